Source: an optimization exercise on an open RTL-to-GDS flow (aim: small area, a short achievable clock period and few clock cycles). Production flows keep margins and buffers that such runs may drop. At most, simulation tests tie the RTL to the original design; equivalence was not proved. The runs stand in the order in which they began. Some may have run side by side, so a run need not build on the results above it, and the first need not be the original design. The series may have gaps, and a smaller design here may also do less where the tests do not look. Function not checked in runs 2, 3 and 5 to 7: the RTL went through the layout flow alone. Power figures rest on the tool's default switching activity, not on a simulated workload.

==> flow/design.v <==
module ALU
(
	data1_i,
	data2_i,
	ALUCtrl_i,
	data_o
);
input			[31:0] data1_i,data2_i;
input			[2:0]  ALUCtrl_i;
output			[31:0] data_o;
assign data_o=(ALUCtrl_i==3'b000)? data1_i+data2_i:  
			  (ALUCtrl_i==3'b001)? data1_i-data2_i:  
			  (ALUCtrl_i==3'b010)? data1_i&data2_i:  
			  (ALUCtrl_i==3'b011)? data1_i|data2_i:  
			  (ALUCtrl_i==3'b100)? data1_i*data2_i:  
			  32'd0;
endmodule
module ALU_Control
(
	funct_i,
	ALUOp_i,
	ALUCtrl_o
);
input			[5:0] funct_i;
input			[1:0] ALUOp_i;
output		[2:0] ALUCtrl_o;
assign ALUCtrl_o=(ALUOp_i==2'b01)? 3'b000:  
				 (ALUOp_i==2'b10)? 3'b011:      
				 (ALUOp_i==2'b11)? 3'b001:      
				 (funct_i==6'b100000)? 3'b000:  
				 (funct_i==6'b100010)? 3'b001:  
				 (funct_i==6'b100100)? 3'b010:  
				 (funct_i==6'b100101)? 3'b011:  
				 (funct_i==6'b011000)? 3'b100:  
				 3'b101;
endmodule
module Adder
(
	data1_in,
	data2_in,
	data_o
);
input			[31:0] data1_in,data2_in;
output			[31:0] data_o;
assign			data_o = data1_in + data2_in;
endmodule
module Control
(
	Op_i,
	Control_o,
	Branch_o,
	Jump_o
);
input			[5:0] Op_i;
wire			ALUSrc,RegWrite,RegDst,MemtoReg,Memory_write, Memory_read;
wire			[1:0] ALUOp;
output			Jump_o,Branch_o;
output			[31:0] Control_o;
assign			RegDst=(Op_i==6'b000000)?   1'b1:1'b0;      
assign			RegWrite=(Op_i==6'b000000                   
							|| Op_i==6'b001000                      
							|| Op_i==6'b001101                      
							|| Op_i==6'b100011)? 1'b1:1'b0;         
assign			ALUSrc=(Op_i==6'b000000)?   1'b0:1'b1;      
assign			MemtoReg=(Op_i==6'b100011)? 1'b1:1'b0;      
assign			Memory_write=(Op_i==6'b101011)? 1'b1:1'b0;  
assign			Memory_read=(Op_i==6'b100011)? 1'b1:1'b0;   
assign			ALUOp=(Op_i==6'b000000)? 2'b00:             
						     (Op_i==6'b100011 || Op_i==6'b101011 || Op_i==6'b001000)? 2'b01: 
						     (Op_i==6'b001101)? 2'b10: 
						     (Op_i==6'b000100)? 2'b11: 
						      2'b00;
assign			Control_o = {24'b0,RegDst,ALUSrc,ALUOp,Memory_write,Memory_read,MemtoReg,RegWrite};	
assign         Branch_o = (Op_i == 6'b000100)? 1'b1 : 1'b0;
assign         Jump_o = (Op_i == 6'b000010)? 1'b1 : 1'b0;
endmodule
module Equal(
   data1_i,
   data2_i,
   data_o 
);
input    [31:0]   data1_i, data2_i;
output            data_o;
assign data_o = (data1_i == data2_i)? 1'b1 : 1'b0;
endmodule
module Forwarding_Unit
(
    Regdst_i_WB,
    Regdst_i_M,
    EX_RSaddr_i,
    EX_RTaddr_i,
    ID_RSaddr_i,
    ID_RTaddr_i,
    Stage4_RegWrite_i,
    Stage3_RegWrite_i,
    mux7_o,
    mux6_o,
    mux9_o,
    mux10_o
);
input        Stage4_RegWrite_i, Stage3_RegWrite_i;
input  [4:0] EX_RSaddr_i, EX_RTaddr_i, ID_RSaddr_i, ID_RTaddr_i, Regdst_i_WB, Regdst_i_M;
output [1:0] mux7_o, mux6_o;
output       mux9_o, mux10_o;
assign mux6_o = ((Stage3_RegWrite_i == 1) && (Regdst_i_M != 0) && (Regdst_i_M == EX_RSaddr_i))? 2'b10: 
                ((Stage4_RegWrite_i == 1) && (Regdst_i_WB != 0) && !((Stage3_RegWrite_i == 1) && (Regdst_i_M != 0) && (Regdst_i_M == EX_RSaddr_i)) && (Regdst_i_WB == EX_RSaddr_i))? 2'b01:
                2'b00;
assign mux7_o = ((Stage3_RegWrite_i == 1) && (Regdst_i_M != 0) && (Regdst_i_M == EX_RTaddr_i))? 2'b10: 
                ((Stage4_RegWrite_i == 1) && (Regdst_i_WB != 0) && !((Stage3_RegWrite_i == 1) && (Regdst_i_M != 0) && (Regdst_i_M == EX_RTaddr_i)) && (Regdst_i_WB == EX_RTaddr_i))? 2'b01:2'b00;               
assign mux9_o = ((Stage4_RegWrite_i == 1) && (Regdst_i_WB != 0)  && (Regdst_i_WB == ID_RSaddr_i))? 1 : 0;
assign mux10_o = ((Stage4_RegWrite_i == 1) && (Regdst_i_WB != 0)  && (Regdst_i_WB == ID_RTaddr_i))? 1 : 0;
endmodule
module Hazard_Detection_Unit(
   RTaddr_i,
   inst_i,
   Memory_read_i,
   EX_RegWrite_i,
   EX_RDaddr_i,
   M_RegWrite_i,
   M_RDaddr_i,
   HD_o_PC,
   HD_o_Stage1,
   HD_o_mux3
);
input    [4:0]    RTaddr_i;
input    [31:0]   inst_i;
input             Memory_read_i;
input             EX_RegWrite_i, M_RegWrite_i;
input    [4:0]    EX_RDaddr_i, M_RDaddr_i;
output            HD_o_PC, HD_o_Stage1, HD_o_mux3;
reg               HD_o_PC, HD_o_Stage1, HD_o_mux3;
wire              load_use;
wire              branch_dep;
assign load_use = (Memory_read_i == 1 && (RTaddr_i == inst_i[25:21] || RTaddr_i == inst_i[20:16]));
assign branch_dep = (inst_i[31:26] == 6'b000100) &&
   ((EX_RegWrite_i && EX_RDaddr_i != 5'd0 && (EX_RDaddr_i == inst_i[25:21] || EX_RDaddr_i == inst_i[20:16])) ||
    (M_RegWrite_i  && M_RDaddr_i  != 5'd0 && (M_RDaddr_i  == inst_i[25:21] || M_RDaddr_i  == inst_i[20:16])));
always @(*) begin
   if(load_use || branch_dep) begin
      HD_o_PC = 1;
      HD_o_Stage1 = 1;
      HD_o_mux3 = 1;
   end   
   else begin 
      HD_o_PC = 0;
      HD_o_Stage1 = 0;
      HD_o_mux3 = 0;
   end   
end
endmodule
module JumpAddr(
   inst_26,
   mux1_o_3,
   jump_addr 
);
input    [25:0]   inst_26;
input    [3:0]    mux1_o_3;
output   [31:0]   jump_addr;
assign jump_addr = {mux1_o_3, inst_26, 1'b0, 1'b0};
endmodule
module MUX32
(
	data1_i,
	data2_i,
	select_i,
	data_o
);
input			[31:0] data1_i,data2_i;
input			select_i;
output			[31:0] data_o;
assign data_o=(select_i==1'b0)? data1_i:data2_i;
endmodule
module MUX32v3(
	data1_i,
	data2_i,
	data3_i,
	select_i,
	data_o
);
input	[31:0]	data1_i,data2_i,data3_i;
input	[1:0]	select_i;
output 	[31:0]	data_o;
assign	data_o=(select_i==2'b00)? data1_i: 
			   (select_i==2'b01)? data2_i: 
			   data3_i; 
endmodule
module MUX5
(
	data1_i,
	data2_i,
	select_i,
	data_o
);
input			[4:0] data1_i,data2_i;
input			select_i;
output			[4:0] data_o;
assign data_o=(select_i==1'b0)? data1_i:data2_i;
endmodule
module PC
(
	clk_i,
    rst_i,
	stall_i,
	pcEnable_i,
	pc_i,
	pc_o
);
input				   clk_i;
input				   rst_i;
input				   stall_i;
input          pcEnable_i;
input	 [31:0]		pc_i;
output	[31:0]		pc_o;
reg		[31:0]		pc_o;
always@(posedge clk_i or negedge rst_i) begin
    if(~rst_i) begin
        pc_o <= 32'b0;
    end
    else begin
    	if(stall_i) begin
    	end
    	else if( pcEnable_i )
    		pc_o <= pc_i;
    end
end
endmodule
module Registers
(
    clk_i,
    RSaddr_i,
    RTaddr_i,
    RDaddr_i, 
    RDdata_i,
    RegWrite_i, 
    RSdata_o, 
    RTdata_o 
);
input               clk_i;
input   [4:0]       RSaddr_i;
input   [4:0]       RTaddr_i;
input   [4:0]       RDaddr_i;
input   [31:0]      RDdata_i;
input               RegWrite_i;
output  [31:0]      RSdata_o; 
output  [31:0]      RTdata_o;
reg     [31:0]      register        [0:31];
assign  RSdata_o = (RSaddr_i == 5'd0) ? 32'd0 : register[RSaddr_i];
assign  RTdata_o = (RTaddr_i == 5'd0) ? 32'd0 : register[RTaddr_i];
always@(posedge clk_i) begin
    if(RegWrite_i)
        register[RDaddr_i] <= RDdata_i;
end
endmodule 
module Sign_Extend
(
	data_i,
	data_o
);
input			[15:0] data_i;
output			[31:0] data_o;
assign data_o = {16'b0, data_i};
endmodule
module Stage1(
	inst_i,
	inst_o,
   HD_i,
   stall_i,
   flush_i,
   data1_i,
   data1_o_1,
	clk_i,
   rst_i
);
input  [31:0] inst_i, data1_i;
input         clk_i, rst_i, HD_i, flush_i, stall_i;
output [31:0] inst_o, data1_o_1;
reg    [31:0] inst_o, data1_o_1;
always@ (posedge clk_i or negedge rst_i) begin
   if(~rst_i) begin
      inst_o <= 0;
      data1_o_1 <= 0;
   end
   else if(HD_i || stall_i) begin
      inst_o <= inst_o;
      data1_o_1 <= data1_o_1;
   end 
   else if(flush_i) begin
      inst_o <= 0;
      data1_o_1 <= 0;
   end
   else begin
      inst_o <= inst_i;
      data1_o_1 <= data1_i;
   end   
end
endmodule
module Stage2(
    RegWrite_i_2,
    RegWrite_o_2,
    MemtoReg_i_2,
    MemtoReg_o_2,
    Memory_write_i_2,
    Memory_write_o_2,
    Memory_read_i_2,
    Memory_read_o_2,
    ALUSrc_i_2,
    ALUOp_i_2,
    RegDst_i_2,
    ALUSrc_o_2,
    ALUOp_o_2,
    RegDst_o_2,
    clk_i,
	RSdata_i,
    RSdata_o,
    RTdata_i,
    RTdata_o,
	Sign_extend_i,
    Sign_extend_o,
	RSaddr_i,
	RSaddr_o,
	RTaddr_i,
	RTaddr_o,
	RDaddr_i,
	RDaddr_o,
   funct_i,
   funct_o,
   stall_i,
   rst_i
);
input         RegWrite_i_2,MemtoReg_i_2,Memory_write_i_2,Memory_read_i_2,ALUSrc_i_2,RegDst_i_2, clk_i;
output        RegWrite_o_2,MemtoReg_o_2,Memory_write_o_2,Memory_read_o_2,ALUSrc_o_2,RegDst_o_2;
reg           RegWrite_o_2,MemtoReg_o_2,Memory_write_o_2,Memory_read_o_2,ALUSrc_o_2,RegDst_o_2;
input  [1:0]  ALUOp_i_2;
output [1:0]  ALUOp_o_2;
(* fsm_encoding = "none" *)
reg    [1:0]  ALUOp_o_2;
input  [31:0] RSdata_i, RTdata_i, Sign_extend_i;
output [31:0] RSdata_o, RTdata_o, Sign_extend_o;
reg    [31:0] RSdata_o, RTdata_o, Sign_extend_o;
input  [4:0]  RSaddr_i, RTaddr_i, RDaddr_i;
output [4:0]  RSaddr_o, RTaddr_o, RDaddr_o;
reg    [4:0]  RSaddr_o, RTaddr_o, RDaddr_o;
input  [5:0]  funct_i;
output [5:0]  funct_o;
reg    [5:0]  funct_o;
input         stall_i, rst_i;
always @(posedge clk_i or negedge rst_i)begin
   if(~rst_i) begin
      RegWrite_o_2 <= 1'b0;
      MemtoReg_o_2 <= 1'b0;
      Memory_write_o_2 <= 1'b0;
      Memory_read_o_2 <= 1'b0;
   end
   else if(stall_i) begin
   end
   else begin
      RegWrite_o_2 <= RegWrite_i_2;
      MemtoReg_o_2 <= MemtoReg_i_2;	
      Memory_write_o_2 <= Memory_write_i_2;
      Memory_read_o_2 <= Memory_read_i_2;
   end
end
always @(posedge clk_i)begin
   if(stall_i) begin
   end
   else begin
      ALUSrc_o_2 <= ALUSrc_i_2;
      RegDst_o_2 <= RegDst_i_2;
      ALUOp_o_2 <= ALUOp_i_2;
      RSdata_o <= RSdata_i;
      RTdata_o <= RTdata_i;
      Sign_extend_o <= Sign_extend_i;
      RSaddr_o <= RSaddr_i;
      RTaddr_o <= RTaddr_i;
      RDaddr_o <= RDaddr_i;
      funct_o <= funct_i;
   end
end
endmodule
module Stage3(
	RegWrite_i_3,
    RegWrite_o_3,
    MemtoReg_i_3,
    MemtoReg_o_3,
    Memory_write_i_3,
    Memory_write_o_3,
    Memory_read_i_3,
    Memory_read_o_3,
    clk_i,
    rst_i,
    Data1_i,
    Data1_o,
    mux7_output_data_i,
    mux7_output_data_o,
	RDaddr_i,
    RDaddr_o,
    stall_i
);
input	      RegWrite_i_3,MemtoReg_i_3,Memory_write_i_3,Memory_read_i_3,clk_i,rst_i,stall_i;
output        RegWrite_o_3,MemtoReg_o_3,Memory_write_o_3,Memory_read_o_3;
input  [31:0] Data1_i, mux7_output_data_i;
output [31:0] Data1_o, mux7_output_data_o;
input  [4:0]  RDaddr_i;
output [4:0]  RDaddr_o;
reg	       RegWrite_o_3, MemtoReg_o_3, Memory_write_o_3, Memory_read_o_3;
reg [31:0] Data1_o, mux7_output_data_o;
reg [4:0]  RDaddr_o;
always @(posedge clk_i or negedge rst_i) begin
   if(~rst_i) begin
      RegWrite_o_3 <= 1'b0;
      MemtoReg_o_3 <= 1'b0;
      Memory_write_o_3 <= 1'b0;
      Memory_read_o_3 <= 1'b0;
   end
   else if(stall_i) begin
   end
   else begin
      RegWrite_o_3 <= RegWrite_i_3;
      MemtoReg_o_3 <= MemtoReg_i_3;	
      Memory_write_o_3 <= Memory_write_i_3;
      Memory_read_o_3 <= Memory_read_i_3;
   end
end
always @(posedge clk_i) begin
   if(stall_i) begin
   end
   else begin
      Data1_o <= Data1_i;
      mux7_output_data_o <= mux7_output_data_i;
      RDaddr_o <= RDaddr_i;
   end
end
endmodule
module Stage4(
	clk_i,
	rst_i,
	RegWrite_i_4,
	MemtoReg_i_4,
	RegWrite_o_4,
	MemtoReg_o_4,
	Data1_i,
	Data1_o,
    Data2_i,
	Data2_o,
    RDaddr_i,
    RDaddr_o,
    done_o,
    stall_i
);
input	      RegWrite_i_4,MemtoReg_i_4,clk_i,rst_i;
output	      RegWrite_o_4,MemtoReg_o_4;
input  [31:0] Data1_i, Data2_i;
output [31:0] Data1_o, Data2_o;
input  [4:0]  RDaddr_i;
output [4:0]  RDaddr_o;
output        done_o;
input         stall_i;
reg    		  RegWrite_o_4, MemtoReg_o_4, done_o;
reg    [31:0] Data1_o, Data2_o;
reg	   [4:0]  RDaddr_o;
always @(posedge clk_i or negedge rst_i) begin
   if(~rst_i) begin
      RegWrite_o_4 <= 1'b0;
      MemtoReg_o_4 <= 1'b0;
      done_o <= 1'b0;
   end
   else if(stall_i) begin
      done_o <= 1'b1;
   end
   else begin
      RegWrite_o_4 <= RegWrite_i_4;
      MemtoReg_o_4 <= MemtoReg_i_4;
      done_o <= 1'b0;
   end
end
always @(posedge clk_i) begin
   if(stall_i) begin
   end
   else begin
      Data1_o <= Data1_i;
      Data2_o <= Data2_i;
      RDaddr_o <= RDaddr_i;
   end
end
endmodule
module dcache_data_sram
(
	clk_i,
	addr_i,
	data_i,
	enable_i,
	write_i,
	data_o
);
input				  clk_i;
input	[2:0]		addr_i;
input	[255:0]	data_i;
input				  enable_i;
input				  write_i;
output	[255:0] 	data_o;
reg		[255:0]		memory 			[0:7];	
always@(posedge clk_i) begin
    if(enable_i && write_i) begin
		memory[addr_i]   <= data_i;
	end
end
assign 	data_o = (enable_i) ? memory[addr_i] : 256'b0;
endmodule
module dcache_tag_sram
(
	clk_i,
	rst_i,
	addr_i,
	data_i,
	enable_i,
	write_i,
	data_o
);
input				  clk_i;
input				  rst_i;
input	[2:0]		addr_i;
input	[25:0]	data_i;
input				  enable_i;
input				  write_i;
output	[25:0] 		data_o;
reg		[23:0]		memory 			[0:7];
reg		[7:0]		valid;
reg		[7:0]		dirty;
always@(posedge clk_i) begin
    if(enable_i && write_i) begin
		memory[addr_i]   <= data_i[23:0];
	end
end
always@(posedge clk_i or negedge rst_i) begin
    if(~rst_i) begin
		valid <= 8'b0;
		dirty <= 8'b0;
	end
    else if(enable_i && write_i) begin
		valid[addr_i] <= data_i[25];
		dirty[addr_i] <= data_i[24];
	end
end
assign 	data_o = (enable_i) ? {valid[addr_i], dirty[addr_i], memory[addr_i]} : 26'b0;
endmodule
module dcache_top
(
	clk_i, 
	rst_i,
	mem_data_i, 
	mem_ack_i, 	
	mem_data_o, 
	mem_addr_o, 	
	mem_enable_o, 
	mem_write_o, 
	p1_data_i, 
	p1_addr_i, 	
	p1_MemRead_i, 
	p1_MemWrite_i, 
	p1_data_o, 
	p1_stall_o
);
input				clk_i; 
input				rst_i;
input	[256-1:0]	  mem_data_i; 
input				      mem_ack_i; 
output	[256-1:0]	mem_data_o; 
output	[32-1:0]	mem_addr_o; 	
output				    mem_enable_o; 
output				    mem_write_o; 
input	[32-1:0]	p1_data_i; 
input	[32-1:0]	p1_addr_i; 	
input				    p1_MemRead_i; 
input				    p1_MemWrite_i; 
output	[32-1:0]p1_data_o; 
output				  p1_stall_o; 
wire	[2:0]		  cache_sram_index;
wire				    cache_sram_enable;
wire	[25:0]		cache_sram_tag;
wire	[255:0]		cache_sram_data;
wire				    cache_sram_write;
wire	[25:0]		sram_cache_tag;
wire	[255:0]		sram_cache_data;
wire				sram_valid;
wire				sram_dirty;
parameter 			STATE_IDLE			  = 3'h0,
					      STATE_READMISS		= 3'h1,
					      STATE_READMISSOK	= 3'h2,
					      STATE_WRITEBACK		= 3'h3,
					      STATE_MISS			  = 3'h4;
reg		[2:0]		state;
reg					  mem_enable;
reg					  mem_write;
reg					  cache_we;
wire				  cache_dirty;
reg					  write_back;
wire	[4:0]		  p1_offset;
wire	[2:0]		  p1_index;
wire	[23:0]		p1_tag;
wire	[255:0]		r_hit_data;
wire	[23:0]		sram_tag;
wire				    hit;
reg		[255:0]		w_hit_data;
wire				    write_hit;
wire				    p1_req;
reg		[31:0]		p1_data;
assign 	p1_req     = p1_MemRead_i | p1_MemWrite_i;
assign	p1_offset  = p1_addr_i[4:0];
assign	p1_index   = p1_addr_i[7:5];
assign	p1_tag     = p1_addr_i[31:8];
assign	p1_stall_o = ~hit & p1_req;
assign	p1_data_o  = p1_data; 
assign	sram_valid = sram_cache_tag[25];
assign	sram_dirty = sram_cache_tag[24];
assign	sram_tag   = sram_cache_tag[23:0];
assign	cache_sram_index  = p1_index;
assign	cache_sram_enable = p1_req;
assign	cache_sram_write  = cache_we | write_hit;
assign	cache_sram_tag    = {1'b1, cache_dirty, p1_tag};	
assign	cache_sram_data   = (hit) ? w_hit_data : mem_data_i;
assign	mem_enable_o = mem_enable;
assign	mem_addr_o   = (write_back) ? {sram_tag, p1_index, 5'b0} : {p1_tag, p1_index, 5'b0};
assign	mem_data_o   = sram_cache_data;
assign	mem_write_o  = mem_write;
assign	write_hit    = hit & p1_MemWrite_i;
assign	cache_dirty  = write_hit;
assign hit = (p1_tag == sram_tag && sram_valid == 1)? 1'b1:1'b0;
assign r_hit_data = (hit)? sram_cache_data : 0;
always@(*) begin
	p1_data = hit? 
      (p1_offset == 28 ? r_hit_data[255:224]:
      p1_offset == 24 ? r_hit_data[223:192]:
      p1_offset == 20 ? r_hit_data[191:160]:
      p1_offset == 16 ? r_hit_data[159:128]:
      p1_offset == 12 ? r_hit_data[127:96]:
      p1_offset == 8  ? r_hit_data[95:64]:
      p1_offset == 4  ? r_hit_data[63:32]:
      p1_offset == 0  ? r_hit_data[31:0] : 32'b0) : 32'b0; 
end
always@(*) begin
   w_hit_data = {
      p1_offset == 28 ? p1_data_i : r_hit_data[255:224],
      p1_offset == 24 ? p1_data_i : r_hit_data[223:192],
      p1_offset == 20 ? p1_data_i : r_hit_data[191:160],   
      p1_offset == 16 ? p1_data_i : r_hit_data[159:128],
      p1_offset == 12 ? p1_data_i : r_hit_data[127:96],
      p1_offset == 8 ? p1_data_i : r_hit_data[95:64],
      p1_offset == 4 ? p1_data_i : r_hit_data[63:32],
      p1_offset == 0 ? p1_data_i : r_hit_data[31:0]
   };
end
always@(posedge clk_i or negedge rst_i) begin
	if(~rst_i) begin
		state      <= STATE_IDLE;
		mem_enable <= 1'b0;
		mem_write  <= 1'b0;
		cache_we   <= 1'b0; 
		write_back <= 1'b0;
	end
	else begin
		case(state)		
			STATE_IDLE: begin
				if(p1_req && !hit) begin	 
					state <= STATE_MISS;
				end
				else begin
					state <= STATE_IDLE;
				end
			end
			STATE_MISS: begin
				if(sram_dirty) begin		 
               mem_enable <= 1'b1;
               mem_write  <= 1'b1;
               write_back <= 1'b1;
					state <= STATE_WRITEBACK;
				end
				else begin					 
               mem_enable <= 1'b1;
               mem_write  <= 1'b0;
               write_back <= 1'b0;
					state <= STATE_READMISS;
				end
			end
			STATE_READMISS: begin
				if(mem_ack_i) begin			 
               cache_we   <= 1'b1; 
               mem_enable <= 1'b0;
               mem_write <= 1'b0;
               state <= STATE_READMISSOK;
				end
				else begin
					state <= STATE_READMISS;
				end
			end
			STATE_READMISSOK: begin			 
               cache_we <= 1'b0;
               state <= STATE_IDLE;
			end
			STATE_WRITEBACK: begin
				if(mem_ack_i) begin			 
               write_back <= 1'b0;
               mem_enable <= 1'b1;
               mem_write <= 1'b0;
               state <= STATE_READMISS;
				end
				else begin
					state <= STATE_WRITEBACK;
				end
			end
			default: begin
				state <= STATE_IDLE;
			end
		endcase
	end
end
dcache_tag_sram dcache_tag_sram
(
	.clk_i(clk_i),
	.rst_i(rst_i),
	.addr_i(cache_sram_index),
	.data_i(cache_sram_tag),
	.enable_i(cache_sram_enable),
	.write_i(cache_sram_write),
	.data_o(sram_cache_tag)
);
dcache_data_sram dcache_data_sram
(
	.clk_i(clk_i),
	.addr_i(cache_sram_index),
	.data_i(cache_sram_data),
	.enable_i(cache_sram_enable),
	.write_i(cache_sram_write),
	.data_o(sram_cache_data)
);
endmodule
module CPU
(
    clk_i, 
	rst_i,
	imem_addr_o,
	imem_data_i,
	mem_data_i, 
	mem_ack_i, 	
	mem_data_o, 
	mem_addr_o, 	
	mem_enable_o, 
	mem_write_o,
	wb_valid_o,
	wb_rd_o,
	wb_data_o
);
input               clk_i;
input               rst_i;
input	[255:0]	mem_data_i; 
input			mem_ack_i; 	
output	[255:0]	mem_data_o; 
output	[31:0]	mem_addr_o; 	
output			mem_enable_o; 
output			mem_write_o; 
output	[31:0]	imem_addr_o;
input	[31:0]	imem_data_i;
output			wb_valid_o;
output	[4:0]	wb_rd_o;
output	[31:0]	wb_data_o;
wire  [31:0]   inst, inst_addr, instReadData;
wire  [31:0]   controlSignal_o;
wire           branch_o, jump_o, equal_o;
wire  [31:0]   Add_PC_o;
wire           HD_o_PC, HD_o_Stage1, HD_o_mux3;   
wire  [31:0]   PC_i;
wire  [31:0]   jump_addr;
wire  [31:0]   Adder_o;
wire  [31:0]   signExtend_o;
wire  [31:0]   ALU_o;
wire  [31:0]   mux1_o, mux3_o, mux4_o, mux5_o, mux6_o, mux7_o, mux9_o, mux10_o;
wire  [4:0]    mux8_o;
wire  [31:0]   Stage1_PC_o;
wire  [31:0]   Stage2_signExtend_o, Stage2_RSdata_o, Stage2_RTdata_o;
wire  [4:0]    Stage2_RTaddr_o, Stage2_RDaddr_o, Stage2_RSaddr_o;
wire  [5:0]    Stage2_funct_o;
wire  [1:0]    Stage2_ALUOp_o;
wire           Stage2_RegDst_o, Stage2_ALUSrc_o;
wire           Stage2_MemRead_o, Stage2_MemWrite_o, Stage2_MemtoReg_o, Stage2_RegWrite_o;
wire  [31:0]   Stage3_addr_o, Stage3_WriteData_o;
wire           Stage3_MemWrite_o, Stage3_MemRead_o, Stage3_RegWrite_o, Stage3_MemtoReg_o;
wire  [4:0]    Stage3_RDaddr_o;
wire  [31:0]   Stage4_Data1_o, Stage4_Data2_o;
wire  [4:0]    Stage4_RDaddr_o;
wire           Stage4_RegWrite_o, Stage4_MemtoReg_o;
wire  [31:0]   RSdata, RTdata;
wire  [2:0]    ALUCtrl_o;
wire  [31:0]   Data_Memory_o;
wire  [1:0]    Forwarding_Unit_mux6_o, Forwarding_Unit_mux7_o;
wire          Forwarding_Unit_mux9_o, Forwarding_Unit_mux10_o;
wire           cache_stall;
Control Control(
    .Op_i           (inst[31:26]),
    .Control_o      (controlSignal_o),
    .Branch_o       (branch_o),
    .Jump_o         (jump_o)
);
Adder Add_PC(
    .data1_in   (inst_addr),
    .data2_in   (32'd4),
    .data_o     (Add_PC_o)
);
PC PC(
    .clk_i      (clk_i),
	 .rst_i		 (rst_i),
    .stall_i    (cache_stall),
    .pcEnable_i (~HD_o_PC),
    .pc_i       (PC_i),
    .pc_o       (inst_addr)
);
assign imem_addr_o  = inst_addr;
assign instReadData = imem_data_i;
wire           Stage4_done_o;
assign wb_valid_o = Stage4_RegWrite_o && (Stage4_RDaddr_o != 5'd0) && !Stage4_done_o;
assign wb_rd_o    = Stage4_RDaddr_o;
assign wb_data_o  = mux5_o;
MUX32 mux1(
    .data1_i    (Add_PC_o),  
    .data2_i    (Adder_o),  
    .select_i   (branch_o && equal_o),
    .data_o     (mux1_o)
);
MUX32 mux2(
    .data1_i    (mux1_o), 
    .data2_i    (jump_addr), 
    .select_i   (jump_o),
    .data_o     (PC_i)
);
Adder Adder(
    .data1_in   (signExtend_o << 2),
    .data2_in   (Stage1_PC_o),
    .data_o     (Adder_o)
);
Registers Registers(
    .clk_i      (clk_i),
    .RSaddr_i   (inst[25:21]),
    .RTaddr_i   (inst[20:16]),
    .RDaddr_i   (Stage4_RDaddr_o),
    .RDdata_i   (mux5_o),
    .RegWrite_i (Stage4_RegWrite_o), 
    .RSdata_o   (RSdata), 
    .RTdata_o   (RTdata) 
);
MUX5 mux8(
    .data1_i    (Stage2_RTaddr_o), 
    .data2_i    (Stage2_RDaddr_o),
    .select_i   (Stage2_RegDst_o),
    .data_o     (mux8_o)
);
MUX32 mux4(
    .data1_i    (mux7_o),
    .data2_i    (Stage2_signExtend_o),
    .select_i   (Stage2_ALUSrc_o),
    .data_o     (mux4_o)
);
Sign_Extend Sign_Extend(
    .data_i     (inst[15:0]),
    .data_o     (signExtend_o)
);
ALU ALU(
    .data1_i    (mux6_o),
    .data2_i    (mux4_o),
    .ALUCtrl_i  (ALUCtrl_o),
    .data_o     (ALU_o)
);
ALU_Control ALU_Control(
    .funct_i    (Stage2_funct_o),
    .ALUOp_i    (Stage2_ALUOp_o),
    .ALUCtrl_o  (ALUCtrl_o)
);
MUX32 mux5(
    .data1_i(Stage4_Data2_o), 
    .data2_i(Stage4_Data1_o), 
    .select_i(Stage4_MemtoReg_o),
    .data_o(mux5_o)
);
MUX32v3 mux6(
    .data1_i(Stage2_RSdata_o),
    .data2_i(mux5_o),
    .data3_i(Stage3_addr_o), 
    .select_i(Forwarding_Unit_mux6_o),
    .data_o(mux6_o)
);
MUX32v3 mux7(
    .data1_i(Stage2_RTdata_o),
    .data2_i(mux5_o),
    .data3_i(Stage3_addr_o),
    .select_i(Forwarding_Unit_mux7_o),
    .data_o(mux7_o)
);
Forwarding_Unit Forwarding_Unit(
    .Regdst_i_WB(Stage4_RDaddr_o), 
    .Regdst_i_M(Stage3_RDaddr_o), 
    .EX_RSaddr_i(Stage2_RSaddr_o),
    .EX_RTaddr_i(Stage2_RTaddr_o), 
    .ID_RSaddr_i(inst[25:21]),
    .ID_RTaddr_i(inst[20:16]),
    .Stage4_RegWrite_i(Stage4_RegWrite_o),
    .Stage3_RegWrite_i(Stage3_RegWrite_o),
    .mux7_o(Forwarding_Unit_mux7_o),
    .mux6_o(Forwarding_Unit_mux6_o),
    .mux9_o(Forwarding_Unit_mux9_o),
    .mux10_o(Forwarding_Unit_mux10_o)
);
Stage4 Stage4(
    .RegWrite_i_4(Stage3_RegWrite_o),
    .RegWrite_o_4(Stage4_RegWrite_o), 
    .MemtoReg_i_4(Stage3_MemtoReg_o),
    .MemtoReg_o_4(Stage4_MemtoReg_o),
    .clk_i(clk_i),
    .Data1_i(Data_Memory_o),
	.Data1_o(Stage4_Data1_o),
    .Data2_i(Stage3_addr_o), 
	.Data2_o(Stage4_Data2_o),
    .RDaddr_i(Stage3_RDaddr_o), 
    .RDaddr_o(Stage4_RDaddr_o), 
    .done_o(Stage4_done_o),
    .rst_i(rst_i),
    .stall_i(cache_stall)
);
Stage3 Stage3(
    .RegWrite_i_3(Stage2_RegWrite_o),
    .RegWrite_o_3(Stage3_RegWrite_o),
    .MemtoReg_i_3(Stage2_MemtoReg_o),
    .MemtoReg_o_3(Stage3_MemtoReg_o),
    .Memory_write_i_3(Stage2_MemWrite_o),
    .Memory_write_o_3(Stage3_MemWrite_o),
    .Memory_read_i_3(Stage2_MemRead_o),
    .Memory_read_o_3(Stage3_MemRead_o),
    .clk_i(clk_i),
    .Data1_i(ALU_o),
    .Data1_o(Stage3_addr_o), 
    .mux7_output_data_i(mux7_o), 
    .mux7_output_data_o(Stage3_WriteData_o),
	 .RDaddr_i(mux8_o),
    .RDaddr_o(Stage3_RDaddr_o), 
    .rst_i(rst_i),
    .stall_i(cache_stall)
);
Stage2 Stage2(
    .RegWrite_i_2(mux3_o[0]),
    .RegWrite_o_2(Stage2_RegWrite_o),
    .MemtoReg_i_2(mux3_o[1]),
    .MemtoReg_o_2(Stage2_MemtoReg_o),
    .Memory_write_i_2(mux3_o[3]),
    .Memory_write_o_2(Stage2_MemWrite_o),
    .Memory_read_i_2(mux3_o[2]),
    .Memory_read_o_2(Stage2_MemRead_o),
    .ALUSrc_i_2(mux3_o[6]),
    .ALUOp_i_2(mux3_o[5:4]),
    .RegDst_i_2(mux3_o[7]),
    .ALUSrc_o_2(Stage2_ALUSrc_o),
    .ALUOp_o_2(Stage2_ALUOp_o),
    .RegDst_o_2(Stage2_RegDst_o),
    .clk_i(clk_i),
    .RSdata_i(mux9_o), 
    .RSdata_o(Stage2_RSdata_o),
    .RTdata_i(mux10_o), 
    .RTdata_o(Stage2_RTdata_o),
    .Sign_extend_i(signExtend_o),
    .Sign_extend_o(Stage2_signExtend_o),
    .RSaddr_i(inst[25:21]),
    .RSaddr_o(Stage2_RSaddr_o),
    .RTaddr_i(inst[20:16]),
    .RTaddr_o(Stage2_RTaddr_o), 
    .RDaddr_i(inst[15:11]),
    .RDaddr_o(Stage2_RDaddr_o),
    .funct_i(inst[5:0]),
    .funct_o(Stage2_funct_o),
    .rst_i(rst_i),
    .stall_i(cache_stall)
);
MUX32 mux3(
    .data1_i(controlSignal_o), 
    .data2_i(32'd0), 
    .select_i(HD_o_mux3),             
    .data_o(mux3_o) 
);
Stage1 Stage1(
	.inst_i(instReadData),
	.inst_o(inst),
    .HD_i(HD_o_Stage1),
    .stall_i(cache_stall),
    .flush_i(jump_o || (branch_o && equal_o)),
    .data1_i(Add_PC_o),
    .data1_o_1(Stage1_PC_o),
    .clk_i(clk_i),
    .rst_i(rst_i)
);
Hazard_Detection_Unit HD_Unit(
    .RTaddr_i(Stage2_RTaddr_o), 
    .inst_i(inst),
    .Memory_read_i(Stage2_MemRead_o),
    .EX_RegWrite_i(Stage2_RegWrite_o),
    .EX_RDaddr_i(mux8_o),
    .M_RegWrite_i(Stage3_RegWrite_o),
    .M_RDaddr_i(Stage3_RDaddr_o),
    .HD_o_PC(HD_o_PC),
    .HD_o_Stage1(HD_o_Stage1),
    .HD_o_mux3(HD_o_mux3)
);
Equal Equal(
    .data1_i(mux9_o), 
    .data2_i(mux10_o), 
    .data_o(equal_o)
);
JumpAddr JumpAddr(
    .inst_26(inst[25:0]),
    .mux1_o_3(mux1_o[31:28]),
    .jump_addr(jump_addr)    
);
MUX32 mux9(
   .data1_i(RSdata),
   .data2_i(mux5_o),
   .select_i(Forwarding_Unit_mux9_o),
   .data_o(mux9_o)
);
MUX32 mux10(
   .data1_i(RTdata),
   .data2_i(mux5_o),
   .select_i(Forwarding_Unit_mux10_o),
   .data_o(mux10_o)
);
dcache_top dcache
(
	.clk_i(clk_i), 
	.rst_i(rst_i),
	.mem_data_i(mem_data_i), 
	.mem_ack_i(mem_ack_i), 	
	.mem_data_o(mem_data_o), 
	.mem_addr_o(mem_addr_o), 	
	.mem_enable_o(mem_enable_o), 
	.mem_write_o(mem_write_o), 
	.p1_data_i(Stage3_WriteData_o), 
	.p1_addr_i(Stage3_addr_o), 	
	.p1_MemRead_i(Stage3_MemRead_o), 
	.p1_MemWrite_i(Stage3_MemWrite_o), 
	.p1_data_o(Data_Memory_o), 
	.p1_stall_o(cache_stall)
);
endmodule
==> flow/run.sh <==
#!/bin/bash
# synth_recipe.tcl (not shown) runs the flow's synth.tcl, then flattens the netlist and writes it again
# the make line also repeats each setting of config.mk as NAME=value (left out here)
make -C /OpenROAD-flow-scripts/flow DESIGN_CONFIG=/design/flow/config.mk WORK_HOME=/design/flow/orfs CLKGATE_MAP_FILE= SYNTH_SCRIPT=/design/flow/synth_recipe.tcl finish
==> flow/config.mk <==
export PLATFORM = sky130hd
export DESIGN_NAME = CPU
export DESIGN_NICKNAME = CPU
export VERILOG_FILES = /design/flow/design.v
export SDC_FILE = /design/flow/constraint.sdc
export NUM_CORES = 4
export LEC_CHECK = 0
export CAP_MARGIN = 20
export CORE_MARGIN = 2
export CORE_UTILIZATION = 40
export PLACE_DENSITY = 0.6
export SLEW_MARGIN = 20
==> flow/constraint.sdc <==
create_clock -name core_clock -period 15.0 [get_ports {clk_i}]
set_input_delay 3.0000 -clock core_clock [delete_from_list [all_inputs] [get_ports {clk_i}]]
set_output_delay 3.0000 -clock core_clock [all_outputs]
set_load 0.01 [all_outputs]
==> results.sh, run 1 <==
export IMPL_synth_top_family_by_area="multiplexers"
export IMPL_hold_viol=0
export IMPL_routed_wl_um=651800
export IMPL_synth_edff_count=3496
export IMPL_utilization=0.4632
export IMPL_grt_max_degree=127
export IMPL_drc_errors=0
export IMPL_ctsLongestPathBuffers=4
export IMPL_slew_violations=0
export IMPL_yosys_area_top_type="edfxtp_1"
export IMPL_synthCells=11110
export IMPL_antenna_left=0
export IMPL_final_nets=12720
export IMPL_criticalPathCategory="flop to flop"
export IMPL_ctsHoldBuffers=0
export IMPL_die_w_um=670.5
export IMPL_design_core_area_sq_um=442100
export IMPL_insertion_delay_ns=1.03
export IMPL_synth_seq_area_share=0.6091
export IMPL_antenna_found_initial=44
export IMPL_io_pins=651
export IMPL_cts_tree="done"
export IMPL_hp_class="flop to flop"
export IMPL_cts_post_setup_buffers_inserted=0
export IMPL_largestRegisters="dcache.dcache_data_sram.memory x2048, Registers.register x1024, dcache.dcache_tag_sram.memory x192"
export IMPL_instances_no_fill=18050
export IMPL_cts_buffers=385
export IMPL_crit_required_ns=15.66
export IMPL_vias_per_cell=6.110
export IMPL_min_period_ns=11.46
export IMPL_post_cts_resized_instances=0
export IMPL_finalWorstSetupSlack_ns=3.539
export IMPL_syn_area_sq_um=177700
export IMPL_drive_gt1_frac=0.1902
export IMPL_area_growth_pct=15.21
export IMPL_fmax_mhz=87.25
export IMPL_timing_critical_path_buf_inv=4
export IMPL_grt_pass1_vias=110200
export IMPL_cts_root_buf="clkbuf_16"
export IMPL_row_count=244
export IMPL_dr_pass1_iters=6
export IMPL_clock_skew_ns=0.1285
export IMPL_grt_use_total=0.2846
export IMPL_synthXorXnorAreaFrac=0.01336
export IMPL_worstSetupStartpointType="flop"
export IMPL_place_inst=17300
export IMPL_ys_flop_type="edfxtp_1"
export IMPL_multiInputGateArea_sq_um=64690
export IMPL_fillers=38090
export IMPL_synth_avg_cell_area_sq_um=16.00
export IMPL_cap_violations=0
export IMPL_start_util=0.4020
export IMPL_place_hpwl_um=435200
export IMPL_globalplace_congestion=1.005
export IMPL_cts_clk_slew_worst_paths_ns=0.07
export IMPL_cts_htree_levels=5
export IMPL_relSlewSlack=0.1530
export IMPL_yosys_area_share_simple=0.05053
export IMPL_synth_cell_types=100
export IMPL_vias=110300
export IMPL_largest_reg_flops=2048
export IMPL_regArea_sq_um=108300
export IMPL_synth_adder_area_share=0.06306
export IMPL_finalCritPeriodShare=0.7640
export IMPL_drtIter0Drc=13660
export IMPL_routedWlPerCell_um=36.12
export IMPL_yosysWarnings=10
export IMPL_ys_seq_elements=3627
export IMPL_top_register="dcache.dcache_data_sram.memory"
export IMPL_cp_common_cell="fa_1"
export IMPL_fin_hold_ws_ns=0.4525
export IMPL_synthTopCellsByArea="edfxtp_1 (59%), mux4_2 (15%), fa_1 (4.6%)"
export IMPL_overflow=0
export IMPL_synthMuxAreaShare=0.1894
export IMPL_setup_viol=0
export IMPL_max_stage_delay_ns=0.82
export IMPL_portBuffers=645
export IMPL_cp_arrival_ns=12.12
export IMPL_synth_compound_area_share=0.04461
export IMPL_place_ws_ns=3.943
export IMPL_synth_top_area_share=0.5907
export IMPL_grt_pass1_wl_um=901500
export IMPL_crit_path_top_delay_cell="o211a_1"
export IMPL_dieArea_sq_um=449600
export IMPL_outcome="no timing/DRC/antenna violations"
export IMPL_tightest_slew_ns=1.235
export IMPL_cts_sinks=3627
export IMPL_rsz0062_at_grt="false"
export IMPL_async_flop_share=0.03529
export IMPL_worstSetupEndpointType="flop"
export IMPL_cp_top_family="adder cells"
export IMPL_die_h_um=670.5
export IMPL_cp_max_fo=19
Yosys cell counts, types with 27 or more instances:
| cell type | number |
|---|---|
| a211oi_1 | 30 |
| a21o_1 | 41 |
| a21oi_1 | 235 |
| a221oi_1 | 48 |
| a22o_1 | 43 |
| a32oi_1 | 47 |
| and3_1 | 38 |
| buf_1 | 153 |
| buf_2 | 114 |
| buf_4 | 31 |
| clkbuf_1 | 406 |
| dfrtp_1 | 128 |
| edfxtp_1 | 3496 |
| fa_1 | 411 |
| ha_1 | 238 |
| inv_1 | 556 |
| mux2_2 | 56 |
| mux2i_1 | 680 |
| mux4_2 | 1164 |
| nand2_1 | 809 |
| nand3_1 | 87 |
| nor2_1 | 880 |
| nor2b_1 | 27 |
| nor3_1 | 96 |
| nor4_1 | 44 |
| o211ai_1 | 37 |
| o21a_1 | 28 |
| o21ai_0 | 456 |
| o22ai_1 | 69 |
| xnor2_1 | 174 |
| xor2_1 | 79 |
through the flow:
step           area (sq um)  setup TNS, ns
2_1_floorplan        177700       -1014.80
3_3_place_gp         191900              0
3_5_place_dp         192000              0
4_1_cts              204600              0
5_1_grt              204700              0
6_report             204700              0
logic make-up after synthesis:
logic type	count (synthesis)
flip-flops	3627
buffers and inverters	1301
adder cells (fa/ha/maj)	649
XOR/XNOR	260
other	1
AND/OR/NAND/NOR	2121
multiplexers	1900
AO/OA/AOI/OAI	1251
metal layers:
layer / GRT usage / vias up / wire length (um)
met5: 0 / - / 356
met4: 0.1478 / 28 / 41340
met3: 0.06138 / 1203 / 61230
met2: 0.4517 / 6045 / 303900
met1: 0.3693 / 58680 / 245000
li1: - / 44290 / -
worst reg2reg max path, delay by kind of cell (launching register included):
kind            cells  cell delay (ns)
fa+ha+maj           9             3.88
compound gates     10             2.71
simple gates        7             2.36
buf+inv             4             0.87
flops               1             0.67
mux                 1             0.43
xor+xnor            1             0.21
final cells by class:
cell class,instances,share of cell area
Sequential cell,3627,0.5289
Multi-Input combinational cell,6186,0.3160
Timing Repair Buffer,1005,0.04623
Clock buffer,466,0.04898
Inverter,573,0.01054
Clock inverter,239,0.01280
Tap cell,5904,0.03608
Antenna cell,45,0.0005500
cells in the final DEF, fill, tap and decap left out, drive strengths merged, types with 18 or more instances in the layout:
master | Yosys | final
a211oi | 30 | 30
a21o | 41 | 41
a21oi | 235 | 235
a221oi | 48 | 48
a22o | 43 | 43
a22oi | 19 | 19
a32oi | 51 | 51
and3 | 38 | 38
buf | 322 | 361
bufinv | 0 | 37
clkbuf | 406 | 466
clkdlybuf4s50 | 0 | 644
clkinv | 4 | 172
dfrtp | 128 | 128
diode | 0 | 45
edfxtp | 3496 | 3496
fa | 411 | 411
ha | 238 | 238
inv | 569 | 589
mux2 | 56 | 56
mux2i | 680 | 680
mux4 | 1164 | 1164
nand2 | 809 | 809
nand2b | 24 | 24
nand3 | 87 | 87
nand4 | 25 | 25
nor2 | 881 | 881
nor2b | 27 | 27
nor3 | 98 | 98
nor4 | 45 | 45
o211ai | 38 | 38
o21a | 28 | 28
o21ai | 485 | 485
o21bai | 18 | 18
o221ai | 24 | 24
o22ai | 70 | 70
o31ai | 27 | 27
or2 | 18 | 18
xnor2 | 174 | 174
xor2 | 79 | 79
worst paths after layout:
kind | slack (ns) | cells after the start | to | startpoint
worst max-delay path | 3.54 | 32 | Stage3.Data1_o[31]$_DFFE_PN_ | Stage4.RDaddr_o[3]$_DFFE_PN_
worst min-delay path | 0.45 | 2 | dcache.dcache_tag_sram.valid[0]$_DFFE_PN0P_ | dcache.dcache_tag_sram.valid[0]$_DFFE_PN0P_
worst max register to register | 3.54 | 32 | Stage3.Data1_o[31]$_DFFE_PN_ | Stage4.RDaddr_o[3]$_DFFE_PN_
worst min register to register | 0.45 | 2 | dcache.dcache_tag_sram.valid[0]$_DFFE_PN0P_ | dcache.dcache_tag_sram.valid[0]$_DFFE_PN0P_
max in group asynchronous | 11.27 | 2 | dcache.dcache_tag_sram.dirty[2]$_DFFE_PN0P_ | rst_i
min in group asynchronous | 2.07 | 1 | Stage1.data1_o_1[31]$_DFFE_PN0P_ | rst_i
Testbench counts, summed over its fixed seeds: cycles 73,702.
Power of run 1 is left out: the tool's default activity adds up to more than one toggle a clock period on the data nets, which glitch-free logic cannot reach.
==> run 2: changes to the inputs <==
==> flow/design.v (replaced) <==
module mul_csa_ex(input [31:0] a_i, input [31:0] b_i, output [127:0] rows_o);
wire [31:0] pp0 = {32{b_i[0]}} & a_i;
wire [31:0] pp1 = {32{b_i[1]}} & {a_i[30:0], 1'b0};
wire [31:0] pp2 = {32{b_i[2]}} & {a_i[29:0], 2'b0};
wire [31:0] pp3 = {32{b_i[3]}} & {a_i[28:0], 3'b0};
wire [31:0] pp4 = {32{b_i[4]}} & {a_i[27:0], 4'b0};
wire [31:0] pp5 = {32{b_i[5]}} & {a_i[26:0], 5'b0};
wire [31:0] pp6 = {32{b_i[6]}} & {a_i[25:0], 6'b0};
wire [31:0] pp7 = {32{b_i[7]}} & {a_i[24:0], 7'b0};
wire [31:0] pp8 = {32{b_i[8]}} & {a_i[23:0], 8'b0};
wire [31:0] pp9 = {32{b_i[9]}} & {a_i[22:0], 9'b0};
wire [31:0] pp10 = {32{b_i[10]}} & {a_i[21:0], 10'b0};
wire [31:0] pp11 = {32{b_i[11]}} & {a_i[20:0], 11'b0};
wire [31:0] pp12 = {32{b_i[12]}} & {a_i[19:0], 12'b0};
wire [31:0] pp13 = {32{b_i[13]}} & {a_i[18:0], 13'b0};
wire [31:0] pp14 = {32{b_i[14]}} & {a_i[17:0], 14'b0};
wire [31:0] pp15 = {32{b_i[15]}} & {a_i[16:0], 15'b0};
wire [31:0] pp16 = {32{b_i[16]}} & {a_i[15:0], 16'b0};
wire [31:0] pp17 = {32{b_i[17]}} & {a_i[14:0], 17'b0};
wire [31:0] pp18 = {32{b_i[18]}} & {a_i[13:0], 18'b0};
wire [31:0] pp19 = {32{b_i[19]}} & {a_i[12:0], 19'b0};
wire [31:0] pp20 = {32{b_i[20]}} & {a_i[11:0], 20'b0};
wire [31:0] pp21 = {32{b_i[21]}} & {a_i[10:0], 21'b0};
wire [31:0] pp22 = {32{b_i[22]}} & {a_i[9:0], 22'b0};
wire [31:0] pp23 = {32{b_i[23]}} & {a_i[8:0], 23'b0};
wire [31:0] pp24 = {32{b_i[24]}} & {a_i[7:0], 24'b0};
wire [31:0] pp25 = {32{b_i[25]}} & {a_i[6:0], 25'b0};
wire [31:0] pp26 = {32{b_i[26]}} & {a_i[5:0], 26'b0};
wire [31:0] pp27 = {32{b_i[27]}} & {a_i[4:0], 27'b0};
wire [31:0] pp28 = {32{b_i[28]}} & {a_i[3:0], 28'b0};
wire [31:0] pp29 = {32{b_i[29]}} & {a_i[2:0], 29'b0};
wire [31:0] pp30 = {32{b_i[30]}} & {a_i[1:0], 30'b0};
wire [31:0] pp31 = {32{b_i[31]}} & {a_i[0:0], 31'b0};
wire [31:0] es0_0 = pp0 ^ pp1 ^ pp2;
wire [31:0] ec0_0m = (pp0 & pp1) | (pp0 & pp2) | (pp1 & pp2);
wire [31:0] ec0_0 = {ec0_0m[30:0], 1'b0};
wire [31:0] es0_1 = pp3 ^ pp4 ^ pp5;
wire [31:0] ec0_1m = (pp3 & pp4) | (pp3 & pp5) | (pp4 & pp5);
wire [31:0] ec0_1 = {ec0_1m[30:0], 1'b0};
wire [31:0] es0_2 = pp6 ^ pp7 ^ pp8;
wire [31:0] ec0_2m = (pp6 & pp7) | (pp6 & pp8) | (pp7 & pp8);
wire [31:0] ec0_2 = {ec0_2m[30:0], 1'b0};
wire [31:0] es0_3 = pp9 ^ pp10 ^ pp11;
wire [31:0] ec0_3m = (pp9 & pp10) | (pp9 & pp11) | (pp10 & pp11);
wire [31:0] ec0_3 = {ec0_3m[30:0], 1'b0};
wire [31:0] es0_4 = pp12 ^ pp13 ^ pp14;
wire [31:0] ec0_4m = (pp12 & pp13) | (pp12 & pp14) | (pp13 & pp14);
wire [31:0] ec0_4 = {ec0_4m[30:0], 1'b0};
wire [31:0] es0_5 = pp15 ^ pp16 ^ pp17;
wire [31:0] ec0_5m = (pp15 & pp16) | (pp15 & pp17) | (pp16 & pp17);
wire [31:0] ec0_5 = {ec0_5m[30:0], 1'b0};
wire [31:0] es0_6 = pp18 ^ pp19 ^ pp20;
wire [31:0] ec0_6m = (pp18 & pp19) | (pp18 & pp20) | (pp19 & pp20);
wire [31:0] ec0_6 = {ec0_6m[30:0], 1'b0};
wire [31:0] es0_7 = pp21 ^ pp22 ^ pp23;
wire [31:0] ec0_7m = (pp21 & pp22) | (pp21 & pp23) | (pp22 & pp23);
wire [31:0] ec0_7 = {ec0_7m[30:0], 1'b0};
wire [31:0] es0_8 = pp24 ^ pp25 ^ pp26;
wire [31:0] ec0_8m = (pp24 & pp25) | (pp24 & pp26) | (pp25 & pp26);
wire [31:0] ec0_8 = {ec0_8m[30:0], 1'b0};
wire [31:0] es0_9 = pp27 ^ pp28 ^ pp29;
wire [31:0] ec0_9m = (pp27 & pp28) | (pp27 & pp29) | (pp28 & pp29);
wire [31:0] ec0_9 = {ec0_9m[30:0], 1'b0};
wire [31:0] es1_0 = es0_0 ^ ec0_0 ^ es0_1;
wire [31:0] ec1_0m = (es0_0 & ec0_0) | (es0_0 & es0_1) | (ec0_0 & es0_1);
wire [31:0] ec1_0 = {ec1_0m[30:0], 1'b0};
wire [31:0] es1_1 = ec0_1 ^ es0_2 ^ ec0_2;
wire [31:0] ec1_1m = (ec0_1 & es0_2) | (ec0_1 & ec0_2) | (es0_2 & ec0_2);
wire [31:0] ec1_1 = {ec1_1m[30:0], 1'b0};
wire [31:0] es1_2 = es0_3 ^ ec0_3 ^ es0_4;
wire [31:0] ec1_2m = (es0_3 & ec0_3) | (es0_3 & es0_4) | (ec0_3 & es0_4);
wire [31:0] ec1_2 = {ec1_2m[30:0], 1'b0};
wire [31:0] es1_3 = ec0_4 ^ es0_5 ^ ec0_5;
wire [31:0] ec1_3m = (ec0_4 & es0_5) | (ec0_4 & ec0_5) | (es0_5 & ec0_5);
wire [31:0] ec1_3 = {ec1_3m[30:0], 1'b0};
wire [31:0] es1_4 = es0_6 ^ ec0_6 ^ es0_7;
wire [31:0] ec1_4m = (es0_6 & ec0_6) | (es0_6 & es0_7) | (ec0_6 & es0_7);
wire [31:0] ec1_4 = {ec1_4m[30:0], 1'b0};
wire [31:0] es1_5 = ec0_7 ^ es0_8 ^ ec0_8;
wire [31:0] ec1_5m = (ec0_7 & es0_8) | (ec0_7 & ec0_8) | (es0_8 & ec0_8);
wire [31:0] ec1_5 = {ec1_5m[30:0], 1'b0};
wire [31:0] es1_6 = es0_9 ^ ec0_9 ^ pp30;
wire [31:0] ec1_6m = (es0_9 & ec0_9) | (es0_9 & pp30) | (ec0_9 & pp30);
wire [31:0] ec1_6 = {ec1_6m[30:0], 1'b0};
wire [31:0] es2_0 = es1_0 ^ ec1_0 ^ es1_1;
wire [31:0] ec2_0m = (es1_0 & ec1_0) | (es1_0 & es1_1) | (ec1_0 & es1_1);
wire [31:0] ec2_0 = {ec2_0m[30:0], 1'b0};
wire [31:0] es2_1 = ec1_1 ^ es1_2 ^ ec1_2;
wire [31:0] ec2_1m = (ec1_1 & es1_2) | (ec1_1 & ec1_2) | (es1_2 & ec1_2);
wire [31:0] ec2_1 = {ec2_1m[30:0], 1'b0};
wire [31:0] es2_2 = es1_3 ^ ec1_3 ^ es1_4;
wire [31:0] ec2_2m = (es1_3 & ec1_3) | (es1_3 & es1_4) | (ec1_3 & es1_4);
wire [31:0] ec2_2 = {ec2_2m[30:0], 1'b0};
wire [31:0] es2_3 = ec1_4 ^ es1_5 ^ ec1_5;
wire [31:0] ec2_3m = (ec1_4 & es1_5) | (ec1_4 & ec1_5) | (es1_5 & ec1_5);
wire [31:0] ec2_3 = {ec2_3m[30:0], 1'b0};
wire [31:0] es2_4 = es1_6 ^ ec1_6 ^ pp31;
wire [31:0] ec2_4m = (es1_6 & ec1_6) | (es1_6 & pp31) | (ec1_6 & pp31);
wire [31:0] ec2_4 = {ec2_4m[30:0], 1'b0};
wire [31:0] es3_0 = es2_0 ^ ec2_0 ^ es2_1;
wire [31:0] ec3_0m = (es2_0 & ec2_0) | (es2_0 & es2_1) | (ec2_0 & es2_1);
wire [31:0] ec3_0 = {ec3_0m[30:0], 1'b0};
wire [31:0] es3_1 = ec2_1 ^ es2_2 ^ ec2_2;
wire [31:0] ec3_1m = (ec2_1 & es2_2) | (ec2_1 & ec2_2) | (es2_2 & ec2_2);
wire [31:0] ec3_1 = {ec3_1m[30:0], 1'b0};
wire [31:0] es3_2 = es2_3 ^ ec2_3 ^ es2_4;
wire [31:0] ec3_2m = (es2_3 & ec2_3) | (es2_3 & es2_4) | (ec2_3 & es2_4);
wire [31:0] ec3_2 = {ec3_2m[30:0], 1'b0};
wire [31:0] es4_0 = es3_0 ^ ec3_0 ^ es3_1;
wire [31:0] ec4_0m = (es3_0 & ec3_0) | (es3_0 & es3_1) | (ec3_0 & es3_1);
wire [31:0] ec4_0 = {ec4_0m[30:0], 1'b0};
wire [31:0] es4_1 = ec3_1 ^ es3_2 ^ ec3_2;
wire [31:0] ec4_1m = (ec3_1 & es3_2) | (ec3_1 & ec3_2) | (es3_2 & ec3_2);
wire [31:0] ec4_1 = {ec4_1m[30:0], 1'b0};
wire [31:0] es5_0 = es4_0 ^ ec4_0 ^ es4_1;
wire [31:0] ec5_0m = (es4_0 & ec4_0) | (es4_0 & es4_1) | (ec4_0 & es4_1);
wire [31:0] ec5_0 = {ec5_0m[30:0], 1'b0};
assign rows_o = {ec2_4, ec4_1, ec5_0, es5_0};
endmodule
module mul_csa_mem(input [127:0] rows_i, output [31:0] p_o);
wire [31:0] r0 = rows_i[31:0];
wire [31:0] r1 = rows_i[63:32];
wire [31:0] r2 = rows_i[95:64];
wire [31:0] r3 = rows_i[127:96];
wire [31:0] ms0_0 = r0 ^ r1 ^ r2;
wire [31:0] mc0_0m = (r0 & r1) | (r0 & r2) | (r1 & r2);
wire [31:0] mc0_0 = {mc0_0m[30:0], 1'b0};
wire [31:0] ms1_0 = ms0_0 ^ mc0_0 ^ r3;
wire [31:0] mc1_0m = (ms0_0 & mc0_0) | (ms0_0 & r3) | (mc0_0 & r3);
wire [31:0] mc1_0 = {mc1_0m[30:0], 1'b0};
assign p_o = ms1_0 + mc1_0;
endmodule
module CPU
(
    clk_i,
    rst_i,
    imem_addr_o,
    imem_data_i,
    mem_data_i,
    mem_ack_i,
    mem_data_o,
    mem_addr_o,
    mem_enable_o,
    mem_write_o,
    wb_valid_o,
    wb_rd_o,
    wb_data_o
);
input               clk_i;
input               rst_i;
input   [255:0]     mem_data_i;
input               mem_ack_i;
output  [255:0]     mem_data_o;
output  [31:0]      mem_addr_o;
output              mem_enable_o;
output              mem_write_o;
output  [31:0]      imem_addr_o;
input   [31:0]      imem_data_i;
output              wb_valid_o;
output  [4:0]       wb_rd_o;
output  [31:0]      wb_data_o;
localparam OP_ADD = 3'd0, OP_SUB = 3'd1, OP_AND = 3'd2, OP_OR = 3'd3, OP_ZERO = 3'd4;
wire        stall;           
wire        hazard;          
wire        taken;           
reg  [31:0] pc;
wire [31:0] pc4 = pc + 32'd4;
wire        if_jump = (imem_data_i[31:26] == 6'b000010);
wire [31:0] jtarget = {pc4[31:28], imem_data_i[25:0], 2'b00};
reg  [31:0] ex_btarget;
assign imem_addr_o = pc;
always @(posedge clk_i or negedge rst_i) begin
    if (~rst_i)
        pc <= 32'd0;
    else if (~stall) begin
        if (taken)
            pc <= ex_btarget;
        else if (~hazard)
            pc <= if_jump ? jtarget : pc4;
    end
end
reg  [31:0] id_inst;
reg  [31:0] id_pc4;
always @(posedge clk_i or negedge rst_i) begin
    if (~rst_i)
        id_inst <= 32'd0;
    else if (~stall) begin
        if (taken)
            id_inst <= 32'd0;
        else if (~hazard)
            id_inst <= imem_data_i;
    end
end
always @(posedge clk_i) begin
    if (~stall & ~hazard)
        id_pc4 <= pc4;
end
wire [5:0]  id_op    = id_inst[31:26];
wire [4:0]  id_rs    = id_inst[25:21];
wire [4:0]  id_rt    = id_inst[20:16];
wire [4:0]  id_rd    = id_inst[15:11];
wire [5:0]  id_funct = id_inst[5:0];
wire [15:0] id_imm   = id_inst[15:0];
wire id_isR    = (id_op == 6'b000000);
wire id_isAddi = (id_op == 6'b001000);
wire id_isOri  = (id_op == 6'b001101);
wire id_isLw   = (id_op == 6'b100011);
wire id_isSw   = (id_op == 6'b101011);
wire id_isBeq  = (id_op == 6'b000100) && (id_imm != 16'd0);    
wire id_isMul  = id_isR && (id_funct == 6'b011000);
wire [4:0] id_dest = id_isR ? id_rd : (id_isAddi | id_isOri | id_isLw) ? id_rt : 5'd0;
wire       id_useImm = id_isAddi | id_isOri | id_isLw | id_isSw;
wire       id_useRt  = id_isR | id_isSw | id_isBeq;
reg  [2:0] id_aluop;
always @(*) begin
    if (id_isR) begin
        case (id_funct)
            6'b100000: id_aluop = OP_ADD;
            6'b100010: id_aluop = OP_SUB;
            6'b100100: id_aluop = OP_AND;
            6'b100101: id_aluop = OP_OR;
            default:   id_aluop = OP_ZERO;    
        endcase
    end
    else if (id_isOri)
        id_aluop = OP_OR;
    else
        id_aluop = OP_ADD;
end
reg  [31:0] regs [1:31];
reg  [4:0]  wb_dest;
reg  [31:0] wb_data;
reg         wb_done;
always @(posedge clk_i) begin
    if (wb_dest != 5'd0)
        regs[wb_dest] <= wb_data;
end
wire [31:0] rf_a = (id_rs == 5'd0) ? 32'd0 : (id_rs == wb_dest) ? wb_data : regs[id_rs];
wire [31:0] rf_b = (id_rt == 5'd0) ? 32'd0 : (id_rt == wb_dest) ? wb_data : regs[id_rt];
reg  [4:0]  ex_dest;
reg         ex_isLw, ex_isMul;
reg  [4:0]  mem_dest;
assign hazard = (ex_isLw | ex_isMul) && (ex_dest != 5'd0) &&
                ((ex_dest == id_rs) || (id_useRt && ex_dest == id_rt));
wire id_fa_m = (id_rs != 5'd0) && (id_rs == ex_dest);
wire id_fa_w = (id_rs != 5'd0) && (id_rs == mem_dest);
wire id_fb_m = (id_rt != 5'd0) && (id_rt == ex_dest);
wire id_fb_w = (id_rt != 5'd0) && (id_rt == mem_dest);
reg  [31:0] ex_a, ex_b;
reg  [15:0] ex_imm;
reg  [2:0]  ex_aluop;
reg         ex_useImm;
reg         ex_isSw, ex_isBeq;
reg         ex_fa_m, ex_fa_w, ex_fb_m, ex_fb_w;
always @(posedge clk_i or negedge rst_i) begin
    if (~rst_i) begin
        ex_dest  <= 5'd0;
        ex_isLw  <= 1'b0;
        ex_isSw  <= 1'b0;
        ex_isMul <= 1'b0;
        ex_isBeq <= 1'b0;
    end
    else if (~stall) begin
        if (taken | hazard) begin
            ex_dest  <= 5'd0;
            ex_isLw  <= 1'b0;
            ex_isSw  <= 1'b0;
            ex_isMul <= 1'b0;
            ex_isBeq <= 1'b0;
        end
        else begin
            ex_dest  <= id_dest;
            ex_isLw  <= id_isLw;
            ex_isSw  <= id_isSw;
            ex_isMul <= id_isMul;
            ex_isBeq <= id_isBeq;
        end
    end
end
always @(posedge clk_i) begin
    if (~stall) begin
        ex_a       <= rf_a;
        ex_b       <= rf_b;
        ex_imm     <= id_imm;
        ex_aluop   <= id_aluop;
        ex_useImm  <= id_useImm;
        ex_fa_m    <= id_fa_m;
        ex_fa_w    <= id_fa_w & ~id_fa_m;
        ex_fb_m    <= id_fb_m;
        ex_fb_w    <= id_fb_w & ~id_fb_m;
        ex_btarget <= id_pc4 + {14'd0, id_imm, 2'b00};
    end
end
reg  [31:0] mem_res;
wire [31:0] opa = ex_fa_m ? mem_res : ex_fa_w ? wb_data : ex_a;
wire [31:0] opb = ex_fb_m ? mem_res : ex_fb_w ? wb_data : ex_b;
wire [31:0] alub = ex_useImm ? {16'd0, ex_imm} : opb;
reg  [31:0] alu_res;
always @(*) begin
    case (ex_aluop)
        OP_ADD:  alu_res = opa + alub;
        OP_SUB:  alu_res = opa - alub;
        OP_AND:  alu_res = opa & alub;
        OP_OR:   alu_res = opa | alub;
        default: alu_res = 32'd0;
    endcase
end
assign taken = ex_isBeq && (opa == opb);
wire [127:0] mul_rows;
mul_csa_ex mul_ex(.a_i(opa), .b_i(opb), .rows_o(mul_rows));
reg  [31:0] mem_sd;
reg         mem_isLw, mem_isSw, mem_isMul;
reg  [127:0] mem_rows;
always @(posedge clk_i or negedge rst_i) begin
    if (~rst_i) begin
        mem_dest  <= 5'd0;
        mem_isLw  <= 1'b0;
        mem_isSw  <= 1'b0;
        mem_isMul <= 1'b0;
    end
    else if (~stall) begin
        mem_dest  <= ex_dest;
        mem_isLw  <= ex_isLw;
        mem_isSw  <= ex_isSw;
        mem_isMul <= ex_isMul;
    end
end
always @(posedge clk_i) begin
    if (~stall) begin
        mem_res  <= alu_res;
        mem_sd   <= opb;
        mem_rows <= mul_rows;
    end
end
wire [31:0] mul_res;
mul_csa_mem mul_mem(.rows_i(mem_rows), .p_o(mul_res));
wire [5:0]  line = mem_res[10:5];
wire [2:0]  woff = mem_res[4:2];
reg  [255:0] f_data;
reg  [5:0]   f_tag;
reg          f_valid, f_dirty;
reg  [5:0]   m_tag;
reg          m_valid;
reg          busy;           
reg          busy_rd;        
wire rd_ack = busy & busy_rd & mem_ack_i;
wire hit_f  = f_valid & (f_tag == line);
wire hit_m0 = m_valid & (m_tag == line);
wire hit_m  = hit_m0 | rd_ack;                  
wire f_free = ~f_valid | ~f_dirty;
wire want_rd = (mem_isLw | mem_isSw) & ~hit_f & ~hit_m0;
wire want_wr = mem_isSw & ~hit_f & hit_m0 & ~f_free;
wire f_fill  = mem_isSw & ~hit_f & hit_m & (f_free | ~busy);
assign stall = (mem_isLw & ~hit_f & ~hit_m) |
               (mem_isSw & ~hit_f & ~(hit_m & (f_free | ~busy)));
assign mem_enable_o = ~busy & (want_rd | want_wr);
assign mem_write_o  = want_wr;
assign mem_addr_o   = want_wr ? {21'd0, f_tag, 5'd0} : {mem_res[31:5], 5'd0};
assign mem_data_o   = f_data;
always @(posedge clk_i or negedge rst_i) begin
    if (~rst_i) begin
        busy    <= 1'b0;
        busy_rd <= 1'b0;
        m_valid <= 1'b0;
        f_valid <= 1'b0;
        f_dirty <= 1'b0;
    end
    else begin
        if (mem_enable_o) begin
            busy    <= 1'b1;
            busy_rd <= want_rd;
        end
        else if (mem_ack_i)
            busy    <= 1'b0;
        if (rd_ack)
            m_valid <= 1'b1;
        if (f_fill) begin
            f_valid <= 1'b1;
            f_dirty <= 1'b1;
        end
        else if (mem_isSw & hit_f)
            f_dirty <= 1'b1;
    end
end
always @(posedge clk_i) begin
    if (rd_ack)
        m_tag <= line;
    if (f_fill)
        f_tag <= line;
end
genvar gw;
generate
    for (gw = 0; gw < 8; gw = gw + 1) begin : g_fword
        wire sel = (woff == gw);
        always @(posedge clk_i) begin
            if (f_fill | (mem_isSw & hit_f & sel))
                f_data[32*gw+31:32*gw] <= (mem_isSw & sel) ? mem_sd : mem_data_i[32*gw+31:32*gw];
        end
    end
endgenerate
wire [31:0] f_word = f_data[32*woff +: 32];
wire [31:0] m_word = mem_data_i[32*woff +: 32];
wire [31:0] ld_word = hit_f ? f_word : m_word;
always @(posedge clk_i or negedge rst_i) begin
    if (~rst_i) begin
        wb_dest <= 5'd0;
        wb_done <= 1'b0;
    end
    else begin
        wb_done <= stall;
        if (~stall)
            wb_dest <= mem_dest;
    end
end
always @(posedge clk_i) begin
    if (~stall)
        wb_data <= mem_isLw ? ld_word : mem_isMul ? mul_res : mem_res;
end
assign wb_valid_o = (wb_dest != 5'd0) & ~wb_done;
assign wb_rd_o    = wb_dest;
assign wb_data_o  = wb_data;
endmodule
==> results.sh, run 2 <==
export IMPL_top_register="regs"
export IMPL_cts_clk_slew_worst_paths_ns=0.06
export IMPL_routed_wl_um=383200
export IMPL_post_cts_resized_instances=0
export IMPL_routedWlPerCell_um=35.28
export IMPL_setup_viol=0
export IMPL_cts_root_buf="clkbuf_16"
export IMPL_yosysWarnings=1
export IMPL_yosysMostFrequentCell="edfxtp_1"
export IMPL_async_flop_share=0.05516
export IMPL_tightest_slew_ns=1.251
export IMPL_cp_startpoint="mem_res[5]$_DFFE_PN_"
export IMPL_slew_violations=0
export IMPL_synth_cell_types=80
export IMPL_dieArea_sq_um=249000
export IMPL_cp_common_cell="nand2_1"
export IMPL_cap_violations=0
export IMPL_dr_pass1_iters=8
export IMPL_cp_cell_sequence="xnor2_1 -> nand4_1 -> nor4_2 -> buf_4 -> or3b_2 -> inv_1 -> nand2_1 -> nand2_1 -> clkdlybuf4s50_1"
export IMPL_cts_htree_levels=4
export IMPL_area_growth_pct=16.98
export IMPL_cts_sinks=1668
export IMPL_cp_arrival_ns=4.91
export IMPL_max_stage_delay_ns=0.89
export IMPL_cts_buffers=187
export IMPL_largestRegisters="regs x992, f_data x256, mem_rows x68"
export IMPL_largest_reg_flops=992
export IMPL_crit_required_ns=12.00
export IMPL_outcome="no timing/DRC/antenna violations"
export IMPL_grt_pass1_wl_um=531500
export IMPL_relSlewSlack=0.1663
export IMPL_synthTopCellsByCount="edfxtp_1 (1576), mux4_2 (590), nor2_1 (587), inv_1 (435), mux2_2 (433)"
export IMPL_ctsHoldBuffers=0
export IMPL_drtIter0Drc=8266
export IMPL_synth_top_area_share=0.4829
export IMPL_globalplace_congestion=0.9700
export IMPL_die_h_um=499.0
export IMPL_crit_path_top_delay_cell="or3b_2"
export IMPL_synth_seq_area_share=0.5064
export IMPL_synth_avg_cell_area_sq_um=14.20
export IMPL_grt_use_total=0.3029
export IMPL_worstSetupEndpointType="output port"
export IMPL_timing_rr_end="mem_res[28]$_DFFE_PN_"
export IMPL_synth_edff_count=1576
export IMPL_vias=67160
export IMPL_min_period_ns=7.914
export IMPL_timing_critical_path_buf_inv=3
export IMPL_cp_top_family="buffers and inverters"
export IMPL_design_core_area_sq_um=243500
export IMPL_cts_tree="done"
export IMPL_fillers=21190
export IMPL_vias_per_cell=6.184
export IMPL_tns_ns=0
export IMPL_ys_flop_type="edfxtp_1"
export IMPL_synthTopCellsByArea="edfxtp_1 (48%), mux4_2 (14%), fa_1 (8.5%)"
export IMPL_reg2regPathDepth=23
export IMPL_crit_end="mem_addr_o[7]"
export IMPL_final_nets=8361
export IMPL_cp_num_cells=9
export IMPL_worstSetupStartpointType="flop"
export IMPL_hold_viol=0
export IMPL_grt_pass1_vias=67530
export IMPL_rsz0062_at_grt="false"
export IMPL_antenna_left=0
export IMPL_cts_post_setup_buffers_inserted=0
export IMPL_syn_area_sq_um=98000
export IMPL_utilization=0.4709
export IMPL_cp_max_fo=43
export IMPL_insertion_delay_ns=0.91
export IMPL_rr_startpoint="ex_fb_w$_DFFE_PN_"
export IMPL_row_count=181
export IMPL_overflow=0
export IMPL_die_w_um=499.0
export IMPL_mostFrequentLayoutCells="edfxtp_1 (1576), clkdlybuf4s50_1 (644), mux4_2 (590)"
export IMPL_place_hpwl_um=267200
export IMPL_drive_gt1_frac=0.2115
export IMPL_criticalPathCategory="flop to output port"
export IMPL_ctsLongestPathBuffers=3
export IMPL_finalCritPeriodShare=0.5276
export IMPL_io_pins=651
export IMPL_grt_max_degree=134
export IMPL_synthCells=6904
export IMPL_drc_errors=0
export IMPL_clock_skew_ns=0.09657
export IMPL_fmax_mhz=126.4
export IMPL_hp_class="flop to flop"
export IMPL_yosys_area_top_type="edfxtp_1"
export IMPL_ys_seq_elements=1668
export IMPL_final_common_cell="edfxtp_1"
export IMPL_start_util=0.4026
export IMPL_fin_hold_ws_ns=0.4194
export IMPL_r2r_slack_ns=7.89
export IMPL_antenna_found_initial=55
export IMPL_portBuffers=645
## run 2: cell types whose count changed after synthesis, moves of 121 or more
cell	before	now
edfxtp_1	3496	1576
mux4_2	1164	590
mux2i_1	680	235
nand2_1	809	421
mux2_2	56	433
nor2_1	880	587
o21ai_0	456	177
inv_1	556	435
## run 2: per-stage QoR
stage | setup slack [ns] | cells | instance area (sq um)
global placement | 7.916 | 10480 | 108600
CTS | 7.044 | 10820 | 114500
detailed placement | 7.846 | 10480 | 108600
floorplan | 5.880 | 6908 | 98020
finish | 7.086 | 10860 | 114600
global route | 6.918 | 10830 | 114600
## run 2: cell type report
cell class	instances	area, sq um	area share
Timing Repair Buffer	843	8028	0.07003
Clock buffer	229	4868	0.04247
Tap cell	3202	4006	0.03495
Inverter	468	1759	0.01535
Clock inverter	110	1105	0.009637
Multi-Input combinational cell	4302	45110	0.3935
Antenna cell	39	97.59	0.0008513
Sequential cell	1668	49660	0.4332
## run 2: metal layers
metal	track usage	share of wire	wire, um
met1	0.3755	0.37	141300
met2	0.4871	0.47	179800
met3	0.07478	0.096	36930
met4	0.1671	0.065	24870
met5	0	0.00066	252
## run 2: how the worst min path moves through the flow
stage | from | to | slack, ns | depth (start not counted)
floorplan | id_pc4[0]$_DFFE_PP_ | ex_btarget[0]$_DFFE_PN_ | 0.40 | 0
global placement | id_pc4[0]$_DFFE_PP_ | ex_btarget[0]$_DFFE_PN_ | 0.40 | 0
detailed placement | id_pc4[1]$_DFFE_PP_ | ex_btarget[1]$_DFFE_PN_ | 0.41 | 0
CTS | id_pc4[1]$_DFFE_PP_ | ex_btarget[1]$_DFFE_PN_ | 0.42 | 0
global route | id_pc4[1]$_DFFE_PP_ | ex_btarget[1]$_DFFE_PN_ | 0.42 | 0
finish | id_pc4[0]$_DFFE_PP_ | ex_btarget[0]$_DFFE_PN_ | 0.42 | 0
## run 2: kinds of logic after synthesis
family	count (synthesis)	share of synthesized area
flip-flops	1668	0.5064
adder cells (fa/ha/maj)	616	0.1101
multiplexers	1260	0.2098
AND/OR/NAND/NOR	1335	0.05843
other	1	0.00003826
AO/OA/AOI/OAI	849	0.05612
buffers and inverters	938	0.03793
XOR/XNOR	237	0.02118
Power of run 2 is left out for the same reason.
==> run 3: changes to the inputs <==
--- a/flow/config.mk
+++ b/flow/config.mk
@@ -7,2 +7,3 @@
 export LEC_CHECK = 0
+export ABC_CLOCK_PERIOD_IN_PS = 4000
 export CAP_MARGIN = 20
==> results.sh, run 3 <==
export IMPL_io_pins=651
export IMPL_die_w_um=499.0
export IMPL_synth_avg_cell_area_sq_um=14.20
export IMPL_dr_pass1_iters=8
export IMPL_cp_arrival_ns=4.91
export IMPL_dieArea_sq_um=249000
export IMPL_synthTopCellsByCount="edfxtp_1 (1576), mux4_2 (590), nor2_1 (587), inv_1 (435), mux2_2 (433)"
export IMPL_largestRegisters="regs x992, f_data x256, mem_rows x68"
export IMPL_cp_max_fo=43
export IMPL_drc_errors=0
export IMPL_yosysWarnings=1
export IMPL_place_hpwl_um=267200
export IMPL_portBuffers=645
export IMPL_post_cts_resized_instances=0
export IMPL_grt_pass1_vias=67530
export IMPL_finalCritPeriodShare=0.5276
export IMPL_worstSetupEndpointType="output port"
export IMPL_finalInstanceArea_sq_um=114600
export IMPL_cp_top_family="buffers and inverters"
export IMPL_relSlewSlack=0.1663
export IMPL_cts_tree="done"
export IMPL_grt_max_degree=134
export IMPL_routedWlPerCell_um=35.28
export IMPL_row_count=181
export IMPL_synth_top_area_share=0.4829
export IMPL_syn_area_sq_um=98000
export IMPL_vias_per_cell=6.184
export IMPL_overflow=0
export IMPL_design_core_area_sq_um=243500
export IMPL_mostFrequentLayoutCells="edfxtp_1 (1576), clkdlybuf4s50_1 (644), mux4_2 (590)"
export IMPL_synth_edff_count=1576
export IMPL_min_period_ns=7.914
export IMPL_top_register="regs"
export IMPL_cts_sinks=1668
export IMPL_rsz0062_at_grt="false"
export IMPL_cts_htree_levels=4
export IMPL_synth_cell_types=80
export IMPL_grt_pass1_wl_um=531500
export IMPL_antenna_left=0
export IMPL_globalplace_congestion=0.9700
export IMPL_final_nets=8361
export IMPL_die_h_um=499.0
export IMPL_drtIter0Drc=8266
export IMPL_insertion_delay_ns=0.91
export IMPL_largest_reg_flops=992
export IMPL_place_inst=10480
export IMPL_fillers=21190
export IMPL_ys_seq_elements=1668
export IMPL_worstSetupStartpointType="flop"
export IMPL_slew_violations=0
export IMPL_outcome="no timing/DRC/antenna violations"
export IMPL_max_stage_delay_ns=0.89
export IMPL_synthCells=6904
export IMPL_cap_violations=0
export IMPL_instances_no_fill=10860
export IMPL_area_growth_pct=16.98
export IMPL_hold_viol=0
export IMPL_criticalPathCategory="flop to output port"
export IMPL_cts_buffers=187
export IMPL_start_util=0.4026
export IMPL_dpl_cell_area_sq_um=108600
export IMPL_yosysMostFrequentCell="edfxtp_1"
export IMPL_drive_gt1_frac=0.2115
export IMPL_grt_use_total=0.3029
export IMPL_ctsLongestPathBuffers=3
export IMPL_cts_post_setup_buffers_inserted=0
export IMPL_ys_flop_type="edfxtp_1"
export IMPL_antenna_found_initial=55
export IMPL_final_common_cell="edfxtp_1"
export IMPL_clock_skew_ns=0.09657
export IMPL_crit_path_top_delay_cell="or3b_2"
export IMPL_ctsHoldBuffers=0
export IMPL_yosys_area_top_type="edfxtp_1"
export IMPL_synth_seq_area_share=0.5064
export IMPL_vias=67160
export IMPL_tightest_slew_ns=1.251
export IMPL_cts_clk_slew_worst_paths_ns=0.06
export IMPL_async_flop_share=0.05516
export IMPL_timing_critical_path_buf_inv=3
export IMPL_cp_cell_sequence="xnor2_1 -> nand4_1 -> nor4_2 -> buf_4 -> or3b_2 -> inv_1 -> nand2_1 -> nand2_1 -> clkdlybuf4s50_1"
export IMPL_tns_ns=0
export IMPL_fmax_mhz=126.4
export IMPL_routed_wl_um=383200
export IMPL_synthTopCellsByArea="edfxtp_1 (48%), mux4_2 (14%), fa_1 (8.5%)"
export IMPL_cts_root_buf="clkbuf_16"
export IMPL_hp_class="flop to flop"
export IMPL_cp_common_cell="nand2_1"
export IMPL_setup_viol=0
export IMPL_crit_required_ns=12.00
[run 3: final timing paths]
path                                       from                      end  slack [ns]  cells past startpoint
max                        mem_res[5]$_DFFE_PN_            mem_addr_o[7]        7.09                      9
min                         id_pc4[0]$_DFFE_PP_  ex_btarget[0]$_DFFE_PN_        0.42                      0
max reg2reg                   ex_fb_w$_DFFE_PN_    mem_res[28]$_DFFE_PN_        7.89                     23
min reg2reg                 id_pc4[0]$_DFFE_PP_  ex_btarget[0]$_DFFE_PN_        0.42                      0
max in group asynchronous                 rst_i  id_inst[17]$_DFFE_PN0P_       11.47                      2
min in group asynchronous                 rst_i        pc[7]$_DFFE_PN0P_        2.16                      1
[run 3: through the flow]
step                setup slack [ns]  utilization  hold WS, ns
finish                         7.086       0.4709       0.4194
global route                   6.918       0.4706       0.4237
CTS                            7.044       0.4705       0.4199
detailed placement             7.846       0.4459       0.4061
global placement               7.916       0.4459       0.4017
floorplan                      5.880            -       0.4003
[run 3: final cells by class]
type                    count  area (sq um)  share of cell area
diodes                     39         97.59           0.0008513
clock buffers             229          4868             0.04247
clock inverters           110          1105            0.009637
inverters                 468          1759             0.01535
multi-input cells        4302         45110              0.3935
flip-flops and latches   1668         49660              0.4332
well taps                3202          4006             0.03495
repair buffers            843          8028             0.07003
[run 3: cell families (layout without fill, tap and decap cells)]
kind of cell / Yosys count / count (layout) / synth area share
flops: 1668 / 1668 / 0.5064
simple gates: 1335 / 1335 / 0.05843
mux: 1260 / 1260 / 0.2098
buf+inv: 938 / 1650 / 0.03793
compound gates: 849 / 849 / 0.05612
fa+ha+maj: 616 / 616 / 0.1101
xor+xnor: 237 / 237 / 0.02118
other cells: 1 / 44 / 0.00003826
[run 3: routing by layer]
metal,vias up,part of all wire,GRT usage
li1,27030,-,-
met3,882,0.096,0.07478
met4,34,0.065,0.1671
met5,-,0.00066,0
met2,3983,0.47,0.4871
met1,35230,0.37,0.3755
[run 3: worst reg2reg max path: stages (launching register included)]
cell and delay, ns:
edfxtp_1 0.34, buf_4 0.50, mux2i_1 0.34, o21a_1 0.56
inv_2 0.43, a21boi_0 0.46, ha_1 0.27, o2111ai_1 0.20
or3_1 0.52, nor2_1 0.28, o21a_1 0.32, nor2_1 0.09
xnor2_1 0.14, ha_1 0.36, or2_2 0.31, a21oi_1 0.16
a31oi_1 0.08, and2_1 0.18, a41oi_1 0.26, a21oi_1 0.15
o2bb2ai_1 0.22, o41ai_1 0.34, xor2_1 0.18, o21ai_0 0.10
Power of run 3 is left out for the same reason.
==> run 4: changes to the inputs <==
--- a/flow/design.v
+++ b/flow/design.v
@@ -130,3 +130,36 @@
 wire [31:0] mc1_0 = {mc1_0m[30:0], 1'b0};
-assign p_o = ms1_0 + mc1_0;
+Adder add_p(.a_i(ms1_0), .b_i(mc1_0), .c_i(1'b0), .s_o(p_o));
+endmodule
+module Adder
+(
+    a_i,
+    b_i,
+    c_i,
+    s_o
+);
+input   [31:0]  a_i, b_i;
+input           c_i;
+output  [31:0]  s_o;
+wire [31:0] g0 = a_i & b_i;
+wire [31:0] p0 = a_i ^ b_i;
+wire [31:0] g [0:5];
+wire [31:0] p [0:5];
+assign g[0] = {g0[31:1], g0[0] | (p0[0] & c_i)};
+assign p[0] = p0;
+genvar l, i;
+generate
+    for (l = 0; l < 5; l = l + 1) begin : g_lvl
+        for (i = 0; i < 32; i = i + 1) begin : g_bit
+            if (i >= (1 << l)) begin : g_op
+                assign g[l+1][i] = g[l][i] | (p[l][i] & g[l][i-(1<<l)]);
+                assign p[l+1][i] = p[l][i] & p[l][i-(1<<l)];
+            end
+            else begin : g_pass
+                assign g[l+1][i] = g[l][i];
+                assign p[l+1][i] = p[l][i];
+            end
+        end
+    end
+endgenerate
+assign s_o = p0 ^ {g[5][30:0], c_i};
 endmodule
@@ -171,2 +204,4 @@
 assign imem_addr_o = pc;
+wire [31:0] pc_seq = hazard ? pc : pc4;
+wire [31:0] pc_nxt = taken ? ex_btarget : (if_jump & ~hazard) ? jtarget : pc_seq;
 always @(posedge clk_i or negedge rst_i) begin
@@ -174,8 +209,4 @@
         pc <= 32'd0;
-    else if (~stall) begin
-        if (taken)
-            pc <= ex_btarget;
-        else if (~hazard)
-            pc <= if_jump ? jtarget : pc4;
-    end
+    else if (~stall)
+        pc <= pc_nxt;
 end
@@ -248,2 +279,4 @@
 wire id_fb_w = (id_rt != 5'd0) && (id_rt == mem_dest);
+wire [31:0] id_btarget;
+Adder add_bt(.a_i(id_pc4), .b_i({14'd0, id_imm, 2'b00}), .c_i(1'b0), .s_o(id_btarget));
 reg  [31:0] ex_a, ex_b;
@@ -252,2 +285,3 @@
 reg         ex_useImm;
+reg         ex_rs0;
 reg         ex_isSw, ex_isBeq;
@@ -286,2 +320,3 @@
         ex_useImm  <= id_useImm;
+        ex_rs0     <= (id_rs == 5'd0);
         ex_fa_m    <= id_fa_m;
@@ -290,3 +325,3 @@
         ex_fb_w    <= id_fb_w & ~id_fb_m;
-        ex_btarget <= id_pc4 + {14'd0, id_imm, 2'b00};
+        ex_btarget <= id_btarget;
     end
@@ -297,2 +332,5 @@
 wire [31:0] alub = ex_useImm ? {16'd0, ex_imm} : opb;
+wire        ex_sub = (ex_aluop == OP_SUB);
+wire [31:0] addsub;
+Adder add_alu(.a_i(opa), .b_i(alub ^ {32{ex_sub}}), .c_i(ex_sub), .s_o(addsub));
 reg  [31:0] alu_res;
@@ -300,4 +338,4 @@
     case (ex_aluop)
-        OP_ADD:  alu_res = opa + alub;
-        OP_SUB:  alu_res = opa - alub;
+        OP_ADD:  alu_res = addsub;
+        OP_SUB:  alu_res = addsub;
         OP_AND:  alu_res = opa & alub;
@@ -309,3 +347,3 @@
 wire [127:0] mul_rows;
-mul_csa_ex mul_ex(.a_i(opa), .b_i(opb), .rows_o(mul_rows));
+mul_csa_ex mul_ex(.a_i(opa & {32{ex_isMul}}), .b_i(opb & {32{ex_isMul}}), .rows_o(mul_rows));
 reg  [31:0] mem_sd;
@@ -331,5 +369,6 @@
         mem_sd   <= opb;
-        mem_rows <= mul_rows;
     end
 end
+always @(posedge clk_i)
+    mem_rows <= mul_rows;
 wire [31:0] mul_res;
@@ -345,15 +384,23 @@
 reg          busy_rd;        
-wire rd_ack = busy & busy_rd & mem_ack_i;
-wire hit_f  = f_valid & (f_tag == line);
-wire hit_m0 = m_valid & (m_tag == line);
-wire hit_m  = hit_m0 | rd_ack;                  
-wire f_free = ~f_valid | ~f_dirty;
-wire want_rd = (mem_isLw | mem_isSw) & ~hit_f & ~hit_m0;
-wire want_wr = mem_isSw & ~hit_f & hit_m0 & ~f_free;
-wire f_fill  = mem_isSw & ~hit_f & hit_m & (f_free | ~busy);
-assign stall = (mem_isLw & ~hit_f & ~hit_m) |
-               (mem_isSw & ~hit_f & ~(hit_m & (f_free | ~busy)));
-assign mem_enable_o = ~busy & (want_rd | want_wr);
-assign mem_write_o  = want_wr;
-assign mem_addr_o   = want_wr ? {21'd0, f_tag, 5'd0} : {mem_res[31:5], 5'd0};
+reg  [5:0]   pend_line;      
+reg  [8:0]   next_ld;        
+wire hit_f   = f_valid & (f_tag == line);
+wire hit_m   = m_valid & (m_tag == line);
+wire f_fill  = mem_isSw & ~hit_f & hit_m & (~f_dirty | ~busy);
+wire ld_wait = mem_isLw & ~hit_f & ~hit_m;
+wire sw_wait = mem_isSw & ~hit_f & ~(hit_m & (~f_dirty | ~busy));
+assign stall = sw_wait | ld_wait;
+wire req_mem = (mem_isLw | mem_isSw) & ~hit_f & (~hit_m | (mem_isSw & f_dirty));
+wire [5:0] ex_line = ex_imm[10:5];
+wire req_ex  = (ex_isLw | ex_isSw) & ex_rs0 &
+               ~(f_valid & (f_tag == ex_line)) & ~(m_valid & (m_tag == ex_line));
+wire req_seq = mem_isLw & ~hit_f & hit_m & (mem_res[10:2] == next_ld);
+wire sel_ex  = ~req_mem & req_ex;
+wire sel_seq = ~req_mem & ~req_ex & req_seq;
+wire pf_copy = ~busy & sel_seq & ~f_dirty;         
+wire f_clean = ~busy & sel_seq & f_dirty;          
+assign mem_enable_o = ~busy & (req_mem | req_ex | req_seq);
+assign mem_write_o  = req_mem ? hit_m : (~req_ex & f_dirty);
+wire [5:0] rd_line  = req_mem ? line : req_ex ? ex_line : line + 6'd1;
+assign mem_addr_o   = {21'd0, mem_write_o ? f_tag : rd_line, 5'd0};
 assign mem_data_o   = f_data;
@@ -366,2 +413,3 @@
         f_dirty <= 1'b0;
+        next_ld <= 9'd0;
     end
@@ -370,7 +418,9 @@
             busy    <= 1'b1;
-            busy_rd <= want_rd;
+            busy_rd <= ~mem_write_o;
         end
-        else if (mem_ack_i)
+        else if (mem_ack_i) begin
             busy    <= 1'b0;
-        if (rd_ack)
+            busy_rd <= 1'b0;
+        end
+        if (busy_rd & mem_ack_i)
             m_valid <= 1'b1;
@@ -382,2 +432,8 @@
             f_dirty <= 1'b1;
+        else if (f_clean)
+            f_dirty <= 1'b0;
+        else if (pf_copy)
+            f_valid <= 1'b1;
+        if (mem_isLw & ~stall)
+            next_ld <= mem_res[10:2] + 9'd1;
     end
@@ -385,5 +441,7 @@
 always @(posedge clk_i) begin
-    if (rd_ack)
-        m_tag <= line;
-    if (f_fill)
+    if (busy_rd & mem_ack_i)
+        m_tag <= pend_line;
+    if (mem_enable_o)
+        pend_line <= rd_line;
+    if (f_fill | pf_copy)
         f_tag <= line;
@@ -395,3 +453,3 @@
         always @(posedge clk_i) begin
-            if (f_fill | (mem_isSw & hit_f & sel))
+            if (f_fill | pf_copy | (mem_isSw & hit_f & sel))
                 f_data[32*gw+31:32*gw] <= (mem_isSw & sel) ? mem_sd : mem_data_i[32*gw+31:32*gw];
==> flow/flow/run.sh (new file) <==
#!/bin/bash
# Layout flow: the standard layout (standard.sh, unchanged synthesis, floorplan, placement,
# CTS and routing at the design's clock period and SDC), with repair_timing asked to leave a
# setup margin, so that it sizes and buffers the critical paths beyond the 15 ns the SDC needs.
# Each tool's output goes to make_finish.log here (and ORFS's own logs under orfs/logs/).
set -euo pipefail
cd "$(dirname "$0")/.."
MARGIN=$(cat flow/setup_margin.txt)
echo "standard layout with SETUP_SLACK_MARGIN=$MARGIN"
bash standard.sh finish SETUP_SLACK_MARGIN="$MARGIN" > make_finish.log 2>&1 || { tail -50 make_finish.log; exit 1; }
tail -5 make_finish.log
ls -l out/final.def
==> flow/flow/setup_margin.txt (new file) <==
10
==> flow/standard.sh (new file) <==
#!/bin/bash
# synth_recipe.tcl (not shown) runs the flow's synth.tcl, then flattens the netlist and writes it again
# the make line also repeats each setting of config.mk as NAME=value (left out here)
make -C /OpenROAD-flow-scripts/flow DESIGN_CONFIG=/design/flow/config.mk WORK_HOME=/design/flow/orfs CLKGATE_MAP_FILE= SYNTH_SCRIPT=/design/flow/synth_recipe.tcl "${@:-finish}"
--- a/flow/config.mk
+++ b/flow/config.mk
@@ -7,3 +7,2 @@
 export LEC_CHECK = 0
-export ABC_CLOCK_PERIOD_IN_PS = 4000
 export CAP_MARGIN = 20
removed: flow/run.sh
==> results.sh, run 4 <==
export IMPL_outcome="no timing/DRC/antenna violations"
export IMPL_power_density_nw_per_um2=213.4
export IMPL_tns_ns=0
export IMPL_reg2regPathDepth=44
export IMPL_globalplace_congestion=1.029
export IMPL_crit_required_ns=12.00
export IMPL_finalCritPeriodShare=0.4338
export IMPL_cts_sinks=1684
export IMPL_grt_use_total=0.3341
export IMPL_largestRegisters="regs x992, f_data x256, mem_rows x68"
export IMPL_fmax_mhz=153.7
export IMPL_grt_pass1_vias=70130
export IMPL_dieArea_sq_um=250500
export IMPL_synth_cell_types=89
export IMPL_die_h_um=500.5
export IMPL_worstSetupEndpointType="output port"
export IMPL_cp_top_family="simple AND/OR/NAND/NOR gates"
export IMPL_grt_max_degree=117
export IMPL_async_flop_share=0.05998
export IMPL_timing_critical_path_buf_inv=2
export IMPL_largest_reg_flops=992
export IMPL_synth_edff_count=1515
export IMPL_clock_skew_ns=0.08799
export IMPL_ys_seq_elements=1684
export IMPL_cellLeakagePower_uw=0.04346
export IMPL_design_core_area_sq_um=245500
export IMPL_antenna_found_initial=83
export IMPL_final_common_cell="edfxtp_1"
export IMPL_place_hpwl_um=281000
export IMPL_cts_clk_slew_worst_paths_ns=0.06
export IMPL_io_pins=651
export IMPL_yosysMostFrequentCell="edfxtp_1"
export IMPL_routedWlPerCell_um=37.16
export IMPL_portBuffers=624
export IMPL_dr_pass1_iters=6
export IMPL_ctsLongestPathBuffers=3
export IMPL_cp_num_cells=10
export IMPL_crit_path_top_delay_cell="or4_4"
export IMPL_hold_viol=0
export IMPL_cp_cell_sequence="xnor2_2 -> nand4_1 -> or4_4 -> o21a_1 -> o21ai_4 -> buf_6 -> nand3_4 -> o21ai_4 -> mux2_4 -> buf_8"
export IMPL_start_util=0.4017
export IMPL_cts_root_buf="clkbuf_16"
export IMPL_antenna_left=0
export IMPL_cp_common_cell="o21ai_4"
export IMPL_criticalPathCategory="flop to output port"
export IMPL_relSlewSlack=0.2487
export IMPL_min_period_ns=6.507
export IMPL_synth_top_area_share=0.4614
export IMPL_rr_startpoint="mem_res[6]$_DFFE_PN_"
export IMPL_p_sw_uw=11200
export IMPL_vias_per_cell=6.144
export IMPL_row_count=182
export IMPL_finalWorstSetupSlack_ns=8.493
export IMPL_hp_class="flop to flop"
export IMPL_yosys_area_top_type="edfxtp_1"
export IMPL_area_growth_pct=22.89
export IMPL_p_total_uw=25850
export IMPL_tightest_slew_ns=1.120
export IMPL_timing_rr_end="pend_line[0]$_DFFE_PP_"
export IMPL_die_w_um=500.5
export IMPL_regArea_sq_um=49430
export IMPL_place_ws_ns=8.044
export IMPL_vias=70020
export IMPL_r2r_slack_ns=8.51
export IMPL_multiInputGateArea_sq_um=47570
export IMPL_cp_max_fo=8
export IMPL_synth_avg_cell_area_sq_um=13.90
export IMPL_yosysWarnings=2
export IMPL_ir_worst_vdd_mv=0.3142
export IMPL_rsz0062_at_grt="true"
export IMPL_drc_errors=0
export IMPL_max_stage_delay_ns=0.59
export IMPL_cts_htree_levels=4
export IMPL_ys_flop_type="edfxtp_1"
export IMPL_worstSetupStartpointType="flop"
export IMPL_cts_buffers=189
export IMPL_overflow=0
export IMPL_switching_share=0.4333
export IMPL_syn_area_sq_um=98600
export IMPL_setup_viol=0
export IMPL_synthTopCellsByArea="edfxtp_1 (46%), mux4_2 (13%), fa_1 (8.4%)"
export IMPL_cp_arrival_ns=3.51
export IMPL_synthCells=7091
export IMPL_utilization=0.4936
export IMPL_cts_tree="done"
export IMPL_grt_pass1_wl_um=580200
export IMPL_routed_wl_um=423500
export IMPL_fillers=21090
export IMPL_crit_end="mem_addr_o[6]"
export IMPL_drtIter0Drc=7938
export IMPL_clockPowerShare=0.184
export IMPL_final_nets=8830
export IMPL_p_comb_frac=0.528
export IMPL_pwr_share_seq=0.289
export IMPL_slew_violations=0
export IMPL_mostFrequentLayoutCells="edfxtp_1 (1515), mux4_2 (557), clkdlybuf4s50_1 (547)"
export IMPL_top_register="regs"
export IMPL_cap_violations=0
export IMPL_cp_startpoint="mem_res[6]$_DFFE_PN_"
export IMPL_insertion_delay_ns=0.89
export IMPL_synth_seq_area_share=0.5008
export IMPL_drive_gt1_frac=0.2675
export IMPL_power_internal_uw=14650
export IMPL_synthTopCellsByCount="edfxtp_1 (1515), nor2_1 (593), mux4_2 (557), nand2_1 (464), fa_1 (416)"
[run 4: cell count changes after synthesis, sizes merged, moves of 65 or more]
cell    previous run  this run
nor3              97        32
a21oi            270       187
a221oi           110         2
a211oi            13       197
mux2i            237       420
mux2             433       300
dfxtp              0        68
[run 4: cell type report]
cell class / instances / area share
Sequential cell: 1684 / 0.4080
Clock buffer: 247 / 0.04217
Antenna cell: 61 / 0.001260
Clock inverter: 107 / 0.01009
Tap cell: 3220 / 0.03325
Multi-Input combinational cell: 4508 / 0.3926
Inverter: 426 / 0.01468
Timing Repair Buffer: 1143 / 0.09802
[run 4: stage by stage]
step / instances / hold slack, ns / area [sq um]
final: 11400 / 0.4192 / 121200
after global routing: 11360 / 0.4330 / 121100
after CTS: 11300 / 0.4218 / 120200
after detailed placement: 10650 / 0.4080 / 108900
after global placement: 10650 / 0.4032 / 108900
after floorplan: 7116 / 0.4003 / 98940
[run 4: worst min path at each step]
| stage | from | end | depth (start not counted) |
|---|---|---|---|
| 2_1_floorplan | id_pc4[0]$_DFFE_PP_ | ex_btarget[0]$_DFFE_PN_ | 0 |
| 3_3_place_gp | id_pc4[0]$_DFFE_PP_ | ex_btarget[0]$_DFFE_PN_ | 0 |
| 3_5_place_dp | id_pc4[0]$_DFFE_PP_ | ex_btarget[0]$_DFFE_PN_ | 0 |
| 4_1_cts | id_pc4[1]$_DFFE_PP_ | ex_btarget[1]$_DFFE_PN_ | 0 |
| 5_1_grt | id_pc4[1]$_DFFE_PP_ | ex_btarget[1]$_DFFE_PN_ | 0 |
| 6_report | id_pc4[0]$_DFFE_PP_ | ex_btarget[0]$_DFFE_PN_ | 0 |
[run 4: routing by layer]
layer	wire, um	part of all wire	track usage	vias up
li1	-	-	-	28410
met1	156300	0.37	0.4087	36640
met2	195900	0.46	0.5269	3863
met3	38470	0.091	0.08470	1067
met4	32460	0.077	0.2156	48
met5	335	0.00079	0	-
[run 4: kinds of logic after synthesis]
group | count (synthesis) | synth area share
compound gates | 933 | 0.06251
other cells | 1 | 0.00003803
buf+inv | 925 | 0.03822
flops | 1684 | 0.5008
mux | 1277 | 0.2052
simple gates | 1390 | 0.06054
xor+xnor | 277 | 0.02475
fa+ha+maj | 604 | 0.1079
[run 4: power groups by stage]
stage	Sequential (uW)	Clock, uW	Combinational [uW]
after floorplan	7250	0	7150
after global placement	7560	0	11500
after detailed placement	7570	0	11500
after CTS	7450	4810	13200
after global routing	7520	4990	14200
final	7460	4750	13600
[run 4: timing repair]
action                                  in CTS  in global routing
endpoints found under the hold margin        0                  0
pin swaps                                  151                 89
gates cloned                                17                  0
hold buffers                                 0                  0
setup buffers                              281                 33
gates resized for setup                    768                154
endpoints found under the setup margin     275                120
Testbench counts for the RTL of run 4, summed over its fixed seeds: cycles 61,225.
==> run 5: changes to the inputs <==
--- a/flow/design.v
+++ b/flow/design.v
@@ -1,34 +1,86 @@
 module mul_csa_ex(input [31:0] a_i, input [31:0] b_i, output [127:0] rows_o);
-wire [31:0] pp0 = {32{b_i[0]}} & a_i;
-wire [31:0] pp1 = {32{b_i[1]}} & {a_i[30:0], 1'b0};
-wire [31:0] pp2 = {32{b_i[2]}} & {a_i[29:0], 2'b0};
-wire [31:0] pp3 = {32{b_i[3]}} & {a_i[28:0], 3'b0};
-wire [31:0] pp4 = {32{b_i[4]}} & {a_i[27:0], 4'b0};
-wire [31:0] pp5 = {32{b_i[5]}} & {a_i[26:0], 5'b0};
-wire [31:0] pp6 = {32{b_i[6]}} & {a_i[25:0], 6'b0};
-wire [31:0] pp7 = {32{b_i[7]}} & {a_i[24:0], 7'b0};
-wire [31:0] pp8 = {32{b_i[8]}} & {a_i[23:0], 8'b0};
-wire [31:0] pp9 = {32{b_i[9]}} & {a_i[22:0], 9'b0};
-wire [31:0] pp10 = {32{b_i[10]}} & {a_i[21:0], 10'b0};
-wire [31:0] pp11 = {32{b_i[11]}} & {a_i[20:0], 11'b0};
-wire [31:0] pp12 = {32{b_i[12]}} & {a_i[19:0], 12'b0};
-wire [31:0] pp13 = {32{b_i[13]}} & {a_i[18:0], 13'b0};
-wire [31:0] pp14 = {32{b_i[14]}} & {a_i[17:0], 14'b0};
-wire [31:0] pp15 = {32{b_i[15]}} & {a_i[16:0], 15'b0};
-wire [31:0] pp16 = {32{b_i[16]}} & {a_i[15:0], 16'b0};
-wire [31:0] pp17 = {32{b_i[17]}} & {a_i[14:0], 17'b0};
-wire [31:0] pp18 = {32{b_i[18]}} & {a_i[13:0], 18'b0};
-wire [31:0] pp19 = {32{b_i[19]}} & {a_i[12:0], 19'b0};
-wire [31:0] pp20 = {32{b_i[20]}} & {a_i[11:0], 20'b0};
-wire [31:0] pp21 = {32{b_i[21]}} & {a_i[10:0], 21'b0};
-wire [31:0] pp22 = {32{b_i[22]}} & {a_i[9:0], 22'b0};
-wire [31:0] pp23 = {32{b_i[23]}} & {a_i[8:0], 23'b0};
-wire [31:0] pp24 = {32{b_i[24]}} & {a_i[7:0], 24'b0};
-wire [31:0] pp25 = {32{b_i[25]}} & {a_i[6:0], 25'b0};
-wire [31:0] pp26 = {32{b_i[26]}} & {a_i[5:0], 26'b0};
-wire [31:0] pp27 = {32{b_i[27]}} & {a_i[4:0], 27'b0};
-wire [31:0] pp28 = {32{b_i[28]}} & {a_i[3:0], 28'b0};
-wire [31:0] pp29 = {32{b_i[29]}} & {a_i[2:0], 29'b0};
-wire [31:0] pp30 = {32{b_i[30]}} & {a_i[1:0], 30'b0};
-wire [31:0] pp31 = {32{b_i[31]}} & {a_i[0:0], 31'b0};
+wire [32:0] bx = {b_i, 1'b0};
+wire [32:0] a1 = {1'b0, a_i};
+wire [32:0] a2 = {a_i, 1'b0};
+wire d0_one = bx[1] ^ bx[0];
+wire d0_two = (bx[2] & ~bx[1] & ~bx[0]) | (~bx[2] & bx[1] & bx[0]);
+wire d0_neg = bx[2] & ~(bx[1] & bx[0]);
+wire [31:0] m0 = ({32{d0_one}} & a1[31:0]) | ({32{d0_two}} & a2[31:0]);
+wire [31:0] pp0 = m0 ^ {32{d0_neg}};
+wire d1_one = bx[3] ^ bx[2];
+wire d1_two = (bx[4] & ~bx[3] & ~bx[2]) | (~bx[4] & bx[3] & bx[2]);
+wire d1_neg = bx[4] & ~(bx[3] & bx[2]);
+wire [29:0] m1 = ({30{d1_one}} & a1[29:0]) | ({30{d1_two}} & a2[29:0]);
+wire [31:0] pp1 = {m1 ^ {30{d1_neg}}, 2'b0};
+wire d2_one = bx[5] ^ bx[4];
+wire d2_two = (bx[6] & ~bx[5] & ~bx[4]) | (~bx[6] & bx[5] & bx[4]);
+wire d2_neg = bx[6] & ~(bx[5] & bx[4]);
+wire [27:0] m2 = ({28{d2_one}} & a1[27:0]) | ({28{d2_two}} & a2[27:0]);
+wire [31:0] pp2 = {m2 ^ {28{d2_neg}}, 4'b0};
+wire d3_one = bx[7] ^ bx[6];
+wire d3_two = (bx[8] & ~bx[7] & ~bx[6]) | (~bx[8] & bx[7] & bx[6]);
+wire d3_neg = bx[8] & ~(bx[7] & bx[6]);
+wire [25:0] m3 = ({26{d3_one}} & a1[25:0]) | ({26{d3_two}} & a2[25:0]);
+wire [31:0] pp3 = {m3 ^ {26{d3_neg}}, 6'b0};
+wire d4_one = bx[9] ^ bx[8];
+wire d4_two = (bx[10] & ~bx[9] & ~bx[8]) | (~bx[10] & bx[9] & bx[8]);
+wire d4_neg = bx[10] & ~(bx[9] & bx[8]);
+wire [23:0] m4 = ({24{d4_one}} & a1[23:0]) | ({24{d4_two}} & a2[23:0]);
+wire [31:0] pp4 = {m4 ^ {24{d4_neg}}, 8'b0};
+wire d5_one = bx[11] ^ bx[10];
+wire d5_two = (bx[12] & ~bx[11] & ~bx[10]) | (~bx[12] & bx[11] & bx[10]);
+wire d5_neg = bx[12] & ~(bx[11] & bx[10]);
+wire [21:0] m5 = ({22{d5_one}} & a1[21:0]) | ({22{d5_two}} & a2[21:0]);
+wire [31:0] pp5 = {m5 ^ {22{d5_neg}}, 10'b0};
+wire d6_one = bx[13] ^ bx[12];
+wire d6_two = (bx[14] & ~bx[13] & ~bx[12]) | (~bx[14] & bx[13] & bx[12]);
+wire d6_neg = bx[14] & ~(bx[13] & bx[12]);
+wire [19:0] m6 = ({20{d6_one}} & a1[19:0]) | ({20{d6_two}} & a2[19:0]);
+wire [31:0] pp6 = {m6 ^ {20{d6_neg}}, 12'b0};
+wire d7_one = bx[15] ^ bx[14];
+wire d7_two = (bx[16] & ~bx[15] & ~bx[14]) | (~bx[16] & bx[15] & bx[14]);
+wire d7_neg = bx[16] & ~(bx[15] & bx[14]);
+wire [17:0] m7 = ({18{d7_one}} & a1[17:0]) | ({18{d7_two}} & a2[17:0]);
+wire [31:0] pp7 = {m7 ^ {18{d7_neg}}, 14'b0};
+wire d8_one = bx[17] ^ bx[16];
+wire d8_two = (bx[18] & ~bx[17] & ~bx[16]) | (~bx[18] & bx[17] & bx[16]);
+wire d8_neg = bx[18] & ~(bx[17] & bx[16]);
+wire [15:0] m8 = ({16{d8_one}} & a1[15:0]) | ({16{d8_two}} & a2[15:0]);
+wire [31:0] pp8 = {m8 ^ {16{d8_neg}}, 16'b0};
+wire d9_one = bx[19] ^ bx[18];
+wire d9_two = (bx[20] & ~bx[19] & ~bx[18]) | (~bx[20] & bx[19] & bx[18]);
+wire d9_neg = bx[20] & ~(bx[19] & bx[18]);
+wire [13:0] m9 = ({14{d9_one}} & a1[13:0]) | ({14{d9_two}} & a2[13:0]);
+wire [31:0] pp9 = {m9 ^ {14{d9_neg}}, 18'b0};
+wire d10_one = bx[21] ^ bx[20];
+wire d10_two = (bx[22] & ~bx[21] & ~bx[20]) | (~bx[22] & bx[21] & bx[20]);
+wire d10_neg = bx[22] & ~(bx[21] & bx[20]);
+wire [11:0] m10 = ({12{d10_one}} & a1[11:0]) | ({12{d10_two}} & a2[11:0]);
+wire [31:0] pp10 = {m10 ^ {12{d10_neg}}, 20'b0};
+wire d11_one = bx[23] ^ bx[22];
+wire d11_two = (bx[24] & ~bx[23] & ~bx[22]) | (~bx[24] & bx[23] & bx[22]);
+wire d11_neg = bx[24] & ~(bx[23] & bx[22]);
+wire [9:0] m11 = ({10{d11_one}} & a1[9:0]) | ({10{d11_two}} & a2[9:0]);
+wire [31:0] pp11 = {m11 ^ {10{d11_neg}}, 22'b0};
+wire d12_one = bx[25] ^ bx[24];
+wire d12_two = (bx[26] & ~bx[25] & ~bx[24]) | (~bx[26] & bx[25] & bx[24]);
+wire d12_neg = bx[26] & ~(bx[25] & bx[24]);
+wire [7:0] m12 = ({8{d12_one}} & a1[7:0]) | ({8{d12_two}} & a2[7:0]);
+wire [31:0] pp12 = {m12 ^ {8{d12_neg}}, 24'b0};
+wire d13_one = bx[27] ^ bx[26];
+wire d13_two = (bx[28] & ~bx[27] & ~bx[26]) | (~bx[28] & bx[27] & bx[26]);
+wire d13_neg = bx[28] & ~(bx[27] & bx[26]);
+wire [5:0] m13 = ({6{d13_one}} & a1[5:0]) | ({6{d13_two}} & a2[5:0]);
+wire [31:0] pp13 = {m13 ^ {6{d13_neg}}, 26'b0};
+wire d14_one = bx[29] ^ bx[28];
+wire d14_two = (bx[30] & ~bx[29] & ~bx[28]) | (~bx[30] & bx[29] & bx[28]);
+wire d14_neg = bx[30] & ~(bx[29] & bx[28]);
+wire [3:0] m14 = ({4{d14_one}} & a1[3:0]) | ({4{d14_two}} & a2[3:0]);
+wire [31:0] pp14 = {m14 ^ {4{d14_neg}}, 28'b0};
+wire d15_one = bx[31] ^ bx[30];
+wire d15_two = (bx[32] & ~bx[31] & ~bx[30]) | (~bx[32] & bx[31] & bx[30]);
+wire d15_neg = bx[32] & ~(bx[31] & bx[30]);
+wire [1:0] m15 = ({2{d15_one}} & a1[1:0]) | ({2{d15_two}} & a2[1:0]);
+wire [31:0] pp15 = {m15 ^ {2{d15_neg}}, 30'b0};
+wire [31:0] ppn = {1'b0, d15_neg, 1'b0, d14_neg, 1'b0, d13_neg, 1'b0, d12_neg, 1'b0, d11_neg, 1'b0, d10_neg, 1'b0, d9_neg, 1'b0, d8_neg, 1'b0, d7_neg, 1'b0, d6_neg, 1'b0, d5_neg, 1'b0, d4_neg, 1'b0, d3_neg, 1'b0, d2_neg, 1'b0, d1_neg, 1'b0, d0_neg};
 wire [31:0] es0_0 = pp0 ^ pp1 ^ pp2;
@@ -48,17 +100,2 @@
 wire [31:0] ec0_4 = {ec0_4m[30:0], 1'b0};
-wire [31:0] es0_5 = pp15 ^ pp16 ^ pp17;
-wire [31:0] ec0_5m = (pp15 & pp16) | (pp15 & pp17) | (pp16 & pp17);
-wire [31:0] ec0_5 = {ec0_5m[30:0], 1'b0};
-wire [31:0] es0_6 = pp18 ^ pp19 ^ pp20;
-wire [31:0] ec0_6m = (pp18 & pp19) | (pp18 & pp20) | (pp19 & pp20);
-wire [31:0] ec0_6 = {ec0_6m[30:0], 1'b0};
-wire [31:0] es0_7 = pp21 ^ pp22 ^ pp23;
-wire [31:0] ec0_7m = (pp21 & pp22) | (pp21 & pp23) | (pp22 & pp23);
-wire [31:0] ec0_7 = {ec0_7m[30:0], 1'b0};
-wire [31:0] es0_8 = pp24 ^ pp25 ^ pp26;
-wire [31:0] ec0_8m = (pp24 & pp25) | (pp24 & pp26) | (pp25 & pp26);
-wire [31:0] ec0_8 = {ec0_8m[30:0], 1'b0};
-wire [31:0] es0_9 = pp27 ^ pp28 ^ pp29;
-wire [31:0] ec0_9m = (pp27 & pp28) | (pp27 & pp29) | (pp28 & pp29);
-wire [31:0] ec0_9 = {ec0_9m[30:0], 1'b0};
 wire [31:0] es1_0 = es0_0 ^ ec0_0 ^ es0_1;
@@ -72,14 +109,5 @@
 wire [31:0] ec1_2 = {ec1_2m[30:0], 1'b0};
-wire [31:0] es1_3 = ec0_4 ^ es0_5 ^ ec0_5;
-wire [31:0] ec1_3m = (ec0_4 & es0_5) | (ec0_4 & ec0_5) | (es0_5 & ec0_5);
+wire [31:0] es1_3 = ec0_4 ^ pp15 ^ ppn;
+wire [31:0] ec1_3m = (ec0_4 & pp15) | (ec0_4 & ppn) | (pp15 & ppn);
 wire [31:0] ec1_3 = {ec1_3m[30:0], 1'b0};
-wire [31:0] es1_4 = es0_6 ^ ec0_6 ^ es0_7;
-wire [31:0] ec1_4m = (es0_6 & ec0_6) | (es0_6 & es0_7) | (ec0_6 & es0_7);
-wire [31:0] ec1_4 = {ec1_4m[30:0], 1'b0};
-wire [31:0] es1_5 = ec0_7 ^ es0_8 ^ ec0_8;
-wire [31:0] ec1_5m = (ec0_7 & es0_8) | (ec0_7 & ec0_8) | (es0_8 & ec0_8);
-wire [31:0] ec1_5 = {ec1_5m[30:0], 1'b0};
-wire [31:0] es1_6 = es0_9 ^ ec0_9 ^ pp30;
-wire [31:0] ec1_6m = (es0_9 & ec0_9) | (es0_9 & pp30) | (ec0_9 & pp30);
-wire [31:0] ec1_6 = {ec1_6m[30:0], 1'b0};
 wire [31:0] es2_0 = es1_0 ^ ec1_0 ^ es1_1;
@@ -90,11 +118,2 @@
 wire [31:0] ec2_1 = {ec2_1m[30:0], 1'b0};
-wire [31:0] es2_2 = es1_3 ^ ec1_3 ^ es1_4;
-wire [31:0] ec2_2m = (es1_3 & ec1_3) | (es1_3 & es1_4) | (ec1_3 & es1_4);
-wire [31:0] ec2_2 = {ec2_2m[30:0], 1'b0};
-wire [31:0] es2_3 = ec1_4 ^ es1_5 ^ ec1_5;
-wire [31:0] ec2_3m = (ec1_4 & es1_5) | (ec1_4 & ec1_5) | (es1_5 & ec1_5);
-wire [31:0] ec2_3 = {ec2_3m[30:0], 1'b0};
-wire [31:0] es2_4 = es1_6 ^ ec1_6 ^ pp31;
-wire [31:0] ec2_4m = (es1_6 & ec1_6) | (es1_6 & pp31) | (ec1_6 & pp31);
-wire [31:0] ec2_4 = {ec2_4m[30:0], 1'b0};
 wire [31:0] es3_0 = es2_0 ^ ec2_0 ^ es2_1;
@@ -102,18 +121,6 @@
 wire [31:0] ec3_0 = {ec3_0m[30:0], 1'b0};
-wire [31:0] es3_1 = ec2_1 ^ es2_2 ^ ec2_2;
-wire [31:0] ec3_1m = (ec2_1 & es2_2) | (ec2_1 & ec2_2) | (es2_2 & ec2_2);
+wire [31:0] es3_1 = ec2_1 ^ es1_3 ^ ec1_3;
+wire [31:0] ec3_1m = (ec2_1 & es1_3) | (ec2_1 & ec1_3) | (es1_3 & ec1_3);
 wire [31:0] ec3_1 = {ec3_1m[30:0], 1'b0};
-wire [31:0] es3_2 = es2_3 ^ ec2_3 ^ es2_4;
-wire [31:0] ec3_2m = (es2_3 & ec2_3) | (es2_3 & es2_4) | (ec2_3 & es2_4);
-wire [31:0] ec3_2 = {ec3_2m[30:0], 1'b0};
-wire [31:0] es4_0 = es3_0 ^ ec3_0 ^ es3_1;
-wire [31:0] ec4_0m = (es3_0 & ec3_0) | (es3_0 & es3_1) | (ec3_0 & es3_1);
-wire [31:0] ec4_0 = {ec4_0m[30:0], 1'b0};
-wire [31:0] es4_1 = ec3_1 ^ es3_2 ^ ec3_2;
-wire [31:0] ec4_1m = (ec3_1 & es3_2) | (ec3_1 & ec3_2) | (es3_2 & ec3_2);
-wire [31:0] ec4_1 = {ec4_1m[30:0], 1'b0};
-wire [31:0] es5_0 = es4_0 ^ ec4_0 ^ es4_1;
-wire [31:0] ec5_0m = (es4_0 & ec4_0) | (es4_0 & es4_1) | (ec4_0 & es4_1);
-wire [31:0] ec5_0 = {ec5_0m[30:0], 1'b0};
-assign rows_o = {ec2_4, ec4_1, ec5_0, es5_0};
+assign rows_o = {ec3_1, es3_1, ec3_0, es3_0};
 endmodule
@@ -386,22 +393,27 @@
 reg  [8:0]   next_ld;        
-wire hit_f   = f_valid & (f_tag == line);
-wire hit_m   = m_valid & (m_tag == line);
-wire f_fill  = mem_isSw & ~hit_f & hit_m & (~f_dirty | ~busy);
-wire ld_wait = mem_isLw & ~hit_f & ~hit_m;
-wire sw_wait = mem_isSw & ~hit_f & ~(hit_m & (~f_dirty | ~busy));
+reg          mh_f, mh_m;     
+reg          mseq;           
+reg          xh_f, xh_m;     
+wire mem_op = mem_isLw | mem_isSw;
+wire f_fill  = mem_isSw & ~mh_f & mh_m & (~f_dirty | ~busy);
+wire ld_wait = mem_isLw & ~mh_f & ~mh_m;
+wire sw_wait = mem_isSw & ~mh_f & ~(mh_m & (~f_dirty | ~busy));
 assign stall = sw_wait | ld_wait;
-wire req_mem = (mem_isLw | mem_isSw) & ~hit_f & (~hit_m | (mem_isSw & f_dirty));
-wire [5:0] ex_line = ex_imm[10:5];
-wire req_ex  = (ex_isLw | ex_isSw) & ex_rs0 &
-               ~(f_valid & (f_tag == ex_line)) & ~(m_valid & (m_tag == ex_line));
-wire req_seq = mem_isLw & ~hit_f & hit_m & (mem_res[10:2] == next_ld);
-wire sel_ex  = ~req_mem & req_ex;
-wire sel_seq = ~req_mem & ~req_ex & req_seq;
-wire pf_copy = ~busy & sel_seq & ~f_dirty;         
-wire f_clean = ~busy & sel_seq & f_dirty;          
-assign mem_enable_o = ~busy & (req_mem | req_ex | req_seq);
-assign mem_write_o  = req_mem ? hit_m : (~req_ex & f_dirty);
-wire [5:0] rd_line  = req_mem ? line : req_ex ? ex_line : line + 6'd1;
+wire req_seq = mem_isLw & ~mh_f & mh_m & mseq;
+wire req_ex  = (ex_isLw | ex_isSw) & ex_rs0 & ~xh_f & ~xh_m;
+wire pf_copy = ~busy & req_seq & ~f_dirty;         
+wire f_clean = ~busy & req_seq & f_dirty;          
+assign mem_enable_o = ~busy & (mem_op ? ~mh_f & (~mh_m | (mem_isSw & f_dirty) | (mem_isLw & mseq)) : req_ex);
+assign mem_write_o  = mem_op & mh_m & f_dirty;
+wire [5:0] rd_line  = ~mem_op ? ex_imm[10:5] : mh_m ? line + 6'd1 : line;
 assign mem_addr_o   = {21'd0, mem_write_o ? f_tag : rd_line, 5'd0};
 assign mem_data_o   = f_data;
+wire       rd_done = busy_rd & mem_ack_i;
+wire       f_load  = f_fill | pf_copy;
+wire [5:0] f_tag_n = f_load ? line : f_tag;
+wire       f_val_n = f_valid | f_load;
+wire [5:0] line_n  = stall ? line : alu_res[10:5];
+wire [8:0] word_n  = stall ? mem_res[10:2] : alu_res[10:2];
+wire [5:0] xline_n = stall ? ex_imm[10:5] : id_imm[10:5];
+wire [8:0] next_ld_n = (mem_isLw & ~stall) ? mem_res[10:2] + 9'd1 : next_ld;
 always @(posedge clk_i or negedge rst_i) begin
@@ -414,2 +426,7 @@
         next_ld <= 9'd0;
+        mh_f    <= 1'b0;
+        mh_m    <= 1'b0;
+        mseq    <= 1'b0;
+        xh_f    <= 1'b0;
+        xh_m    <= 1'b0;
     end
@@ -424,3 +441,3 @@
         end
-        if (busy_rd & mem_ack_i)
+        if (rd_done)
             m_valid <= 1'b1;
@@ -430,3 +447,3 @@
         end
-        else if (mem_isSw & hit_f)
+        else if (mem_isSw & mh_f)
             f_dirty <= 1'b1;
@@ -436,4 +453,8 @@
             f_valid <= 1'b1;
-        if (mem_isLw & ~stall)
-            next_ld <= mem_res[10:2] + 9'd1;
+        next_ld <= next_ld_n;
+        mh_f    <= f_val_n & (f_tag_n == line_n);
+        mh_m    <= rd_done ? (pend_line == line_n) : (m_valid & (m_tag == line_n));
+        mseq    <= (word_n == next_ld_n);
+        xh_f    <= f_val_n & (f_tag_n == xline_n);
+        xh_m    <= rd_done ? (pend_line == xline_n) : (m_valid & (m_tag == xline_n));
     end
@@ -441,3 +462,3 @@
 always @(posedge clk_i) begin
-    if (busy_rd & mem_ack_i)
+    if (rd_done)
         m_tag <= pend_line;
@@ -445,3 +466,3 @@
         pend_line <= rd_line;
-    if (f_fill | pf_copy)
+    if (f_load)
         f_tag <= line;
@@ -453,3 +474,3 @@
         always @(posedge clk_i) begin
-            if (f_fill | pf_copy | (mem_isSw & hit_f & sel))
+            if (f_load | (mem_isSw & mh_f & sel))
                 f_data[32*gw+31:32*gw] <= (mem_isSw & sel) ? mem_sd : mem_data_i[32*gw+31:32*gw];
@@ -460,3 +481,3 @@
 wire [31:0] m_word = mem_data_i[32*woff +: 32];
-wire [31:0] ld_word = hit_f ? f_word : m_word;
+wire [31:0] ld_word = mh_f ? f_word : m_word;
 always @(posedge clk_i or negedge rst_i) begin
==> results.sh, run 5 <==
export IMPL_outcome="no timing/DRC/antenna violations"
export IMPL_cts_tree="done"
export IMPL_cts_clk_slew_worst_paths_ns=0.06
export IMPL_area_growth_pct=20.16
export IMPL_yosysWarnings=2
export IMPL_ir_worst_vdd_mv=0.2326
export IMPL_grt_pass1_vias=66420
export IMPL_setup_viol=0
export IMPL_cp_cell_sequence="buf_12 -> ha_4 -> buf_4 -> nand2_4 -> xor2_2 -> a21oi_2 -> mux2_4 -> buf_6"
export IMPL_r2r_slack_ns=9.33
export IMPL_hp_class="flop to flop"
export IMPL_vias=67110
export IMPL_synth_avg_cell_area_sq_um=14.30
export IMPL_drc_errors=0
export IMPL_grt_pass1_wl_um=520300
export IMPL_grt_use_total=0.2952
export IMPL_cts_sinks=1710
export IMPL_start_util=0.4032
export IMPL_largestRegisters="regs x992, f_data x256, mem_rows x89"
export IMPL_cts_root_buf="clkbuf_16"
export IMPL_drtIter0Drc=7575
export IMPL_worstSetupEndpointType="output port"
export IMPL_cp_arrival_ns=2.68
export IMPL_antenna_left=0
export IMPL_tns_ns=0
export IMPL_dr_pass1_iters=6
export IMPL_final_nets=8161
export IMPL_place_ws_ns=8.108
export IMPL_synthTopCellsByCount="edfxtp_1 (1509), mux4_2 (673), xnor2_1 (425), nand2_1 (398), clkbuf_1 (354)"
export IMPL_min_path_cells=0
export IMPL_final_common_cell="edfxtp_1"
export IMPL_p_sw_uw=10390
export IMPL_hold_viol=0
export IMPL_largest_reg_flops=992
export IMPL_max_stage_delay_ns=0.52
export IMPL_worstSetupStartpointType="flop"
export IMPL_antenna_found_initial=49
export IMPL_criticalPathCategory="flop to output port"
export IMPL_routedWlPerCell_um=34.37
export IMPL_ctsLongestPathBuffers=3
export IMPL_clockPowerShare=0.191
export IMPL_die_h_um=496.8
export IMPL_drive_gt1_frac=0.2515
export IMPL_async_flop_share=0.06199
export IMPL_dieArea_sq_um=246800
export IMPL_worstHoldStart="id_pc4[1]$_DFFE_PP_"
export IMPL_tightest_slew_ns=1.203
export IMPL_ys_seq_elements=1710
export IMPL_row_count=180
export IMPL_synth_top_area_share=0.4664
export IMPL_insertion_delay_ns=0.85
export IMPL_switching_share=0.4163
export IMPL_cellLeakagePower_uw=0.04045
export IMPL_pwr_share_seq=0.306
export IMPL_fillers=20650
export IMPL_synth_seq_area_share=0.5133
export IMPL_place_hpwl_um=247000
export IMPL_reg2regPathDepth=41
export IMPL_crit_required_ns=12.00
export IMPL_clock_skew_ns=0.03879
export IMPL_relSlewSlack=0.1980
export IMPL_power_density_nw_per_um2=213.8
export IMPL_finalWorstSetupSlack_ns=9.322
export IMPL_routed_wl_um=373500
export IMPL_ctsHoldBuffers=0
export IMPL_mostFrequentLayoutCells="edfxtp_1 (1509), mux4_2 (673), clkdlybuf4s50_1 (524)"
export IMPL_synth_edff_count=1509
export IMPL_rr_startpoint="mem_res[6]$_DFFE_PP_"
export IMPL_globalplace_congestion=0.9770
export IMPL_rsz0062_at_grt="true"
export IMPL_power_internal_uw=14570
export IMPL_timing_rr_end="pend_line[4]$_DFFE_PP_"
export IMPL_design_core_area_sq_um=241000
export IMPL_cts_buffers=192
export IMPL_yosys_area_top_type="edfxtp_1"
export IMPL_cap_violations=0
export IMPL_synthCells=6794
export IMPL_synth_cell_types=86
export IMPL_grt_max_degree=146
export IMPL_io_pins=651
export IMPL_die_w_um=496.8
export IMPL_vias_per_cell=6.175
export IMPL_timing_critical_path_buf_inv=3
export IMPL_cts_htree_levels=4
export IMPL_syn_area_sq_um=97160
export IMPL_holdPathEnd="ex_btarget[1]$_DFFE_PP_"
export IMPL_cp_max_fo=4
export IMPL_min_period_ns=5.678
export IMPL_yosysMostFrequentCell="edfxtp_1"
export IMPL_crit_path_top_delay_cell="edfxtp_1"
export IMPL_ys_flop_type="edfxtp_1"
export IMPL_cp_startpoint="mem_res[6]$_DFFE_PP_"
export IMPL_overflow=0
export IMPL_portBuffers=624
export IMPL_p_comb_frac=0.503
export IMPL_fmax_mhz=176.1
export IMPL_slew_violations=0
export IMPL_finalCritPeriodShare=0.3785
export IMPL_synthTopCellsByArea="edfxtp_1 (47%), mux4_2 (16%), fa_1 (4.1%)"
export IMPL_top_register="regs"
export IMPL_cp_top_family="flip-flops"
run 5: changes by cell type in the layout (fill, tap and decap cells not counted), sizes merged, moves of 40 or more:
cell,delta
nor2,-301
xnor2,+232
fa,-215
inv,-169
a22oi,+161
mux2i,-152
mux4,+116
buf,-115
nand2,-68
o21ai,+57
o221ai,-47
o22ai,-40
run 5: per-stage QoR:
stage	cells	utilization	hold WS (ns)	total power [uW]	cell area [sq um]
after global placement	10280	0.4448	0.4022	19010	107200
after global routing	10850	0.4843	0.4298	25960	116700
final	10870	0.4845	0.4258	24960	116700
after detailed placement	10280	0.4448	0.4070	19090	107200
after CTS	10780	0.4789	0.4301	24460	115400
after floorplan	6819	-	0.4003	14690	97440
run 5: cell type report:
class / instances / area [sq um] / area share
tap: 3185 / 3985 / 0.03414
multi-input combinational: 4330 / 45450 / 0.3893
sequential: 1710 / 49930 / 0.4277
clock buffer: 246 / 5185 / 0.04441
clock inverter: 106 / 1054 / 0.009024
inverter: 238 / 977.2 / 0.008370
antenna: 24 / 60.06 / 0.0005144
timing repair buffer: 1028 / 10100 / 0.08653
run 5: logic make-up after synthesis:
logic type | count (synthesis) | share of synthesized area
xor gates and xnor gates | 532 | 0.04810
muxes | 1219 | 0.2159
other | 1 | 0.00003860
DFF | 1710 | 0.5133
and+or+nand+nor | 1031 | 0.04836
AOI/OAI and AO/OA | 1134 | 0.07690
buffers and inverters | 781 | 0.03262
adders and majority gates | 386 | 0.06483
run 5: what timing repair did:
action	in CTS	in global routing
cloned	9	3
pin swaps	26	44
setup endpoints to repair	259	142
resized for setup	372	179
setup buffers	133	65
run 5: routing by layer:
metal | share of wire | GRT usage | vias up
met5 | 0.00072 | 0 | -
met4 | 0.063 | 0.1595 | 44
met3 | 0.091 | 0.07008 | 807
met2 | 0.47 | 0.4697 | 3438
met1 | 0.38 | 0.3734 | 35110
li1 | - | - | 27710
run 5: how the worst max path moves through the flow:
stage          slack (ns)  cells past startpoint                    to
3_3_place_gp         8.14                     24  mem_rows[31]$_DFF_P_
2_1_floorplan        9.53                     26  mem_rows[31]$_DFF_P_
5_1_grt              9.28                      8         mem_addr_o[7]
4_1_cts              9.35                      7        mem_addr_o[10]
6_report             9.32                      8         mem_addr_o[7]
3_5_place_dp         8.11                     24  mem_rows[31]$_DFF_P_
run 5: power groups by stage:
stage | clock network (uW) | logic [uW] | registers, uW
6_report | 4760 | 12600 | 7640
4_1_cts | 4820 | 12000 | 7620
5_1_grt | 4990 | 13300 | 7710
3_3_place_gp | 0 | 11300 | 7710
2_1_floorplan | 0 | 7260 | 7430
3_5_place_dp | 0 | 11400 | 7720
run 5: worst reg2reg max path: cells and delay by family, from the launching register on:
kind	cells	cell delay (ns)
flops	1	0.52
compound gates	1	0.11
xor+xnor	1	0.16
buf+inv	37	4.37
fa+ha+maj	1	0.17
simple gates	1	0.10
==> run 6: changes to the inputs <==
--- a/flow/design.v
+++ b/flow/design.v
@@ -275,4 +275,14 @@
 end
-wire [31:0] rf_a = (id_rs == 5'd0) ? 32'd0 : (id_rs == wb_dest) ? wb_data : regs[id_rs];
-wire [31:0] rf_b = (id_rt == 5'd0) ? 32'd0 : (id_rt == wb_dest) ? wb_data : regs[id_rt];
+reg  [31:0] rd_a, rd_b;
+integer k;
+always @(*) begin
+    rd_a = 32'd0;
+    rd_b = 32'd0;
+    for (k = 1; k < 32; k = k + 1) begin
+        rd_a = rd_a | (regs[k] & {32{id_rs == k}});
+        rd_b = rd_b | (regs[k] & {32{id_rt == k}});
+    end
+end
+wire [31:0] rf_a = (id_rs != 5'd0 && id_rs == wb_dest) ? wb_data : rd_a;
+wire [31:0] rf_b = (id_rt != 5'd0 && id_rt == wb_dest) ? wb_data : rd_b;
 reg  [4:0]  ex_dest;
==> flow/flow/run.sh (replaced) <==
#!/bin/bash
# Layout flow: the standard layout (standard.sh: the standard synthesis, floorplan, placement,
# CTS and routing at the design's clock period and SDC) with two changes:
#  - repair_timing is asked to leave a setup margin (flow/setup_margin.txt), so that it sizes and
#    buffers the critical paths beyond what the 15 ns clock needs;
#  - after placement's repair_design, flow/post_resize.tcl makes the port buffers buf_4 and runs
#    repair_timing on the placement.
# make's output goes to make_finish.log here; each ORFS step keeps its own log under orfs/logs/.
set -euo pipefail
cd "$(dirname "$0")/.."
MARGIN=$(cat flow/setup_margin.txt)
echo "standard layout with SETUP_SLACK_MARGIN=$MARGIN and flow/post_resize.tcl"
bash standard.sh finish SETUP_SLACK_MARGIN="$MARGIN" POST_RESIZE_TCL="$PWD/flow/post_resize.tcl" \
  > make_finish.log 2>&1 || { tail -50 make_finish.log; exit 1; }
tail -5 make_finish.log
ls -l out/final.def
==> flow/flow/post_resize.tcl (new file) <==
# Hook run by ORFS's resize step (POST_RESIZE_TCL), after repair_design on the global placement.
# 1. The port buffers that buffer_ports chose (the library's weakest buffer) become buf_4.
# 2. repair_timing with the setup margin the flow was given, on placement parasitics.
foreach inst [get_cells -quiet {input* output*}] {
  set ref [get_property $inst ref_name]
  if { [string match "sky130_fd_sc_hd__*buf*" $ref] && $ref != "sky130_fd_sc_hd__buf_4" } {
    replace_cell $inst sky130_fd_sc_hd__buf_4
  }
}
estimate_parasitics -placement
repair_timing -setup -setup_margin $::env(SETUP_SLACK_MARGIN) -repair_tns 100 -verbose
report_worst_slack -max
==> flow/flow/setup_margin.txt (replaced) <==
9.8
--- a/flow/config.mk
+++ b/flow/config.mk
@@ -10,2 +10,4 @@
 export CORE_UTILIZATION = 40
+export CTS_CLUSTER_DIAMETER = 100
+export CTS_CLUSTER_SIZE = 30
 export PLACE_DENSITY = 0.6
==> results.sh, run 6 <==
export IMPL_outcome="did not finish"
export IMPL_haltStage="placement repair (3_4_place_resized)"
export IMPL_stop_error="Error: resize.tcl, 39 can't read \"::env(SETUP_SLACK_MARGIN)\": no such variable"
export IMPL_portBuffers=624
export IMPL_synth_avg_cell_area_sq_um=13.01
export IMPL_synthTopCellsByArea="edfxtp_1 (49%), a22oi_1 (5.0%), fa_1 (4.4%)"
export IMPL_synthCells=7090
export IMPL_synth_seq_area_share=0.5408
export IMPL_async_flop_share=0.06199
export IMPL_yosysWarnings=2
export IMPL_die_w_um=484.2
export IMPL_synth_edff_count=1509
export IMPL_synth_top_area_share=0.4914
export IMPL_synth_cell_types=84
export IMPL_die_h_um=484.2
export IMPL_start_util=0.4015
export IMPL_globalplace_congestion=1.018
export IMPL_yosysMostFrequentCell="edfxtp_1"
export IMPL_ys_seq_elements=1710
export IMPL_io_pins=651
export IMPL_ys_flop_type="edfxtp_1"
export IMPL_yosys_area_top_type="edfxtp_1"
export IMPL_row_count=176
export IMPL_syn_area_sq_um=92220
export IMPL_synthTopCellsByCount="edfxtp_1 (1509), a22oi_1 (611), xnor2_1 (430), clkbuf_1 (394), nand2_1 (376)"
## run 6: cell types whose count changed after synthesis, moves of 160 or more
cell      previous run  this run
a211oi_1           223        13
a221oi_1             4       242
a22o_1              54       284
a22oi_1            164       611
mux4_2             673       156
nand4_1             27       187
## run 6: cells by family after synthesis
kind of cell | share of synthesized area
buffers and inverters | 0.03441
flip-flops | 0.5408
AO/OA/AOI/OAI | 0.1497
XOR/XNOR | 0.04977
other | 0.00004066
AND/OR/NAND/NOR | 0.06667
adder cells (fa/ha/maj) | 0.06852
multiplexers | 0.09016
## run 6: worst min-delay path by stage
stage             slack (ns)                       to  depth (start not counted)           startpoint
floorplan               0.40  ex_btarget[0]$_DFFE_PP_                          0  id_pc4[0]$_DFFE_PP_
global placement        0.40  ex_btarget[1]$_DFFE_PP_                          0  id_pc4[1]$_DFFE_PP_
## run 6: stage by stage
step                    cells  area [sq um]  setup WS [ns]  hold slack (ns)
after floorplan          7115         92490          9.800           0.4003
after global placement  10460        102700          8.770           0.4018
==> run 7: changes to the inputs <==
--- a/flow/design.v
+++ b/flow/design.v
@@ -405,3 +405,2 @@
 reg          mseq;           
-reg          xh_f, xh_m;     
 wire mem_op = mem_isLw | mem_isSw;
@@ -411,12 +410,13 @@
 assign stall = sw_wait | ld_wait;
+reg          req_en, req_wr;
+reg  [5:0]   req_line;
 wire req_seq = mem_isLw & ~mh_f & mh_m & mseq;
-wire req_ex  = (ex_isLw | ex_isSw) & ex_rs0 & ~xh_f & ~xh_m;
 wire pf_copy = ~busy & req_seq & ~f_dirty;         
 wire f_clean = ~busy & req_seq & f_dirty;          
-assign mem_enable_o = ~busy & (mem_op ? ~mh_f & (~mh_m | (mem_isSw & f_dirty) | (mem_isLw & mseq)) : req_ex);
-assign mem_write_o  = mem_op & mh_m & f_dirty;
-wire [5:0] rd_line  = ~mem_op ? ex_imm[10:5] : mh_m ? line + 6'd1 : line;
-assign mem_addr_o   = {21'd0, mem_write_o ? f_tag : rd_line, 5'd0};
+assign mem_enable_o = req_en;
+assign mem_write_o  = req_wr;
+assign mem_addr_o   = {21'd0, req_line, 5'd0};
 assign mem_data_o   = f_data;
 wire       rd_done = busy_rd & mem_ack_i;
+wire       busy_n  = req_en | (busy & ~mem_ack_i);
 wire       f_load  = f_fill | pf_copy;
@@ -424,6 +424,21 @@
 wire       f_val_n = f_valid | f_load;
+wire       f_dirty_n = f_fill | (mem_isSw & mh_f) | (f_dirty & ~f_clean);
+wire       isLw_n  = stall ? mem_isLw : ex_isLw;
+wire       isSw_n  = stall ? mem_isSw : ex_isSw;
 wire [5:0] line_n  = stall ? line : alu_res[10:5];
 wire [8:0] word_n  = stall ? mem_res[10:2] : alu_res[10:2];
+wire       xop_n   = stall ? (ex_isLw | ex_isSw) & ex_rs0 :
+                     ~(taken | hazard) & (id_isLw | id_isSw) & (id_rs == 5'd0);
 wire [5:0] xline_n = stall ? ex_imm[10:5] : id_imm[10:5];
 wire [8:0] next_ld_n = (mem_isLw & ~stall) ? mem_res[10:2] + 9'd1 : next_ld;
+wire       mh_f_n  = f_val_n & (f_tag_n == line_n);
+wire       mh_m_n  = rd_done ? (pend_line == line_n) : (m_valid & (m_tag == line_n));
+wire       mseq_n  = (word_n == next_ld_n);
+wire       xh_f_n  = f_val_n & (f_tag_n == xline_n);
+wire       xh_m_n  = rd_done ? (pend_line == xline_n) : (m_valid & (m_tag == xline_n));
+wire       op_n    = isLw_n | isSw_n;
+wire       wr_n    = op_n & mh_m_n & f_dirty_n;
+wire       en_n    = ~busy_n & (op_n ? ~mh_f_n & (~mh_m_n | (isSw_n & f_dirty_n) | (isLw_n & mseq_n))
+                                     : xop_n & ~xh_f_n & ~xh_m_n);
+wire [5:0] rline_n = wr_n ? f_tag_n : ~op_n ? xline_n : mh_m_n ? line_n + 6'd1 : line_n;
 always @(posedge clk_i or negedge rst_i) begin
@@ -439,9 +454,9 @@
         mseq    <= 1'b0;
-        xh_f    <= 1'b0;
-        xh_m    <= 1'b0;
+        req_en  <= 1'b0;
+        req_wr  <= 1'b0;
     end
     else begin
-        if (mem_enable_o) begin
+        if (req_en) begin
             busy    <= 1'b1;
-            busy_rd <= ~mem_write_o;
+            busy_rd <= ~req_wr;
         end
@@ -453,18 +468,10 @@
             m_valid <= 1'b1;
-        if (f_fill) begin
-            f_valid <= 1'b1;
-            f_dirty <= 1'b1;
-        end
-        else if (mem_isSw & mh_f)
-            f_dirty <= 1'b1;
-        else if (f_clean)
-            f_dirty <= 1'b0;
-        else if (pf_copy)
-            f_valid <= 1'b1;
+        f_valid <= f_val_n;
+        f_dirty <= f_dirty_n;
         next_ld <= next_ld_n;
-        mh_f    <= f_val_n & (f_tag_n == line_n);
-        mh_m    <= rd_done ? (pend_line == line_n) : (m_valid & (m_tag == line_n));
-        mseq    <= (word_n == next_ld_n);
-        xh_f    <= f_val_n & (f_tag_n == xline_n);
-        xh_m    <= rd_done ? (pend_line == xline_n) : (m_valid & (m_tag == xline_n));
+        mh_f    <= mh_f_n;
+        mh_m    <= mh_m_n;
+        mseq    <= mseq_n;
+        req_en  <= en_n;
+        req_wr  <= wr_n;
     end
@@ -474,6 +481,7 @@
         m_tag <= pend_line;
-    if (mem_enable_o)
-        pend_line <= rd_line;
+    if (req_en)
+        pend_line <= req_line;
     if (f_load)
         f_tag <= line;
+    req_line <= rline_n;
 end
==> results.sh, run 7 <==
export IMPL_outcome="did not finish"
export IMPL_haltStage="placement repair (3_4_place_resized)"
export IMPL_stop_error="Error: resize.tcl, 39 can't read \"::env(SETUP_SLACK_MARGIN)\": no such variable"
export IMPL_die_w_um=484.7
export IMPL_synth_seq_area_share=0.5409
export IMPL_start_util=0.4020
export IMPL_globalplace_congestion=1.003
export IMPL_async_flop_share=0.06177
export IMPL_ys_seq_elements=1716
export IMPL_syn_area_sq_um=92420
export IMPL_synthTopCellsByArea="edfxtp_1 (49%), a22oi_1 (4.9%), fa_1 (4.4%)"
export IMPL_synth_top_area_share=0.4903
export IMPL_synth_avg_cell_area_sq_um=12.91
export IMPL_portBuffers=624
export IMPL_row_count=176
export IMPL_synth_edff_count=1509
export IMPL_yosysMostFrequentCell="edfxtp_1"
export IMPL_yosysWarnings=2
export IMPL_io_pins=651
export IMPL_synth_cell_types=103
export IMPL_ys_flop_type="edfxtp_1"
export IMPL_die_h_um=484.7
export IMPL_synthCells=7161
export IMPL_yosys_area_top_type="edfxtp_1"
export IMPL_synthTopCellsByCount="edfxtp_1 (1509), a22oi_1 (599), nand2_1 (422), xnor2_1 (419), clkbuf_1 (399)"
run 7: cell families after synthesis:
| family | count (synthesis) | share of synthesized area |
|---|---|---|
| AOI/OAI and AO/OA | 1885 | 0.1549 |
| muxes | 549 | 0.08415 |
| DFF | 1716 | 0.5409 |
| buffers and inverters | 817 | 0.03588 |
| xor gates and xnor gates | 501 | 0.04748 |
| adders and majority gates | 388 | 0.06839 |
| other | 1 | 0.00004058 |
| and+or+nand+nor | 1304 | 0.06831 |
run 7: per-stage QoR:
step,hold WS (ns),setup WS [ns]
3_3_place_gp,0.4042,8.565
2_1_floorplan,0.4003,9.753
run 7: how the worst max path moves through the flow:
stage                               to  cells after the start  slack [ns]
global placement  mem_rows[31]$_DFF_P_                     19        8.57
floorplan         mem_rows[31]$_DFF_P_                     28        9.75
==> run 8: changes to the inputs <==
--- a/flow/design.v
+++ b/flow/design.v
@@ -1,2 +1,2 @@
-module mul_csa_ex(input [31:0] a_i, input [31:0] b_i, output [127:0] rows_o);
+module mul_csa_ex(input [31:0] a_i, input [31:0] b_i, output [191:0] rows_o);
 wire [32:0] bx = {b_i, 1'b0};
@@ -118,11 +118,5 @@
 wire [31:0] ec2_1 = {ec2_1m[30:0], 1'b0};
-wire [31:0] es3_0 = es2_0 ^ ec2_0 ^ es2_1;
-wire [31:0] ec3_0m = (es2_0 & ec2_0) | (es2_0 & es2_1) | (ec2_0 & es2_1);
-wire [31:0] ec3_0 = {ec3_0m[30:0], 1'b0};
-wire [31:0] es3_1 = ec2_1 ^ es1_3 ^ ec1_3;
-wire [31:0] ec3_1m = (ec2_1 & es1_3) | (ec2_1 & ec1_3) | (es1_3 & ec1_3);
-wire [31:0] ec3_1 = {ec3_1m[30:0], 1'b0};
-assign rows_o = {ec3_1, es3_1, ec3_0, es3_0};
+assign rows_o = {ec1_3, es1_3, ec2_1, es2_1, ec2_0, es2_0};
 endmodule
-module mul_csa_mem(input [127:0] rows_i, output [31:0] p_o);
+module mul_csa_mem(input [191:0] rows_i, output [31:0] p_o);
 wire [31:0] r0 = rows_i[31:0];
@@ -131,2 +125,4 @@
 wire [31:0] r3 = rows_i[127:96];
+wire [31:0] r4 = rows_i[159:128];
+wire [31:0] r5 = rows_i[191:160];
 wire [31:0] ms0_0 = r0 ^ r1 ^ r2;
@@ -134,6 +130,12 @@
 wire [31:0] mc0_0 = {mc0_0m[30:0], 1'b0};
-wire [31:0] ms1_0 = ms0_0 ^ mc0_0 ^ r3;
-wire [31:0] mc1_0m = (ms0_0 & mc0_0) | (ms0_0 & r3) | (mc0_0 & r3);
+wire [31:0] ms0_1 = r3 ^ r4 ^ r5;
+wire [31:0] mc0_1m = (r3 & r4) | (r3 & r5) | (r4 & r5);
+wire [31:0] mc0_1 = {mc0_1m[30:0], 1'b0};
+wire [31:0] ms1_0 = ms0_0 ^ mc0_0 ^ ms0_1;
+wire [31:0] mc1_0m = (ms0_0 & mc0_0) | (ms0_0 & ms0_1) | (mc0_0 & ms0_1);
 wire [31:0] mc1_0 = {mc1_0m[30:0], 1'b0};
-Adder add_p(.a_i(ms1_0), .b_i(mc1_0), .c_i(1'b0), .s_o(p_o));
+wire [31:0] ms2_0 = ms1_0 ^ mc1_0 ^ mc0_1;
+wire [31:0] mc2_0m = (ms1_0 & mc1_0) | (ms1_0 & mc0_1) | (mc1_0 & mc0_1);
+wire [31:0] mc2_0 = {mc2_0m[30:0], 1'b0};
+Adder add_p(.a_i(ms2_0), .b_i(mc2_0), .c_i(1'b0), .s_o(p_o));
 endmodule
@@ -270,3 +272,3 @@
 reg  [31:0] wb_data;
-reg         wb_done;
+reg         wb_valid;        
 always @(posedge clk_i) begin
@@ -363,3 +365,3 @@
 assign taken = ex_isBeq && (opa == opb);
-wire [127:0] mul_rows;
+wire [191:0] mul_rows;
 mul_csa_ex mul_ex(.a_i(opa & {32{ex_isMul}}), .b_i(opb & {32{ex_isMul}}), .rows_o(mul_rows));
@@ -367,3 +369,3 @@
 reg         mem_isLw, mem_isSw, mem_isMul;
-reg  [127:0] mem_rows;
+reg  [191:0] mem_rows;
 always @(posedge clk_i or negedge rst_i) begin
@@ -402,13 +404,23 @@
 reg  [5:0]   pend_line;      
+reg          sb_valid;
+reg  [5:0]   sb_line;
+reg  [2:0]   sb_woff;
+reg  [31:0]  sb_data;
 reg  [8:0]   next_ld;        
 reg          mh_f, mh_m;     
+reg          msb;            
 reg          mseq;           
+reg          sb_hm;          
 wire mem_op = mem_isLw | mem_isSw;
-wire f_fill  = mem_isSw & ~mh_f & mh_m & (~f_dirty | ~busy);
-wire ld_wait = mem_isLw & ~mh_f & ~mh_m;
-wire sw_wait = mem_isSw & ~mh_f & ~(mh_m & (~f_dirty | ~busy));
-assign stall = sw_wait | ld_wait;
 reg          req_en, req_wr;
 reg  [5:0]   req_line;
-wire req_seq = mem_isLw & ~mh_f & mh_m & mseq;
+wire wr_now  = req_en & req_wr;                    
+wire sb_drain = sb_valid & sb_hm & ~busy_rd & (~f_dirty | wr_now) & ~(mem_isSw & mh_f);
+wire f_fill  = mem_isSw & ~mh_f & mh_m & ~sb_valid & ~busy_rd & (~f_dirty | wr_now);
+wire sb_take = mem_isSw & ~mh_f & ~f_fill & ~msb & (~sb_valid | sb_drain);
+wire rd_me   = busy_rd & mem_ack_i & (pend_line == line);
+wire ld_wait = mem_isLw & (msb | (~mh_f & (~mh_m | busy_rd) & ~rd_me));
+wire sw_wait = mem_isSw & ~mh_f & ~f_fill & ~sb_take;
+assign stall = sw_wait | ld_wait;
+wire req_seq = mem_isLw & ~mh_f & mh_m & mseq & ~sb_valid;
 wire pf_copy = ~busy & req_seq & ~f_dirty;         
@@ -421,6 +433,8 @@
 wire       busy_n  = req_en | (busy & ~mem_ack_i);
-wire       f_load  = f_fill | pf_copy;
-wire [5:0] f_tag_n = f_load ? line : f_tag;
+wire       f_load  = f_fill | pf_copy | sb_drain;
+wire [5:0] f_tag_n = sb_drain ? sb_line : (f_fill | pf_copy) ? line : f_tag;
 wire       f_val_n = f_valid | f_load;
-wire       f_dirty_n = f_fill | (mem_isSw & mh_f) | (f_dirty & ~f_clean);
+wire       f_dirty_n = f_fill | sb_drain | (mem_isSw & mh_f) | (f_dirty & ~f_clean);
+wire       sb_val_n  = (sb_valid & ~sb_drain) | sb_take;
+wire [5:0] sb_line_n = sb_take ? line : sb_line;
 wire       isLw_n  = stall ? mem_isLw : ex_isLw;
@@ -435,3 +449,5 @@
 wire       mh_m_n  = rd_done ? (pend_line == line_n) : (m_valid & (m_tag == line_n));
+wire       msb_n   = sb_val_n & (sb_line_n == line_n);
 wire       mseq_n  = (word_n == next_ld_n);
+wire       sb_hm_n = rd_done ? (pend_line == sb_line_n) : (m_valid & (m_tag == sb_line_n));
 wire       xh_f_n  = f_val_n & (f_tag_n == xline_n);
@@ -439,19 +455,25 @@
 wire       op_n    = isLw_n | isSw_n;
-wire       wr_n    = op_n & mh_m_n & f_dirty_n;
-wire       en_n    = ~busy_n & (op_n ? ~mh_f_n & (~mh_m_n | (isSw_n & f_dirty_n) | (isLw_n & mseq_n))
-                                     : xop_n & ~xh_f_n & ~xh_m_n);
-wire [5:0] rline_n = wr_n ? f_tag_n : ~op_n ? xline_n : mh_m_n ? line_n + 6'd1 : line_n;
+wire       sbw_n   = sb_hm_n & f_dirty_n & ~(isSw_n & mh_f_n);
+wire       need_n  = op_n & ~mh_f_n & (~mh_m_n | (isSw_n & f_dirty_n) | (isLw_n & mseq_n));
+wire       wr_n    = sb_val_n ? sbw_n : need_n & mh_m_n & f_dirty_n;
+wire       en_n    = ~busy_n & (sb_val_n ? ~sb_hm_n | sbw_n :
+                                need_n | (xop_n & ~xh_f_n & ~xh_m_n));
+wire [5:0] rline_n = wr_n ? f_tag_n : sb_val_n ? sb_line_n : ~need_n ? xline_n :
+                     mh_m_n ? line_n + 6'd1 : line_n;
 always @(posedge clk_i or negedge rst_i) begin
     if (~rst_i) begin
-        busy    <= 1'b0;
-        busy_rd <= 1'b0;
-        m_valid <= 1'b0;
-        f_valid <= 1'b0;
-        f_dirty <= 1'b0;
-        next_ld <= 9'd0;
-        mh_f    <= 1'b0;
-        mh_m    <= 1'b0;
-        mseq    <= 1'b0;
-        req_en  <= 1'b0;
-        req_wr  <= 1'b0;
+        busy     <= 1'b0;
+        busy_rd  <= 1'b0;
+        m_valid  <= 1'b0;
+        f_valid  <= 1'b0;
+        f_dirty  <= 1'b0;
+        sb_valid <= 1'b0;
+        next_ld  <= 9'd0;
+        mh_f     <= 1'b0;
+        mh_m     <= 1'b0;
+        msb      <= 1'b0;
+        mseq     <= 1'b0;
+        sb_hm    <= 1'b0;
+        req_en   <= 1'b0;
+        req_wr   <= 1'b0;
     end
@@ -468,10 +490,13 @@
             m_valid <= 1'b1;
-        f_valid <= f_val_n;
-        f_dirty <= f_dirty_n;
-        next_ld <= next_ld_n;
-        mh_f    <= mh_f_n;
-        mh_m    <= mh_m_n;
-        mseq    <= mseq_n;
-        req_en  <= en_n;
-        req_wr  <= wr_n;
+        f_valid  <= f_val_n;
+        f_dirty  <= f_dirty_n;
+        sb_valid <= sb_val_n;
+        next_ld  <= next_ld_n;
+        mh_f     <= mh_f_n;
+        mh_m     <= mh_m_n;
+        msb      <= msb_n;
+        mseq     <= mseq_n;
+        sb_hm    <= sb_hm_n;
+        req_en   <= en_n;
+        req_wr   <= wr_n;
     end
@@ -484,5 +509,13 @@
     if (f_load)
-        f_tag <= line;
+        f_tag <= f_tag_n;
     req_line <= rline_n;
+    if (sb_take) begin
+        sb_line <= line;
+        sb_woff <= woff;
+        sb_data <= mem_sd;
+    end
 end
+wire [31:0] st_data = sb_drain ? sb_data : mem_sd;
+wire [2:0]  st_woff = sb_drain ? sb_woff : woff;
+wire        st_any  = sb_drain | mem_isSw;
 genvar gw;
@@ -490,6 +523,6 @@
     for (gw = 0; gw < 8; gw = gw + 1) begin : g_fword
-        wire sel = (woff == gw);
+        wire sel = (st_woff == gw);
         always @(posedge clk_i) begin
-            if (f_load | (mem_isSw & mh_f & sel))
-                f_data[32*gw+31:32*gw] <= (mem_isSw & sel) ? mem_sd : mem_data_i[32*gw+31:32*gw];
+            if (f_load | (mem_isSw & mh_f & (woff == gw)))
+                f_data[32*gw+31:32*gw] <= (st_any & sel) ? st_data : mem_data_i[32*gw+31:32*gw];
         end
@@ -502,7 +535,7 @@
     if (~rst_i) begin
-        wb_dest <= 5'd0;
-        wb_done <= 1'b0;
+        wb_dest  <= 5'd0;
+        wb_valid <= 1'b0;
     end
     else begin
-        wb_done <= stall;
+        wb_valid <= ~stall & (mem_dest != 5'd0);
         if (~stall)
@@ -515,3 +548,3 @@
 end
-assign wb_valid_o = (wb_dest != 5'd0) & ~wb_done;
+assign wb_valid_o = wb_valid;
 assign wb_rd_o    = wb_dest;
--- a/flow/flow/post_resize.tcl
+++ b/flow/flow/post_resize.tcl
@@ -10,3 +10,6 @@
 estimate_parasitics -placement
-repair_timing -setup -setup_margin $::env(SETUP_SLACK_MARGIN) -repair_tns 100 -verbose
+set fp [open [file join [file dirname [info script]] setup_margin.txt]]
+set margin [string trim [read $fp]]
+close $fp
+repair_timing -setup -setup_margin $margin -repair_tns 100 -verbose
 report_worst_slack -max
==> flow/flow/setup_margin.txt (replaced) <==
10.3
--- a/flow/config.mk
+++ b/flow/config.mk
@@ -10,4 +10,2 @@
 export CORE_UTILIZATION = 40
-export CTS_CLUSTER_DIAMETER = 100
-export CTS_CLUSTER_SIZE = 30
 export PLACE_DENSITY = 0.6
==> results.sh, run 8 <==
export IMPL_top_register="regs"
export IMPL_synthTopCellsByCount="edfxtp_1 (1550), a22oi_1 (670), nand2_1 (558), xnor2_1 (460), clkbuf_1 (436)"
export IMPL_routed_wl_um=460500
export IMPL_synth_top_area_share=0.4892
export IMPL_cellLeakagePower_uw=0.04236
export IMPL_portBuffers=624
export IMPL_cts_htree_levels=4
export IMPL_synthTopCellsByArea="edfxtp_1 (49%), a22oi_1 (5.3%), xnor2_1 (4.2%)"
export IMPL_finalInstanceArea_sq_um=116500
export IMPL_setup_viol=0
export IMPL_rr_startpoint="ex_fb_w$_DFFE_PN_"
export IMPL_finalCritPeriodShare=0.3497
export IMPL_fillers=20630
export IMPL_final_nets=9197
export IMPL_synth_seq_area_share=0.5440
export IMPL_min_period_ns=5.245
export IMPL_yosysMostFrequentCell="edfxtp_1"
export IMPL_cts_clk_slew_worst_paths_ns=0.06
export IMPL_overflow=0
export IMPL_row_count=179
export IMPL_antenna_left=0
export IMPL_ir_worst_vdd_mv=0.1812
export IMPL_ctsHoldBuffers=0
export IMPL_dpl_cell_area_sq_um=106700
export IMPL_place_hpwl_um=283300
export IMPL_drive_gt1_frac=0.2396
export IMPL_max_stage_delay_ns=0.29
export IMPL_yosysWarnings=2
export IMPL_power_density_nw_per_um2=214.6
export IMPL_synthCells=7745
export IMPL_dr_pass1_iters=10
export IMPL_r2r_slack_ns=9.90
export IMPL_drtIter0Drc=14800
export IMPL_async_flop_share=0.06113
export IMPL_area_growth_pct=22.50
export IMPL_crit_required_ns=15.78
export IMPL_grt_pass1_wl_um=620600
export IMPL_cts_tree="done"
export IMPL_ys_seq_elements=1783
export IMPL_hold_viol=0
export IMPL_insertion_delay_ns=0.90
export IMPL_clock_skew_ns=0.06810
export IMPL_start_util=0.4011
export IMPL_ctsLongestPathBuffers=3
export IMPL_grt_use_total=0.3658
export IMPL_hp_class="flop to flop"
export IMPL_cts_buffers=192
export IMPL_cp_cell_sequence="buf_6 -> and3b_2 -> nand4_1 -> o211ai_1 -> buf_4 -> nand2_8 -> clkinv_16 -> buf_16 -> and3_4 -> buf_4 -> mux2_4 -> and4b_2 -> a221oi_2 -> o21ba_4 -> o21ai_1 -> a31o_1 -> mux2_4"
export IMPL_globalplace_congestion=0.9687
export IMPL_largest_reg_flops=992
export IMPL_crit_path_top_delay_cell="o21ba_4"
export IMPL_timing_rr_end="req_line[4]$_DFF_P_"
export IMPL_final_common_cell="edfxtp_1"
export IMPL_min_path_cells=0
export IMPL_synth_edff_count=1550
export IMPL_criticalPathCategory="primary input to flop"
export IMPL_synth_avg_cell_area_sq_um=12.28
export IMPL_mostFrequentLayoutCells="edfxtp_1 (1550), buf_4 (953), a22oi_1 (668)"
export IMPL_routedWlPerCell_um=38.70
export IMPL_grt_max_degree=104
export IMPL_holdPathEnd="ex_btarget[0]$_DFFE_PN_"
export IMPL_die_w_um=491.7
export IMPL_design_core_area_sq_um=237200
export IMPL_reg2regPathDepth=23
export IMPL_grt_pass1_vias=76150
export IMPL_io_pins=651
export IMPL_cap_violations=0
export IMPL_synth_cell_types=115
export IMPL_cp_top_family="compound AO/OA/AOI/OAI gates"
export IMPL_drc_errors=0
export IMPL_worstHoldStart="id_pc4[0]$_DFFE_PP_"
export IMPL_cts_root_buf="clkbuf_16"
export IMPL_fmax_mhz=190.7
export IMPL_cp_arrival_ns=6.02
export IMPL_rsz0062_at_grt="true"
export IMPL_cp_max_fo=11
export IMPL_outcome="no timing/DRC/antenna violations"
export IMPL_syn_area_sq_um=95130
export IMPL_largestRegisters="regs x992, f_data x256, mem_rows x112"
export IMPL_die_h_um=491.7
export IMPL_dieArea_sq_um=241800
export IMPL_vias=81150
export IMPL_antenna_found_initial=40
export IMPL_tns_ns=0
export IMPL_timing_critical_path_buf_inv=5
export IMPL_cts_sinks=1783
export IMPL_worstSetupEndpointType="flop"
export IMPL_vias_per_cell=6.820
export IMPL_tightest_slew_ns=1.304
export IMPL_slew_violations=0
export IMPL_relSlewSlack=0.1288
export IMPL_ys_flop_type="edfxtp_1"
export IMPL_worstSetupStartpointType="primary input"
export IMPL_yosys_area_top_type="edfxtp_1"
==> run 8: final cells by class <==
| cell class | count | area, sq um | area share |
|---|---|---|---|
| multi-input combinational | 5075 | 42250 | 0.3625 |
| clock buffer | 238 | 5230 | 0.04488 |
| antenna | 31 | 77.57 | 0.0006656 |
| timing repair inverter | 4 | 87.58 | 0.0007515 |
| tap | 3167 | 3963 | 0.03400 |
| inverter | 325 | 1304 | 0.01119 |
| timing repair buffer | 1155 | 10590 | 0.09087 |
| clock inverter | 121 | 1267 | 0.01088 |
| sequential | 1783 | 51770 | 0.4442 |
==> run 8: kinds of logic (layout without fill, tap and decap cells) <==
group | after synthesis | after routing | share of synthesized area
simple gates | 1621 | 1626 | 0.08067
mux | 364 | 364 | 0.06020
flops | 1783 | 1783 | 0.5440
xor+xnor | 532 | 532 | 0.04898
fa+ha+maj | 382 | 382 | 0.06581
compound gates | 2144 | 2145 | 0.1620
buf+inv | 918 | 1843 | 0.03826
other cells | 1 | 57 | 0.00003942
==> run 8: report_power, final <==
group	switching, uW	total, uW	internal [uW]	leakage, uW
combinational	8070	12700	4630	0.0226
sequential	581	7350	6770	0.0167
clock	2160	4970	2800	0.00316
==> run 8: what timing repair did <==
action / 4_1_cts / 5_1_grt
resized for setup: 139 / 147
setup buffers: 86 / 77
setup endpoints to repair: 64 / 87
pin swaps: 29 / 80
gates cloned: 22 / 6
==> run 8: worst register-to-register path: cells and delay by family, from the launching register on <==
family	cells	cell delay, ns
buffers and inverters	4	0.58
and+or+nand+nor	6	1.01
AOI/OAI and AO/OA	9	1.85
xor gates and xnor gates	1	0.19
muxes	2	0.44
adders and majority gates	1	0.44
DFF	1	0.51
==> run 8: metal layers <==
metal | GRT usage | routed length, um | part of all wire
met2 | 0.5438 | 196100 | 0.43
met5 | 0.0005952 | 299 | 0.00065
met3 | 0.1487 | 69230 | 0.15
met4 | 0.2617 | 43250 | 0.094
met1 | 0.4277 | 151700 | 0.33
==> run 8: how the worst max path moves through the flow <==
stage               from                  end  slack, ns  cells after the start
2_1_floorplan  mem_ack_i  req_line[0]$_DFF_P_       9.31                     14
3_3_place_gp   mem_ack_i  req_line[4]$_DFF_P_       6.15                     16
3_5_place_dp   mem_ack_i  req_line[1]$_DFF_P_       8.80                     16
4_1_cts        mem_ack_i  req_line[0]$_DFF_P_       9.81                     18
5_1_grt        mem_ack_i  req_line[4]$_DFF_P_       9.69                     17
6_report       mem_ack_i  req_line[4]$_DFF_P_       9.76                     17
==> run 8: stage by stage <==
stage	std cells	worst slack, ns	utilization	hold WS [ns]	power, uW
global route	11880	9.694	0.4911	0.4386	25560
floorplan	7770	9.308	-	0.4003	13260
CTS	11780	9.807	0.4855	0.4330	23850
detailed placement	11320	8.800	0.4498	0.4189	18200
finish	11900	9.755	0.4914	0.4324	25010
global placement	11220	6.154	0.4462	0.4026	17320
Testbench counts for the RTL of run 8, summed over its fixed seeds: cycles 55,981.
==> run 9: changes to the inputs <==
--- a/flow/design.v
+++ b/flow/design.v
@@ -416,5 +416,7 @@
 reg  [5:0]   req_line;
-wire wr_now  = req_en & req_wr;                    
-wire sb_drain = sb_valid & sb_hm & ~busy_rd & (~f_dirty | wr_now) & ~(mem_isSw & mh_f);
-wire f_fill  = mem_isSw & ~mh_f & mh_m & ~sb_valid & ~busy_rd & (~f_dirty | wr_now);
+reg          req_sb;         
+reg          req_pf;         
+reg  [5:0]   pf_line;        
+wire sb_drain = sb_valid & sb_hm & ~busy_rd & (~f_dirty | (req_en & req_wr & req_sb));
+wire f_fill  = mem_isSw & ~mh_f & mh_m & ~sb_valid & ~busy_rd & ~f_dirty;
 wire sb_take = mem_isSw & ~mh_f & ~f_fill & ~msb & (~sb_valid | sb_drain);
@@ -422,7 +424,7 @@
 wire ld_wait = mem_isLw & (msb | (~mh_f & (~mh_m | busy_rd) & ~rd_me));
-wire sw_wait = mem_isSw & ~mh_f & ~f_fill & ~sb_take;
+wire sw_wait = mem_isSw & (mh_f ? sb_drain : ~f_fill & ~sb_take);
 assign stall = sw_wait | ld_wait;
-wire req_seq = mem_isLw & ~mh_f & mh_m & mseq & ~sb_valid;
-wire pf_copy = ~busy & req_seq & ~f_dirty;         
-wire f_clean = ~busy & req_seq & f_dirty;          
+wire seq_go  = mem_isLw & ~mh_f & mh_m & mseq & ~sb_valid & ~busy_rd;
+wire pf_copy = req_en & req_pf & ~req_wr & ~f_fill & ~(mem_isSw & mh_f);    
+wire f_clean = req_en & req_pf & req_wr;                                     
 assign mem_enable_o = req_en;
@@ -434,3 +436,3 @@
 wire       f_load  = f_fill | pf_copy | sb_drain;
-wire [5:0] f_tag_n = sb_drain ? sb_line : (f_fill | pf_copy) ? line : f_tag;
+wire [5:0] f_tag_n = sb_drain ? sb_line : f_fill ? line : pf_copy ? pf_line : f_tag;
 wire       f_val_n = f_valid | f_load;
@@ -455,9 +457,8 @@
 wire       op_n    = isLw_n | isSw_n;
-wire       sbw_n   = sb_hm_n & f_dirty_n & ~(isSw_n & mh_f_n);
-wire       need_n  = op_n & ~mh_f_n & (~mh_m_n | (isSw_n & f_dirty_n) | (isLw_n & mseq_n));
-wire       wr_n    = sb_val_n ? sbw_n : need_n & mh_m_n & f_dirty_n;
-wire       en_n    = ~busy_n & (sb_val_n ? ~sb_hm_n | sbw_n :
-                                need_n | (xop_n & ~xh_f_n & ~xh_m_n));
-wire [5:0] rline_n = wr_n ? f_tag_n : sb_val_n ? sb_line_n : ~need_n ? xline_n :
-                     mh_m_n ? line_n + 6'd1 : line_n;
+wire       pf_n    = ~sb_val_n & seq_go;
+wire       wr_n    = sb_val_n ? sb_hm_n & f_dirty_n : pf_n & f_dirty_n;
+wire       en_n    = ~busy_n & (sb_val_n ? ~sb_hm_n | f_dirty_n :
+                                pf_n | (op_n ? ~mh_f_n & ~mh_m_n : xop_n & ~xh_f_n & ~xh_m_n));
+wire [5:0] rline_n = wr_n ? f_tag_n : sb_val_n ? sb_line_n : pf_n ? line + 6'd1 :
+                     op_n ? line_n : xline_n;
 always @(posedge clk_i or negedge rst_i) begin
@@ -478,2 +479,4 @@
         req_wr   <= 1'b0;
+        req_sb   <= 1'b0;
+        req_pf   <= 1'b0;
     end
@@ -501,2 +504,4 @@
         req_wr   <= wr_n;
+        req_sb   <= sb_val_n;
+        req_pf   <= pf_n;
     end
@@ -511,2 +516,4 @@
     req_line <= rline_n;
+    if (seq_go)
+        pf_line <= line;
     if (sb_take) begin
==> flow/flow/post_resize.tcl (replaced) <==
# Hook run by ORFS's resize step (POST_RESIZE_TCL), after repair_design on the global placement.
# 1. The port buffers that buffer_ports chose (the library's weakest buffer, a delay cell) become
#    buf_4, or buf_1 on the wide data inputs, which have time to spare.
# 2. repair_timing with the setup margin in setup_margin.txt, on placement parasitics.
foreach inst [get_cells -quiet {input* output*}] {
  set ref [get_property $inst ref_name]
  if { ![string match "sky130_fd_sc_hd__*buf*" $ref] } { continue }
  set want sky130_fd_sc_hd__buf_4
  foreach pin [get_pins -of_objects $inst -filter "direction==input"] {
    foreach p [get_ports -quiet -of_objects [get_nets -of_objects $pin]] {
      if { [string match "mem_data_i*" [get_name $p]] || [string match "imem_data_i*" [get_name $p]] } {
        set want sky130_fd_sc_hd__buf_1
      }
    }
  }
  if { $ref != $want } {
    replace_cell $inst $want
  }
}
estimate_parasitics -placement
set fp [open [file join [file dirname [info script]] setup_margin.txt]]
set margin [string trim [read $fp]]
close $fp
repair_timing -setup -setup_margin $margin -repair_tns 100 -verbose
report_worst_slack -max
==> flow/flow/setup_margin.txt (replaced) <==
10.6
==> results.sh, run 9 <==
export IMPL_insertion_delay_ns=0.89
export IMPL_largestRegisters="regs x992, f_data x256, mem_rows x112"
export IMPL_synth_top_area_share=0.4896
export IMPL_antenna_left=0
export IMPL_grt_pass1_vias=78060
export IMPL_slew_violations=0
export IMPL_clockPowerShare=0.269
export IMPL_timing_rr_end="ex_b[2]$_DFFE_PN_"
export IMPL_criticalPathCategory="primary input to flop"
export IMPL_routedWlPerCell_um=39.42
export IMPL_cts_clk_slew_worst_paths_ns=0.06
export IMPL_p_comb_frac=0.360
export IMPL_grt_pass1_wl_um=650300
export IMPL_dieArea_sq_um=242300
export IMPL_synth_edff_count=1555
export IMPL_switching_share=0.3558
export IMPL_die_h_um=492.3
export IMPL_globalplace_congestion=1.055
export IMPL_yosysWarnings=2
export IMPL_vias=83730
export IMPL_synthTopCellsByArea="edfxtp_1 (49%), a22oi_1 (4.3%), xnor2_1 (4.2%)"
export IMPL_routed_wl_um=484400
export IMPL_cellLeakagePower_uw=0.04386
export IMPL_final_nets=9568
export IMPL_antenna_found_initial=79
export IMPL_worstSetupStartpointType="primary input"
export IMPL_cts_sinks=1789
export IMPL_power_internal_uw=11650
export IMPL_min_period_ns=4.770
export IMPL_vias_per_cell=6.814
export IMPL_pwr_share_seq=0.371
export IMPL_cap_violations=0
export IMPL_ctsLongestPathBuffers=3
export IMPL_synth_avg_cell_area_sq_um=12.25
export IMPL_synth_cell_types=105
export IMPL_finalCritPeriodShare=0.3180
export IMPL_die_w_um=492.3
export IMPL_relSlewSlack=0.04773
export IMPL_syn_area_sq_um=95370
export IMPL_worstSetupEndpointType="flop"
export IMPL_grt_busiest_layer="met2"
export IMPL_cp_arrival_ns=5.53
export IMPL_tightest_slew_ns=1.418
export IMPL_yosysMostFrequentCell="edfxtp_1"
export IMPL_cts_buffers=189
export IMPL_fin_hold_ws_ns=0.4193
export IMPL_outcome="no timing/DRC/antenna violations"
export IMPL_grt_use_total=0.3849
export IMPL_fmax_mhz=209.6
export IMPL_ir_worst_vdd_mv=0.1816
export IMPL_synthTopCellsByCount="edfxtp_1 (1555), nand2_1 (562), a22oi_1 (547), xnor2_1 (460), clkbuf_1 (431)"
export IMPL_dr_pass1_iters=9
export IMPL_cp_startpoint="mem_ack_i"
export IMPL_met3_usage=0.1706
export IMPL_tns_ns=0
export IMPL_met2_usage=0.5740
export IMPL_drtIter0Drc=16550
export IMPL_cp_max_fo=5
export IMPL_clock_skew_ns=0.06041
export IMPL_hp_class="flop to flop"
export IMPL_drive_gt1_frac=0.2520
export IMPL_r2r_slack_ns=10.32
export IMPL_synth_seq_area_share=0.5445
export IMPL_start_util=0.4017
export IMPL_io_pins=651
export IMPL_cts_root_buf="clkbuf_16"
export IMPL_top_register="regs"
export IMPL_rsz0062_at_grt="true"
export IMPL_yosys_area_top_type="edfxtp_1"
export IMPL_setup_viol=0
export IMPL_row_count=179
export IMPL_ys_seq_elements=1789
export IMPL_grt_max_degree=96
export IMPL_crit_end="req_en$_DFF_PN0_"
export IMPL_p_sw_uw=6433
export IMPL_crit_required_ns=15.76
export IMPL_drc_errors=0
export IMPL_mostFrequentLayoutCells="edfxtp_1 (1555), buf_4 (616), a22oi_1 (539)"
export IMPL_reg2regPathDepth=7
export IMPL_hold_viol=0
export IMPL_ys_flop_type="edfxtp_1"
export IMPL_synthCells=7785
export IMPL_ctsHoldBuffers=0
export IMPL_area_growth_pct=27.41
export IMPL_async_flop_share=0.06149
export IMPL_portBuffers=624
export IMPL_final_common_cell="edfxtp_1"
export IMPL_use_met1=0.4526
export IMPL_power_density_nw_per_um2=148.8
export IMPL_cts_tree="done"
export IMPL_overflow=0
export IMPL_design_core_area_sq_um=237400
export IMPL_largest_reg_flops=992
export IMPL_place_hpwl_um=305000
export IMPL_cts_htree_levels=4
export IMPL_rr_startpoint="id_inst[16]$_DFFE_PN0P_"
-- run 9: how the worst min path moves through the flow --
stage | startpoint | endpoint | cells past startpoint
after floorplan | id_pc4[0]$_DFFE_PP_ | ex_btarget[0]$_DFFE_PN_ | 0
after detailed placement | id_pc4[0]$_DFFE_PP_ | ex_btarget[0]$_DFFE_PN_ | 0
after CTS | id_pc4[0]$_DFFE_PP_ | ex_btarget[0]$_DFFE_PN_ | 0
after global routing | id_pc4[0]$_DFFE_PP_ | ex_btarget[0]$_DFFE_PN_ | 0
final | id_pc4[0]$_DFFE_PP_ | ex_btarget[0]$_DFFE_PN_ | 0
after global placement | id_pc4[0]$_DFFE_PP_ | ex_btarget[0]$_DFFE_PN_ | 0
-- run 9: what timing repair did --
| item | 4_1_cts | 5_1_grt |
|---|---|---|
| gates resized for setup | 555 | 149 |
| pin swaps | 54 | 103 |
| buffers inserted | 239 | 90 |
| cloned | 32 | 1 |
| endpoints found under the setup margin | 392 | 446 |
-- run 9: power by group through the flow --
stage	combinational, uW	sequential, uW	clock (uW)
after floorplan	2380	6900	0
after global placement	4590	6810	0
after detailed placement	4970	6800	0
after CTS	6060	6700	4860
after global routing	6660	6740	5050
final	6510	6710	4860
-- run 9: layout make-up --
type	instances	area, sq um
clock inverters	119	1269
clock buffers	233	5030
well taps	3167	3963
flip-flops and latches	1789	51980
fillers	20360	115900
inverters	309	1303
repair inverters	15	295.3
repair buffers	1478	14640
multi-input cells	5125	42900
diodes	52	130.1
-- run 9: critical path, cell delays in order --
cell       delay, ns
buf_8           0.09
nand2_8         0.05
or4_4           0.43
o221ai_4        0.24
nand3_4         0.20
clkinv_16       0.12
buf_16          0.14
nor2_4          0.05
or3_4           0.40
a221oi_4        0.29
nand3_2         0.15
o311ai_2        0.25
o2bb2ai_1       0.11
-- run 9: metal layers --
| layer | vias up | wire length, um |
|---|---|---|
| met2 | 7979 | 206300 |
| met3 | 2271 | 75410 |
| met4 | 78 | 41230 |
| li1 | 32300 | - |
| met5 | - | 757 |
| met1 | 41100 | 160600 |
-- run 9: kinds of logic after synthesis --
kind of cell | Yosys count | synth area share
AOI/OAI and AO/OA | 2129 | 0.1602
xor gates and xnor gates | 537 | 0.04932
adders and majority gates | 391 | 0.06658
buffers and inverters | 898 | 0.03735
DFF | 1789 | 0.5445
muxes | 363 | 0.05976
other | 1 | 0.00003932
and+or+nand+nor | 1677 | 0.08221
-- run 9: stage by stage --
step                      total power (uW)  instance area [sq um]  std cells  utilization  worst slack [ns]
after floorplan                       9286                  95910       7810            -             9.590
after global placement               11390                 106200      11270       0.4473             7.403
after detailed placement             11770                 108700      11520       0.4578             9.289
after CTS                            17620                 120100      12140       0.5057             10.26
after global routing                 18450                 121400      12250       0.5114             10.12
final                                18080                 121500      12290       0.5118             10.23
Testbench counts for the RTL of run 9, summed over its fixed seeds: cycles 56,484.
==> run 10: changes to the inputs <==
--- a/flow/design.v
+++ b/flow/design.v
@@ -433,4 +433,4 @@
 assign mem_data_o   = f_data;
-wire       rd_done = busy_rd & mem_ack_i;
 wire       busy_n  = req_en | (busy & ~mem_ack_i);
+wire       rd_done = busy_rd & mem_ack_i;
 wire       f_load  = f_fill | pf_copy | sb_drain;
@@ -441,24 +441,53 @@
 wire [5:0] sb_line_n = sb_take ? line : sb_line;
-wire       isLw_n  = stall ? mem_isLw : ex_isLw;
-wire       isSw_n  = stall ? mem_isSw : ex_isSw;
-wire [5:0] line_n  = stall ? line : alu_res[10:5];
-wire [8:0] word_n  = stall ? mem_res[10:2] : alu_res[10:2];
-wire       xop_n   = stall ? (ex_isLw | ex_isSw) & ex_rs0 :
-                     ~(taken | hazard) & (id_isLw | id_isSw) & (id_rs == 5'd0);
-wire [5:0] xline_n = stall ? ex_imm[10:5] : id_imm[10:5];
-wire [8:0] next_ld_n = (mem_isLw & ~stall) ? mem_res[10:2] + 9'd1 : next_ld;
-wire       mh_f_n  = f_val_n & (f_tag_n == line_n);
-wire       mh_m_n  = rd_done ? (pend_line == line_n) : (m_valid & (m_tag == line_n));
-wire       msb_n   = sb_val_n & (sb_line_n == line_n);
-wire       mseq_n  = (word_n == next_ld_n);
-wire       sb_hm_n = rd_done ? (pend_line == sb_line_n) : (m_valid & (m_tag == sb_line_n));
-wire       xh_f_n  = f_val_n & (f_tag_n == xline_n);
-wire       xh_m_n  = rd_done ? (pend_line == xline_n) : (m_valid & (m_tag == xline_n));
-wire       op_n    = isLw_n | isSw_n;
 wire       pf_n    = ~sb_val_n & seq_go;
-wire       wr_n    = sb_val_n ? sb_hm_n & f_dirty_n : pf_n & f_dirty_n;
-wire       en_n    = ~busy_n & (sb_val_n ? ~sb_hm_n | f_dirty_n :
-                                pf_n | (op_n ? ~mh_f_n & ~mh_m_n : xop_n & ~xh_f_n & ~xh_m_n));
-wire [5:0] rline_n = wr_n ? f_tag_n : sb_val_n ? sb_line_n : pf_n ? line + 6'd1 :
-                     op_n ? line_n : xline_n;
+wire       if_memop = ((imem_data_i[31:26] == 6'b100011) | (imem_data_i[31:26] == 6'b101011)) &
+                      (imem_data_i[25:21] == 5'd0);
+wire [21:0] nx_a [0:1];
+genvar ga;
+generate
+    for (ga = 0; ga < 2; ga = ga + 1) begin : g_nx
+        wire       ack     = (ga == 1);
+        wire       a_rdme  = busy_rd & ack & (pend_line == line);
+        wire       a_stall = sw_wait | (mem_isLw & (msb | (~mh_f & (~mh_m | busy_rd) & ~a_rdme)));
+        wire       a_done  = busy_rd & ack;
+        wire       a_busy  = req_en | (busy & ~ack);
+        wire       isLw_n  = a_stall ? mem_isLw : ex_isLw;
+        wire       isSw_n  = a_stall ? mem_isSw : ex_isSw;
+        wire [5:0] line_n  = a_stall ? line : alu_res[10:5];
+        wire [8:0] word_n  = a_stall ? mem_res[10:2] : alu_res[10:2];
+        wire       xop_n   = a_stall ? (ex_isLw | ex_isSw) & ex_rs0 :
+                             ~(taken | hazard) & (id_isLw | id_isSw) & (id_rs == 5'd0);
+        wire [5:0] xline_n = a_stall ? ex_imm[10:5] : id_imm[10:5];
+        wire       iop_n   = (a_stall | hazard) ? (id_isLw | id_isSw) & (id_rs == 5'd0) : ~taken & if_memop;
+        wire [5:0] iline_n = (a_stall | hazard) ? id_imm[10:5] : imem_data_i[10:5];
+        wire [8:0] next_ld_n = (mem_isLw & ~a_stall) ? mem_res[10:2] + 9'd1 : next_ld;
+        wire       mh_f_n  = f_val_n & (f_tag_n == line_n);
+        wire       mh_m_n  = a_done ? (pend_line == line_n) : (m_valid & (m_tag == line_n));
+        wire       msb_n   = sb_val_n & (sb_line_n == line_n);
+        wire       mseq_n  = (word_n == next_ld_n);
+        wire       sb_hm_n = a_done ? (pend_line == sb_line_n) : (m_valid & (m_tag == sb_line_n));
+        wire       xh_f_n  = f_val_n & (f_tag_n == xline_n);
+        wire       xh_m_n  = a_done ? (pend_line == xline_n) : (m_valid & (m_tag == xline_n));
+        wire       ih_f_n  = f_val_n & (f_tag_n == iline_n);
+        wire       ih_m_n  = a_done ? (pend_line == iline_n) : (m_valid & (m_tag == iline_n));
+        wire       xreq_n  = xop_n & ~xh_f_n & ~xh_m_n;
+        wire       op_n    = isLw_n | isSw_n;
+        wire       wr_n    = sb_val_n ? sb_hm_n & f_dirty_n : pf_n & f_dirty_n;
+        wire       en_n    = ~a_busy & (sb_val_n ? ~sb_hm_n | f_dirty_n :
+                                        pf_n | (op_n ? ~mh_f_n & ~mh_m_n : xreq_n | (iop_n & ~ih_f_n & ~ih_m_n)));
+        wire [5:0] rline_n = wr_n ? f_tag_n : sb_val_n ? sb_line_n : pf_n ? line + 6'd1 :
+                             op_n ? line_n : xreq_n ? xline_n : iline_n;
+        assign nx_a[ga] = {en_n, wr_n, rline_n, mh_f_n, mh_m_n, msb_n, mseq_n, sb_hm_n, next_ld_n};
+    end
+endgenerate
+wire [21:0] nx = mem_ack_i ? nx_a[1] : nx_a[0];
+wire       en_n      = nx[21];
+wire       wr_n      = nx[20];
+wire [5:0] rline_n   = nx[19:14];
+wire       mh_f_n    = nx[13];
+wire       mh_m_n    = nx[12];
+wire       msb_n     = nx[11];
+wire       mseq_n    = nx[10];
+wire       sb_hm_n   = nx[9];
+wire [8:0] next_ld_n = nx[8:0];
 always @(posedge clk_i or negedge rst_i) begin
==> flow/flow/setup_margin.txt (replaced) <==
10.3
==> results.sh, run 10 <==
export IMPL_cts_clk_slew_worst_paths_ns=0.06
export IMPL_rsz0062_at_grt="true"
export IMPL_clock_skew_ns=0.05750
export IMPL_top_register="regs"
export IMPL_start_util=0.4025
export IMPL_dieArea_sq_um=246000
export IMPL_timing_rr_end="req_en$_DFF_PN0_"
export IMPL_tns_ns=0
export IMPL_routed_wl_um=467800
export IMPL_worstSetupStartpointType="flop"
export IMPL_cts_tree="done"
export IMPL_place_ws_ns=9.920
export IMPL_r2r_slack_ns=10.22
export IMPL_criticalPathCategory="flop to flop"
export IMPL_final_common_cell="edfxtp_1"
export IMPL_antenna_found_initial=44
export IMPL_crit_required_ns=15.74
export IMPL_cp_max_fo=37
export IMPL_synth_edff_count=1556
export IMPL_holdPathEnd="ex_btarget[0]$_DFFE_PP_"
export IMPL_power_density_nw_per_um2=152.1
export IMPL_vias_per_cell=6.855
export IMPL_syn_area_sq_um=96810
export IMPL_hold_viol=0
export IMPL_cts_htree_levels=4
export IMPL_worstHoldStart="id_pc4[0]$_DFFE_PP_"
export IMPL_ctsHoldBuffers=0
export IMPL_outcome="no timing/DRC/antenna violations"
export IMPL_tightest_slew_ns=1.237
export IMPL_fmax_mhz=209.2
export IMPL_portBuffers=624
export IMPL_grt_pass1_vias=77700
export IMPL_antenna_left=0
export IMPL_synth_seq_area_share=0.5367
export IMPL_mostFrequentLayoutCells="edfxtp_1 (1556), buf_4 (702), nand2_1 (633)"
export IMPL_area_growth_pct=20.38
export IMPL_ys_flop_type="edfxtp_1"
export IMPL_synth_avg_cell_area_sq_um=12.13
export IMPL_grt_pass1_wl_um=628800
export IMPL_hp_class="flop to flop"
export IMPL_min_period_ns=4.780
export IMPL_reg2regPathDepth=18
export IMPL_ctsLongestPathBuffers=3
export IMPL_synthCells=7984
export IMPL_largestRegisters="regs x992, f_data x256, mem_rows x112"
export IMPL_ys_seq_elements=1790
export IMPL_slew_violations=0
export IMPL_ir_worst_vdd_mv=0.1152
export IMPL_die_w_um=496.0
export IMPL_routedWlPerCell_um=38.63
export IMPL_cts_sinks=1790
export IMPL_worstSetupEndpointType="flop"
export IMPL_rr_startpoint="wb_data[2]$_DFFE_PP_"
export IMPL_place_hpwl_um=286600
export IMPL_yosysWarnings=2
export IMPL_cts_root_buf="clkbuf_16"
export IMPL_min_path_cells=0
export IMPL_async_flop_share=0.06145
export IMPL_cts_buffers=196
export IMPL_insertion_delay_ns=0.88
export IMPL_synthTopCellsByArea="edfxtp_1 (48%), a22oi_1 (4.9%), xnor2_1 (4.6%)"
export IMPL_synthTopCellsByCount="edfxtp_1 (1556), nand2_1 (657), a22oi_1 (627), xnor2_1 (508), o21ai_0 (467)"
export IMPL_relSlewSlack=0.1675
export IMPL_largest_reg_flops=992
export IMPL_vias=83020
export IMPL_globalplace_congestion=1.002
export IMPL_fin_hold_ws_ns=0.4210
export IMPL_drc_errors=0
export IMPL_finalCritPeriodShare=0.3187
export IMPL_grt_max_degree=79
export IMPL_die_h_um=496.0
export IMPL_drtIter0Drc=15970
export IMPL_cp_arrival_ns=5.52
export IMPL_cap_violations=0
export IMPL_final_nets=9391
export IMPL_io_pins=651
export IMPL_cellLeakagePower_uw=0.04194
export IMPL_yosys_area_top_type="edfxtp_1"
export IMPL_setup_viol=0
export IMPL_synth_top_area_share=0.4827
export IMPL_drive_gt1_frac=0.2000
export IMPL_design_core_area_sq_um=240500
export IMPL_grt_use_total=0.3654
export IMPL_finalWorstSetupSlack_ns=10.22
export IMPL_row_count=180
export IMPL_overflow=0
export IMPL_yosysMostFrequentCell="edfxtp_1"
export IMPL_dr_pass1_iters=13
export IMPL_synth_cell_types=109
run 10: cell count changes after synthesis, sizes merged, moves of 19 or more:
cell / change
a21oi: -83
a221oi: -20
a22o: -31
a22oi: +81
and2: -19
clkbuf: +23
mux2i: +30
nand2: +95
nor2: -28
o21ai: +91
xnor2: +48
xor2: +29
run 10: worst max-delay path: stages, from the launching register on:
cell,delay [ns]
edfxtp_1,0.41
buf_12,0.19
mux2i_1,0.27
o21a_2,0.36
o21ai_0,0.19
xnor2_1,0.17
ha_1,0.35
nor2b_4,0.16
o2111ai_4,0.26
nand2_2,0.10
xor2_2,0.16
a211oi_4,0.40
a2bb2oi_1,0.13
a211oi_1,0.27
or4b_4,0.52
o32ai_4,0.15
o32a_1,0.19
a31oi_1,0.09
a211o_1,0.27
run 10: metal layers:
metal / global-route usage / share of wire / vias up / wire [um]
met3: 0.1466 / 0.15 / 2197 / 70510
met4: 0.2530 / 0.088 / 59 / 41180
met2: 0.5296 / 0.42 / 7980 / 195400
li1: - / - / 32140 / -
met1: 0.4433 / 0.34 / 40650 / 159900
met5: 0.01042 / 0.0016 / - / 754
run 10: layout make-up:
class,instances,area [sq um]
Antenna cell,30,75.07
Clock buffer,232,5335
Clock inverter,132,1269
Fill cell,21360,124000
Inverter,328,1304
Multi-Input combinational cell,5290,43290
Sequential cell,1790,51980
Tap cell,3185,3985
Timing Repair Buffer,1122,9271
Timing Repair inverter,2,22.52
run 10: cells by family (layout without fill, tap and decap cells):
group | Yosys count | in the layout | synth area share
and+or+nand+nor | 1680 | 1682 | 0.08016
DFF | 1790 | 1790 | 0.5367
xor gates and xnor gates | 614 | 614 | 0.05555
other | 1 | 56 | 0.00003874
buffers and inverters | 932 | 1816 | 0.03861
adders and majority gates | 383 | 383 | 0.06475
AOI/OAI and AO/OA | 2199 | 2200 | 0.1632
muxes | 385 | 385 | 0.06099
run 10: report_power, final:
group | total, uW | switching (uW) | internal [uW]
clock network | 5040 | 2170 | 2870
logic | 6060 | 3760 | 2310
registers | 6630 | 410 | 6220
total | 17700 | 6330 | 11400
run 10: worst max path at each step:
stage	depth (start not counted)	slack (ns)	start	end
6_report	18	10.22	wb_data[2]$_DFFE_PP_	req_en$_DFF_PN0_
5_1_grt	20	10.05	ex_fa_m$_DFFE_PP_	req_en$_DFF_PN0_
4_1_cts	22	10.10	ex_fb_m$_DFFE_PP_	req_en$_DFF_PN0_
3_5_place_dp	18	9.92	ex_fa_m$_DFFE_PP_	req_en$_DFF_PN0_
3_3_place_gp	9	8.45	mem_ack_i	pc[2]$_DFFE_PN0P_
2_1_floorplan	20	10.30	ex_isMul$_DFFE_PN0P_	mem_rows[95]$_DFF_P_
run 10: through the flow:
step / std cells / util / area [sq um] / total power [uW]
after floorplan: 8009 / - / 96990 / 9363
after global placement: 11480 / 0.4468 / 107500 / 11530
after detailed placement: 11530 / 0.4421 / 106300 / 11660
after CTS: 11960 / 0.4761 / 114500 / 17110
after global routing: 12090 / 0.4843 / 116500 / 18110
final: 12110 / 0.4845 / 116500 / 17730
run 10: what timing repair did:
| item | in CTS | in global routing |
|---|---|---|
| pin swaps | 6 | 59 |
| setup endpoints to repair | 48 | 71 |
| gates resized for setup | 128 | 168 |
| gates cloned | 21 | 12 |
| buffers inserted | 48 | 106 |
Testbench counts for the RTL of run 10, summed over its fixed seeds: cycles 55,864.
==> run 11: changes to the inputs <==
--- a/flow/config.mk
+++ b/flow/config.mk
@@ -10,2 +10,4 @@
 export CORE_UTILIZATION = 40
+export CTS_CLUSTER_DIAMETER = 60
+export CTS_CLUSTER_SIZE = 20
 export PLACE_DENSITY = 0.6
==> results.sh, run 11 <==
export IMPL_outcome="no timing/DRC/antenna violations"
export IMPL_setup_viol=0
export IMPL_worstSetupEndpointType="flop"
export IMPL_synthTopCellsByArea="edfxtp_1 (48%), a22oi_1 (4.9%), xnor2_1 (4.6%)"
export IMPL_portBuffers=624
export IMPL_drc_errors=0
export IMPL_cts_clk_slew_worst_paths_ns=0.07
export IMPL_insertion_delay_ns=0.89
export IMPL_drtIter0Drc=16530
export IMPL_finalWorstSetupSlack_ns=10.21
export IMPL_cp_cell_sequence="buf_12 -> buf_4 -> mux2_2 -> o211ai_1 -> nand2_1 -> xnor2_1 -> ha_4 -> a21oi_4 -> nand2_2 -> xor2_2 -> a211oi_4 -> a2bb2oi_1 -> a211oi_1 -> or4b_4 -> o32ai_4 -> o32a_1 -> a31oi_1 -> a211o_1"
export IMPL_synth_top_area_share=0.4827
export IMPL_power_density_nw_per_um2=147.0
export IMPL_crit_path_top_delay_cell="or4b_4"
export IMPL_synth_adder_area_share=0.06475
export IMPL_cts_root_buf="clkbuf_16"
export IMPL_rsz0062_at_grt="true"
export IMPL_fillers=21470
export IMPL_ys_seq_elements=1790
export IMPL_place_inst=11530
export IMPL_crit_required_ns=15.73
export IMPL_synth_seq_area_share=0.5367
export IMPL_top_register="regs"
export IMPL_tns_ns=0
export IMPL_final_nets=9336
export IMPL_cap_violations=0
export IMPL_fmax_mhz=208.6
export IMPL_hold_viol=0
export IMPL_place_hpwl_um=286600
export IMPL_largest_reg_flops=992
export IMPL_die_w_um=496.0
export IMPL_synthTopCellsByCount="edfxtp_1 (1556), nand2_1 (657), a22oi_1 (627), xnor2_1 (508), o21ai_0 (467)"
export IMPL_hp_class="flop to flop"
export IMPL_yosys_area_share_simple=0.08016
export IMPL_synth_top_family_by_area="compound AO/OA/AOI/OAI gates"
export IMPL_largestRegisters="regs x992, f_data x256, mem_rows x112"
export IMPL_cts_sinks=1790
export IMPL_criticalPathCategory="flop to flop"
export IMPL_row_count=180
export IMPL_utilization=0.4782
export IMPL_min_period_ns=4.794
export IMPL_synthMuxAreaShare=0.06099
export IMPL_worstSetupStartpointType="flop"
export IMPL_place_ws_ns=9.920
export IMPL_routed_wl_um=466700
export IMPL_area_growth_pct=18.82
export IMPL_syn_area_sq_um=96810
export IMPL_vias=82660
export IMPL_cellLeakagePower_uw=0.04118
export IMPL_synthCells=7984
export IMPL_mostFrequentLayoutCells="edfxtp_1 (1556), buf_4 (702), nand2_1 (632)"
export IMPL_max_stage_delay_ns=0.52
export IMPL_async_flop_share=0.06145
export IMPL_start_util=0.4025
export IMPL_drive_gt1_frac=0.1933
export IMPL_cts_htree_levels=4
export IMPL_clock_skew_ns=0.05370
export IMPL_synth_avg_cell_area_sq_um=12.13
export IMPL_cts_tree="done"
export IMPL_vias_per_cell=6.879
export IMPL_overflow=0
export IMPL_yosys_area_top_type="edfxtp_1"
export IMPL_globalplace_congestion=1.002
export IMPL_dr_pass1_iters=12
export IMPL_antenna_left=0
export IMPL_slew_violations=0
export IMPL_grt_pass1_wl_um=630100
export IMPL_relSlewSlack=0.1331
export IMPL_ctsLongestPathBuffers=3
export IMPL_routedWlPerCell_um=38.84
export IMPL_timing_critical_path_buf_inv=2
export IMPL_synth_cell_types=109
export IMPL_design_core_area_sq_um=240500
export IMPL_synth_compound_area_share=0.1632
export IMPL_cp_top_family="compound AO/OA/AOI/OAI gates"
export IMPL_finalCritPeriodShare=0.3196
export IMPL_dieArea_sq_um=246000
export IMPL_ir_worst_vdd_mv=0.1057
export IMPL_ys_flop_type="edfxtp_1"
export IMPL_tightest_slew_ns=1.290
export IMPL_grt_use_total=0.3666
export IMPL_instances_no_fill=12020
export IMPL_synth_edff_count=1556
export IMPL_die_h_um=496.0
export IMPL_cp_max_fo=9
export IMPL_fin_hold_ws_ns=0.4235
export IMPL_yosysWarnings=2
export IMPL_final_common_cell="edfxtp_1"
export IMPL_antenna_found_initial=55
export IMPL_synthXorXnorAreaFrac=0.05555
export IMPL_cts_buffers=151
export IMPL_cp_arrival_ns=5.52
export IMPL_yosysMostFrequentCell="edfxtp_1"
export IMPL_grt_max_degree=79
export IMPL_grt_pass1_vias=77460
export IMPL_io_pins=651
## run 11: kinds of logic after synthesis
logic type,Yosys count
xor+xnor,614
simple gates,1680
buf+inv,932
other cells,1
mux,385
fa+ha+maj,383
flops,1790
compound gates,2199
## run 11: timing repair
| action | CTS | global route |
|---|---|---|
| endpoints found under the setup margin | 51 | 88 |
| hold buffers | 0 | 0 |
| gates resized for setup | 147 | 138 |
| buffers inserted | 65 | 78 |
| cloned | 26 | 8 |
| pin swaps | 14 | 49 |
## run 11: metrics by stage
stage	total power (uW)	instance area, sq um
6_report	16910	115000
4_1_cts	16380	113400
2_1_floorplan	9363	96990
3_5_place_dp	11660	106300
5_1_grt	17290	114900
3_3_place_gp	11530	107500
## run 11: final cells by class
type | count | area (sq um) | area share
diodes | 41 | 102.6 | 0.0008920
multi-input cells | 5290 | 43310 | 0.3765
well taps | 3185 | 3985 | 0.03465
repair inverters | 2 | 22.52 | 0.0001958
repair buffers | 1112 | 9156 | 0.07960
inverters | 328 | 1319 | 0.01147
clock inverters | 102 | 1250 | 0.01087
clock buffers | 166 | 3897 | 0.03388
flip-flops and latches | 1790 | 51980 | 0.4519
## run 11: worst paths after layout
check	startpoint	to	slack (ns)	depth (start not counted)
max in group asynchronous	rst_i	wb_dest[3]$_DFFE_PN0P_	11.43	2
hold reg to reg	id_pc4[0]$_DFFE_PP_	ex_btarget[0]$_DFFE_PP_	0.42	0
hold / removal	id_pc4[0]$_DFFE_PP_	ex_btarget[0]$_DFFE_PP_	0.42	0
setup / recovery	ex_fb_w$_DFFE_PP_	req_en$_DFF_PN0_	10.21	18
setup reg to reg	ex_fb_w$_DFFE_PP_	req_en$_DFF_PN0_	10.21	18
min in group asynchronous	rst_i	id_inst[6]$_DFFE_PN0P_	2.26	1
## run 11: per-layer routing
layer / GRT usage / wire, um
met3: 0.1476 / 70460
met1: 0.4449 / 159300
met2: 0.5347 / 196000
met4: 0.2469 / 40450
met5: 0.003668 / 462
## run 11: power breakdown
part           total [uW]  internal [uW]  switching [uW]  leakage, uW
registers            6620           6210             410       0.0168
clock network        4240           2080            2170      0.00247
logic                6040           2290            3750       0.0219
total               16900          10600            6330       0.0412
==> run 12: changes to the inputs <==
--- a/flow/design.v
+++ b/flow/design.v
@@ -433,4 +433,4 @@
 assign mem_data_o   = f_data;
-wire       busy_n  = req_en | (busy & ~mem_ack_i);
 wire       rd_done = busy_rd & mem_ack_i;
+wire       busy_n  = req_en | (busy & ~mem_ack_i);
 wire       f_load  = f_fill | pf_copy | sb_drain;
@@ -441,53 +441,31 @@
 wire [5:0] sb_line_n = sb_take ? line : sb_line;
-wire       pf_n    = ~sb_val_n & seq_go;
+wire       isLw_n  = stall ? mem_isLw : ex_isLw;
+wire       isSw_n  = stall ? mem_isSw : ex_isSw;
+wire [5:0] line_n  = stall ? line : alu_res[10:5];
+wire [8:0] word_n  = stall ? mem_res[10:2] : alu_res[10:2];
+wire       xop_n   = stall ? (ex_isLw | ex_isSw) & ex_rs0 :
+                     ~(taken | hazard) & (id_isLw | id_isSw) & (id_rs == 5'd0);
+wire [5:0] xline_n = stall ? ex_imm[10:5] : id_imm[10:5];
 wire       if_memop = ((imem_data_i[31:26] == 6'b100011) | (imem_data_i[31:26] == 6'b101011)) &
                       (imem_data_i[25:21] == 5'd0);
-wire [21:0] nx_a [0:1];
-genvar ga;
-generate
-    for (ga = 0; ga < 2; ga = ga + 1) begin : g_nx
-        wire       ack     = (ga == 1);
-        wire       a_rdme  = busy_rd & ack & (pend_line == line);
-        wire       a_stall = sw_wait | (mem_isLw & (msb | (~mh_f & (~mh_m | busy_rd) & ~a_rdme)));
-        wire       a_done  = busy_rd & ack;
-        wire       a_busy  = req_en | (busy & ~ack);
-        wire       isLw_n  = a_stall ? mem_isLw : ex_isLw;
-        wire       isSw_n  = a_stall ? mem_isSw : ex_isSw;
-        wire [5:0] line_n  = a_stall ? line : alu_res[10:5];
-        wire [8:0] word_n  = a_stall ? mem_res[10:2] : alu_res[10:2];
-        wire       xop_n   = a_stall ? (ex_isLw | ex_isSw) & ex_rs0 :
-                             ~(taken | hazard) & (id_isLw | id_isSw) & (id_rs == 5'd0);
-        wire [5:0] xline_n = a_stall ? ex_imm[10:5] : id_imm[10:5];
-        wire       iop_n   = (a_stall | hazard) ? (id_isLw | id_isSw) & (id_rs == 5'd0) : ~taken & if_memop;
-        wire [5:0] iline_n = (a_stall | hazard) ? id_imm[10:5] : imem_data_i[10:5];
-        wire [8:0] next_ld_n = (mem_isLw & ~a_stall) ? mem_res[10:2] + 9'd1 : next_ld;
-        wire       mh_f_n  = f_val_n & (f_tag_n == line_n);
-        wire       mh_m_n  = a_done ? (pend_line == line_n) : (m_valid & (m_tag == line_n));
-        wire       msb_n   = sb_val_n & (sb_line_n == line_n);
-        wire       mseq_n  = (word_n == next_ld_n);
-        wire       sb_hm_n = a_done ? (pend_line == sb_line_n) : (m_valid & (m_tag == sb_line_n));
-        wire       xh_f_n  = f_val_n & (f_tag_n == xline_n);
-        wire       xh_m_n  = a_done ? (pend_line == xline_n) : (m_valid & (m_tag == xline_n));
-        wire       ih_f_n  = f_val_n & (f_tag_n == iline_n);
-        wire       ih_m_n  = a_done ? (pend_line == iline_n) : (m_valid & (m_tag == iline_n));
-        wire       xreq_n  = xop_n & ~xh_f_n & ~xh_m_n;
-        wire       op_n    = isLw_n | isSw_n;
-        wire       wr_n    = sb_val_n ? sb_hm_n & f_dirty_n : pf_n & f_dirty_n;
-        wire       en_n    = ~a_busy & (sb_val_n ? ~sb_hm_n | f_dirty_n :
-                                        pf_n | (op_n ? ~mh_f_n & ~mh_m_n : xreq_n | (iop_n & ~ih_f_n & ~ih_m_n)));
-        wire [5:0] rline_n = wr_n ? f_tag_n : sb_val_n ? sb_line_n : pf_n ? line + 6'd1 :
-                             op_n ? line_n : xreq_n ? xline_n : iline_n;
-        assign nx_a[ga] = {en_n, wr_n, rline_n, mh_f_n, mh_m_n, msb_n, mseq_n, sb_hm_n, next_ld_n};
-    end
-endgenerate
-wire [21:0] nx = mem_ack_i ? nx_a[1] : nx_a[0];
-wire       en_n      = nx[21];
-wire       wr_n      = nx[20];
-wire [5:0] rline_n   = nx[19:14];
-wire       mh_f_n    = nx[13];
-wire       mh_m_n    = nx[12];
-wire       msb_n     = nx[11];
-wire       mseq_n    = nx[10];
-wire       sb_hm_n   = nx[9];
-wire [8:0] next_ld_n = nx[8:0];
+wire       iop_n   = (stall | hazard) ? (id_isLw | id_isSw) & (id_rs == 5'd0) : ~taken & if_memop;
+wire [5:0] iline_n = (stall | hazard) ? id_imm[10:5] : imem_data_i[10:5];
+wire [8:0] next_ld_n = (mem_isLw & ~stall) ? mem_res[10:2] + 9'd1 : next_ld;
+wire       mh_f_n  = f_val_n & (f_tag_n == line_n);
+wire       mh_m_n  = rd_done ? (pend_line == line_n) : (m_valid & (m_tag == line_n));
+wire       msb_n   = sb_val_n & (sb_line_n == line_n);
+wire       mseq_n  = (word_n == next_ld_n);
+wire       sb_hm_n = rd_done ? (pend_line == sb_line_n) : (m_valid & (m_tag == sb_line_n));
+wire       xh_f_n  = f_val_n & (f_tag_n == xline_n);
+wire       xh_m_n  = rd_done ? (pend_line == xline_n) : (m_valid & (m_tag == xline_n));
+wire       ih_f_n  = f_val_n & (f_tag_n == iline_n);
+wire       ih_m_n  = rd_done ? (pend_line == iline_n) : (m_valid & (m_tag == iline_n));
+wire       xreq_n  = xop_n & ~xh_f_n & ~xh_m_n;
+wire       op_n    = isLw_n | isSw_n;
+wire       pf_n    = ~sb_val_n & seq_go;
+wire       wr_n    = sb_val_n ? sb_hm_n & f_dirty_n : pf_n & f_dirty_n;
+wire       en_n    = ~busy_n & (sb_val_n ? ~sb_hm_n | f_dirty_n :
+                                pf_n | (op_n ? ~mh_f_n & ~mh_m_n : xreq_n | (iop_n & ~ih_f_n & ~ih_m_n)));
+wire [5:0] rline_n = wr_n ? f_tag_n : sb_val_n ? sb_line_n : pf_n ? line + 6'd1 :
+                     op_n ? line_n : xreq_n ? xline_n : iline_n;
 always @(posedge clk_i or negedge rst_i) begin
--- a/flow/flow/run.sh
+++ b/flow/flow/run.sh
@@ -5,3 +5,4 @@
 #    buffers the critical paths beyond what the 15 ns clock needs;
-#  - after placement's repair_design, flow/post_resize.tcl makes the port buffers buf_4 and runs
+#  - after placement's repair_design, flow/post_resize.tcl resizes the port buffers (buf_4, or
+#    buf_1 on the wide data inputs) and runs
 #    repair_timing on the placement.
==> results.sh, run 12 <==
export IMPL_final_nets=9298
export IMPL_slew_violations=0
export IMPL_synth_seq_area_share=0.5399
export IMPL_use_met1=0.4348
export IMPL_yosysMostFrequentCell="edfxtp_1"
export IMPL_dr_pass1_iters=13
export IMPL_dieArea_sq_um=244500
export IMPL_antenna_left=0
export IMPL_finalInstanceArea_sq_um=116100
export IMPL_yosys_area_top_type="edfxtp_1"
export IMPL_ctsLongestPathBuffers=3
export IMPL_ctsHoldBuffers=0
export IMPL_grt_use_total=0.3694
export IMPL_place_hpwl_um=294700
export IMPL_synth_top_area_share=0.4855
export IMPL_final_common_cell="edfxtp_1"
export IMPL_relSlewSlack=0.1728
export IMPL_routedWlPerCell_um=39.26
export IMPL_finalCritPeriodShare=0.3353
export IMPL_grt_pass1_wl_um=632200
export IMPL_drtIter0Drc=16090
export IMPL_synth_edff_count=1556
export IMPL_largest_reg_flops=992
export IMPL_area_growth_pct=20.64
export IMPL_dpl_cell_area_sq_um=107300
export IMPL_criticalPathCategory="primary input to flop"
export IMPL_clock_skew_ns=0.05931
export IMPL_cap_violations=0
export IMPL_cts_clk_slew_worst_paths_ns=0.07
export IMPL_syn_area_sq_um=96240
export IMPL_grt_max_degree=101
export IMPL_cts_htree_levels=4
export IMPL_grt_pass1_vias=77170
export IMPL_routed_wl_um=470400
export IMPL_crit_required_ns=15.75
export IMPL_setup_viol=0
export IMPL_min_period_ns=5.030
export IMPL_overflow=0
export IMPL_ys_flop_type="edfxtp_1"
export IMPL_antenna_found_initial=56
export IMPL_design_core_area_sq_um=239900
export IMPL_tns_ns=0
export IMPL_cp_arrival_ns=5.78
export IMPL_worstSetupStartpointType="primary input"
export IMPL_cts_buffers=154
export IMPL_cts_root_buf="clkbuf_16"
export IMPL_synth_cell_types=100
export IMPL_globalplace_congestion=0.9663
export IMPL_portBuffers=624
export IMPL_cellLeakagePower_uw=0.04160
export IMPL_ys_seq_elements=1790
export IMPL_cts_sinks=1790
export IMPL_io_pins=651
export IMPL_vias_per_cell=6.892
export IMPL_vias=82570
export IMPL_tightest_slew_ns=1.235
export IMPL_drive_gt1_frac=0.2087
export IMPL_synth_avg_cell_area_sq_um=12.24
export IMPL_outcome="no timing/DRC/antenna violations"
export IMPL_multiInputGateArea_sq_um=43080
export IMPL_synthTopCellsByCount="edfxtp_1 (1556), nand2_1 (631), a22oi_1 (605), o21ai_0 (471), clkbuf_1 (462)"
export IMPL_cp_max_fo=8
export IMPL_met3_usage=0.1438
export IMPL_row_count=180
export IMPL_die_w_um=494.5
export IMPL_mostFrequentLayoutCells="edfxtp_1 (1556), buf_4 (725), a22oi_1 (602)"
export IMPL_synthCells=7861
export IMPL_hp_class="flop to flop"
export IMPL_start_util=0.4012
export IMPL_top_register="regs"
export IMPL_cts_tree="done"
export IMPL_power_density_nw_per_um2=202.5
export IMPL_async_flop_share=0.06145
export IMPL_insertion_delay_ns=0.88
export IMPL_largestRegisters="regs x992, f_data x256, mem_rows x112"
export IMPL_drc_errors=0
export IMPL_fmax_mhz=198.8
export IMPL_synthTopCellsByArea="edfxtp_1 (49%), a22oi_1 (4.7%), fa_1 (4.2%)"
export IMPL_hold_viol=0
export IMPL_die_h_um=494.5
export IMPL_ir_worst_vdd_mv=0.1576
export IMPL_grt_busiest_layer="met2"
export IMPL_fillers=21190
export IMPL_yosysWarnings=2
export IMPL_met2_usage=0.5576
export IMPL_worstSetupEndpointType="flop"
export IMPL_regArea_sq_um=51970
export IMPL_rsz0062_at_grt="true"
-- run 12: cell types whose count changed in the layout (fill, tap and decap cells not counted), sizes merged, moves of 16 or more --
cell    change
a31oi      +17
nand2      -25
xnor2      -86
nor2      -103
a221oi     +19
a21oi      -56
o32a       +16
buf        +70
a22oi      -23
and2       +27
o21ai      +18
-- run 12: cell families (layout without fill, tap and decap cells) --
group / after synthesis / in the layout / synth area share
flops: 1790 / 1790 / 0.5399
xor+xnor: 536 / 536 / 0.04878
simple gates: 1603 / 1604 / 0.07942
mux: 375 / 375 / 0.05953
fa+ha+maj: 387 / 387 / 0.06555
compound gates: 2218 / 2225 / 0.1675
other cells: 1 / 66 / 0.00003897
buf+inv: 951 / 1813 / 0.03930
-- run 12: where the power goes --
group	total [uW]	leakage, uW	switching (uW)	internal [uW]
Sequential	7440	0.0168	650	6790
Clock	4350	0.00257	2140	2210
Combinational	11700	0.0222	7430	4280
-- run 12: cell type report --
cell class,instances,share of cell area
inverters,346,0.01216
well taps,3185,0.03432
diodes,40,0.0008622
flip-flops and latches,1790,0.4477
repair buffers,1186,0.08716
multi-input cells,5153,0.3711
clock inverters,109,0.01115
repair inverters,6,0.0009268
clock buffers,166,0.03467
-- run 12: final timing paths --
kind / slack (ns) / endpoint / depth (start not counted) / startpoint
hold reg to reg: 0.42 / ex_btarget[0]$_DFFE_PN_ / 0 / id_pc4[0]$_DFFE_PP_
setup / recovery: 9.97 / req_line[3]$_DFF_P_ / 15 / mem_ack_i
min in group asynchronous: 2.25 / pc[23]$_DFFE_PN0P_ / 1 / rst_i
setup reg to reg: 10.19 / ex_b[29]$_DFFE_PN_ / 9 / id_inst[17]$_DFFE_PN0P_
hold / removal: 0.42 / ex_btarget[0]$_DFFE_PN_ / 0 / id_pc4[0]$_DFFE_PP_
max in group asynchronous: 11.46 / ex_isMul$_DFFE_PN0N_ / 2 / rst_i
-- run 12: metal layers --
| layer | up-vias | wire length, um | share of wire |
|---|---|---|---|
| li1 | 31980 | - | - |
| met1 | 40660 | 157000 | 0.33 |
| met2 | 7723 | 202600 | 0.43 |
| met3 | 2165 | 69260 | 0.15 |
| met4 | 48 | 41060 | 0.087 |
| met5 | - | 404 | 0.00086 |
-- run 12: timing repair --
action / 4_1_cts / 5_1_grt
cloned: 17 / 8
resized for setup: 140 / 182
setup buffers: 55 / 111
pin swaps: 34 / 63
endpoints found under the setup margin: 61 / 80
-- run 12: per-stage QoR --
| step | setup slack, ns | util | hold WS (ns) | power [uW] | instances |
|---|---|---|---|---|---|
| 3_5_place_dp | 8.962 | 0.4473 | 0.4062 | 17530 | 11480 |
| 4_1_cts | 10.04 | 0.4761 | 0.4240 | 22440 | 11820 |
| 5_1_grt | 9.852 | 0.4837 | 0.4329 | 24030 | 11950 |
| 3_3_place_gp | 6.730 | 0.4458 | 0.4023 | 16660 | 11350 |
| 6_report | 9.970 | 0.4840 | 0.4208 | 23510 | 11980 |
| 2_1_floorplan | 9.520 | - | 0.4003 | 12810 | 7886 |
-- run 12: worst max-delay path: stages --
cell and delay (ns):
buf_8 0.09, nand2_8 0.06, a221o_1 0.33, nor4_4 0.25
o21ai_4 0.19, clkinv_16 0.12, buf_16 0.14, mux2i_4 0.29
a221o_1 0.23, a2111oi_4 0.05, nor4_4 0.29, buf_6 0.18
mux2i_1 0.21, mux2i_1 0.11, o221ai_1 0.22
Testbench counts for the RTL of run 12, summed over its fixed seeds: cycles 55,864.
==> run 13: changes to the inputs <==
==> flow/design.v: back to that of run 10 <==
--- a/flow/config.mk
+++ b/flow/config.mk
@@ -9,3 +9,3 @@
 export CORE_MARGIN = 2
-export CORE_UTILIZATION = 40
+export CORE_UTILIZATION = 50
 export CTS_CLUSTER_DIAMETER = 60
==> results.sh, run 13 <==
export IMPL_outcome="no timing/DRC/antenna violations"
export IMPL_clockPowerShare=0.254
export IMPL_clock_skew_ns=0.05683
export IMPL_relSlewSlack=0.1366
export IMPL_finalWorstSetupSlack_ns=10.08
export IMPL_drive_gt1_frac=0.1896
export IMPL_criticalPathCategory="flop to flop"
export IMPL_place_hpwl_um=281400
export IMPL_portBuffers=624
export IMPL_vias_per_cell=7.261
export IMPL_grt_max_degree=95
export IMPL_cp_max_fo=32
export IMPL_synthTopCellsByCount="edfxtp_1 (1556), nand2_1 (657), a22oi_1 (627), xnor2_1 (508), o21ai_0 (467)"
export IMPL_syn_area_sq_um=96810
export IMPL_start_util=0.5032
export IMPL_top_register="regs"
export IMPL_p_comb_frac=0.352
export IMPL_tns_ns=0
export IMPL_ys_seq_elements=1790
export IMPL_design_core_area_sq_um=192400
export IMPL_die_h_um=444.0
export IMPL_synthTopCellsByArea="edfxtp_1 (48%), a22oi_1 (4.9%), xnor2_1 (4.6%)"
export IMPL_mostFrequentLayoutCells="edfxtp_1 (1556), buf_4 (685), nand2_1 (637)"
export IMPL_largestRegisters="regs x992, f_data x256, mem_rows x112"
export IMPL_crit_required_ns=15.57
export IMPL_setup_viol=0
export IMPL_power_internal_uw=10620
export IMPL_min_period_ns=4.919
export IMPL_p_sw_uw=6166
export IMPL_utilization=0.5914
export IMPL_dr_pass1_iters=13
export IMPL_globalplace_congestion=0.9849
export IMPL_yosysMostFrequentCell="edfxtp_1"
export IMPL_area_growth_pct=17.53
export IMPL_grt_pass1_wl_um=624100
export IMPL_synth_seq_area_share=0.5367
export IMPL_row_count=161
export IMPL_largest_reg_flops=992
export IMPL_drtIter0Drc=16230
export IMPL_ys_flop_type="edfxtp_1"
export IMPL_switching_share=0.3674
export IMPL_tightest_slew_ns=1.292
export IMPL_fin_hold_ws_ns=0.4229
export IMPL_ir_worst_vdd_mv=0.1407
export IMPL_cts_clk_slew_worst_paths_ns=0.07
export IMPL_synth_avg_cell_area_sq_um=12.13
export IMPL_synth_cell_types=109
export IMPL_insertion_delay_ns=0.87
export IMPL_final_nets=9317
export IMPL_io_pins=651
export IMPL_vias=82250
export IMPL_place_ws_ns=10.00
export IMPL_cts_htree_levels=4
export IMPL_synth_edff_count=1556
export IMPL_overflow=0
export IMPL_hold_viol=0
export IMPL_fmax_mhz=203.3
export IMPL_hp_class="flop to flop"
export IMPL_synth_top_area_share=0.4827
export IMPL_power_density_nw_per_um2=147.5
export IMPL_grt_pass1_vias=77120
export IMPL_antenna_found_initial=43
export IMPL_drc_errors=0
export IMPL_slew_violations=0
export IMPL_pwr_share_seq=0.395
export IMPL_cts_sinks=1790
export IMPL_ctsLongestPathBuffers=3
export IMPL_final_common_cell="edfxtp_1"
export IMPL_worstSetupStartpointType="flop"
export IMPL_cellLeakagePower_uw=0.04088
export IMPL_finalCritPeriodShare=0.3279
export IMPL_cts_buffers=148
export IMPL_r2r_slack_ns=10.08
export IMPL_cap_violations=0
export IMPL_rsz0062_at_grt="true"
export IMPL_yosysWarnings=2
export IMPL_dieArea_sq_um=197100
export IMPL_grt_use_total=0.4550
export IMPL_routedWlPerCell_um=40.86
export IMPL_routed_wl_um=462800
export IMPL_ctsHoldBuffers=0
export IMPL_synthCells=7984
export IMPL_p_total_uw=16780
export IMPL_yosys_area_top_type="edfxtp_1"
export IMPL_worstSetupEndpointType="flop"
export IMPL_cts_tree="done"
export IMPL_async_flop_share=0.06145
export IMPL_die_w_um=444.0
export IMPL_fillers=15570
export IMPL_antenna_left=0
export IMPL_cts_root_buf="clkbuf_16"
export IMPL_cp_arrival_ns=5.49
run 13: cell count changes after synthesis, moves of 17 or more:
cell / change
and2_1: -25
a221oi_1: -20
nand2_1: +26
xnor2_1: +86
a31oi_1: -17
a21oi_1: +48
a22oi_1: +22
nor2_1: +102
inv_1: -24
run 13: kinds of logic (layout without fill, tap and decap cells):
family,Yosys count,after routing,synth area share
AOI/OAI and AO/OA,2199,2199,0.1632
and+or+nand+nor,1680,1682,0.08016
adders and majority gates,383,383,0.06475
buffers and inverters,932,1690,0.03861
xor gates and xnor gates,614,614,0.05555
other,1,58,0.00003874
DFF,1790,1790,0.5367
muxes,385,385,0.06099
run 13: repair_timing:
| action | 4_1_cts | 5_1_grt |
|---|---|---|
| endpoints found under the setup margin | 46 | 55 |
| buffers inserted | 47 | 67 |
| resized for setup | 125 | 116 |
| cloned | 19 | 6 |
| pin swaps | 20 | 52 |
run 13: area by class of cell:
class,count,area [sq um],share of cell area
multi-input combinational,5289,43260,0.3802
antenna,32,80.08,0.0007038
timing repair inverter,2,22.52,0.0001979
timing repair buffer,1097,8805,0.07738
tap,2526,3161,0.02778
clock inverter,100,1231,0.01082
sequential,1790,51980,0.4569
clock buffer,163,3929,0.03453
inverter,328,1310,0.01151
run 13: final timing paths:
| path | from | cells after the start | to |
|---|---|---|---|
| worst max-delay path | ex_fa_w$_DFFE_PP_ | 16 | mem_res[26]$_DFFE_PP_ |
| worst min-delay path | id_pc4[1]$_DFFE_PP_ | 0 | ex_btarget[1]$_DFFE_PP_ |
| worst max register to register | ex_fa_w$_DFFE_PP_ | 16 | mem_res[26]$_DFFE_PP_ |
| worst min register to register | id_pc4[1]$_DFFE_PP_ | 0 | ex_btarget[1]$_DFFE_PP_ |
| max in group asynchronous | rst_i | 2 | ex_isMul$_DFFE_PN0P_ |
| min in group asynchronous | rst_i | 1 | mem_isMul$_DFFE_PN0P_ |
run 13: per-layer routing:
layer	up-vias	global-route usage	wire length, um
met2	7626	0.6662	195100
met1	40560	0.5628	156300
met3	2090	0.1643	70240
met4	22	0.3124	41010
li1	31950	-	-
met5	-	0	189
run 13: stage by stage:
stage | instance area, sq um | instances
detailed placement | 105900 | 10890
CTS | 112600 | 11220
floorplan | 96990 | 8009
global placement | 106600 | 10820
finish | 113800 | 11330
global route | 113700 | 11310
run 13: worst max-delay path: stages (launching register included):
cell       delay [ns]
edfxtp_1         0.38
clkbuf_16        0.27
mux2i_4          0.43
o21a_1           0.39
inv_1            0.26
ha_1             0.41
a21o_1           0.19
a21o_1           0.21
o21a_4           0.25
buf_12           0.14
o311ai_2         0.40
a31oi_1          0.20
o21a_1           0.23
or2_2            0.30
a31oi_1          0.23
xor2_1           0.19
o22ai_1          0.10
run 13: power groups by stage:
stage	logic (uW)	clock network [uW]	registers (uW)
after floorplan	2650	0	6710
after detailed placement	5000	0	6700
after global routing	6070	4430	6640
after CTS	5480	4260	6590
after global placement	4740	0	6720
final	5900	4260	6620
Testbench counts for the RTL of run 13, summed over its fixed seeds: cycles 55,864.
==> run 14: changes to the inputs <==
--- a/flow/config.mk
+++ b/flow/config.mk
@@ -10,4 +10,4 @@
 export CORE_UTILIZATION = 50
-export CTS_CLUSTER_DIAMETER = 60
-export CTS_CLUSTER_SIZE = 20
+export CTS_CLUSTER_DIAMETER = 80
+export CTS_CLUSTER_SIZE = 24
 export PLACE_DENSITY = 0.6
==> results.sh, run 14 <==
export IMPL_clock_skew_ns=0.07635
export IMPL_pwr_share_seq=0.421
export IMPL_synth_cell_types=109
export IMPL_synth_adder_area_share=0.06475
export IMPL_fmax_mhz=206.3
export IMPL_worstHoldStart="id_pc4[1]$_DFFE_PP_"
export IMPL_r2r_slack_ns=10.15
export IMPL_final_nets=9209
export IMPL_dieArea_sq_um=197100
export IMPL_area_growth_pct=15.20
export IMPL_tightest_slew_ns=1.359
export IMPL_synth_avg_cell_area_sq_um=12.13
export IMPL_grt_max_degree=95
export IMPL_routed_wl_um=456600
export IMPL_top_register="regs"
export IMPL_ctsHoldBuffers=0
export IMPL_hp_class="flop to flop"
export IMPL_switching_share=0.3766
export IMPL_p_comb_frac=0.360
export IMPL_fin_hold_ws_ns=0.4309
export IMPL_p_sw_uw=5921
export IMPL_synthTopCellsByCount="edfxtp_1 (1556), nand2_1 (657), a22oi_1 (627), xnor2_1 (508), o21ai_0 (467)"
export IMPL_synth_compound_area_share=0.1632
export IMPL_async_flop_share=0.06145
export IMPL_cap_violations=0
export IMPL_cp_cell_sequence="buf_6 -> clkbuf_16 -> mux2i_4 -> o21a_2 -> buf_12 -> nor2_4 -> a21oi_2 -> xnor2_2 -> inv_1 -> fa_2 -> nor2b_4 -> o2111ai_4 -> nand2_2 -> xor2_2 -> a211oi_4 -> a2bb2oi_2 -> a211oi_2 -> or4b_4 -> o32ai_4 -> o32a_1 -> a31oi_1 -> a211o_1"
export IMPL_drtIter0Drc=15800
export IMPL_reg2regPathDepth=22
export IMPL_yosys_area_top_type="edfxtp_1"
export IMPL_synthTopCellsByArea="edfxtp_1 (48%), a22oi_1 (4.9%), xnor2_1 (4.6%)"
export IMPL_insertion_delay_ns=0.86
export IMPL_finalWorstSetupSlack_ns=10.15
export IMPL_cts_tree="done"
export IMPL_largest_reg_flops=992
export IMPL_synth_top_family_by_area="compound AO/OA/AOI/OAI gates"
export IMPL_p_total_uw=15720
export IMPL_cts_sinks=1790
export IMPL_cts_buffers=108
export IMPL_min_path_cells=0
export IMPL_yosysMostFrequentCell="edfxtp_1"
export IMPL_worstSetupEndpointType="flop"
export IMPL_antenna_left=0
export IMPL_cts_root_buf="clkbuf_16"
export IMPL_synthXorXnorAreaFrac=0.05555
export IMPL_setup_viol=0
export IMPL_synth_top_area_share=0.4827
export IMPL_overflow=0
export IMPL_yosys_area_share_simple=0.08016
export IMPL_synthCells=7984
export IMPL_ys_seq_elements=1790
export IMPL_globalplace_congestion=0.9849
export IMPL_die_h_um=444.0
export IMPL_final_common_cell="edfxtp_1"
export IMPL_routedWlPerCell_um=40.80
export IMPL_drive_gt1_frac=0.1746
export IMPL_synthMuxAreaShare=0.06099
export IMPL_ys_flop_type="edfxtp_1"
export IMPL_rsz0062_at_grt="true"
export IMPL_outcome="no timing/DRC/antenna violations"
export IMPL_timing_rr_end="req_en$_DFF_PN0_"
export IMPL_place_ws_ns=10.00
export IMPL_vias=81130
export IMPL_ir_worst_vdd_mv=0.1450
export IMPL_power_internal_uw=9802
export IMPL_max_stage_delay_ns=0.52
export IMPL_die_w_um=444.0
export IMPL_largestRegisters="regs x992, f_data x256, mem_rows x112"
export IMPL_grt_use_total=0.4462
export IMPL_criticalPathCategory="flop to flop"
export IMPL_mostFrequentLayoutCells="edfxtp_1 (1556), nand2_1 (637), buf_4 (630)"
export IMPL_cts_clk_slew_worst_paths_ns=0.09
export IMPL_rr_startpoint="ex_fb_w$_DFFE_PP_"
export IMPL_min_period_ns=4.847
export IMPL_cellLeakagePower_uw=0.03974
export IMPL_io_pins=651
export IMPL_cp_arrival_ns=5.53
export IMPL_relSlewSlack=0.09208
export IMPL_crit_required_ns=15.69
export IMPL_tns_ns=0
export IMPL_yosysWarnings=2
export IMPL_instances_no_fill=11190
export IMPL_slew_violations=0
export IMPL_worstSetupStartpointType="flop"
export IMPL_grt_pass1_wl_um=614700
export IMPL_holdPathEnd="ex_btarget[1]$_DFFE_PP_"
export IMPL_place_hpwl_um=281400
export IMPL_cts_htree_levels=3
export IMPL_portBuffers=624
export IMPL_synth_seq_area_share=0.5367
export IMPL_vias_per_cell=7.249
export IMPL_hold_viol=0
export IMPL_cp_max_fo=6
export IMPL_finalCritPeriodShare=0.3231
export IMPL_clockPowerShare=0.219
export IMPL_crit_path_top_delay_cell="or4b_4"
export IMPL_place_inst=10890
export IMPL_design_core_area_sq_um=192400
export IMPL_start_util=0.5032
export IMPL_drc_errors=0
export IMPL_dr_pass1_iters=10
export IMPL_ctsLongestPathBuffers=3
export IMPL_row_count=161
export IMPL_syn_area_sq_um=96810
export IMPL_antenna_found_initial=38
export IMPL_power_density_nw_per_um2=141.0
export IMPL_grt_pass1_vias=76280
export IMPL_synth_edff_count=1556
-- run 14: cell counts after synthesis --
No cell type changed its count.
-- run 14: layout make-up --
| type | count | area [sq um] |
|---|---|---|
| inverters | 328 | 1309 |
| clock buffers | 127 | 2890 |
| repair inverters | 2 | 22.52 |
| clock inverters | 67 | 835.8 |
| diodes | 34 | 85.08 |
| fillers | 15800 | 80860 |
| multi-input cells | 5289 | 43270 |
| well taps | 2526 | 3161 |
| flip-flops and latches | 1790 | 51980 |
| repair buffers | 1029 | 7961 |
-- run 14: logic make-up after synthesis --
group / after synthesis
other cells: 1
fa+ha+maj: 383
buf+inv: 932
flops: 1790
xor+xnor: 614
mux: 385
simple gates: 1680
compound gates: 2199
-- run 14: power groups by stage --
stage          sequential, uW  clock (uW)  combinational (uW)
2_1_floorplan            6710           0                2650
3_3_place_gp             6720           0                4740
3_5_place_dp             6700           0                5000
4_1_cts                  6590        3440                5180
5_1_grt                  6640        3600                5850
6_report                 6620        3440                5670
-- run 14: repair_timing --
item	4_1_cts	5_1_grt
resized for setup	117	99
endpoints found under the setup margin	48	56
buffers inserted	17	38
pin swaps	15	49
cloned	3	13
-- run 14: layer usage --
layer | up-vias | global-route usage | routed length (um)
met2 | 7293 | 0.6593 | 194900
met3 | 1943 | 0.1456 | 65860
met4 | 22 | 0.3113 | 39870
li1 | 31690 | - | -
met5 | - | 0 | 162
met1 | 40180 | 0.5552 | 155800
-- run 14: through the flow --
stage | cell area, sq um | util
3_3_place_gp | 106600 | 0.5543
4_1_cts | 110300 | 0.5735
5_1_grt | 111500 | 0.5794
6_report | 111500 | 0.5797
3_5_place_dp | 105900 | 0.5504
2_1_floorplan | 96990 | -
-- run 14: critical path, delay by kind of cell (launching register included) --
kind / cells / cell delay [ns]
fa+ha+maj: 1 / 0.42
simple gates: 4 / 0.89
flops: 1 / 0.41
mux: 1 / 0.19
xor+xnor: 2 / 0.28
compound gates: 10 / 1.96
buf+inv: 4 / 0.53
-- run 14: worst max-delay path by stage --
stage / startpoint / cells after the start / slack, ns / endpoint
2_1_floorplan: ex_isMul$_DFFE_PN0P_ / 20 / 10.30 / mem_rows[95]$_DFF_P_
3_3_place_gp: mem_ack_i / 8 / 7.36 / ex_a[14]$_DFFE_PP_
3_5_place_dp: mem_data_i[191] / 5 / 10.00 / wb_data[31]$_DFFE_PP_
4_1_cts: ex_fb_w$_DFFE_PP_ / 21 / 10.18 / mem_rows[95]$_DFF_P_
5_1_grt: ex_fb_w$_DFFE_PP_ / 22 / 10.02 / req_en$_DFF_PN0_
6_report: ex_fb_w$_DFFE_PP_ / 22 / 10.15 / req_en$_DFF_PN0_
==> run 15: changes to the inputs <==
==> flow/flow/setup_margin.txt (replaced) <==
10.2
--- a/flow/config.mk
+++ b/flow/config.mk
@@ -9,5 +9,5 @@
 export CORE_MARGIN = 2
-export CORE_UTILIZATION = 50
-export CTS_CLUSTER_DIAMETER = 80
-export CTS_CLUSTER_SIZE = 24
+export CORE_UTILIZATION = 40
+export CTS_CLUSTER_DIAMETER = 60
+export CTS_CLUSTER_SIZE = 20
 export PLACE_DENSITY = 0.6
==> results.sh, run 15 <==
export IMPL_antenna_found_initial=47
export IMPL_timing_critical_path_buf_inv=5
export IMPL_portBuffers=624
export IMPL_io_pins=651
export IMPL_worstSetupStartpointType="flop"
export IMPL_ctsHoldBuffers=0
export IMPL_dieArea_sq_um=246000
export IMPL_grt_max_degree=85
export IMPL_synth_adder_area_share=0.06475
export IMPL_hold_viol=0
export IMPL_relSlewSlack=0.1063
export IMPL_ctsLongestPathBuffers=3
export IMPL_syn_area_sq_um=96810
export IMPL_insertion_delay_ns=0.88
export IMPL_crit_required_ns=15.71
export IMPL_cp_max_fo=5
export IMPL_tns_ns=0
export IMPL_criticalPathCategory="flop to flop"
export IMPL_synthTopCellsByArea="edfxtp_1 (48%), a22oi_1 (4.9%), xnor2_1 (4.6%)"
export IMPL_design_core_area_sq_um=240500
export IMPL_top_register="regs"
export IMPL_worstSetupEndpointType="flop"
export IMPL_ir_worst_vdd_mv=0.1339
export IMPL_final_nets=9216
export IMPL_cts_buffers=153
export IMPL_synth_top_area_share=0.4827
export IMPL_setup_viol=0
export IMPL_routed_wl_um=453500
export IMPL_cts_root_buf="clkbuf_16"
export IMPL_grt_pass1_vias=76460
export IMPL_place_inst=11520
export IMPL_cts_tree="done"
export IMPL_grt_use_total=0.3568
export IMPL_synthCells=7984
export IMPL_area_growth_pct=16.33
export IMPL_drive_gt1_frac=0.1763
export IMPL_cellLeakagePower_uw=0.03993
export IMPL_hp_class="flop to flop"
export IMPL_mostFrequentLayoutCells="edfxtp_1 (1556), nand2_1 (639), buf_4 (629)"
export IMPL_die_w_um=496.0
export IMPL_cts_clk_slew_worst_paths_ns=0.08
export IMPL_row_count=180
export IMPL_cp_top_family="compound AO/OA/AOI/OAI gates"
export IMPL_largest_reg_flops=992
export IMPL_fillers=21740
export IMPL_overflow=0
export IMPL_max_stage_delay_ns=0.57
export IMPL_tightest_slew_ns=1.330
export IMPL_cp_cell_sequence="buf_6 -> buf_12 -> mux2i_4 -> o21a_4 -> buf_12 -> nor2_4 -> a21oi_2 -> xnor2_2 -> inv_1 -> fa_2 -> nor2b_4 -> o2111ai_4 -> a21oi_2 -> o21a_2 -> o31ai_4 -> buf_12 -> a21oi_4 -> xnor2_1 -> or4_4 -> a2111oi_4 -> o21ai_0 -> a211o_1"
export IMPL_slew_violations=0
export IMPL_start_util=0.4025
export IMPL_power_density_nw_per_um2=144.7
export IMPL_final_common_cell="edfxtp_1"
export IMPL_outcome="no timing/DRC/antenna violations"
export IMPL_finalCritPeriodShare=0.3226
export IMPL_synth_edff_count=1556
export IMPL_ys_seq_elements=1790
export IMPL_synthXorXnorAreaFrac=0.05555
export IMPL_synth_seq_area_share=0.5367
export IMPL_yosysMostFrequentCell="edfxtp_1"
export IMPL_synthMuxAreaShare=0.06099
export IMPL_async_flop_share=0.06145
export IMPL_vias=80880
export IMPL_yosysWarnings=2
export IMPL_ys_flop_type="edfxtp_1"
export IMPL_synth_cell_types=109
export IMPL_drc_errors=0
export IMPL_cp_common_cell="buf_12"
export IMPL_synth_avg_cell_area_sq_um=12.13
export IMPL_yosys_area_top_type="edfxtp_1"
export IMPL_fmax_mhz=206.6
export IMPL_instances_no_fill=11890
export IMPL_die_h_um=496.0
export IMPL_cts_htree_levels=4
export IMPL_place_hpwl_um=288300
export IMPL_rsz0062_at_grt="true"
export IMPL_cts_sinks=1790
export IMPL_yosys_area_share_simple=0.08016
export IMPL_synth_compound_area_share=0.1632
export IMPL_drtIter0Drc=15100
export IMPL_routedWlPerCell_um=38.16
export IMPL_synthTopCellsByCount="edfxtp_1 (1556), nand2_1 (657), a22oi_1 (627), xnor2_1 (508), o21ai_0 (467)"
export IMPL_grt_pass1_wl_um=615100
export IMPL_crit_path_top_delay_cell="or4_4"
export IMPL_min_period_ns=4.839
export IMPL_cap_violations=0
export IMPL_antenna_left=0
export IMPL_vias_per_cell=6.805
export IMPL_synth_top_family_by_area="compound AO/OA/AOI/OAI gates"
export IMPL_dr_pass1_iters=13
export IMPL_clock_skew_ns=0.05209
export IMPL_cp_arrival_ns=5.55
export IMPL_largestRegisters="regs x992, f_data x256, mem_rows x112"
export IMPL_globalplace_congestion=0.9892
-- run 15: cell type report --
| cell class | count | area, sq um | share of cell area |
|---|---|---|---|
| clock buffer | 170 | 4051 | 0.03597 |
| timing repair buffer | 991 | 6989 | 0.06206 |
| tap | 3185 | 3985 | 0.03539 |
| timing repair inverter | 2 | 22.52 | 0.0002000 |
| antenna | 28 | 70.07 | 0.0006222 |
| clock inverter | 103 | 1149 | 0.01020 |
| inverter | 328 | 1304 | 0.01158 |
| multi-input combinational | 5289 | 43080 | 0.3825 |
| sequential | 1790 | 51970 | 0.4615 |
-- run 15: routing by layer --
| metal | track usage | wire, um | part of all wire |
|---|---|---|---|
| met4 | 0.2424 | 39970 | 0.088 |
| met1 | 0.4341 | 155900 | 0.34 |
| met5 | 0.01622 | 686 | 0.0015 |
| met3 | 0.1286 | 64150 | 0.14 |
| met2 | 0.5283 | 192800 | 0.43 |
-- run 15: power breakdown --
| group | total (uW) | switching, uW | leakage (uW) | internal (uW) |
|---|---|---|---|---|
| logic | 5430 | 3520 | 0.0206 | 1900 |
| registers | 6600 | 382 | 0.0168 | 6210 |
| clock network | 4270 | 2160 | 0.00252 | 2110 |
| total | 16300 | 6070 | 0.0399 | 10200 |
-- run 15: stage by stage --
stage / hold WS, ns / area, sq um / utilization / setup slack, ns / total power [uW]
after floorplan: 0.4003 / 96970 / - / 10.21 / 9362
after global placement: 0.4015 / 107500 / 0.4471 / 8.337 / 11520
after detailed placement: 0.4151 / 105800 / 0.4397 / 9.868 / 11610
after CTS: 0.4317 / 111300 / 0.4628 / 10.00 / 15860
after global routing: 0.4414 / 112600 / 0.4680 / 10.01 / 16700
final: 0.4288 / 112600 / 0.4682 / 10.16 / 16300
-- run 15: kinds of logic after synthesis --
| family | Yosys count |
|---|---|
| compound gates | 2199 |
| flops | 1790 |
| simple gates | 1680 |
| buf+inv | 932 |
| xor+xnor | 614 |
| mux | 385 |
| fa+ha+maj | 383 |
| other cells | 1 |
-- run 15: path summary, 6_finish.rpt --
kind | slack (ns) | end | start | cells past startpoint
setup / recovery | 10.16 | req_en$_DFF_PN0_ | ex_fb_w$_DFFE_PP_ | 22
hold / removal | 0.43 | ex_btarget[1]$_DFFE_PP_ | id_pc4[1]$_DFFE_PP_ | 0
setup reg to reg | 10.16 | req_en$_DFF_PN0_ | ex_fb_w$_DFFE_PP_ | 22
hold reg to reg | 0.43 | ex_btarget[1]$_DFFE_PP_ | id_pc4[1]$_DFFE_PP_ | 0
max in group asynchronous | 11.45 | id_inst[17]$_DFFE_PN0P_ | rst_i | 2
min in group asynchronous | 2.23 | id_inst[7]$_DFFE_PN0P_ | rst_i | 1
-- run 15: repair_timing --
item	in CTS	in global routing
pin swaps	7	61
setup endpoints to repair	42	79
buffers inserted	7	52
cloned	3	2
gates resized for setup	53	162

-- re-timing with driven ports --
How much do the figures lean on ideal ports? The routed layouts below were timed once more, with nothing changed but the port constraints.
Step 1: set_driving_cell puts a clkbuf_16 on clk_i and a buf_2 on each other input, an assumption about the parent block.
Step 2 also shifts input and output timing later by t, the mid clock arrival at the registers, as if the neighbouring blocks saw the same clock.
Slacks: no drivers / after step 1 / after step 2; pairs: no drivers / after step 1.
run | t (ns) | setup WS [ns] | hold slack, ns | cell pins on the clock port's net
run 1 | 1.073 | 3.539 / 3.539 / 3.539 | 0.453 / 0.453 / 0.453 | 1
run 2 | 0.953 | 7.086 / 6.994 / 7.690 | 0.419 / 0.419 / 0.419 | 1
run 3 | 0.953 | 7.086 / 6.994 / 7.690 | 0.419 / 0.419 / 0.419 | 1
run 4 | 0.932 | 8.493 / 8.402 / 8.505 | 0.419 / 0.419 / 0.419 | 1
run 5 | 0.932 | 9.322 / 9.231 / 9.143 | 0.426 / 0.426 / 0.426 | 1
run 8 | 0.968 | 9.755 / 9.797 / 8.828 | 0.432 / 0.432 / 0.432 | 1
run 9 | 0.953 | 10.230 / 10.255 / 9.303 | 0.419 / 0.419 / 0.419 | 1
run 10 | 0.953 | 10.220 / 10.171 / 9.920 | 0.421 / 0.421 / 0.421 | 1
run 11 | 0.962 | 10.206 / 10.171 / 9.966 | 0.423 / 0.423 / 0.423 | 1
run 12 | 0.940 | 9.970 / 9.987 / 9.047 | 0.421 / 0.421 / 0.421 | 1
run 13 | 0.948 | 10.081 / 10.081 / 9.816 | 0.423 / 0.423 / 0.423 | 1
run 14 | 0.922 | 10.153 / 10.153 / 9.805 | 0.431 / 0.431 / 0.431 | 1
run 15 | 0.944 | 10.161 / 10.103 / 9.908 | 0.429 / 0.429 / 0.429 | 1
After both steps every run listed still meets setup and hold.
